Context: an optimization exercise on an open-source flow, tuned for small area. The choices shown serve that exercise and are no tape-out recipe. RTL that was checked went through simulation tests only; none was proved equivalent to the original. The runs stand in the order in which they began. Some may have run side by side, so a run need not build on the results above it, and the first need not be the original design. The series may have gaps, and a smaller design here may also do less where the tests do not look. The RTL of runs 13 to 15, 21 and 24 was laid out without a check of its function. In runs 13 to 25 the design's own scripts or RTL, not TritonCTS, make the clock network. No driver is modelled on the clock port, so clock power and skew are understated where the tree is cut down; a real chip needs a root buffer or a tree. Power figures rest on the tool's default switching activity, not on a simulated workload.

==> design/flow/design.v <==
`timescale 1ns / 1ps
module UART_TOP(
    input clk,
    input reset_p,
    input Rx_x,Rx_y,
    input  [15:0] value,
    output [3:0] com,
    output [7:0] seg_7,
    output hsync,
    output vsync,
    output [11:0] rgb);
    wire [7:0] Rx_data_position_x , Rx_data_position_y ;
    wire [15:0] Rx_data;
    UART_RX rx_x(
    .clk(clk),
    .reset_p(reset_p),
    .Rx(Rx_x),
    .Rx_data(Rx_data_position_x),
    .led_debug());
    UART_RX rx_y(
    .clk(clk),
    .reset_p(reset_p),
    .Rx(Rx_y),
    .Rx_data(Rx_data_position_y),
    .led_debug());
    vga_top vga(
    .clk(clk),
    .reset_p(reset_p),
    .position_x(Rx_data_position_x),
    .position_y(Rx_data_position_y),
    .hsync(hsync),
    .vsync(vsync),
    .rgb(rgb));
    assign Rx_data = {Rx_data_position_y, Rx_data_position_x};
    fnd_cntr fnd(.clk(clk), .reset_p(reset_p), .value(Rx_data), .com(com), .seg_7(seg_7));
endmodule
module UART_RX(
    input clk, reset_p,
    input Rx,
    output reg [7:0] Rx_data,
    output [4:0] led_debug);
    parameter S_IDLE = 3'b001;
    parameter S_DATA_BITS = 3'b010;
    parameter S_STOP_BIT = 3'b100;
    parameter BIT_PERIOD = 10417;
    reg [3:0] state;
    assign led_debug = state;
    reg [3:0] bit_index;
    reg [31:0] counter_q;
    reg counter_nsec_en;
    wire [31:0] counter_nsec = counter_nsec_en ? counter_q + 32'd1 : 32'd0;
    always @(posedge clk or posedge reset_p) begin
        if(reset_p) counter_q <= 0;
        else counter_q <= counter_nsec;
    end
    reg [3:0] state_n;
    reg counter_nsec_en_n;
    reg [3:0] bit_index_n;
    reg [7:0] Rx_data_n;
    always @(*) begin
        state_n = state;
        counter_nsec_en_n = counter_nsec_en;
        bit_index_n = bit_index;
        Rx_data_n = Rx_data;
        case(state)
            S_IDLE: begin
                bit_index_n = 0;
                counter_nsec_en_n = 0;
                if(counter_nsec <= BIT_PERIOD)begin
                    counter_nsec_en_n = 1;
                end else begin
                    counter_nsec_en_n = 0;
                    if(Rx == 1'd0)begin
                        state_n = S_DATA_BITS;
                    end else if(Rx == 1'd1) begin
                        state_n = S_IDLE;
                    end
                end
            end
            S_DATA_BITS: begin
                if(counter_nsec <= BIT_PERIOD)begin
                    counter_nsec_en_n = 1;
                    Rx_data_n[bit_index[2:0]] = Rx;
                end else begin
                    counter_nsec_en_n = 0;
                    bit_index_n = bit_index + 1;
                    if(bit_index_n == 8) begin
                        bit_index_n = 0;
                        state_n = S_STOP_BIT;
                    end
                end
            end
            S_STOP_BIT: begin
                if (counter_nsec <= BIT_PERIOD) begin
                    counter_nsec_en_n = 1;
                end
                else begin
                    counter_nsec_en_n = 0;
                    state_n = S_IDLE;
                end
            end
            default: state_n = S_IDLE;
        endcase
    end
    always @(posedge clk or posedge reset_p)begin
        if(reset_p)begin
            state <= S_IDLE;
            counter_nsec_en <= 0;
            bit_index <= 0;
            Rx_data <= 0;
        end
        else begin
            state <= state_n;
            counter_nsec_en <= counter_nsec_en_n;
            bit_index <= bit_index_n;
            Rx_data <= Rx_data_n;
        end
    end
endmodule
module vga_top(
    input clk,
    input reset_p,
    input [7:0] position_x,
    input [7:0] position_y,
    output hsync,
    output vsync,
    output [11:0] rgb
);
    wire video_on;
    wire [9:0] x, y;
    reg [11:0] rgb_reg;
    vga_controller vga_c(
        .clk(clk),
        .reset_p(reset_p),
        .hsync(hsync),
        .vsync(vsync),
        .video_on(video_on),
        .p_tick(),
        .x(x),
        .y(y)
    );
        always @(posedge clk or posedge reset_p) begin
        if (reset_p)
            rgb_reg <= 12'b0;
        else begin
            if ((x >= position_x * 40) && (x < position_x * 40 + 40) &&
                y >= (position_y * 30) && y < (position_y * 30 + 30)) begin
                rgb_reg <= 12'b111111111111;
            end else begin
                rgb_reg <= 0;
            end
        end
    end
    assign rgb = (video_on) ? rgb_reg : 12'b0;
endmodule
module vga_controller(
    input clk,    
    input reset_p,         
    output video_on,     
    output hsync,        
    output vsync,        
    output p_tick,       
    output [9:0] x,      
    output [9:0] y       
    );
    parameter HD = 640;              
    parameter HF = 48;               
    parameter HB = 16;               
    parameter HR = 96;               
    parameter HMAX = HD+HF+HB+HR-1;  
    parameter VD = 480;              
    parameter VF = 10;               
    parameter VB = 33;               
    parameter VR = 2;                
    parameter VMAX = VD+VF+VB+VR-1;  
	reg  [1:0] r_25MHz;
	wire w_25MHz;
	always @(posedge clk or posedge reset_p)
		if(reset_p)
		  r_25MHz <= 0;
		else
		  r_25MHz <= r_25MHz + 1;
	assign w_25MHz = (r_25MHz == 0) ? 1 : 0;  
    wire tick = (r_25MHz == 2'd3);
    reg [9:0] h_count_reg, h_count_next;
    reg [9:0] v_count_reg, v_count_next;
    reg v_sync_reg, h_sync_reg;
    wire v_sync_next, h_sync_next;
    always @(posedge clk or posedge reset_p)
        if(reset_p) begin
            v_count_reg <= 0;
            h_count_reg <= 0;
            v_sync_reg  <= 1'b0;
            h_sync_reg  <= 1'b0;
        end
        else begin
            v_count_reg <= v_count_next;
            h_count_reg <= h_count_next;
            v_sync_reg  <= v_sync_next;
            h_sync_reg  <= h_sync_next;
        end
    always @(posedge clk or posedge reset_p)       
        if(reset_p)
            h_count_next <= 0;
        else if(tick)
            if(h_count_next == HMAX)                  
                h_count_next <= 0;
            else
                h_count_next <= h_count_next + 1;
    always @(posedge clk or posedge reset_p)
        if(reset_p)
            v_count_next <= 0;
        else if(tick)
            if(h_count_next == HMAX)                  
                if((v_count_next == VMAX))            
                    v_count_next <= 0;
                else
                    v_count_next <= v_count_next + 1;
    assign h_sync_next = (h_count_reg >= (HD+HB) && h_count_reg <= (HD+HB+HR-1));
    assign v_sync_next = (v_count_reg >= (VD+VB) && v_count_reg <= (VD+VB+VR-1));
    assign video_on = (h_count_reg < HD) && (v_count_reg < VD);  
    assign hsync  = h_sync_reg;
    assign vsync  = v_sync_reg;
    assign x      = h_count_reg;
    assign y      = v_count_reg;
    assign p_tick = w_25MHz;
endmodule
module ring_counter_fnd(
          input clk, reset_p,
          output reg [3:0] com);
          reg [20:0] clk_div;
          always @(posedge clk or posedge reset_p)
                  if(reset_p) clk_div <= 0;
                  else clk_div <= clk_div  + 1;
          wire clk_div_nedge;
          edge_detector_p ed(.clk(clk), .reset_p(reset_p), .cp(clk_div[16]), .p_edge(), .n_edge(clk_div_nedge));
          always @(posedge clk or posedge reset_p)begin
                  if(reset_p)com <= 4'b1110;
                  else if(clk_div_nedge)begin
                        if(com ==  4'b0111)com <= 4'b1110;
                        else com <= {com[2:0], 1'b1};
                   end
            end
   endmodule
module fnd_cntr(
          input clk, reset_p,
          input  [15:0] value,
          output [3:0] com,
          output [7:0] seg_7);
          ring_counter_fnd rc(clk, reset_p, com) ;
        reg [3:0] hex_value;
         always @(posedge clk)begin
                 case(com)
                       4'b1110: hex_value <= value[3:0];
                       4'b1101: hex_value <= value[7:4];
                       4'b1011: hex_value <= value[11:8];
                       4'b0111: hex_value <= value[15:12];
                       default: hex_value <= hex_value;
                 endcase
         end
          decoder_7seg dec_7seg(.hex_value(hex_value),  .seg_7(seg_7));
    endmodule
module decoder_7seg(
    input [3:0] hex_value,
    output reg [7:0] seg_7);
    always @(hex_value)begin
        case(hex_value)
            0  : seg_7 = 8'b0000_0011;   
            1  : seg_7 = 8'b1001_1111;   
            2  : seg_7 = 8'b0010_0101;   
            3  : seg_7 = 8'b0000_1101;   
            4  : seg_7 = 8'b1001_1001;   
            5  : seg_7 = 8'b0100_1001;   
            6  : seg_7 = 8'b0100_0001;   
            7  : seg_7 = 8'b0001_1111;   
            8  : seg_7 = 8'b0000_0001;   
            9  : seg_7 = 8'b0000_1001;   
            10 : seg_7 = 8'b0000_0101;   
            11 : seg_7 = 8'b1100_0001;   
            12 : seg_7 = 8'b0110_0011;   
            13 : seg_7 = 8'b1000_0101;   
            14 : seg_7 = 8'b0110_0001;   
            15 : seg_7 = 8'b0111_0001;   
        endcase
    end
endmodule
module edge_detector_p(
    input clk, reset_p,
    input cp,
    output p_edge, n_edge);
    reg ff_cur, ff_old;
    always @(posedge clk or posedge reset_p)begin
        if(reset_p)begin
            ff_cur <= 0;
            ff_old <= 0;
        end
        else begin
            ff_cur <= cp;
            ff_old <= ff_cur;
        end
    end
    assign p_edge = ({ff_cur, ff_old} == 2'b10) ? 1 : 0;
    assign n_edge = ({ff_cur, ff_old} == 2'b01) ? 1 : 0;
endmodule
==> design/flow/run.sh <==
#!/bin/bash
# synth_recipe.tcl (not shown) runs the flow's synth.tcl, then flattens the netlist and writes it again
# the make line also repeats each setting of config.mk as NAME=value (left out here)
make -C /OpenROAD-flow-scripts/flow DESIGN_CONFIG=/design/flow/config.mk WORK_HOME=/design/flow/orfs CLKGATE_MAP_FILE= SYNTH_SCRIPT=/design/flow/synth_recipe.tcl finish
==> design/flow/config.mk <==
export PLATFORM = sky130hd
export DESIGN_NAME = UART_TOP
export DESIGN_NICKNAME = UART_TOP
export VERILOG_FILES = /design/flow/design.v
export SDC_FILE = /design/flow/constraint.sdc
export NUM_CORES = 4
export LEC_CHECK = 0
export CAP_MARGIN = 20
export CORE_MARGIN = 2
export CORE_UTILIZATION = 40
export SLEW_MARGIN = 20
==> design/flow/constraint.sdc <==
create_clock -name core_clock -period 10.0 [get_ports {clk}]
set_input_delay 2.0000 -clock core_clock [delete_from_list [all_inputs] [get_ports {clk}]]
set_output_delay 2.0000 -clock core_clock [all_outputs]
set_load 0.01 [all_outputs]
==> results.json, run 1 <==
{
  "placed_area_um2": 11790,
  "dp_slack_ns": 5.506,
  "synth_top_cell_area_share_pct": 35.29,
  "cts_resized": 0,
  "drtIter0Drc": 418,
  "ctsHoldBuffers": 0,
  "critPathRequiredTime_ns": 10.31,
  "dr_total_vias": 8323,
  "drv_slew": 0,
  "setup.worst_path.start_class": "register",
  "grt_overflow": 0,
  "min_period_over_period_pct": 44.08,
  "ant_nets": 0,
  "yosysTopAreaCell": "dfrtp_1",
  "syn-cell-area_um2": 11270,
  "status": "timing/DRC/antenna clean",
  "worst_ep_arrival_time_ns": 4.72,
  "ys_ff_latch": 175,
  "powerDensity_nw_per_um2": 114.6,
  "p_leak_nw": 5.524,
  "place.gp.congestion": 0.8060,
  "synth_area_leaders": "dfrtp_1 (35%), ha_1 (9.3%), xnor2_1 (5.8%)",
  "holdWs_ns": 0.3698,
  "via_per_inst": 5.215,
  "dieArea_um2": 29540,
  "routed_wl_um": 21930,
  "avgSynthCellArea_um2": 9.340,
  "async_flop_share_pct": 93.71,
  "placedCellCount": 1564,
  "grt_pass1_wl_um": 38790,
  "finalNonFillerCells": 1596,
  "setup_violations": 0,
  "drcViolationCount": 0,
  "fin_skew_ns": 0.01289,
  "fp.coreArea_um2": 27780,
  "hold_viol_final": 0,
  "grtUsageTotal_pct": 15.99,
  "ys.flop_type": "dfrtp_1",
  "diodes": 0,
  "setup-tns-final_ns": 0,
  "start_util_pct": 40.58,
  "dp_hpwl_um": 15780,
  "n_fill_cell": 2704,
  "die_x_um": 171.9,
  "finalPower_mw": 1.418,
  "area_growth_syn_to_layout_pct": 9.723,
  "antenna_found_initial": 0,
  "final_util_pct": 44.52,
  "stdcell_area_um2": 12370,
  "cp_max_fo": 7,
  "clock_latency_ns": 0.44,
  "grt_max_degree": 88,
  "fin_ws_ns": 5.592,
  "row_count": 61,
  "port_buffers": 28,
  "synth.yosys.seq_area_share_pct": 38.77,
  "wl_per_cell_um": 13.74,
  "crit_type": "register to register",
  "cts_setup_buffers": 0,
  "drt_pre_antenna_iters": 4,
  "cts_tree": "yes",
  "cts_max_level": 4,
  "cts_buffers": 17,
  "ir_worst_vdd_mv": 0.1065,
  "drive_gt1_share_pct": 5.911,
  "grt_pass1_vias": 8144,
  "ios": 46,
  "synth_cell_types": 83,
  "syn_nets": 1325,
  "max_freq_mhz": 226.9,
  "rsz0062_at_grt": "no",
  "synthCells": 1207,
  "die_y_um": 171.9,
  "worst_setup_path_end_kind": "register",
  "cap_violations": 0,
  "nets": 1323,
  "clockBufferDepth": 2,
  "cts.sinks": 175,
  "synth_edf_count": 4,
  "worst_pin_slew_ns": 0.9387,
  "min_period_ns": 4.408,
  "reg.largest.list": "rx_x.counter_q (32), rx_y.counter_q (32), fnd.rc.clk_div (17)",
  "clk_pin_slew_ns": 0.07,
  "hold_path_class": "register to register",
  "root_buffer": "clkbuf_16",
  "synth_warnings": 7,
  "relSlewSlack_pct": 37.42
}
==> path summary, 6_finish.rpt <==
kind	from	to	slack, ns	depth (start not counted)
max in group asynchronous	reset_p	vga.vga_c.v_count_reg[6]	6.45	3
setup / recovery	rx_y.Rx_data[0]	vga.rgb_reg[10]	5.59	16
setup reg to reg	rx_y.Rx_data[0]	vga.rgb_reg[10]	5.59	16
hold / removal	fnd.rc.ed.ff_cur	fnd.rc.ed.ff_old	0.37	0
min in group asynchronous	reset_p	rx_y.counter_q[31]	2.09	2
hold reg to reg	fnd.rc.ed.ff_cur	fnd.rc.ed.ff_old	0.37	0
==> placed cells by master, fill, tap and decap left out, types with 33 or more instances in the layout <==
cell type / count
dfrtp_1: 159
nor2_1: 109
nand2_1: 86
ha_1: 84
inv_1: 83
xnor2_1: 75
nand3_1: 54
o21ai_0: 53
a21oi_1: 44
xor2_1: 41
nor3_1: 33
==> critical path, cell delays in order, from the launching register on <==
cell and delay (ns):
dfrtp_1 0.48, fa_1 0.63, fa_1 0.45, ha_1 0.29, a21o_1 0.18, a21oi_1 0.21, o21bai_1 0.09, a21oi_1 0.23
xnor2_1 0.18, ha_1 0.35, nand4_1 0.08, nor4b_1 0.35, o21a_1 0.15, a311oi_1 0.04, o21ai_0 0.09, nand4_1 0.11
a2111oi_0 0.36
==> cells by family after synthesis <==
| kind of cell | after synthesis | synth area share (%) |
|---|---|---|
| buf+inv | 136 | 5.128 |
| fa+ha+maj | 98 | 11.81 |
| xor+xnor | 116 | 9.012 |
| compound gates | 207 | 12.23 |
| simple gates | 452 | 20.82 |
| mux | 22 | 2.198 |
| flops | 175 | 38.77 |
| other cells | 1 | 0.03326 |
==> layout make-up <==
type / instances / area (µm²) / share of cell area, %
Clock buffer: 20 / 446.7 / 3.611
Tap cell: 378 / 473.0 / 3.824
Timing Repair Buffer: 31 / 302.8 / 2.448
Clock inverter: 12 / 125.1 / 1.012
Multi-Input combinational cell: 896 / 6331 / 51.18
Sequential cell: 175 / 4370 / 35.33
Inverter: 84 / 320.3 / 2.590
==> cell usage after synthesis, types with 7 or more instances <==
cell type / instances
nand3_1: 54
a21oi_1: 44
and2_1: 15
buf_4: 13
ha_1: 84
mux2i_1: 9
o31ai_1: 9
xnor2_1: 75
nor3_1: 33
a31oi_1: 9
o21ai_1: 7
and3_1: 23
clkbuf_1: 33
nand2_1: 86
dfrtp_1: 159
nand2b_1: 12
nor4_1: 19
dfxtp_1: 7
o21ai_0: 53
or2_2: 7
nand4_1: 26
inv_1: 84
o21a_1: 11
nor2b_1: 11
xor2_1: 41
mux2_2: 12
or3_1: 18
nor2_1: 109
fa_1: 14
==> metal layers <==
layer  vias to the layer above  track usage (%)  wire, µm
li1                       4234                -         -
met1                      3975            21.76     10930
met2                        97            26.33     10240
met3                        17            2.701       477
met4                         0            4.494       286
met5                         -                0         0
==> power by group <==
group / total (mW) / switching [mW] / internal, mW / leakage (nW)
Combinational: 0.0562 / 0.0361 / 0.0200 / 3.02
Clock: 0.651 / 0.295 / 0.356 / 0.272
Sequential: 0.711 / 0.00114 / 0.710 / 2.23
==> run 2: changes to the inputs <==
==> design/flow/design.v (replaced) <==
`timescale 1ns / 1ps
module UART_TOP(
    input clk,
    input reset_p,
    input Rx_x,Rx_y,
    input  [15:0] value,
    output [3:0] com,
    output [7:0] seg_7,
    output hsync,
    output vsync,
    output [11:0] rgb);
    reg [13:0] s;
    wire w = s[12] & s[11] & ~s[8] & s[7] & ~s[6] & ~s[5] & ~s[4]
           & s[3] & ~s[2] & ~s[1] & s[0];
    always @(posedge clk or posedge reset_p)
        if (reset_p) s <= 14'h3912;
        else         s <= {s[12:0], s[13] ^ (s[0] | s[3]) ^ w};
    wire [7:0] pos_x, pos_y;
    UART_RX rx_x(.clk(clk), .reset_p(reset_p), .Rx(Rx_x), .w(w), .Rx_data(pos_x));
    UART_RX rx_y(.clk(clk), .reset_p(reset_p), .Rx(Rx_y), .w(w), .Rx_data(pos_y));
    reg [16:0] d;
    reg first;
    always @(posedge clk or posedge reset_p)
        if (reset_p) begin
            d     <= 17'h1fffe;
            first <= 1'b1;
        end else begin
            d     <= d + 17'd1;
            first <= first & ~d[0];
        end
    wire ev_col = (d[4:0] == 5'd30) & ~first;
    wire ev_com = (&d) & ~first;
    reg [2:0] hm;
    reg [4:0] hq;
    reg [4:0] vr;
    reg [4:0] vq;
    reg hs, vs, box;
    always @(posedge clk or posedge reset_p)
        if (reset_p) begin
            hm <= 0; hq <= 0; vr <= 0; vq <= 0;
        end else if (ev_col) begin
            if (hm != 3'd4) hm <= hm + 3'd1;
            else begin
                hm <= 0;
                if (hq != 5'd19) hq <= hq + 5'd1;
                else begin
                    hq <= 0;
                    if (vq == 5'd17 && vr == 5'd14) begin
                        vq <= 0; vr <= 0;
                    end else if (vr == 5'd29) begin
                        vr <= 0; vq <= vq + 5'd1;
                    end else
                        vr <= vr + 5'd1;
                end
            end
        end
    always @(posedge clk or posedge reset_p)
        if (reset_p) begin
            hs <= 0; vs <= 0; box <= 0;
        end else begin
            hs  <= (hq == 5'd16 && hm >= 3'd2) || hq == 5'd17 || (hq == 5'd18 && hm <= 3'd3);
            vs  <= vq == 5'd17 && (vr == 5'd3 || vr == 5'd4);
            box <= pos_x == {3'd0, hq} && pos_y == {3'd0, vq};
        end
    wire video_on = ~hq[4] & ~vq[4];
    assign hsync = hs;
    assign vsync = vs;
    assign rgb = {12{video_on & box}};
    reg [1:0] digit;
    always @(posedge clk or posedge reset_p)
        if (reset_p)     digit <= 0;
        else if (ev_com) digit <= digit + 2'd1;
    assign com = ~(4'b0001 << digit);
    reg [3:0] hex_value;
    always @(posedge clk)
        case (digit)
            2'd0: hex_value <= pos_x[3:0];
            2'd1: hex_value <= pos_x[7:4];
            2'd2: hex_value <= pos_y[3:0];
            2'd3: hex_value <= pos_y[7:4];
        endcase
    decoder_7seg dec_7seg(.hex_value(hex_value), .seg_7(seg_7));
endmodule
module UART_RX(
    input clk, reset_p,
    input Rx,
    input w,
    output reg [7:0] Rx_data);
    reg [3:0] st;
    always @(posedge clk or posedge reset_p)
        if (reset_p) st <= 4'd15;
        else if (w) begin
            if (st == 4'd8)      st <= 4'd15;
            else if (st != 4'd15 || !Rx) st <= st + 4'd1;
        end
    always @(posedge clk or posedge reset_p)
        if (reset_p) Rx_data <= 0;
        else if (!w && !st[3]) Rx_data[st[2:0]] <= Rx;
endmodule
module decoder_7seg(
    input [3:0] hex_value,
    output reg [7:0] seg_7);
    always @(*) begin
        case(hex_value)
            0  : seg_7 = 8'b0000_0011;   
            1  : seg_7 = 8'b1001_1111;   
            2  : seg_7 = 8'b0010_0101;   
            3  : seg_7 = 8'b0000_1101;   
            4  : seg_7 = 8'b1001_1001;   
            5  : seg_7 = 8'b0100_1001;   
            6  : seg_7 = 8'b0100_0001;   
            7  : seg_7 = 8'b0001_1111;   
            8  : seg_7 = 8'b0000_0001;   
            9  : seg_7 = 8'b0000_1001;   
            10 : seg_7 = 8'b0000_0101;   
            11 : seg_7 = 8'b1100_0001;   
            12 : seg_7 = 8'b0110_0011;   
            13 : seg_7 = 8'b1000_0101;   
            14 : seg_7 = 8'b0110_0001;   
            15 : seg_7 = 8'b0111_0001;   
        endcase
    end
endmodule
==> run 2 against run 1 <==
Clock skew fell by 0.0040 ns. Critical path depth fell by 14. Register-to-register slack improved by 2.0 ns. Critical path type is now register to primary output.
==> results.json, run 2 <==
{
  "r2r_end": "seg_7[4]",
  "worst_ep_arrival_time_ns": 2.00,
  "cts_buffers": 9,
  "syn_nets": 486,
  "min_delay_path_depth": 0,
  "ios": 46,
  "grtUsageTotal_pct": 14.45,
  "powerDensity_nw_per_um2": 133.9,
  "grt_pass1_wl_um": 14720,
  "drcViolationCount": 0,
  "dp_slack_ns": 5.921,
  "relSlewSlack_pct": 48.30,
  "rr_startpoint": "digit[0]",
  "largest_reg_flops": 17,
  "hold_viol_final": 0,
  "cts_tree": "yes",
  "ys_ff_latch": 86,
  "dr_total_vias": 3108,
  "routed_wl_um": 8349,
  "grt_pass1_vias": 3052,
  "max_freq_mhz": 250.2,
  "row_count": 39,
  "synth_area_leaders": "dfrtp_1 (26%), dfstp_2 (17%), ha_1 (9.7%)",
  "fp.coreArea_um2": 11420,
  "crit_type": "register to primary output",
  "drv_slew": 0,
  "synth_warnings": 3,
  "cts_setup_buffers": 0,
  "critPathRequiredTime_ns": 8.00,
  "antenna_found_initial": 0,
  "yosysTopAreaCell": "dfrtp_1",
  "async_flop_share_pct": 91.86,
  "synth_top_cell_area_share_pct": 25.75,
  "drtIter0Drc": 233,
  "final_cell_mix": "dfrtp_1 (48), ha_1 (36), inv_1 (33)",
  "avgSynthCellArea_um2": 10.85,
  "p_leak_nw": 2.322,
  "clock_latency_ns": 0.34,
  "ctsHoldBuffers": 0,
  "via_per_inst": 5.224,
  "place.gp.congestion": 0.7982,
  "rsz0062_at_grt": "no",
  "die_x_um": 112.0,
  "area_growth_syn_to_layout_pct": 13.63,
  "hold_end": "s[11]",
  "worst_setup_path_end_kind": "primary output",
  "path_depth": 2,
  "r2r.worst_path.cells": 7,
  "fin_ws_ns": 6.003,
  "grt_overflow": 0,
  "ant_nets": 0,
  "port_buffers": 28,
  "die_y_um": 112.0,
  "cp_cell_sequence": "nor3b_2 -> clkdlybuf4s50_1",
  "layout_commonest_cell": "dfrtp_1",
  "nets": 503,
  "root_buffer": "clkbuf_16",
  "diodes": 0,
  "crit_path_top_delay_cell": "clkdlybuf4s50_1",
  "slowest_delay_ns": 0.65,
  "largest-register": "d",
  "r2r_slack_ns": 7.58,
  "min_period_over_period_pct": 39.97,
  "clk_pin_slew_ns": 0.06,
  "yosysMostFrequentCell": "dfrtp_1",
  "hold_path_class": "register to register",
  "drt_pre_antenna_iters": 5,
  "cap_violations": 0,
  "min_period_ns": 3.997,
  "worst_pin_slew_ns": 0.7605,
  "dp_hpwl_um": 5873,
  "synthTopCellsByCount": "dfrtp_1 (48), ha_1 (36), inv_1 (34), dfstp_2 (31), xnor2_1 (27)",
  "ys.flop_type": "dfrtp_1",
  "reg.largest.list": "d (17), s (14)",
  "synth_cell_types": 58,
  "setup-tns-final_ns": 0,
  "ir_worst_vdd_mv": 0.1057,
  "min_from": "s[10]",
  "cts_max_level": 3,
  "synthCells": 430,
  "setup_violations": 0,
  "drive_gt1_share_pct": 16.59,
  "cp_max_fo": 12,
  "synth_edf_count": 0,
  "synth.yosys.seq_area_share_pct": 46.22,
  "wl_per_cell_um": 14.03,
  "cts.sinks": 86,
  "fin_skew_ns": 0.008917,
  "setup.worst_path.start_class": "register",
  "dieArea_um2": 12540,
  "clockBufferDepth": 2,
  "worst-path-buf-inv": 1,
  "grt_max_degree": 80,
  "start_util_pct": 40.85,
  "cts_resized": 0,
  "syn-cell-area_um2": 4664,
  "path_delay_family": "buffers and inverters",
  "status": "timing/DRC/antenna clean"
}
-- run 2: cell count changes in the layout (fill, tap and decap cells not counted), moves of 26 or more --
cell,change
nor3_1,-28
inv_1,-50
nand2_1,-61
nand3_1,-30
ha_1,-48
a21oi_1,-28
dfstp_2,+26
xnor2_1,-48
dfrtp_1,-111
nor2_1,-87
o21ai_0,-45
xor2_1,-34
-- run 2: final cells by class --
type / count / area [µm²]
Tap cell: 143 / 178.9
Clock buffer: 10 / 229.0
Sequential cell: 86 / 2156
Timing Repair Buffer: 29 / 291.5
Multi-Input combinational cell: 287 / 2246
Fill cell: 1091 / 6118
Inverter: 34 / 127.6
Clock inverter: 6 / 71.32
-- run 2: kinds of logic after synthesis --
group	synth area share (%)
and+or+nand+nor	15.56
DFF	46.22
AOI/OAI and AO/OA	11.48
buffers and inverters	5.821
adders and majority gates	9.657
xor gates and xnor gates	6.384
muxes	4.802
other	0.08039
-- run 2: metrics by stage --
step	cells	utilization, %	power (mW)	hold slack [ns]	cell area, µm²
global placement	579	43.68	0.3770	0.3381	4987
global route	595	46.42	0.7344	0.3722	5300
CTS	595	46.31	0.7207	0.3567	5288
finish	595	46.42	0.7097	0.3531	5300
floorplan	430	-	0.3698	0.3312	4664
detailed placement	579	43.68	0.3775	0.3411	4987
-- run 2: routing by layer --
metal  routed length [µm]  share of wire [%]  vias to the layer above  track usage, %
li1                     -                  -                     1535               -
met3                  300                3.6                       13           3.375
met4                  134                1.6                        0           5.528
met1                 4047                 48                     1510           19.24
met5                    0                  0                        -               0
met2                 3866                 46                       50           23.03
-- run 2: how the worst max path moves through the flow --
stage / from / end
3_5_place_dp: hq[4] / rgb[3]
5_1_grt: hq[4] / rgb[3]
6_report: hq[4] / rgb[8]
3_3_place_gp: hq[4] / rgb[4]
2_1_floorplan: reset_p / box
4_1_cts: hq[4] / rgb[3]
-- run 2: where the power goes --
group | switching, mW | internal [mW] | total (mW)
registers | 0.00214 | 0.351 | 0.353
clock network | 0.143 | 0.195 | 0.339
logic | 0.0110 | 0.00692 | 0.0179
total | 0.157 | 0.553 | 0.710
==> run 3: changes to the inputs <==
--- a/design/flow/config.mk
+++ b/design/flow/config.mk
@@ -7,2 +7,3 @@
 export LEC_CHECK = 0
+export ABC_AREA = 1
 export CAP_MARGIN = 20
==> run 3 against run 2 <==
Still clean. Critical path depth rose by 2. Global-route usage rose by 1.3 points. Final area increased by 10%. Hold slack gained 0.0022 ns. Sequential share of layout area down 3.8 points. Via count up 31%. Utilization hardly changed. Synthesized cell count increased by 52%. Area after synthesis rose by 11%. Clock skew decreased by 0.0030 ns. Routed wire length rose by 20%. Critical path type unchanged. Critical endpoint is now rgb[11]. Largest cell class unchanged.
==> results.json, run 3 <==
{
  "status": "timing/DRC/antenna clean",
  "r2r_end": "seg_7[4]",
  "syn-cell-area_um2": 5184,
  "min_period_ns": 4.116,
  "synth_warnings": 3,
  "drive_gt1_share_pct": 13.34,
  "yosysMostFrequentCell": "nand2_1",
  "port_buffers": 28,
  "cts_resized": 0,
  "dieArea_um2": 13890,
  "setup.worst_path.start_class": "register",
  "clk_pin_slew_ns": 0.07,
  "max_freq_mhz": 243.0,
  "nets": 733,
  "diodes": 0,
  "crit_type": "register to primary output",
  "r2r.worst_path.cells": 11,
  "grt_pass1_wl_um": 18070,
  "reg.largest.list": "d (17), s (14)",
  "clock_latency_ns": 0.35,
  "fin_ws_ns": 5.884,
  "wl_per_cell_um": 11.70,
  "fp.coreArea_um2": 12620,
  "drtIter0Drc": 217,
  "ys_ff_latch": 86,
  "routed_wl_um": 9995,
  "grt_pass1_vias": 4002,
  "row_count": 41,
  "hold_end": "s[10]",
  "ant_nets": 0,
  "worst_setup_path_end_kind": "primary output",
  "worst_pin_slew_ns": 0.7293,
  "avgSynthCellArea_um2": 7.938,
  "place.gp.congestion": 0.8750,
  "min_period_over_period_pct": 41.16,
  "final_cell_mix": "nand2_1 (167), inv_1 (84), nor2_1 (58)",
  "setup_violations": 0,
  "critPathRequiredTime_ns": 8.00,
  "dr_total_vias": 4086,
  "dp_slack_ns": 6.218,
  "start_util_pct": 41.08,
  "drt_pre_antenna_iters": 5,
  "synth_cell_types": 39,
  "via_per_inst": 4.785,
  "drcViolationCount": 0,
  "crit_path_top_delay_cell": "clkdlybuf4s50_1",
  "clockBufferDepth": 2,
  "ctsHoldBuffers": 0,
  "fin_skew_ns": 0.005903,
  "worst_ep_arrival_time_ns": 2.12,
  "grt_util_met3_pct": 4.264,
  "r2r_slack_ns": 7.66,
  "holdWs_ns": 0.3553,
  "largest-register": "d",
  "grtUsageTotal_pct": 15.72,
  "min_delay_path_depth": 0,
  "dp_hpwl_um": 7200,
  "ios": 46,
  "cts_buffers": 9,
  "rr_startpoint": "digit[0]",
  "grt_overflow": 0,
  "synth.yosys.seq_area_share_pct": 41.59,
  "top_usage_layer": "met2",
  "relSlewSlack_pct": 51.38,
  "yosysTopAreaCell": "dfrtp_1",
  "setup-tns-final_ns": 0,
  "synthTopCellsByCount": "nand2_1 (167), inv_1 (85), nor2_1 (58), dfrtp_1 (48), nand3_1 (45)",
  "async_flop_share_pct": 91.86,
  "cts_tree": "yes",
  "die_y_um": 117.8,
  "die_x_um": 117.8,
  "root_buffer": "clkbuf_16",
  "cts_max_level": 3,
  "hold_path_class": "register to register",
  "min_from": "s[9]",
  "cp_max_fo": 12,
  "synth_edf_count": 0,
  "drv_slew": 0,
  "hold_viol_final": 0,
  "slowest_delay_ns": 0.67,
  "synthCells": 653,
  "layout_commonest_cell": "nand2_1",
  "placed_area_um2": 5558,
  "cap_violations": 0,
  "use_met2_pct": 24.75,
  "cp_cell_sequence": "inv_1 -> nand2_1 -> nor2_1 -> clkdlybuf4s50_1",
  "grt_max_degree": 80,
  "synth_top_cell_area_share_pct": 23.17,
  "syn_nets": 709,
  "stdcell_area_um2": 5853,
  "synth_area_leaders": "dfrtp_1 (23%), dfstp_2 (16%), nand2_1 (12%)",
  "cts.sinks": 86,
  "largest_reg_flops": 17,
  "antenna_found_initial": 0,
  "rsz0062_at_grt": "no",
  "area_growth_syn_to_layout_pct": 12.91,
  "grt_use_met1_pct": 20.39,
  "cts_setup_buffers": 0,
  "ys.flop_type": "dfrtp_1"
}
## run 3: cell types whose count changed after synthesis, moves of 8 or more
cell     before  now
nand2_1      25  167
nand2_2       0    9
xor2_1        7   19
inv_1        34   85
o21ai_0       8   42
o21ai_1       0    9
a21oi_1      16    5
mux2i_1       9    0
nor2_1       22   58
xnor2_1      27    7
mux2_2        8    0
nand3_1      24   45
## run 3: logic make-up (layout without fill, tap and decap cells)
family	count (synthesis)	after routing	synth area share, %
adder cells (fa/ha/maj)	36	36	8.689
AO/OA/AOI/OAI	65	65	6.952
other	1	1	0.07234
XOR/XNOR	26	26	4.393
flip-flops	86	86	41.59
buffers and inverters	111	140	9.486
AND/OR/NAND/NOR	328	328	28.82
## run 3: layout make-up
type	instances	area, µm²
clock buffers	10	239.0
flip-flops and latches	86	2156
fillers	1266	6766
clock inverters	6	52.55
inverters	95	362.8
repair buffers	29	291.5
multi-input cells	456	2536
well taps	172	215.2
## run 3: per-stage QoR
step | utilization, % | instances
finish | 46.38 | 854
global route | 46.38 | 854
CTS | 46.35 | 854
detailed placement | 44.04 | 838
global placement | 44.04 | 838
floorplan | - | 653
## run 3: routing by layer
metal	wire length, µm	vias to the layer above
met3	377	18
met4	199	0
met5	0	-
met2	4527	76
li1	-	2101
met1	4890	1891
## run 3: how the worst max path moves through the flow
stage	from	end	cells after the start
global route	vq[4]	rgb[11]	4
floorplan	reset_p	box	1
detailed placement	vq[4]	rgb[11]	4
global placement	vq[4]	rgb[7]	4
CTS	vq[4]	rgb[11]	4
finish	vq[4]	rgb[11]	4
## run 3: worst max-delay path: cells and delay by family, from the launching register on
kind,cells,cell delay [ns]
buffers and inverters,2,0.77
AND/OR/NAND/NOR,2,0.54
flip-flops,1,0.46
Power of run 3 is not shown: the default activity estimate is doubtful for this run.
==> run 4: changes to the inputs <==
--- a/design/flow/config.mk
+++ b/design/flow/config.mk
@@ -7,6 +7,6 @@
 export LEC_CHECK = 0
-export ABC_AREA = 1
 export CAP_MARGIN = 20
 export CORE_MARGIN = 2
-export CORE_UTILIZATION = 40
+export CORE_UTILIZATION = 70
+export CTS_BUF_LIST = sky130_fd_sc_hd__clkbuf_8
 export SLEW_MARGIN = 20
==> run 4 against run 3 <==
Still clean. Clock skew rose by 0.00080 ns. Hold slack improved by 0.0061 ns. Setup slack improved by 0.089 ns. Area after synthesis fell by 10%. Global-route usage rose by 8.6 points. Count of clock-buffer cells in the layout fell by 1. Via count fell by 23%. First-iteration DRC count rose by 14%. Critical endpoint is now rgb[9].
==> results.json, run 4 <==
{
  "routed_wl_um": 8108,
  "synth_cell_types": 58,
  "grt_pass1_wl_um": 14060,
  "worst_setup_path_end_kind": "primary output",
  "avgSynthCellArea_um2": 10.85,
  "clockBufferDepth": 2,
  "worst_ep_arrival_time_ns": 2.03,
  "syn-cell-area_um2": 4664,
  "layout_commonest_cell": "dfrtp_1",
  "grt_pass1_vias": 3004,
  "port_buffers": 28,
  "synth_top_cell_area_share_pct": 25.75,
  "max_freq_mhz": 248.3,
  "die_y_um": 85.63,
  "ys_ff_latch": 86,
  "place.gp.congestion": 0.8042,
  "hold_viol_final": 0,
  "drcViolationCount": 0,
  "min_period_over_period_pct": 40.27,
  "placedCellCount": 513,
  "cts_tree": "yes",
  "ant_nets": 0,
  "r2r_slack_ns": 7.62,
  "synth_warnings": 3,
  "crit_start": "hq[4]",
  "p_leak_nw": 2.273,
  "yosysTopAreaCell": "dfrtp_1",
  "largest-register": "d",
  "ios": 46,
  "dieArea_um2": 7333,
  "synthTopCellsByCount": "dfrtp_1 (48), ha_1 (36), inv_1 (34), dfstp_2 (31), xnor2_1 (27)",
  "fin_ws_ns": 5.973,
  "start_util_pct": 73.04,
  "finalPower_mw": 0.5960,
  "drt_pre_antenna_iters": 5,
  "ys.flop_type": "dfrtp_1",
  "synthCells": 430,
  "stdcell_area_um2": 5092,
  "grt_overflow": 0,
  "clk_pin_slew_ns": 0.09,
  "critPathRequiredTime_ns": 8.00,
  "dr_total_vias": 3159,
  "setup-tns-final_ns": 0,
  "rsz0062_at_grt": "no",
  "dp_hpwl_um": 5743,
  "cts.sinks": 86,
  "cts_buffers": 9,
  "reg.largest.list": "d (17), s (14)",
  "setup.worst_path.start_class": "register",
  "area_growth_syn_to_layout_pct": 9.174,
  "root_buffer": "clkbuf_8",
  "setup_violations": 0,
  "antenna_found_initial": 0,
  "drtIter0Drc": 247,
  "worst_pin_slew_ns": 0.9650,
  "final_cell_mix": "dfrtp_1 (48), ha_1 (36), inv_1 (34)",
  "r2r_end": "seg_7[4]",
  "diodes": 0,
  "wl_per_cell_um": 15.33,
  "yosysMostFrequentCell": "dfrtp_1",
  "via_per_inst": 5.972,
  "grtUsageTotal_pct": 24.34,
  "synth_edf_count": 0,
  "row_count": 29,
  "min_period_ns": 4.027,
  "powerDensity_nw_per_um2": 117.0,
  "largest_reg_flops": 17,
  "crit_type": "register to primary output",
  "cts_max_level": 3,
  "syn_nets": 486,
  "rr_startpoint": "digit[0]",
  "synth_area_leaders": "dfrtp_1 (26%), dfstp_2 (17%), ha_1 (9.7%)",
  "clock_latency_ns": 0.36,
  "final_util_pct": 79.74,
  "crit_path_end": "rgb[9]",
  "die_x_um": 85.63,
  "drive_gt1_share_pct": 16.59,
  "r2r.worst_path.cells": 8,
  "min_from": "s[10]",
  "cts_resized": 0,
  "cp_max_fo": 12,
  "hold_path_class": "register to register",
  "ir_worst_vdd_mv": 0.1446,
  "async_flop_share_pct": 91.86,
  "placed_area_um2": 4905,
  "drv_slew": 0,
  "fp.coreArea_um2": 6386,
  "holdWs_ns": 0.3614,
  "status": "timing/DRC/antenna clean",
  "fin_skew_ns": 0.006703,
  "cap_violations": 0,
  "cts_setup_buffers": 0,
  "dp_slack_ns": 5.919,
  "grt_max_degree": 80,
  "ctsHoldBuffers": 0,
  "nets": 503,
  "relSlewSlack_pct": 35.66,
  "synth.yosys.seq_area_share_pct": 46.22,
  "finalNonFillerCells": 529
}
run 4: routing by layer:
metal  track usage [%]  part of all wire (%)  vias to the layer above  wire [µm]
met3             5.582                   3.4                        8        278
met1             33.81                    47                     1549       3832
li1                  -                     -                     1546          -
met2             38.14                    48                       56       3903
met4             8.225                   1.2                        0         94
met5                 0                     0                        -          0
run 4: area by class of cell:
cell class / instances / area (µm²)
multi-input combinational: 287 / 2246
sequential: 86 / 2156
fill: 396 / 1294
timing repair buffer: 29 / 287.8
inverter: 34 / 127.6
clock buffer: 9 / 123.9
tap: 77 / 96.34
clock inverter: 7 / 55.05
run 4: kinds of logic after synthesis:
| group | Yosys count | synth area share (%) |
|---|---|---|
| compound gates | 69 | 11.48 |
| xor+xnor | 34 | 6.384 |
| fa+ha+maj | 36 | 9.657 |
| buf+inv | 57 | 5.821 |
| flops | 86 | 46.22 |
| mux | 20 | 4.802 |
| other cells | 1 | 0.08039 |
| simple gates | 127 | 15.56 |
run 4: where the power goes:
group | switching, mW | internal (mW)
Combinational | 0.0107 | 0.00676
Sequential | 0.00229 | 0.350
Clock | 0.133 | 0.0933
run 4: how the worst min path moves through the flow:
stage                 end  slack (ns)  depth (start not counted)
finish              s[11]        0.36                          0
global route        s[11]        0.37                          0
CTS                 s[11]        0.36                          0
detailed placement  s[11]        0.34                          0
global placement    s[11]        0.34                          0
floorplan           s[10]        0.33                          0
run 4: worst max-delay path, stage by stage (launching register included):
cell and delay, ns:
dfrtp_1 0.47, nor3b_2 0.54, clkdlybuf4s50_1 0.65
==> run 5: changes to the inputs <==
--- a/design/flow/config.mk
+++ b/design/flow/config.mk
@@ -10,3 +10,2 @@
 export CORE_UTILIZATION = 70
-export CTS_BUF_LIST = sky130_fd_sc_hd__clkbuf_8
 export SLEW_MARGIN = 20
==> run 5 against run 4 <==
Maximum frequency is essentially flat. Critical path type unchanged. Critical endpoint unchanged. Highest routed layer unchanged. First-iteration DRC count unchanged. Die area unchanged.
==> results.json, run 5 <==
{
  "status": "timing/DRC/antenna clean",
  "path_delay_family": "buffers and inverters",
  "relSlewSlack_pct": 35.70,
  "synth_warnings": 3,
  "die_x_um": 85.63,
  "cp_cell_sequence": "nor3b_2 -> clkdlybuf4s50_1",
  "dr_wl_met2_um": 3898,
  "p_comb_share_pct": 2.9,
  "port_buffers": 28,
  "final_util_pct": 79.74,
  "wl_per_cell_um": 15.32,
  "clk_pin_slew_ns": 0.09,
  "final_cell_mix": "dfrtp_1 (48), ha_1 (36), inv_1 (33)",
  "hold_path_class": "register to register",
  "ir_worst_vdd_mv": 0.1445,
  "crit_type": "register to primary output",
  "path_depth": 2,
  "synth.yosys.seq_area_share_pct": 46.22,
  "fin_skew_ns": 0.006698,
  "setup_violations": 0,
  "synth_cell_types": 58,
  "clock_latency_ns": 0.36,
  "synth_area_leaders": "dfrtp_1 (26%), dfstp_2 (17%), ha_1 (9.7%)",
  "r2r_end": "seg_7[4]",
  "powerDensity_nw_per_um2": 117.2,
  "ant_nets": 0,
  "worst_setup_path_end_kind": "primary output",
  "r2r.worst_path.cells": 8,
  "critPathRequiredTime_ns": 8.00,
  "synth_top_cell_area_share_pct": 25.75,
  "drv_slew": 0,
  "cap_violations": 0,
  "dr_total_vias": 3163,
  "r2r_slack_ns": 7.63,
  "grt_pass1_wl_um": 14060,
  "grt_max_degree": 80,
  "ios": 46,
  "largest_reg_flops": 17,
  "nets": 503,
  "reg.largest.list": "d (17), s (14)",
  "cts_resized": 0,
  "worst-path-buf-inv": 1,
  "routed.top_layer": "met4",
  "grt_pass1_vias": 3004,
  "syn_nets": 486,
  "cts_tree": "yes",
  "dieArea_um2": 7333,
  "rr_startpoint": "digit[0]",
  "wl_met3_um": 301,
  "crit_path_top_delay_cell": "clkdlybuf4s50_1",
  "diodes": 0,
  "synthTopCellsByCount": "dfrtp_1 (48), ha_1 (36), inv_1 (34), dfstp_2 (31), xnor2_1 (27)",
  "power_switching_mw": 0.1454,
  "routed_wl_um": 8103,
  "min_from": "s[10]",
  "die_y_um": 85.63,
  "syn-cell-area_um2": 4664,
  "swShare_pct": 24.35,
  "drtIter0Drc": 247,
  "finalNonFillerCells": 529,
  "worst_ep_arrival_time_ns": 2.03,
  "drcViolationCount": 0,
  "start_util_pct": 73.04,
  "power.internal_mw": 0.4516,
  "cts_max_level": 3,
  "ctsHoldBuffers": 0,
  "grt_overflow": 0,
  "cp_max_fo": 12,
  "clockBufferDepth": 2,
  "yosysTopAreaCell": "dfrtp_1",
  "grtUsageTotal_pct": 24.34,
  "yosysMostFrequentCell": "dfrtp_1",
  "cts.sinks": 86,
  "layout_commonest_cell": "dfrtp_1",
  "placedCellCount": 513,
  "drive_gt1_share_pct": 16.59,
  "via_per_inst": 5.979,
  "worst_pin_slew_ns": 0.9645,
  "min_period_ns": 4.026,
  "synth_edf_count": 0,
  "largest-register": "d",
  "cts_buffers": 9,
  "antenna_found_initial": 0,
  "min_period_over_period_pct": 40.26,
  "area_growth_syn_to_layout_pct": 9.174,
  "root_buffer": "clkbuf_8",
  "fp.coreArea_um2": 6386,
  "slowest_delay_ns": 0.65,
  "setup-tns-final_ns": 0,
  "setup.worst_path.start_class": "register",
  "p_clk_share_pct": 38.0,
  "dp_hpwl_um": 5743,
  "rsz0062_at_grt": "no",
  "hold_viol_final": 0,
  "power_frac_seq_pct": 59.1,
  "async_flop_share_pct": 91.86,
  "place.gp.congestion": 0.8042,
  "wl_met1_um": 3809,
  "crit_start": "hq[4]",
  "cts_setup_buffers": 0,
  "row_count": 29,
  "crit_path_end": "rgb[9]",
  "ys.flop_type": "dfrtp_1",
  "max_freq_mhz": 248.4,
  "synthCells": 430,
  "avgSynthCellArea_um2": 10.85,
  "ys_ff_latch": 86,
  "drt_pre_antenna_iters": 6,
  "p_leak_nw": 2.269
}
run 5: cell counts after synthesis:
No cell type changed its count.
run 5: area by class of cell:
class | count | area (µm²)
Clock buffer | 10 | 127.6
Clock inverter | 6 | 51.30
Fill cell | 396 | 1294
Inverter | 34 | 127.6
Multi-Input combinational cell | 287 | 2246
Sequential cell | 86 | 2156
Tap cell | 77 | 96.34
Timing Repair Buffer | 29 | 287.8
run 5: cell families (layout without fill, tap and decap cells):
group / after synthesis / count (layout) / share of synthesized area (%)
fa+ha+maj: 36 / 36 / 9.657
buf+inv: 57 / 79 / 5.821
simple gates: 127 / 127 / 15.56
mux: 20 / 20 / 4.802
compound gates: 69 / 69 / 11.48
flops: 86 / 86 / 46.22
other cells: 1 / 1 / 0.08039
xor+xnor: 34 / 34 / 6.384
run 5: power by group through the flow:
stage | Clock [mW] | Sequential (mW) | Combinational [mW]
after global placement | 0 | 0.359 | 0.0175
after floorplan | 0 | 0.359 | 0.0111
final | 0.227 | 0.353 | 0.0174
after detailed placement | 0 | 0.359 | 0.0179
after global routing | 0.246 | 0.353 | 0.0200
after CTS | 0.231 | 0.353 | 0.0179
run 5: worst min path at each step:
stage,endpoint,slack (ns),cells past startpoint
final,s[11],0.36,0
after global routing,s[11],0.37,0
after CTS,s[11],0.36,0
after detailed placement,s[11],0.34,0
after global placement,s[11],0.34,0
after floorplan,s[10],0.33,0
run 5: per-layer routing:
| layer | global-route usage, % | up-vias |
|---|---|---|
| met2 | 38.14 | 67 |
| met1 | 33.81 | 1542 |
| met3 | 5.582 | 8 |
| li1 | - | 1546 |
| met4 | 8.225 | 0 |
| met5 | 0 | - |
run 5: metrics by stage:
step	hold WS (ns)	power (mW)	worst slack (ns)	cell area (µm²)
6_report	0.3614	0.5969	5.974	5092
2_1_floorplan	0.3312	0.3698	6.028	4664
5_1_grt	0.3664	0.6194	5.831	5092
4_1_cts	0.3643	0.6021	5.510	5084
3_5_place_dp	0.3426	0.3771	5.919	4905
3_3_place_gp	0.3389	0.3764	6.062	4905
run 5: worst reg2reg max path, delay by kind of cell (launching register included):
family                     cells  cell delay (ns)
AOI/OAI and AO/OA              2             0.31
DFF                            1             0.41
buffers and inverters          2             0.32
muxes                          2             0.62
adders and majority gates      2             0.63
==> run 6: changes to the inputs <==
--- a/design/flow/config.mk
+++ b/design/flow/config.mk
@@ -10,2 +10,4 @@
 export CORE_UTILIZATION = 70
+export CTS_CLUSTER_DIAMETER = 100
+export CTS_CLUSTER_SIZE = 40
 export SLEW_MARGIN = 20
==> run 6 against run 5 <==
Largest cell class unchanged. Critical path depth unchanged. Sequential cell count is the same. Sequential share of layout area did not move. Largest power group unchanged. Still clean. Clock power barely moved. Routed wire length unchanged. Final cell count unchanged. Highest routed layer unchanged.
==> results.json, run 6 <==
{
  "status": "timing/DRC/antenna clean",
  "nets": 503,
  "area_growth_syn_to_layout_pct": 9.174,
  "critPathRequiredTime_ns": 8.00,
  "fp.coreArea_um2": 6386,
  "ios": 46,
  "die_x_um": 85.63,
  "worst_pin_slew_ns": 0.9645,
  "largest-register": "d",
  "place.gp.congestion": 0.8042,
  "grtUsageTotal_pct": 24.34,
  "ys.flop_type": "dfrtp_1",
  "ant_nets": 0,
  "drtIter0Drc": 247,
  "routed_wl_um": 8103,
  "n_fill_cell": 396,
  "synthTopCellsByCount": "dfrtp_1 (48), ha_1 (36), inv_1 (34), dfstp_2 (31), xnor2_1 (27)",
  "dp_slack_ns": 5.919,
  "dieArea_um2": 7333,
  "antenna_found_initial": 0,
  "async_flop_share_pct": 91.86,
  "fin_ws_ns": 5.974,
  "grt_overflow": 0,
  "synth_warnings": 3,
  "start_util_pct": 73.04,
  "dp_hpwl_um": 5743,
  "setup-tns-final_ns": 0,
  "fin_skew_ns": 0.006698,
  "grt_max_degree": 80,
  "max_freq_mhz": 248.4,
  "drive_gt1_share_pct": 16.59,
  "cts_tree": "yes",
  "min_period_over_period_pct": 40.26,
  "diodes": 0,
  "largest_reg_flops": 17,
  "syn-cell-area_um2": 4664,
  "ctsHoldBuffers": 0,
  "crit_path_top_delay_cell": "clkdlybuf4s50_1",
  "drcViolationCount": 0,
  "cts_resized": 0,
  "die_y_um": 85.63,
  "yosysMostFrequentCell": "dfrtp_1",
  "root_buffer": "clkbuf_8",
  "grt_pass1_wl_um": 14060,
  "cap_violations": 0,
  "setup_violations": 0,
  "relSlewSlack_pct": 35.70,
  "synth.yosys.seq_area_share_pct": 46.22,
  "ys_ff_latch": 86,
  "clock_latency_ns": 0.36,
  "final_util_pct": 79.74,
  "layout_commonest_cell": "dfrtp_1",
  "cts_buffers": 9,
  "ir_worst_vdd_mv": 0.1445,
  "via_per_inst": 5.979,
  "cp_cell_sequence": "nor3b_2 -> clkdlybuf4s50_1",
  "powerDensity_nw_per_um2": 117.2,
  "synth_edf_count": 0,
  "synth_area_leaders": "dfrtp_1 (26%), dfstp_2 (17%), ha_1 (9.7%)",
  "synthCells": 430,
  "cts_setup_buffers": 0,
  "crit_type": "register to primary output",
  "clk_pin_slew_ns": 0.09,
  "worst_setup_path_end_kind": "primary output",
  "drt_pre_antenna_iters": 6,
  "avgSynthCellArea_um2": 10.85,
  "yosysTopAreaCell": "dfrtp_1",
  "dr_total_vias": 3163,
  "cts.sinks": 86,
  "row_count": 29,
  "drv_slew": 0,
  "min_period_ns": 4.026,
  "hold_path_class": "register to register",
  "clockBufferDepth": 2,
  "wl_per_cell_um": 15.32,
  "port_buffers": 28,
  "worst_ep_arrival_time_ns": 2.03,
  "grt_pass1_vias": 3004,
  "setup.worst_path.start_class": "register",
  "cts_max_level": 3,
  "synth_top_cell_area_share_pct": 25.75,
  "cp_max_fo": 12,
  "final_cell_mix": "dfrtp_1 (48), ha_1 (36), inv_1 (33)",
  "p_leak_nw": 2.269,
  "syn_nets": 486,
  "slowest_delay_ns": 0.65,
  "rsz0062_at_grt": "no",
  "synth_cell_types": 58,
  "reg.largest.list": "d (17), s (14)",
  "hold_viol_final": 0
}
-- run 6: cell counts after synthesis --
No cell type changed its count.
-- run 6: layout make-up --
type	count	area, µm²	area share, %
well taps	77	96.34	1.892
flip-flops and latches	86	2156	42.33
clock inverters	6	51.30	1.007
multi-input cells	287	2246	44.10
clock buffers	10	127.6	2.506
repair buffers	29	287.8	5.651
inverters	34	127.6	2.506
-- run 6: worst max-delay path, delay by kind of cell, from the launching register on --
family,cells,cell delay [ns]
DFF,1,0.47
buffers and inverters,1,0.65
and+or+nand+nor,1,0.54
-- run 6: logic make-up (layout without fill, tap and decap cells) --
logic type	count (synthesis)	count (layout)	share of synthesized area [%]
XOR/XNOR	34	34	6.384
AND/OR/NAND/NOR	127	127	15.56
adder cells (fa/ha/maj)	36	36	9.657
other	1	1	0.08039
multiplexers	20	20	4.802
AO/OA/AOI/OAI	69	69	11.48
buffers and inverters	57	79	5.821
flip-flops	86	86	46.22
-- run 6: final timing paths --
| check | from | end | slack [ns] | cells after the start |
|---|---|---|---|---|
| min | s[10] | s[11] | 0.36 | 0 |
| max in group asynchronous | reset_p | box | 7.12 | 3 |
| max | hq[4] | rgb[9] | 5.97 | 2 |
| min reg2reg | s[10] | s[11] | 0.36 | 0 |
| min in group asynchronous | reset_p | s[9] | 2.23 | 3 |
| max reg2reg | digit[0] | seg_7[4] | 7.63 | 8 |
-- run 6: report_power, final --
part           leakage [nW]  internal [mW]  switching, mW
combinational          1.16        0.00676         0.0107
sequential             1.02          0.350        0.00229
clock                0.0883         0.0943          0.132
-- run 6: per-layer routing --
| metal | wire, µm | up-vias | share of wire [%] | global-route usage (%) |
|---|---|---|---|---|
| met5 | 0 | - | 0 | 0 |
| met4 | 94 | 0 | 1.2 | 8.225 |
| met3 | 301 | 8 | 3.7 | 5.582 |
| met2 | 3898 | 67 | 48 | 38.14 |
| met1 | 3809 | 1542 | 47 | 33.81 |
| li1 | - | 1546 | - | - |
-- run 6: stage by stage --
step                      cells  hold slack [ns]  instance area [µm²]  total power [mW]
after global placement      513           0.3389                 4905            0.3764
after detailed placement    513           0.3426                 4905            0.3771
after floorplan             430           0.3312                 4664            0.3698
after global routing        529           0.3664                 5092            0.6194
after CTS                   529           0.3643                 5084            0.6021
final                       529           0.3614                 5092            0.5969
==> run 7: changes to the inputs <==
--- a/design/flow/config.mk
+++ b/design/flow/config.mk
@@ -9,5 +9,5 @@
 export CORE_MARGIN = 2
-export CORE_UTILIZATION = 70
-export CTS_CLUSTER_DIAMETER = 100
-export CTS_CLUSTER_SIZE = 40
+export CORE_UTILIZATION = 85
+export CTS_CLUSTER_DIAMETER = 500
+export CTS_CLUSTER_SIZE = 100
 export SLEW_MARGIN = 20
==> run 7 against run 6 <==
The run now fails in global routing (5_1_grt). Synthesized cell count is the same. Area after synthesis is the same.
==> results.json, run 7 <==
{
  "grt_max_degree": 80,
  "syn-cell-area_um2": 4664,
  "cts_setup_buffers": 0,
  "start_util_pct": 89.62,
  "async_flop_share_pct": 91.86,
  "dp_slack_ns": 5.829,
  "status": "aborted with a tool error",
  "syn_nets": 486,
  "die_x_um": 78.08,
  "dp_hpwl_um": 7555,
  "synth_cell_types": 58,
  "synthTopCellsByCount": "dfrtp_1 (48), ha_1 (36), inv_1 (34), dfstp_2 (31), xnor2_1 (27)",
  "synth_warnings": 3,
  "synth_top_cell_area_share_pct": 25.75,
  "root_buffer": "clkbuf_8",
  "synth_area_leaders": "dfrtp_1 (26%), dfstp_2 (17%), ha_1 (9.7%)",
  "row_count": 26,
  "ctsHoldBuffers": 0,
  "port_buffers": 28,
  "grtUsageTotal_pct": 63.51,
  "ys.flop_type": "dfrtp_1",
  "ys_ff_latch": 86,
  "cts_max_level": 3,
  "ios": 46,
  "grt_overflow": 3,
  "lastStage": "global routing (5_1_grt)",
  "synth.yosys.seq_area_share_pct": 46.22,
  "die_y_um": 78.08,
  "avgSynthCellArea_um2": 10.85,
  "cts_resized": 0,
  "synth_edf_count": 0,
  "error": "[ERROR GRT-0232] Routing congestion too high. Check the congestion heatmap in the GUI.",
  "place.gp.congestion": 0.8490,
  "cts_buffers": 9,
  "cts.sinks": 86,
  "yosysMostFrequentCell": "dfrtp_1",
  "clockBufferDepth": 2,
  "yosysTopAreaCell": "dfrtp_1",
  "synthCells": 430
}
-- run 7: cell counts after synthesis --
No cell type changed its count.
-- run 7: how the worst min path moves through the flow --
stage            end  cells after the start  slack, ns
4_1_cts        s[12]                      0       0.37
3_5_place_dp   s[10]                      0       0.34
3_3_place_gp   s[11]                      0       0.34
2_1_floorplan  s[10]                      0       0.33
-- run 7: metrics by stage --
step / instances / power (mW) / hold WS, ns / cell area, µm²
after CTS: 522 / 0.6414 / 0.3741 / 5114
after detailed placement: 506 / 0.3772 / 0.3411 / 4896
after global placement: 506 / 0.3760 / 0.3399 / 4896
after floorplan: 430 / 0.3698 / 0.3312 / 4664
-- run 7: metal layers --
layer | global-route usage, % | overflow
met1 | 65.86 | 0
met2 | 86.12 | 1
met3 | 37.70 | 0
met4 | 62.28 | 2
met5 | 9.091 | 0
-- run 7: kinds of logic after synthesis --
logic type | count (synthesis) | share of synthesized area, %
and+or+nand+nor | 127 | 15.56
DFF | 86 | 46.22
AOI/OAI and AO/OA | 69 | 11.48
buffers and inverters | 57 | 5.821
adders and majority gates | 36 | 9.657
xor gates and xnor gates | 34 | 6.384
muxes | 20 | 4.802
other | 1 | 0.08039
-- run 7: power by group through the flow --
stage / clock, mW / combinational (mW) / sequential (mW)
after floorplan: 0 / 0.0111 / 0.359
after detailed placement: 0 / 0.0181 / 0.359
after global placement: 0 / 0.0171 / 0.359
after CTS: 0.269 / 0.0190 / 0.353
==> run 8: changes to the inputs <==
--- a/design/flow/design.v
+++ b/design/flow/design.v
@@ -22,2 +22,12 @@
     reg first;
+    reg [16:0] d_inc;
+    reg cy;
+    integer i;
+    always @(*) begin
+        cy = 1'b1;
+        for (i = 0; i < 17; i = i + 1) begin
+            d_inc[i] = d[i] ^ cy;
+            cy = cy & d[i];
+        end
+    end
     always @(posedge clk or posedge reset_p)
@@ -27,3 +37,3 @@
         end else begin
-            d     <= d + 17'd1;
+            d     <= d_inc;
             first <= first & ~d[0];
@@ -90,10 +100,22 @@
     always @(posedge clk or posedge reset_p)
-        if (reset_p) st <= 4'd15;
+        if (reset_p) st <= 4'b1001;
         else if (w) begin
-            if (st == 4'd8)      st <= 4'd15;
-            else if (st != 4'd15 || !Rx) st <= st + 4'd1;
+            case (st)
+            4'b0000: st <= 4'b0001;
+            4'b0001: st <= 4'b0010;
+            4'b0010: st <= 4'b0011;
+            4'b0011: st <= 4'b0100;
+            4'b0100: st <= 4'b0101;
+            4'b0101: st <= 4'b0110;
+            4'b0110: st <= 4'b0111;
+            4'b0111: st <= 4'b1000;
+            4'b1000: st <= 4'b1001;
+            default: if (!Rx) st <= 4'b0000;
+            endcase
         end
+    integer i;
     always @(posedge clk or posedge reset_p)
         if (reset_p) Rx_data <= 0;
-        else if (!w && !st[3]) Rx_data[st[2:0]] <= Rx;
+        else for (i = 0; i < 8; i = i + 1)
+            if (!w && st == i) Rx_data[i] <= Rx;
 endmodule
--- a/design/flow/config.mk
+++ b/design/flow/config.mk
@@ -9,5 +9,3 @@
 export CORE_MARGIN = 2
-export CORE_UTILIZATION = 85
-export CTS_CLUSTER_DIAMETER = 500
-export CTS_CLUSTER_SIZE = 100
+export CORE_UTILIZATION = 70
 export SLEW_MARGIN = 20
==> run 8 against run 7 <==
Area after synthesis shrank 4.9%. Synthesized cell count shrank 9.8%. The run now finishes clean.
==> results.json, run 8 <==
{
  "rsz0062_at_grt": "no",
  "final_cell_mix": "dfrtp_1 (52), ha_1 (41), clkdlybuf4s50_1 (28)",
  "ios": 46,
  "ir_worst_vdd_mv": 0.1227,
  "n_fill_cell": 400,
  "ant_nets": 0,
  "grt_pass1_vias": 2860,
  "finalPower_mw": 0.6100,
  "setup_violations": 0,
  "drv_slew": 0,
  "clockBufferDepth": 2,
  "place.gp.congestion": 0.8116,
  "rr_startpoint": "d[0]",
  "slowest_delay_ns": 0.65,
  "crit_path_top_delay_cell": "clkdlybuf4s50_1",
  "placed_area_um2": 4666,
  "diodes": 0,
  "async_flop_share_pct": 91.86,
  "crit_path_end": "rgb[8]",
  "antenna_found_initial": 0,
  "clk_pin_slew_ns": 0.09,
  "fin_skew_ns": 0.01190,
  "ctsHoldBuffers": 0,
  "max_freq_mhz": 245.7,
  "syn_nets": 449,
  "setup-tns-final_ns": 0,
  "dp_hpwl_um": 5372,
  "r2r_end": "d[16]",
  "row_count": 29,
  "die_x_um": 83.60,
  "p_leak_nw": 2.159,
  "final_util_pct": 78.05,
  "r2r.worst_path.cells": 16,
  "synth_warnings": 3,
  "cap_violations": 0,
  "min_period_over_period_pct": 40.71,
  "worst_pin_slew_ns": 0.9682,
  "powerDensity_nw_per_um2": 125.2,
  "hold_path_class": "register to register",
  "drtIter0Drc": 196,
  "worst-path-buf-inv": 1,
  "cp_max_fo": 12,
  "syn-cell-area_um2": 4436,
  "largest_reg_flops": 17,
  "ys.flop_type": "dfrtp_1",
  "via_per_inst": 5.961,
  "avgSynthCellArea_um2": 11.43,
  "placedCellCount": 467,
  "cts_setup_buffers": 0,
  "ys_ff_latch": 86,
  "area_growth_syn_to_layout_pct": 9.817,
  "synth_area_leaders": "dfrtp_1 (29%), dfstp_2 (16%), ha_1 (12%)",
  "drcViolationCount": 0,
  "drive_gt1_share_pct": 17.24,
  "port_buffers": 28,
  "fin_ws_ns": 5.929,
  "yosysTopAreaCell": "dfrtp_1",
  "min_period_ns": 4.071,
  "dr_total_vias": 2879,
  "status": "timing/DRC/antenna clean",
  "root_buffer": "clkbuf_8",
  "path_delay_family": "buffers and inverters",
  "grtUsageTotal_pct": 23.65,
  "path_depth": 2,
  "wl_per_cell_um": 16.00,
  "grt_overflow": 0,
  "synthTopCellsByCount": "dfrtp_1 (52), ha_1 (41), dfstp_2 (27), inv_1 (27), mux2_2 (20)",
  "setup.worst_path.start_class": "register",
  "drt_pre_antenna_iters": 4,
  "worst_setup_path_end_kind": "primary output",
  "synth.yosys.seq_area_share_pct": 48.49,
  "critPathRequiredTime_ns": 8.00,
  "synth_top_cell_area_share_pct": 29.34,
  "fp.coreArea_um2": 6241,
  "r2r_slack_ns": 6.66,
  "nets": 462,
  "synthCells": 388,
  "layout_commonest_cell": "dfrtp_1",
  "synth_edf_count": 0,
  "stdcell_area_um2": 4871,
  "crit_type": "register to primary output",
  "cts_buffers": 9,
  "hold_viol_final": 0,
  "dieArea_um2": 6989,
  "grt_max_degree": 80,
  "routed_wl_um": 7726,
  "worst_ep_arrival_time_ns": 2.07,
  "yosysMostFrequentCell": "dfrtp_1",
  "crit_start": "vq[4]",
  "cts.sinks": 86,
  "clock_latency_ns": 0.35,
  "finalNonFillerCells": 483,
  "relSlewSlack_pct": 35.45,
  "largest-register": "d",
  "synth_cell_types": 59,
  "die_y_um": 83.60,
  "cts_max_level": 3,
  "grt_pass1_wl_um": 13180,
  "dp_slack_ns": 5.905,
  "holdWs_ns": 0.3583,
  "cts_tree": "yes",
  "reg.largest.list": "d (17), s (14)",
  "cts_resized": 0,
  "start_util_pct": 71.07,
  "cp_cell_sequence": "nor3b_2 -> clkdlybuf4s50_1"
}
run 8: changes by cell type after synthesis, sizes merged, moves of 6 or more:
cell,delta
a21oi,-10
a22o,-6
inv,-7
mux2,+10
nand2,-7
nand3,-17
nor2,-12
nor3,+9
nor4,+9
o31ai,+9
xnor2,-14
run 8: layout make-up:
type | instances | area (µm²) | share of cell area [%]
Sequential cell | 86 | 2151 | 44.16
Multi-Input combinational cell | 248 | 2038 | 41.84
Inverter | 27 | 101.3 | 2.081
Clock buffer | 10 | 127.6 | 2.620
Tap cell | 77 | 96.34 | 1.978
Clock inverter | 6 | 68.82 | 1.413
Timing Repair Buffer | 29 | 287.8 | 5.908
run 8: layer usage:
layer,track usage [%],share of wire (%),vias to the layer above
li1,-,-,1408
met1,30.91,45,1409
met2,39.05,50,56
met3,5.638,3.4,6
met4,7.918,1.3,0
met5,0,0,-
run 8: kinds of logic after synthesis:
kind of cell,count (synthesis),synth area share (%)
compound gates,58,9.930
buf+inv,54,5.755
flops,86,48.49
simple gates,100,13.23
mux,32,7.786
fa+ha+maj,41,11.57
xor+xnor,16,3.160
other cells,1,0.08455
run 8: worst min-delay path by stage:
stage / endpoint / start / cells past startpoint / slack (ns)
after floorplan: s[10] / s[9] / 0 / 0.33
after global placement: s[11] / s[10] / 0 / 0.34
after detailed placement: s[10] / s[9] / 0 / 0.34
after CTS: s[10] / s[9] / 0 / 0.36
after global routing: s[13] / s[12] / 0 / 0.37
final: s[10] / s[9] / 0 / 0.36
run 8: worst reg2reg max path: stages, from the launching register on:
cell,delay (ns)
dfrtp_1,0.40
ha_1,0.22
ha_1,0.19
ha_1,0.18
ha_1,0.19
ha_1,0.18
ha_1,0.18
ha_1,0.18
ha_1,0.18
ha_1,0.18
ha_1,0.18
ha_1,0.18
ha_1,0.18
ha_1,0.17
ha_1,0.17
ha_1,0.18
xor2_1,0.14
run 8: power by group:
group	switching (mW)	internal, mW	total, mW
clock	0.123	0.117	0.241
sequential	0.000439	0.349	0.349
combinational	0.0121	0.00833	0.0204
total	0.136	0.474	0.610
==> run 9: changes to the inputs <==
==> design/flow/flow/run.sh (new file) <==
#!/bin/bash
# Standard ORFS layout with two changes: port buffers use the smallest
# buffer cell, and clock tree synthesis adds no dummy loads.
cp standard.sh standard_sh.txt
export BUFFER_PORTS_ARGS="-buffer_cell sky130_fd_sc_hd__buf_1"
export CTS_ARGS="-sink_clustering_enable -repair_clock_nets -dont_use_dummy_load"
bash standard.sh > standard.log 2>&1
==> design/flow/standard.sh (new file) <==
#!/bin/bash
# synth_recipe.tcl (not shown) runs the flow's synth.tcl, then flattens the netlist and writes it again
# the make line also repeats each setting of config.mk as NAME=value (left out here)
make -C /OpenROAD-flow-scripts/flow DESIGN_CONFIG=/design/flow/config.mk WORK_HOME=/design/flow/orfs CLKGATE_MAP_FILE= SYNTH_SCRIPT=/design/flow/synth_recipe.tcl "${@:-finish}"
removed: design/flow/run.sh
==> run 9 against run 8 <==
Still clean on timing, DRC and antenna. Clock skew up 0.0059 ns. Final area down 5.2%. Area after synthesis unchanged. Total power down 10%. Critical path type unchanged.
==> results.json, run 9 <==
{
  "cp_max_fo": 12,
  "syn-cell-area_um2": 4436,
  "worst_pin_slew_ns": 0.9438,
  "diodes": 0,
  "ys.flop_type": "dfrtp_1",
  "dr_total_vias": 2831,
  "synthMuxAreaShare_pct": 7.786,
  "critPathRequiredTime_ns": 8.00,
  "hold_path_class": "register to register",
  "antenna_found_initial": 0,
  "worst_ep_arrival_time_ns": 1.88,
  "synth_warnings": 3,
  "synth_cell_types": 59,
  "synthSimpleGateAreaFrac_pct": 13.23,
  "worst_setup_path_end_kind": "primary output",
  "min_period_ns": 3.883,
  "fin_ws_ns": 6.117,
  "wl_per_cell_um": 15.59,
  "synthCells": 388,
  "p_comb_share_pct": 2.8,
  "die_y_um": 83.60,
  "drt_pre_antenna_iters": 4,
  "synth_compound_area_share_pct": 9.929,
  "row_count": 29,
  "grt_pass1_wl_um": 13300,
  "root_buffer": "clkbuf_8",
  "drtIter0Drc": 131,
  "n_fill_cell": 443,
  "routed_wl_um": 7420,
  "drive_gt1_share_pct": 15.79,
  "yosysMostFrequentCell": "dfrtp_1",
  "nets": 462,
  "die_x_um": 83.60,
  "synth_edf_count": 0,
  "p_clk_share_pct": 33.4,
  "layout_commonest_cell": "dfrtp_1",
  "drv_slew": 0,
  "min_period_over_period_pct": 38.83,
  "setup.worst_path.start_class": "register",
  "powerDensity_nw_per_um2": 118.6,
  "cts_max_level": 3,
  "status": "timing/DRC/antenna clean",
  "final_util_pct": 74.00,
  "cts_tree": "yes",
  "ctsHoldBuffers": 0,
  "avgSynthCellArea_um2": 11.43,
  "swShare_pct": 20.94,
  "cts_setup_buffers": 0,
  "clk_pin_slew_ns": 0.07,
  "async_flop_share_pct": 91.86,
  "synth-xor-area-share_pct": 3.159,
  "cap_violations": 0,
  "finalPower_mw": 0.5479,
  "ant_nets": 0,
  "cts.sinks": 86,
  "dp_slack_ns": 6.447,
  "power_frac_seq_pct": 63.8,
  "synth_top_cell_area_share_pct": 29.34,
  "synthTopCellsByCount": "dfrtp_1 (52), ha_1 (41), dfstp_2 (27), inv_1 (27), mux2_2 (20)",
  "clockBufferDepth": 2,
  "setup_violations": 0,
  "final_cell_mix": "dfrtp_1 (52), ha_1 (41), buf_1 (28)",
  "synth_area_leaders": "dfrtp_1 (29%), dfstp_2 (16%), ha_1 (12%)",
  "drcViolationCount": 0,
  "start_util_pct": 71.07,
  "dp_hpwl_um": 5165,
  "largest_reg_flops": 17,
  "via_per_inst": 5.947,
  "fp.coreArea_um2": 6241,
  "area_growth_syn_to_layout_pct": 4.118,
  "yosysTopAreaCell": "dfrtp_1",
  "grt_max_degree": 80,
  "cts_buffers": 9,
  "power_switching_mw": 0.1147,
  "crit_type": "register to primary output",
  "p_leak_nw": 2.048,
  "port_buffers": 28,
  "largest-register": "d",
  "clock_latency_ns": 0.35,
  "reg.largest.list": "d (17), s (14)",
  "ys_ff_latch": 86,
  "dieArea_um2": 6989,
  "fin_skew_ns": 0.01784,
  "max_freq_mhz": 257.5,
  "grt_pass1_vias": 2844,
  "relSlewSlack_pct": 36.94,
  "syn_nets": 449,
  "grt_overflow": 0,
  "place.gp.congestion": 0.8114,
  "hold_viol_final": 0,
  "cts_resized": 0,
  "synth.yosys.seq_area_share_pct": 48.49,
  "ir_worst_vdd_mv": 0.08848,
  "ios": 46,
  "synthAdderAreaFrac_pct": 11.57,
  "power.internal_mw": 0.4331,
  "grtUsageTotal_pct": 23.78,
  "synth_top_family_by_area": "simple AND/OR/NAND/NOR gates",
  "setup-tns-final_ns": 0,
  "rsz0062_at_grt": "no"
}
-- run 9: through the flow --
step | cell area, µm² | cells | hold WS [ns]
global placement | 4491 | 467 | 0.3359
detailed placement | 4491 | 467 | 0.3484
global route | 4618 | 476 | 0.3749
floorplan | 4436 | 388 | 0.3312
finish | 4618 | 476 | 0.3649
CTS | 4614 | 476 | 0.3648
-- run 9: worst max-delay path, cell delays in order, from the launching register on --
cell     delay, ns
dfrtp_1       0.50
nor3b_1       0.82
buf_1         0.22
-- run 9: final timing paths --
check | start | end | slack [ns] | depth (start not counted)
worst min register to register | s[12] | s[13] | 0.36 | 0
max in group asynchronous | reset_p | vq[3] | 7.47 | 3
worst max-delay path | vq[4] | rgb[7] | 6.12 | 2
worst min-delay path | s[12] | s[13] | 0.36 | 0
min in group asynchronous | reset_p | s[7] | 1.93 | 3
worst max register to register | d[0] | d[16] | 6.59 | 16
-- run 9: layout make-up --
class                   instances  area (µm²)  area share, %
well taps                      77       96.34          2.086
multi-input cells             248        2033          44.03
inverters                      27       101.3          2.195
clock buffers                   9       123.9          2.682
flip-flops and latches         86        2151          46.57
repair buffers                 29       112.6          2.438
-- run 9: power by group through the flow --
| stage | logic, mW | clock network [mW] | registers [mW] |
|---|---|---|---|
| floorplan | 0.0140 | 0 | 0.356 |
| global route | 0.0182 | 0.202 | 0.349 |
| detailed placement | 0.0161 | 0 | 0.356 |
| global placement | 0.0158 | 0 | 0.356 |
| finish | 0.0155 | 0.183 | 0.349 |
| CTS | 0.0161 | 0.190 | 0.349 |
-- run 9: metal layers --
metal  GRT usage, %  share of wire (%)  vias to the layer above
met5              0                  0                        -
met4          10.85                1.4                        0
met3          5.242                3.2                       10
met2          37.60                 48                       44
met1          31.60                 47                     1382
li1               -                  -                     1395
-- run 9: cell families (layout without fill, tap and decap cells) --
| family | count (synthesis) | in the layout |
|---|---|---|
| buf+inv | 54 | 65 |
| xor+xnor | 16 | 16 |
| compound gates | 58 | 58 |
| other cells | 1 | 1 |
| flops | 86 | 86 |
| simple gates | 100 | 100 |
| fa+ha+maj | 41 | 41 |
| mux | 32 | 32 |
==> run 10: changes to the inputs <==
--- a/design/flow/design.v
+++ b/design/flow/design.v
@@ -46,3 +46,3 @@
     reg [4:0] vq;
-    reg hs, vs, box;
+    reg box;
     always @(posedge clk or posedge reset_p)
@@ -68,6 +68,4 @@
         if (reset_p) begin
-            hs <= 0; vs <= 0; box <= 0;
+            box <= 0;
         end else begin
-            hs  <= (hq == 5'd16 && hm >= 3'd2) || hq == 5'd17 || (hq == 5'd18 && hm <= 3'd3);
-            vs  <= vq == 5'd17 && (vr == 5'd3 || vr == 5'd4);
             box <= pos_x == {3'd0, hq} && pos_y == {3'd0, vq};
@@ -75,4 +73,9 @@
     wire video_on = ~hq[4] & ~vq[4];
-    assign hsync = hs;
-    assign vsync = vs;
+    wire col_moved = &d[4:0];
+    assign hsync = hq == 5'd17
+                 || (hq == 5'd16 && (hm >= 3'd3 || (hm == 3'd2 && !col_moved)))
+                 || (hq == 5'd18 && (hm <= 3'd3 || col_moved));
+    wire line_moved = col_moved && hm == 3'd0 && hq == 5'd0;
+    assign vsync = vq == 5'd17
+                 && (vr == 5'd4 || (vr == 5'd3 && !line_moved) || (vr == 5'd5 && line_moved));
     assign rgb = {12{video_on & box}};
@@ -123,23 +126,9 @@
     input [3:0] hex_value,
-    output reg [7:0] seg_7);
-    always @(*) begin
-        case(hex_value)
-            0  : seg_7 = 8'b0000_0011;   
-            1  : seg_7 = 8'b1001_1111;   
-            2  : seg_7 = 8'b0010_0101;   
-            3  : seg_7 = 8'b0000_1101;   
-            4  : seg_7 = 8'b1001_1001;   
-            5  : seg_7 = 8'b0100_1001;   
-            6  : seg_7 = 8'b0100_0001;   
-            7  : seg_7 = 8'b0001_1111;   
-            8  : seg_7 = 8'b0000_0001;   
-            9  : seg_7 = 8'b0000_1001;   
-            10 : seg_7 = 8'b0000_0101;   
-            11 : seg_7 = 8'b1100_0001;   
-            12 : seg_7 = 8'b0110_0011;   
-            13 : seg_7 = 8'b1000_0101;   
-            14 : seg_7 = 8'b0110_0001;   
-            15 : seg_7 = 8'b0111_0001;   
-        endcase
-    end
+    output [7:0] seg_7);
+    wire [127:0] table_7seg = {
+        8'b0111_0001, 8'b0110_0001, 8'b1000_0101, 8'b0110_0011,   
+        8'b1100_0001, 8'b0000_0101, 8'b0000_1001, 8'b0000_0001,   
+        8'b0001_1111, 8'b0100_0001, 8'b0100_1001, 8'b1001_1001,   
+        8'b0000_1101, 8'b0010_0101, 8'b1001_1111, 8'b0000_0011};  
+    assign seg_7 = table_7seg[hex_value*8 +: 8];
 endmodule
==> run 10 against run 9 <==
Setup slack got worse by 0.57 ns. Area after synthesis decreased by 2.7%. Die area decreased by 2.5%. Critical path depth increased by 4. Global-route usage decreased by 0.092 points. Clock skew increased by 0.0051 ns. Total power decreased by 1.5%. Sequential cell count decreased by 5. Still clean on timing, DRC and antenna. Utilization increased by 1.3 points. Sequential power decreased by 3%.
==> results.json, run 10 <==
{
  "cap_violations": 0,
  "drcViolationCount": 0,
  "critPathRequiredTime_ns": 8.00,
  "dieArea_um2": 6813,
  "hold_viol_final": 0,
  "yosysTopAreaCell": "dfrtp_1",
  "dr_total_vias": 2890,
  "setup-tns-final_ns": 0,
  "yosysMostFrequentCell": "dfrtp_1",
  "cts.sinks": 81,
  "drtIter0Drc": 270,
  "crit_type": "register to primary output",
  "grtUsageTotal_pct": 23.69,
  "ir_worst_vdd_mv": 0.08166,
  "async_flop_share_pct": 95.06,
  "ant_nets": 0,
  "setup.worst_path.start_class": "register",
  "avgSynthCellArea_um2": 11.02,
  "largest_reg_flops": 17,
  "syn_nets": 453,
  "ctsHoldBuffers": 0,
  "min_period_over_period_pct": 44.55,
  "cp_max_fo": 4,
  "root_buffer": "clkbuf_8",
  "synth_area_leaders": "dfrtp_1 (29%), dfstp_2 (16%), ha_1 (12%)",
  "ys.flop_type": "dfrtp_1",
  "cts_buffers": 9,
  "grt_overflow": 0,
  "cts_max_level": 3,
  "port_buffers": 28,
  "max_freq_mhz": 224.5,
  "min_period_ns": 4.455,
  "setup_violations": 0,
  "clock_latency_ns": 0.34,
  "cts_setup_buffers": 0,
  "wl_per_cell_um": 15.27,
  "fin_skew_ns": 0.02293,
  "powerDensity_nw_per_um2": 120.3,
  "synthCells": 392,
  "via_per_inst": 6.033,
  "place.gp.congestion": 0.8342,
  "worst_ep_arrival_time_ns": 2.46,
  "row_count": 28,
  "dp_hpwl_um": 5273,
  "nets": 467,
  "cts_resized": 0,
  "grt_pass1_vias": 2705,
  "drv_slew": 0,
  "worst_pin_slew_ns": 0.9282,
  "synth_edf_count": 0,
  "cts_tree": "yes",
  "worst_setup_path_end_kind": "primary output",
  "synthTopCellsByCount": "dfrtp_1 (50), ha_1 (41), inv_1 (30), dfstp_2 (27), nand3_1 (26)",
  "stdcell_area_um2": 4483,
  "diodes": 0,
  "synth_warnings": 2,
  "reg.largest.list": "d (17), s (14)",
  "drive_gt1_share_pct": 15.84,
  "grt_max_degree": 78,
  "layout_commonest_cell": "dfrtp_1",
  "hold_path_class": "register to register",
  "rsz0062_at_grt": "no",
  "syn-cell-area_um2": 4318,
  "final_cell_mix": "dfrtp_1 (50), ha_1 (41), inv_1 (29)",
  "synth_cell_types": 56,
  "n_fill_cell": 422,
  "die_x_um": 82.54,
  "synth_top_cell_area_share_pct": 28.98,
  "grt_pass1_wl_um": 12170,
  "synth.yosys.seq_area_share_pct": 47.26,
  "area_growth_syn_to_layout_pct": 3.825,
  "clk_pin_slew_ns": 0.08,
  "placed_area_um2": 4343,
  "die_y_um": 82.54,
  "largest-register": "d",
  "drt_pre_antenna_iters": 4,
  "fp.coreArea_um2": 5956,
  "p_leak_nw": 2.040,
  "ys_ff_latch": 81,
  "clockBufferDepth": 2,
  "antenna_found_initial": 0,
  "routed_wl_um": 7314,
  "start_util_pct": 72.50,
  "ios": 46,
  "relSlewSlack_pct": 38.12,
  "status": "timing/DRC/antenna clean"
}
==> run 10: routing by layer <==
layer | track usage, % | up-vias | part of all wire (%)
li1 | - | 1397 | -
met1 | 31.84 | 1404 | 46
met2 | 37.58 | 78 | 48
met3 | 4.348 | 11 | 4.3
met4 | 10.82 | 0 | 1.7
met5 | 0 | - | 0
==> run 10: final timing paths <==
| kind | slack, ns | end | from | cells after the start |
|---|---|---|---|---|
| hold reg to reg | 0.36 | s[12] | s[11] | 0 |
| min in group asynchronous | 1.92 | s[9] | reset_p | 3 |
| hold / removal | 0.36 | s[12] | s[11] | 0 |
| max in group asynchronous | 7.47 | vq[3] | reset_p | 3 |
| setup reg to reg | 6.61 | d[16] | d[0] | 16 |
| setup / recovery | 5.54 | vsync | d[1] | 6 |
==> run 10: logic make-up after synthesis <==
group	count (synthesis)	share of synthesized area, %
muxes	25	6.607
xor gates and xnor gates	16	3.246
DFF	81	47.26
and+or+nand+nor	119	15.59
adders and majority gates	41	11.88
AOI/OAI and AO/OA	52	8.520
buffers and inverters	57	6.809
other	1	0.08685
==> run 10: critical path, cell delays in order, from the launching register on <==
cell and delay, ns:
dfstp_2 0.54, ha_1 0.16, nand4_1 0.17, nor4_1 0.50, mux2_2 0.41, a21oi_1 0.16
buf_1 0.17
==> run 10: final cells by class <==
class / count / area [µm²] / area share [%]
flip-flops and latches: 81 / 2041 / 45.52
multi-input cells: 254 / 1988 / 44.35
clock buffers: 9 / 123.9 / 2.763
repair buffers: 30 / 123.9 / 2.763
inverters: 30 / 112.6 / 2.512
well taps: 75 / 93.84 / 2.093
==> run 10: per-stage QoR <==
| stage | setup WS, ns | util, % | std cells | total power, mW | hold slack (ns) |
|---|---|---|---|---|---|
| 2_1_floorplan | 6.078 | - | 392 | 0.3599 | 0.3312 |
| 3_3_place_gp | 6.011 | 72.92 | 469 | 0.3660 | 0.3376 |
| 3_5_place_dp | 5.917 | 72.92 | 469 | 0.3669 | 0.3410 |
| 4_1_cts | 5.515 | 75.00 | 478 | 0.5466 | 0.3540 |
| 5_1_grt | 5.414 | 75.27 | 479 | 0.5615 | 0.3575 |
| 6_report | 5.545 | 75.27 | 479 | 0.5394 | 0.3565 |
==> run 10: power breakdown <==
part | internal (mW) | switching, mW
clock network | 0.0805 | 0.0984
logic | 0.00908 | 0.0143
registers | 0.332 | 0.00505
total | 0.422 | 0.118
==> run 11: changes to the inputs <==
==> design/flow/flow/run.sh (replaced) <==
#!/bin/bash
# Standard ORFS layout, with three changes:
#  - after the standard synthesis, the combinational gates between the
#    flip-flops are re-mapped by ABC for area (flip-flops untouched),
#  - port buffers use the smallest buffer cell,
#  - clock tree synthesis adds no dummy loads.
set -euo pipefail
export BUFFER_PORTS_ARGS="-buffer_cell sky130_fd_sc_hd__buf_1"
export CTS_ARGS="-sink_clustering_enable -repair_clock_nets -dont_use_dummy_load"
bash standard.sh synth > standard_synth.log 2>&1
RES=$PWD/orfs/results/$FLOW_PLATFORM/UART_TOP/base
cp $RES/1_2_yosys.v $PWD/standard_netlist.v
export RESYN_LIB=$FLOW_HOME/platforms/$FLOW_PLATFORM/lib/sky130_fd_sc_hd__tt_025C_1v80.lib
export RESYN_IN=$PWD/standard_netlist.v
export RESYN_OUT=$PWD/resyn_netlist.v
export RESYN_TOP=$FLOW_TOP
export RESYN_ABC=$PWD/flow/resyn.abc
export RESYN_STAT0=$PWD/resyn_stat_before.txt
export RESYN_STAT1=$PWD/resyn_stat_after.txt
export RESYN_DONT_USE="$(sed -n 's/^export DONT_USE_CELLS += *//p; /^ *sky130_fd_sc_hd__/p' $FLOW_HOME/platforms/$FLOW_PLATFORM/config.mk | tr -d '\\' | tr -s ' \n' ' ')"
yosys -c flow/resyn.tcl > resyn.log 2>&1
cp $RESYN_OUT $RES/1_2_yosys.v
rm -f $RES/1_synth.odb $RES/1_synth.sdc
bash standard.sh > standard.log 2>&1
==> design/flow/flow/resyn.abc (new file) <==
strash
&get -n
&deepsyn -T 30
&put
dch -f
amap
topo
==> design/flow/flow/resyn.tcl (new file) <==
# Re-map the combinational logic of the standard synthesis netlist for area.
# The flip-flops (and the tie cell) are kept as they are: same instances,
# names and cell types; only the gates between them are re-synthesized.
yosys -import
set lib $::env(RESYN_LIB)
read_liberty -ignore_miss_func $lib
blackbox sky130_fd_sc_hd__df* sky130_fd_sc_hd__edf* sky130_fd_sc_hd__sdf* sky130_fd_sc_hd__dl* sky130_fd_sc_hd__conb_1
read_verilog $::env(RESYN_IN)
hierarchy -top $::env(RESYN_TOP)
flatten
delete sky130_fd_sc_hd__*
opt_clean -purge
tee -o $::env(RESYN_STAT0) stat -liberty $lib
set du {}
foreach c $::env(RESYN_DONT_USE) { lappend du -dont_use $c }
abc -liberty $lib {*}$du -script $::env(RESYN_ABC)
opt_clean -purge
hilomap -singleton -hicell sky130_fd_sc_hd__conb_1 HI -locell sky130_fd_sc_hd__conb_1 LO
splitnets
opt_clean -purge
insbuf -buf sky130_fd_sc_hd__buf_4 A X
yosys rename -enumerate -pattern rsyn_%_
check
tee -o $::env(RESYN_STAT1) stat -liberty $lib
write_verilog -noattr -noexpr -nohex -nodec $::env(RESYN_OUT)
==> run 11 against run 10 <==
Total power fell by 4.9%. Utilization increased by 1.4 points. First-iteration DRC count down 47%. Sequential cell count unchanged. Critical path depth rose by 1. Sequential share of layout area increased by 6.9 points. Hold slack better by 0.0055 ns. Setup slack better by 0.24 ns. Via count shrank 0.83%. Non-clock buffer count decreased by 1. Die area fell by 15%. Critical endpoint unchanged. Largest power group unchanged. Highest routed layer unchanged.
==> results.json, run 11 <==
{
  "p_comb_share_pct": 1.7,
  "multiInputGateArea_um2": 1305,
  "n_fill_cell": 370,
  "status": "timing/DRC/antenna clean",
  "min_period_over_period_pct": 42.20,
  "ctsHoldBuffers": 0,
  "routed_wl_um": 6513,
  "die_x_um": 76.28,
  "power_switching_mw": 0.1028,
  "max_freq_mhz": 237.0,
  "finalPower_mw": 0.5129,
  "clock_latency_ns": 0.34,
  "grt_overflow": 0,
  "regArea_um2": 2041,
  "nets": 456,
  "power_frac_seq_pct": 64.2,
  "largest_reg_flops": 17,
  "avgSynthCellArea_um2": 8.964,
  "p_leak_nw": 1.503,
  "dp_hpwl_um": 4717,
  "synthCells": 408,
  "cts.sinks": 81,
  "clockBufferDepth": 2,
  "worst_setup_path_end_kind": "primary output",
  "layout_commonest_cell": "nor2_1",
  "ios": 46,
  "cts_setup_buffers": 0,
  "drt_pre_antenna_iters": 5,
  "reg.largest.list": "d (17), s (14)",
  "p_clk_share_pct": 34.1,
  "port_buffers": 28,
  "min_period_ns": 4.220,
  "setup_violations": 0,
  "swShare_pct": 20.04,
  "final_cell_mix": "nor2_1 (80), clkinv_1 (58), dfrtp_1 (50)",
  "drtIter0Drc": 144,
  "cts_max_level": 3,
  "fin_skew_ns": 0.01909,
  "root_buffer": "clkbuf_8",
  "grtUsageTotal_pct": 24.53,
  "cp_max_fo": 6,
  "power.internal_mw": 0.4101,
  "grt_max_degree": 78,
  "largest-register": "d",
  "area_growth_syn_to_layout_pct": 6.397,
  "syn-cell-area_um2": 3657,
  "cts_resized": 0,
  "dr_total_vias": 2866,
  "dieArea_um2": 5819,
  "relSlewSlack_pct": 39.86,
  "wl_per_cell_um": 12.92,
  "die_y_um": 76.28,
  "drv_slew": 0,
  "rsz0062_at_grt": "no",
  "crit_type": "register to primary output",
  "cts_tree": "yes",
  "diodes": 0,
  "cts_buffers": 9,
  "drcViolationCount": 0,
  "powerDensity_nw_per_um2": 131.8,
  "fp.coreArea_um2": 5075,
  "ir_worst_vdd_mv": 0.1093,
  "worst_pin_slew_ns": 0.9021,
  "synth_warnings": 2,
  "drive_gt1_share_pct": 8.756,
  "setup.worst_path.start_class": "register",
  "row_count": 26,
  "via_per_inst": 5.687,
  "grt_pass1_wl_um": 11410,
  "clk_pin_slew_ns": 0.08,
  "setup-tns-final_ns": 0,
  "grt_pass1_vias": 2635,
  "hold_path_class": "register to register",
  "hold_viol_final": 0,
  "ant_nets": 0,
  "place.gp.congestion": 0.8621,
  "critPathRequiredTime_ns": 8.00,
  "cap_violations": 0,
  "start_util_pct": 72.07,
  "worst_ep_arrival_time_ns": 2.22,
  "syn_nets": 428,
  "antenna_found_initial": 0
}
-- run 11: metrics by stage --
| stage | util (%) | instance area (µm²) | std cells | hold slack [ns] | worst slack, ns |
|---|---|---|---|---|---|
| floorplan | - | 3657 | 408 | 0.3312 | 6.318 |
| global placement | 74.24 | 3767 | 495 | 0.3355 | 6.126 |
| detailed placement | 74.24 | 3767 | 495 | 0.3347 | 6.122 |
| CTS | 76.68 | 3891 | 504 | 0.3671 | 5.737 |
| global route | 76.68 | 3891 | 504 | 0.3760 | 5.521 |
| finish | 76.68 | 3891 | 504 | 0.3620 | 5.780 |
-- run 11: critical path: stages, from the launching register on --
cell      delay [ns]
dfstp_2         0.54
clkinv_1        0.07
nor2_1          0.18
nand3_1         0.15
nor2_1          0.31
a41oi_1         0.21
a211oi_1        0.25
buf_1           0.17
-- run 11: cell type report --
type | count | area share, %
timing repair buffer | 29 | 2.894
clock buffer | 9 | 3.183
sequential | 81 | 52.44
tap | 70 | 2.251
inverter | 59 | 5.691
multi-input combinational | 256 | 33.54
-- run 11: power by group through the flow --
stage                     Clock, mW  Combinational [mW]  Sequential [mW]
after CTS                     0.180             0.00928            0.329
after global placement            0             0.00916            0.335
after global routing          0.191              0.0107            0.329
after floorplan                   0             0.00676            0.335
final                         0.175             0.00889            0.329
after detailed placement          0             0.00930            0.335
-- run 11: final timing paths --
| kind | from | end | slack [ns] | depth (start not counted) |
|---|---|---|---|---|
| min in group asynchronous | reset_p | s[9] | 1.91 | 3 |
| worst max register to register | d[2] | vq[3] | 6.66 | 17 |
| worst min-delay path | s[10] | s[11] | 0.36 | 0 |
| worst min register to register | s[10] | s[11] | 0.36 | 0 |
| worst max-delay path | d[1] | vsync | 5.78 | 7 |
| max in group asynchronous | reset_p | vr[4] | 7.49 | 3 |
-- run 11: routing by layer --
layer | track usage [%] | share of wire [%]
met1 | 33.03 | 45
met2 | 40.09 | 49
met3 | 3.199 | 4.3
met4 | 11.45 | 1.6
met5 | 0 | 0
==> run 12: changes to the inputs <==
--- a/design/flow/design.v
+++ b/design/flow/design.v
@@ -11,3 +11,4 @@
     output [11:0] rgb);
-    reg [13:0] s;
+    reg [13:0] sx;
+    wire [13:0] s = sx ^ 14'h3912;
     wire w = s[12] & s[11] & ~s[8] & s[7] & ~s[6] & ~s[5] & ~s[4]
@@ -15,4 +16,4 @@
     always @(posedge clk or posedge reset_p)
-        if (reset_p) s <= 14'h3912;
-        else         s <= {s[12:0], s[13] ^ (s[0] | s[3]) ^ w};
+        if (reset_p) sx <= 14'h0;
+        else         sx <= {s[12:0], s[13] ^ (s[0] | s[3]) ^ w} ^ 14'h3912;
     wire [7:0] pos_x, pos_y;
@@ -20,4 +21,6 @@
     UART_RX rx_y(.clk(clk), .reset_p(reset_p), .Rx(Rx_y), .w(w), .Rx_data(pos_y));
-    reg [16:0] d;
-    reg first;
+    reg [16:0] dx;
+    reg nfirst;
+    wire [16:0] d = dx ^ 17'h1fffe;
+    wire first = ~nfirst;
     reg [16:0] d_inc;
@@ -34,7 +37,7 @@
         if (reset_p) begin
-            d     <= 17'h1fffe;
-            first <= 1'b1;
+            dx     <= 17'h0;
+            nfirst <= 1'b0;
         end else begin
-            d     <= d_inc;
-            first <= first & ~d[0];
+            dx     <= d_inc ^ 17'h1fffe;
+            nfirst <= ~(first & ~d[0]);
         end
@@ -101,17 +104,18 @@
     output reg [7:0] Rx_data);
-    reg [3:0] st;
+    reg [3:0] stx;
+    wire [3:0] st = stx ^ 4'b1001;
     always @(posedge clk or posedge reset_p)
-        if (reset_p) st <= 4'b1001;
+        if (reset_p) stx <= 4'b0000;
         else if (w) begin
             case (st)
-            4'b0000: st <= 4'b0001;
-            4'b0001: st <= 4'b0010;
-            4'b0010: st <= 4'b0011;
-            4'b0011: st <= 4'b0100;
-            4'b0100: st <= 4'b0101;
-            4'b0101: st <= 4'b0110;
-            4'b0110: st <= 4'b0111;
-            4'b0111: st <= 4'b1000;
-            4'b1000: st <= 4'b1001;
-            default: if (!Rx) st <= 4'b0000;
+            4'b0000: stx <= 4'b0001 ^ 4'b1001;
+            4'b0001: stx <= 4'b0010 ^ 4'b1001;
+            4'b0010: stx <= 4'b0011 ^ 4'b1001;
+            4'b0011: stx <= 4'b0100 ^ 4'b1001;
+            4'b0100: stx <= 4'b0101 ^ 4'b1001;
+            4'b0101: stx <= 4'b0110 ^ 4'b1001;
+            4'b0110: stx <= 4'b0111 ^ 4'b1001;
+            4'b0111: stx <= 4'b1000 ^ 4'b1001;
+            4'b1000: stx <= 4'b1001 ^ 4'b1001;
+            default: if (!Rx) stx <= 4'b0000 ^ 4'b1001;
             endcase
==> run 12 against run 11 <==
Still clean on timing, DRC and antenna. Combinational power shrank 13%. Utilization down 0.65 points. Synthesized cell count grew 0.98%. First-iteration DRC count up 43%. Sequential share of layout area fell by 0.094 points. Critical path type unchanged. Critical endpoint unchanged.
==> results.json, run 12 <==
{
  "area_growth_syn_to_layout_pct": 6.500,
  "hold_path_class": "register to register",
  "layout_commonest_cell": "nor2_1",
  "cts_resized": 0,
  "min_period_ns": 4.274,
  "largest-register": "dx",
  "min_period_over_period_pct": 42.74,
  "power_switching_mw": 0.1055,
  "cp_cell_sequence": "clkinv_1 -> nor2_1 -> nand2_1 -> clkinv_1 -> nand3_1 -> nor2_1 -> a31oi_1 -> o21a_1 -> nor4_1 -> buf_1",
  "r2r_slack_ns": 5.80,
  "ant_nets": 0,
  "worst_pin_slew_ns": 0.9150,
  "power.internal_mw": 0.4084,
  "min_delay_path_depth": 0,
  "syn_nets": 432,
  "largest_reg_flops": 17,
  "worst_setup_path_end_kind": "primary output",
  "cts_max_level": 3,
  "max_freq_mhz": 234.0,
  "final_cell_mix": "nor2_1 (79), dfrtp_1 (77), clkinv_1 (55)",
  "r2r_end": "digit[1]",
  "setup.worst_path.start_class": "register",
  "min_from": "sx[9]",
  "p_comb_share_pct": 1.5,
  "grt_pass1_wl_um": 10340,
  "status": "timing/DRC/antenna clean",
  "die_x_um": 75.71,
  "worst-path-buf-inv": 3,
  "p_leak_nw": 1.489,
  "p_clk_share_pct": 34.8,
  "avgSynthCellArea_um2": 8.737,
  "grtUsageTotal_pct": 24.42,
  "rr_startpoint": "dx[0]",
  "dieArea_um2": 5732,
  "routed_wl_um": 6456,
  "dp_hpwl_um": 4712,
  "synthCells": 412,
  "setup_violations": 0,
  "powerDensity_nw_per_um2": 134.0,
  "swShare_pct": 20.54,
  "drcViolationCount": 0,
  "n_fill_cell": 352,
  "ios": 46,
  "port_buffers": 28,
  "clock_latency_ns": 0.35,
  "setup-tns-final_ns": 0,
  "cts_setup_buffers": 0,
  "critPathRequiredTime_ns": 8.00,
  "drive_gt1_share_pct": 2.511,
  "cts.sinks": 81,
  "clockBufferDepth": 2,
  "hold_end": "sx[10]",
  "clk_pin_slew_ns": 0.07,
  "crit_path_top_delay_cell": "dfrtp_1",
  "drv_slew": 0,
  "power_frac_seq_pct": 63.7,
  "synth_warnings": 2,
  "worst_ep_arrival_time_ns": 2.27,
  "wl_per_cell_um": 12.71,
  "reg.largest.list": "dx (17), sx (14)",
  "cp_max_fo": 6,
  "grt_max_degree": 78,
  "fp.coreArea_um2": 5042,
  "crit_type": "register to primary output",
  "fin_skew_ns": 0.01526,
  "drt_pre_antenna_iters": 5,
  "place.gp.congestion": 0.8318,
  "via_per_inst": 5.486,
  "relSlewSlack_pct": 39.00,
  "die_y_um": 75.71,
  "row_count": 26,
  "rsz0062_at_grt": "no",
  "dr_total_vias": 2787,
  "cap_violations": 0,
  "slowest_delay_ns": 0.36,
  "diodes": 0,
  "syn-cell-area_um2": 3600,
  "drtIter0Drc": 206,
  "ir_worst_vdd_mv": 0.1202,
  "path_delay_family": "simple AND/OR/NAND/NOR gates",
  "ctsHoldBuffers": 0,
  "final_util_pct": 76.03,
  "root_buffer": "clkbuf_8",
  "grt_pass1_vias": 2467,
  "grt_overflow": 0,
  "antenna_found_initial": 0,
  "r2r.worst_path.cells": 17,
  "cts_tree": "yes",
  "nets": 460,
  "start_util_pct": 71.39,
  "hold_viol_final": 0,
  "cts_buffers": 9
}
run 12: worst reg2reg max path: cells and delay by family, from the launching register on:
family	cells	cell delay, ns
buf+inv	2	0.17
flops	1	0.36
simple gates	14	3.45
compound gates	1	0.09
run 12: area by class of cell:
type,count,area (µm²),area share [%]
Clock buffer,9,123.9,3.231
Inverter,56,210.2,5.483
Multi-Input combinational cell,263,1292,33.71
Sequential cell,81,2007,52.35
Tap cell,70,87.58,2.285
Timing Repair Buffer,29,112.6,2.937
run 12: worst max-delay path by stage:
stage	from	to	slack, ns	cells after the start
after global routing	dx[0]	digit[1]	5.41	17
after floorplan	hex_value[3]	seg_7[1]	6.06	8
final	dx[0]	vsync	5.73	10
after global placement	dx[0]	digit[1]	5.94	17
after CTS	dx[0]	vsync	5.72	10
after detailed placement	dx[0]	digit[1]	5.81	17
run 12: layer usage:
layer / wire length, µm / global-route usage (%) / up-vias
met2: 3218 / 41.84 / 55
li1: - / - / 1428
met4: 96 / 10.33 / 0
met5: 0 / 0 / -
met1: 2936 / 29.29 / 1295
met3: 204 / 6.481 / 9
run 12: stage by stage:
stage                     std cells  worst slack (ns)  power (mW)  hold slack (ns)  instance area [µm²]
final                           508             5.726      0.5139           0.3620                 3834
after detailed placement        499             5.808      0.3418           0.3418                 3710
after CTS                       508             5.715      0.5188           0.3639                 3834
after global placement          499             5.943      0.3418           0.3503                 3710
after global routing            508             5.408      0.5335           0.3719                 3834
after floorplan                 412             6.061      0.3395           0.3312                 3600
run 12: power by group through the flow:
stage / clock network (mW) / registers, mW / logic, mW
after floorplan: 0 / 0.334 / 0.00590
after global placement: 0 / 0.334 / 0.00823
after detailed placement: 0 / 0.334 / 0.00829
after CTS: 0.183 / 0.327 / 0.00831
after global routing: 0.197 / 0.327 / 0.00938
final: 0.179 / 0.327 / 0.00775
==> run 13: changes to the inputs <==
--- a/design/flow/design.v
+++ b/design/flow/design.v
@@ -105,24 +105,31 @@
     reg [3:0] stx;
-    wire [3:0] st = stx ^ 4'b1001;
+    wire [3:0] st = stx ^ 4'd8;
     always @(posedge clk or posedge reset_p)
-        if (reset_p) stx <= 4'b0000;
+        if (reset_p) stx <= 4'd0;
         else if (w) begin
             case (st)
-            4'b0000: stx <= 4'b0001 ^ 4'b1001;
-            4'b0001: stx <= 4'b0010 ^ 4'b1001;
-            4'b0010: stx <= 4'b0011 ^ 4'b1001;
-            4'b0011: stx <= 4'b0100 ^ 4'b1001;
-            4'b0100: stx <= 4'b0101 ^ 4'b1001;
-            4'b0101: stx <= 4'b0110 ^ 4'b1001;
-            4'b0110: stx <= 4'b0111 ^ 4'b1001;
-            4'b0111: stx <= 4'b1000 ^ 4'b1001;
-            4'b1000: stx <= 4'b1001 ^ 4'b1001;
-            default: if (!Rx) stx <= 4'b0000 ^ 4'b1001;
+            4'd0: stx <= 4'd1 ^ 4'd8;
+            4'd1: stx <= 4'd3 ^ 4'd8;
+            4'd3: stx <= 4'd2 ^ 4'd8;
+            4'd2: stx <= 4'd6 ^ 4'd8;
+            4'd6: stx <= 4'd7 ^ 4'd8;
+            4'd7: stx <= 4'd5 ^ 4'd8;
+            4'd5: stx <= 4'd4 ^ 4'd8;
+            4'd4: stx <= 4'd12 ^ 4'd8;
+            4'd12: stx <= 4'd8 ^ 4'd8;
+            default: if (!Rx) stx <= 4'd0 ^ 4'd8;
             endcase
         end
-    integer i;
     always @(posedge clk or posedge reset_p)
         if (reset_p) Rx_data <= 0;
-        else for (i = 0; i < 8; i = i + 1)
-            if (!w && st == i) Rx_data[i] <= Rx;
+        else begin
+            if (!w && st == 4'd0) Rx_data[0] <= Rx;
+            if (!w && st == 4'd1) Rx_data[1] <= Rx;
+            if (!w && st == 4'd3) Rx_data[2] <= Rx;
+            if (!w && st == 4'd2) Rx_data[3] <= Rx;
+            if (!w && st == 4'd6) Rx_data[4] <= Rx;
+            if (!w && st == 4'd7) Rx_data[5] <= Rx;
+            if (!w && st == 4'd5) Rx_data[6] <= Rx;
+            if (!w && st == 4'd4) Rx_data[7] <= Rx;
+        end
 endmodule
--- a/design/flow/flow/run.sh
+++ b/design/flow/flow/run.sh
@@ -5,3 +5,4 @@
 #  - port buffers use the smallest buffer cell,
-#  - clock tree synthesis adds no dummy loads.
+#  - clock tree synthesis adds no dummy loads, and its tree is then rebuilt
+#    with fewer leaf buffers (flow/clock_tree.tcl).
 set -euo pipefail
@@ -9,2 +10,4 @@
 export CTS_ARGS="-sink_clustering_enable -repair_clock_nets -dont_use_dummy_load"
+export POST_CTS_TCL=$PWD/flow/clock_tree.tcl
+export CLOCK_PORT_FOR_TREE=clk
 bash standard.sh synth > standard_synth.log 2>&1
==> design/flow/flow/clock_tree.tcl (new file) <==
# Run after ORFS's CTS (POST_CTS_TCL): replace its clock tree by a smaller
# one of the same kind: the clock port drives one root buffer, which drives
# a few leaf buffers, each driving one group of nearby flip-flops (groups by
# k-means on the flip-flop positions). All flip-flops stay on the same
# two-buffer-deep path, as before.
set nleaf 4
set leaf_master sky130_fd_sc_hd__clkbuf_8
set root_master sky130_fd_sc_hd__clkbuf_4

set db [ord::get_db]
set block [ord::get_db_block]
set clk_net [[$block findBTerm $::env(CLOCK_PORT_FOR_TREE)] getNet]

# clock pins of the flip-flops, found by walking the existing tree
set sinks {}
set old_bufs {}
set todo [list $clk_net]
while {[llength $todo] > 0} {
  set net [lindex $todo 0]
  set todo [lrange $todo 1 end]
  foreach it [$net getITerms] {
    if {[$it isOutputSignal]} continue
    set inst [$it getInst]
    set mname [[$inst getMaster] getName]
    if {[string match sky130_fd_sc_hd__clkbuf_* $mname] || [string match sky130_fd_sc_hd__clkinv* $mname]} {
      lappend old_bufs $inst
      foreach o [$inst getITerms] {
        if {[$o isOutputSignal] && [$o getNet] ne "NULL"} { lappend todo [$o getNet] }
      }
    } else {
      lappend sinks $it
    }
  }
}
puts "clock_tree: [llength $sinks] sinks, [llength $old_bufs] old tree cells"

# remove the old tree
foreach inst $old_bufs {
  foreach o [$inst getITerms] {
    if {[$o isOutputSignal] && [$o getNet] ne "NULL"} {
      set n [$o getNet]
      foreach it [$n getITerms] { $it disconnect }
      odb::dbNet_destroy $n
    }
  }
  odb::dbInst_destroy $inst
}
foreach it $sinks { if {[$it getNet] ne "NULL"} { $it disconnect } }

# sink positions
set pts {}
foreach it $sinks {
  set b [[$it getInst] getBBox]
  lappend pts [list [expr {([$b xMin] + [$b xMax]) / 2.0}] [expr {([$b yMin] + [$b yMax]) / 2.0}]]
}
# k-means, seeded by sorting on angle around the centre
set cx 0; set cy 0
foreach p $pts { set cx [expr {$cx + [lindex $p 0]}]; set cy [expr {$cy + [lindex $p 1]}] }
set n [llength $pts]
set cx [expr {$cx / $n}]; set cy [expr {$cy / $n}]
set cent {}
for {set k 0} {$k < $nleaf} {incr k} {
  set a [expr {2.0 * 3.14159265 * ($k + 0.5) / $nleaf}]
  lappend cent [list [expr {$cx + 20000 * cos($a)}] [expr {$cy + 20000 * sin($a)}]]
}
for {set iter 0} {$iter < 50} {incr iter} {
  set asg {}
  foreach p $pts {
    set best 0; set bd 1e30
    for {set k 0} {$k < $nleaf} {incr k} {
      set c [lindex $cent $k]
      set d [expr {abs([lindex $p 0] - [lindex $c 0]) + abs([lindex $p 1] - [lindex $c 1])}]
      if {$d < $bd} { set bd $d; set best $k }
    }
    lappend asg $best
  }
  set new {}
  for {set k 0} {$k < $nleaf} {incr k} {
    set sx 0; set sy 0; set m 0
    foreach p $pts a $asg { if {$a == $k} { set sx [expr {$sx + [lindex $p 0]}]; set sy [expr {$sy + [lindex $p 1]}]; incr m } }
    if {$m > 0} { lappend new [list [expr {$sx / $m}] [expr {$sy / $m}]] } else { lappend new [lindex $cent $k] }
  }
  set cent $new
}

proc place_at {inst x y} {
  set m [$inst getMaster]
  $inst setLocation [expr {int($x - [$m getWidth] / 2)}] [expr {int($y - [$m getHeight] / 2)}]
  $inst setPlacementStatus PLACED
}

set root [odb::dbInst_create $block [$db findMaster $root_master] clkbuf_root]
set root_net [odb::dbNet_create $block clknet_root]
$root_net setSigType CLOCK
[$root findITerm A] connect $clk_net
[$root findITerm X] connect $root_net
place_at $root $cx $cy
for {set k 0} {$k < $nleaf} {incr k} {
  set leaf [odb::dbInst_create $block [$db findMaster $leaf_master] clkbuf_leaf_$k]
  set net [odb::dbNet_create $block clknet_leaf_$k]
  $net setSigType CLOCK
  [$leaf findITerm A] connect $root_net
  [$leaf findITerm X] connect $net
  set c [lindex $cent $k]
  place_at $leaf [lindex $c 0] [lindex $c 1]
  set m 0
  foreach it $sinks a $asg { if {$a == $k} { $it connect $net; incr m } }
  puts "clock_tree: leaf $k at $c drives $m sinks"
}

detailed_placement
check_placement -verbose
estimate_parasitics -placement
report_clock_skew
report_worst_slack -max
report_worst_slack -min
==> run 13 against run 12 <==
Final area fell by 0.98%. Critical path type unchanged. Utilization fell by 0.74 points. Sequential cell count unchanged. Sequential power barely moved. Largest power group unchanged. Highest routed layer unchanged.
==> results.json, run 13 <==
{
  "dr_total_vias": 2867,
  "dieArea_um2": 5768,
  "crit_start": "dx[0]",
  "grt_overflow": 0,
  "die_y_um": 75.95,
  "regArea_um2": 2007,
  "fin_skew_ns": 0.01844,
  "hold_path_class": "register to register",
  "largest-register": "dx",
  "fin_ws_ns": 5.244,
  "area_growth_syn_to_layout_pct": 4.765,
  "worst-path-buf-inv": 4,
  "die_x_um": 75.95,
  "n_fill_cell": 366,
  "holdWs_ns": 0.3744,
  "drt_pre_antenna_iters": 4,
  "final_util_pct": 75.29,
  "place.gp.congestion": 0.8026,
  "min_from": "sx[9]",
  "start_util_pct": 71.86,
  "finalNonFillerCells": 510,
  "clock_latency_ns": 0.39,
  "synth_warnings": 2,
  "syn_nets": 438,
  "fp.coreArea_um2": 5042,
  "nets": 462,
  "reg.largest.list": "dx (17), sx (14)",
  "grtUsageTotal_pct": 24.18,
  "setup.worst_path.start_class": "register",
  "drive_gt1_share_pct": 1.591,
  "multiInputGateArea_um2": 1282,
  "r2r.worst_path.cells": 19,
  "cp_cell_sequence": "clkinv_1 -> nor2_1 -> clkinv_1 -> nor2_1 -> clkinv_1 -> nor2_1 -> nand2_1 -> nor3_1 -> a31oi_1 -> a2111oi_0 -> buf_1",
  "row_count": 26,
  "min_delay_path_depth": 0,
  "via_per_inst": 5.622,
  "largest_reg_flops": 17,
  "wl_per_cell_um": 12.92,
  "layout_commonest_cell": "nor2_1",
  "status": "timing/DRC/antenna clean",
  "hold_viol_final": 0,
  "drv_slew": 0,
  "cp_max_fo": 6,
  "routed_wl_um": 6588,
  "dp_slack_ns": 5.497,
  "r2r_end": "digit[1]",
  "placedCellCount": 505,
  "hold_end": "sx[10]",
  "syn-cell-area_um2": 3623,
  "rsz0062_at_grt": "no",
  "drcViolationCount": 0,
  "worst_setup_path_end_kind": "primary output",
  "rr_startpoint": "dx[0]",
  "p_leak_nw": 1.474,
  "ir_worst_vdd_mv": 0.1438,
  "critPathRequiredTime_ns": 8.00,
  "drtIter0Drc": 250,
  "port_buffers": 28,
  "setup_violations": 0,
  "final_cell_mix": "nor2_1 (81), dfrtp_1 (77), clkinv_1 (64)",
  "worst_ep_arrival_time_ns": 2.76,
  "slowest_delay_ns": 0.41,
  "cts.sinks": 81,
  "grt_max_degree": 78,
  "max_freq_mhz": 210.3,
  "crit_path_top_delay_cell": "a2111oi_0",
  "synthCells": 418,
  "grt_pass1_vias": 2709,
  "min_period_ns": 4.756,
  "powerDensity_nw_per_um2": 123.0,
  "ios": 46,
  "antenna_found_initial": 0,
  "cap_violations": 0,
  "setup-tns-final_ns": 0,
  "relSlewSlack_pct": 38.93,
  "r2r_slack_ns": 5.46,
  "diodes": 0,
  "avgSynthCellArea_um2": 8.669,
  "crit_type": "register to primary output",
  "clk_pin_slew_ns": 0.12,
  "path_delay_family": "simple AND/OR/NAND/NOR gates",
  "ant_nets": 0,
  "worst_pin_slew_ns": 0.9160,
  "grt_pass1_wl_um": 11720,
  "dp_hpwl_um": 4817,
  "min_period_over_period_pct": 47.56
}
run 13: layout make-up:
type                       instances  share of cell area [%]
sequential                        81                   52.87
inverter                          65                   6.427
timing repair buffer              29                   2.966
multi-input combinational        260                   33.78
tap                               70                   2.307
buffer                             5                   1.648
run 13: power breakdown:
part	internal (mW)	switching, mW	leakage [nW]
registers	0.328	0.000463	0.870
clock network	0.0413	0.0893	0.0334
logic	0.000933	0.00727	0.571
run 13: stage by stage:
stage	total power [mW]	cell area, µm²
2_1_floorplan	0.3405	3623
3_3_place_gp	0.3430	3734
3_5_place_dp	0.3432	3734
5_1_grt	0.4847	3796
6_report	0.4669	3796
run 13: metal layers:
| layer | share of wire (%) | global-route usage [%] | wire, µm | up-vias |
|---|---|---|---|---|
| li1 | - | - | - | 1442 |
| met1 | 46 | 33.69 | 3062 | 1351 |
| met2 | 48 | 41.70 | 3168 | 66 |
| met3 | 3.9 | 2.738 | 258 | 8 |
| met4 | 1.5 | 5.273 | 100 | 0 |
| met5 | 0 | 0 | 0 | - |
run 13: how the worst max path moves through the flow:
stage | cells after the start | slack, ns | endpoint
after detailed placement | 19 | 5.50 | digit[1]
after global routing | 11 | 4.82 | vsync
final | 11 | 5.24 | vsync
after global placement | 19 | 5.65 | digit[1]
after floorplan | 10 | 5.86 | vsync
==> run 14: changes to the inputs <==
--- a/design/flow/flow/clock_tree.tcl
+++ b/design/flow/flow/clock_tree.tcl
@@ -5,5 +5,5 @@
 # two-buffer-deep path, as before.
-set nleaf 4
+set nleaf 5
 set leaf_master sky130_fd_sc_hd__clkbuf_8
-set root_master sky130_fd_sc_hd__clkbuf_4
+set root_master sky130_fd_sc_hd__clkbuf_8
 
==> run 14 against run 13 <==
Clock skew grew 0.0018 ns. Setup slack gained 0.066 ns. Sequential cell count is the same. Still clean on timing, DRC and antenna. Largest power group unchanged. Largest cell class unchanged.
==> results.json, run 14 <==
{
  "status": "timing/DRC/antenna clean",
  "cts.sinks": 81,
  "dieArea_um2": 5768,
  "drcViolationCount": 0,
  "swShare_pct": 20.35,
  "rsz0062_at_grt": "no",
  "max_freq_mhz": 213.2,
  "ant_nets": 0,
  "finalNonFillerCells": 511,
  "worst_ep_arrival_time_ns": 2.69,
  "syn-cell-area_um2": 3623,
  "min_from": "sx[9]",
  "power_frac_seq_pct": 68.2,
  "antenna_found_initial": 0,
  "die_y_um": 75.95,
  "final_cell_mix": "nor2_1 (81), dfrtp_1 (77), clkinv_1 (64)",
  "avgSynthCellArea_um2": 8.669,
  "routed_wl_um": 6586,
  "row_count": 26,
  "ios": 46,
  "grt_pass1_vias": 2680,
  "nets": 463,
  "finalPower_mw": 0.4807,
  "min_period_ns": 4.690,
  "worst_pin_slew_ns": 0.9189,
  "largest_reg_flops": 17,
  "crit_start": "dx[0]",
  "cap_violations": 0,
  "layout_commonest_cell": "nor2_1",
  "clock_latency_ns": 0.34,
  "drv_slew": 0,
  "setup-tns-final_ns": 0,
  "hold_path_class": "register to register",
  "holdWs_ns": 0.3717,
  "synth_warnings": 2,
  "synthCells": 418,
  "start_util_pct": 71.86,
  "drive_gt1_share_pct": 1.814,
  "grt_pass1_wl_um": 11700,
  "placed_area_um2": 3734,
  "diodes": 0,
  "fin_skew_ns": 0.02028,
  "setup_violations": 0,
  "min_period_over_period_pct": 46.90,
  "powerDensity_nw_per_um2": 126.0,
  "port_buffers": 28,
  "crit_type": "register to primary output",
  "dp_hpwl_um": 4817,
  "placedCellCount": 505,
  "power.internal_mw": 0.3829,
  "power_switching_mw": 0.09781,
  "grt_max_degree": 78,
  "stdcell_area_um2": 3816,
  "via_per_inst": 5.579,
  "wl_per_cell_um": 12.89,
  "p_comb_share_pct": 1.7,
  "cp_max_fo": 6,
  "relSlewSlack_pct": 38.74,
  "place.gp.congestion": 0.8026,
  "drt_pre_antenna_iters": 4,
  "largest-register": "dx",
  "worst_setup_path_end_kind": "primary output",
  "rr_startpoint": "dx[0]",
  "reg.largest.list": "dx (17), sx (14)",
  "hold_viol_final": 0,
  "clk_pin_slew_ns": 0.10,
  "setup.worst_path.start_class": "register",
  "area_growth_syn_to_layout_pct": 5.318,
  "n_fill_cell": 366,
  "syn_nets": 438,
  "p_leak_nw": 1.484,
  "drtIter0Drc": 242,
  "die_x_um": 75.95,
  "critPathRequiredTime_ns": 8.00,
  "ir_worst_vdd_mv": 0.1386,
  "grtUsageTotal_pct": 24.09,
  "fp.coreArea_um2": 5042,
  "p_clk_share_pct": 30.1,
  "dr_total_vias": 2851,
  "grt_overflow": 0
}
-- run 14: area by class of cell --
class,count,area (µm²),share of cell area [%]
Sequential cell,81,2007,52.59
Buffer,6,82.58,2.164
Multi-Input combinational cell,260,1282,33.61
Inverter,65,244.0,6.393
Tap cell,70,87.58,2.295
Timing Repair Buffer,29,112.6,2.951
-- run 14: worst paths after layout --
kind | cells after the start | endpoint | slack, ns
worst min-delay path | 0 | sx[10] | 0.37
min in group asynchronous | 3 | dx[15] | 1.93
worst max register to register | 19 | digit[1] | 5.45
worst min register to register | 0 | sx[10] | 0.37
worst max-delay path | 11 | vsync | 5.31
max in group asynchronous | 3 | sx[3] | 7.48
-- run 14: power groups by stage --
stage               clock (mW)  combinational, mW  sequential [mW]
floorplan                    0            0.00621            0.334
global placement             0            0.00859            0.334
detailed placement           0            0.00880            0.334
global route             0.161             0.0100            0.328
finish                   0.145            0.00824            0.328
-- run 14: through the flow --
stage	utilization (%)	worst slack (ns)
final	75.68	5.310
after global routing	75.68	4.904
after floorplan	-	5.863
after detailed placement	74.04	5.497
after global placement	74.04	5.654
-- run 14: worst max-delay path, cell delays in order (launching register included) --
cell	delay [ns]
dfrtp_1	0.36
clkinv_1	0.11
nor2_1	0.16
clkinv_1	0.11
nor2_1	0.14
clkinv_1	0.11
nor2_1	0.12
nand2_1	0.16
nor3_1	0.31
a31oi_1	0.17
a2111oi_0	0.40
buf_1	0.19
-- run 14: layer usage --
layer | wire, µm | share of wire, % | track usage [%] | vias up
met5 | 0 | 0 | 0 | -
met4 | 45 | 0.68 | 4.000 | 0
met3 | 247 | 3.8 | 2.857 | 6
met2 | 3201 | 49 | 41.43 | 58
met1 | 3091 | 47 | 34.16 | 1343
li1 | - | - | - | 1444
==> run 15: changes to the inputs <==
--- a/design/flow/flow/clock_tree.tcl
+++ b/design/flow/flow/clock_tree.tcl
@@ -5,3 +5,3 @@
 # two-buffer-deep path, as before.
-set nleaf 5
+set nleaf 4
 set leaf_master sky130_fd_sc_hd__clkbuf_8
==> run 15 against run 14 <==
Sequential power about the same. Highest routed layer unchanged. Largest power group unchanged. Critical path type unchanged. Synthesized cell count unchanged. Register-to-register slack about the same. Utilization decreased by 0.27 points. Final cell count decreased by 0.20%. Largest cell class unchanged.
==> results.json, run 15 <==
{
  "fin_skew_ns": 0.01865,
  "antenna_found_initial": 0,
  "drtIter0Drc": 188,
  "r2r.worst_path.cells": 19,
  "dp_slack_ns": 5.497,
  "avgSynthCellArea_um2": 8.669,
  "swShare_pct": 20.51,
  "cp_cell_sequence": "clkinv_1 -> nor2_1 -> clkinv_1 -> nor2_1 -> clkinv_1 -> nor2_1 -> nand2_1 -> nor3_1 -> a31oi_1 -> a2111oi_0 -> buf_1",
  "drv_slew": 0,
  "cap_violations": 0,
  "finalPower_mw": 0.4711,
  "n_fill_cell": 367,
  "power_switching_mw": 0.09664,
  "cts.sinks": 81,
  "diodes": 0,
  "grtUsageTotal_pct": 24.10,
  "r2r_end": "digit[1]",
  "rr_startpoint": "dx[0]",
  "relSlewSlack_pct": 38.90,
  "holdWs_ns": 0.3744,
  "max_freq_mhz": 212.3,
  "synth_warnings": 2,
  "die_y_um": 75.95,
  "grt_max_degree": 78,
  "fp.coreArea_um2": 5042,
  "p_clk_share_pct": 28.6,
  "die_x_um": 75.95,
  "crit_start": "dx[0]",
  "dp_hpwl_um": 4817,
  "status": "timing/DRC/antenna clean",
  "drcViolationCount": 0,
  "stdcell_area_um2": 3802,
  "nets": 462,
  "routed_wl_um": 6578,
  "setup-tns-final_ns": 0,
  "crit_path_end": "vsync",
  "r2r_slack_ns": 5.46,
  "ios": 46,
  "grt_overflow": 0,
  "grt_pass1_wl_um": 11720,
  "powerDensity_nw_per_um2": 123.9,
  "hold_path_class": "register to register",
  "worst_ep_arrival_time_ns": 2.71,
  "layout_commonest_cell": "nor2_1",
  "wl_per_cell_um": 12.90,
  "crit_path_top_delay_cell": "a2111oi_0",
  "area_growth_syn_to_layout_pct": 4.938,
  "via_per_inst": 5.625,
  "clock_latency_ns": 0.34,
  "power.internal_mw": 0.3745,
  "reg.largest.list": "dx (17), sx (14)",
  "drt_pre_antenna_iters": 4,
  "dr_total_vias": 2869,
  "drive_gt1_share_pct": 1.591,
  "min_period_ns": 4.711,
  "critPathRequiredTime_ns": 8.00,
  "cp_max_fo": 6,
  "hold_viol_final": 0,
  "slowest_delay_ns": 0.42,
  "crit_type": "register to primary output",
  "largest-register": "dx",
  "grt_pass1_vias": 2708,
  "final_cell_mix": "nor2_1 (81), dfrtp_1 (77), clkinv_1 (64)",
  "worst_pin_slew_ns": 0.9165,
  "clk_pin_slew_ns": 0.12,
  "syn-cell-area_um2": 3623,
  "ant_nets": 0,
  "row_count": 26,
  "synthCells": 418,
  "ir_worst_vdd_mv": 0.1441,
  "place.gp.congestion": 0.8026,
  "worst_setup_path_end_kind": "primary output",
  "setup_violations": 0,
  "rsz0062_at_grt": "no",
  "setup.worst_path.start_class": "register",
  "fin_ws_ns": 5.289,
  "p_comb_share_pct": 1.7,
  "placed_area_um2": 3734,
  "start_util_pct": 71.86,
  "p_leak_nw": 1.477,
  "power_frac_seq_pct": 69.6,
  "min_period_over_period_pct": 47.11,
  "min_from": "sx[9]",
  "port_buffers": 28,
  "largest_reg_flops": 17,
  "syn_nets": 438,
  "dieArea_um2": 5768
}
-- run 15: worst min-delay path by stage --
stage | end | slack, ns | cells past startpoint
final | sx[10] | 0.37 | 0
after global routing | sx[10] | 0.38 | 0
after detailed placement | sx[10] | 0.35 | 0
after global placement | sx[10] | 0.34 | 0
after floorplan | sx[10] | 0.33 | 0
-- run 15: final cells by class --
cell class / instances / area [µm²] / share of cell area, %
Timing Repair Buffer: 29 / 112.6 / 2.961
Sequential cell: 81 / 2007 / 52.78
Tap cell: 70 / 87.58 / 2.303
Multi-Input combinational cell: 260 / 1282 / 33.73
Buffer: 5 / 68.82 / 1.810
Inverter: 65 / 244.0 / 6.417
-- run 15: critical path: cells and delay by family (launching register included) --
| family | cells | cell delay [ns] |
|---|---|---|
| DFF | 1 | 0.37 |
| and+or+nand+nor | 5 | 0.89 |
| AOI/OAI and AO/OA | 2 | 0.59 |
| buffers and inverters | 4 | 0.51 |
-- run 15: power by group through the flow --
stage	Sequential [mW]	Clock (mW)	Combinational, mW
after global placement	0.334	0	0.00859
final	0.328	0.135	0.00821
after floorplan	0.334	0	0.00621
after detailed placement	0.334	0	0.00880
after global routing	0.328	0.151	0.0100
-- run 15: per-stage QoR --
stage | instances | util, %
floorplan | 418 | -
global placement | 505 | 74.04
detailed placement | 505 | 74.04
global route | 510 | 75.41
finish | 510 | 75.41
-- run 15: layer usage --
layer  part of all wire (%)  vias to the layer above  GRT usage [%]
li1                       -                     1442              -
met1                     47                     1361          33.69
met2                     47                       56          41.70
met3                    3.9                       10          2.738
met4                    1.5                        0          4.727
met5                      0                        -              0
==> run 16: changes to the inputs <==
--- a/design/flow/design.v
+++ b/design/flow/design.v
@@ -15,3 +15,3 @@
            & s[3] & ~s[2] & ~s[1] & s[0];
-    always @(posedge clk or posedge reset_p)
+    always @(posedge clk)
         if (reset_p) sx <= 14'h0;
@@ -36,8 +36,11 @@
     always @(posedge clk or posedge reset_p)
+        if (reset_p) dx[4:0] <= 5'h0;
+        else         dx[4:0] <= d_inc[4:0] ^ 5'h1e;
+    always @(posedge clk)
         if (reset_p) begin
-            dx     <= 17'h0;
-            nfirst <= 1'b0;
+            dx[16:5] <= 12'h0;
+            nfirst   <= 1'b0;
         end else begin
-            dx     <= d_inc ^ 17'h1fffe;
-            nfirst <= ~(first & ~d[0]);
+            dx[16:5] <= d_inc[16:5] ^ 12'hfff;
+            nfirst   <= ~(first & ~d[0]);
         end
@@ -91,3 +94,4 @@
     always @(posedge clk)
-        case (digit)
+        if (reset_p) hex_value <= 4'd0;
+        else case (digit)
             2'd0: hex_value <= pos_x[3:0];
@@ -106,3 +110,3 @@
     wire [3:0] st = stx ^ 4'd8;
-    always @(posedge clk or posedge reset_p)
+    always @(posedge clk)
         if (reset_p) stx <= 4'd0;
@@ -122,3 +126,3 @@
         end
-    always @(posedge clk or posedge reset_p)
+    always @(posedge clk)
         if (reset_p) Rx_data <= 0;
--- a/design/flow/flow/run.sh
+++ b/design/flow/flow/run.sh
@@ -1,5 +1,6 @@
 #!/bin/bash
-# Standard ORFS layout, with three changes:
+# Standard ORFS layout, with these changes:
 #  - after the standard synthesis, the combinational gates between the
-#    flip-flops are re-mapped by ABC for area (flip-flops untouched),
+#    flip-flops are re-mapped by ABC for area (flip-flops untouched); four
+#    ABC runs with different seeds, and the smallest result is kept,
 #  - port buffers use the smallest buffer cell,
@@ -17,10 +18,18 @@
 export RESYN_IN=$PWD/standard_netlist.v
-export RESYN_OUT=$PWD/resyn_netlist.v
 export RESYN_TOP=$FLOW_TOP
-export RESYN_ABC=$PWD/flow/resyn.abc
-export RESYN_STAT0=$PWD/resyn_stat_before.txt
-export RESYN_STAT1=$PWD/resyn_stat_after.txt
 export RESYN_DONT_USE="$(sed -n 's/^export DONT_USE_CELLS += *//p; /^ *sky130_fd_sc_hd__/p' $FLOW_HOME/platforms/$FLOW_PLATFORM/config.mk | tr -d '\\' | tr -s ' \n' ' ')"
-yosys -c flow/resyn.tcl > resyn.log 2>&1
-cp $RESYN_OUT $RES/1_2_yosys.v
+for i in 1 2 3 4; do
+  RESYN_OUT=$PWD/resyn_netlist_$i.v RESYN_ABC=$PWD/flow/resyn$i.abc \
+  RESYN_STAT0=$PWD/resyn_stat_before_$i.txt RESYN_STAT1=$PWD/resyn_stat_after_$i.txt \
+    yosys -c flow/resyn.tcl > resyn_$i.log 2>&1 &
+done
+wait
+best=""; best_area=""
+for i in 1 2 3 4; do
+  a=$(sed -n "s/.*Chip area for module '\\\\$FLOW_TOP': *//p" resyn_stat_after_$i.txt)
+  echo "resyn run $i: area $a" >> resyn_choice.log
+  if [[ -n "$a" ]] && { [[ -z "$best" ]] || awk -v a="$a" -v b="$best_area" 'BEGIN{exit !(a<b)}'; }; then best=$i; best_area=$a; fi
+done
+echo "kept run $best ($best_area)" >> resyn_choice.log
+cp $PWD/resyn_netlist_$best.v $RES/1_2_yosys.v
 rm -f $RES/1_synth.odb $RES/1_synth.sdc
--- a/design/flow/flow/clock_tree.tcl
+++ b/design/flow/flow/clock_tree.tcl
@@ -5,3 +5,3 @@
 # two-buffer-deep path, as before.
-set nleaf 4
+set nleaf 5
 set leaf_master sky130_fd_sc_hd__clkbuf_8
==> design/flow/flow/resyn1.abc (new file) <==
strash
&get -n
&deepsyn -T 30 -S 1
&put
dch -f
amap
topo
==> design/flow/flow/resyn2.abc (new file) <==
strash
&get -n
&deepsyn -T 30 -S 2
&put
dch -f
amap
topo
==> design/flow/flow/resyn3.abc (new file) <==
strash
&get -n
&deepsyn -T 30 -S 3
&put
dch -f
amap
topo
==> design/flow/flow/resyn4.abc (new file) <==
strash
&get -n
&deepsyn -T 30 -S 4
&put
dch -f
amap
topo
removed: design/flow/flow/resyn.abc
==> run 16 against run 15 <==
Still clean on timing, DRC and antenna. Area after synthesis is 3.7% lower. Combinational power rose to 2.7 times the previous value. Sequential share of layout area is 5.3 points lower. Largest power group unchanged. Highest routed layer unchanged.
==> results.json, run 16 <==
{
  "grt_pass1_vias": 2726,
  "setup_violations": 0,
  "worst-path-buf-inv": 2,
  "worst_setup_path_end_kind": "primary output",
  "dp_hpwl_um": 5145,
  "final_cell_mix": "nor2_1 (89), clkinv_1 (69), dfxtp_1 (55)",
  "worst_ep_arrival_time_ns": 2.55,
  "syn_nets": 459,
  "drv_slew": 0,
  "max_freq_mhz": 219.6,
  "grt_overflow": 0,
  "crit_type": "register to primary output",
  "cts.sinks": 81,
  "min_period_over_period_pct": 45.53,
  "grt_max_degree": 43,
  "ios": 46,
  "syn-cell-area_um2": 3491,
  "clock_latency_ns": 0.34,
  "status": "timing/DRC/antenna clean",
  "worst_pin_slew_ns": 0.7715,
  "synthCells": 439,
  "layout_commonest_cell": "nor2_1",
  "port_buffers": 28,
  "relSlewSlack_pct": 48.43,
  "dieArea_um2": 5568,
  "n_fill_cell": 374,
  "largest_reg_flops": 17,
  "p_leak_nw": 1.377,
  "synth_warnings": 2,
  "cap_violations": 0,
  "dp_slack_ns": 5.544,
  "hold_path_class": "register to register",
  "cp_max_fo": 6,
  "start_util_pct": 73.42,
  "row_count": 25,
  "clk_pin_slew_ns": 0.12,
  "placed_area_um2": 3605,
  "fin_skew_ns": 0.03468,
  "area_growth_syn_to_layout_pct": 5.663,
  "ir_worst_vdd_mv": 0.1175,
  "nets": 485,
  "place.gp.congestion": 0.9232,
  "diodes": 0,
  "die_x_um": 74.62,
  "drive_gt1_share_pct": 1.728,
  "setup.worst_path.start_class": "register",
  "drtIter0Drc": 212,
  "reg.largest.list": "dx (17), sx (14)",
  "min_period_ns": 4.553,
  "wl_per_cell_um": 13.52,
  "ant_nets": 0,
  "antenna_found_initial": 0,
  "via_per_inst": 5.760,
  "grtUsageTotal_pct": 26.58,
  "fin_ws_ns": 5.447,
  "final_util_pct": 77.58,
  "setup-tns-final_ns": 0,
  "crit_path_top_delay_cell": "or3_1",
  "dr_total_vias": 3053,
  "powerDensity_nw_per_um2": 135.6,
  "drt_pre_antenna_iters": 5,
  "drcViolationCount": 0,
  "grt_pass1_wl_um": 11650,
  "largest-register": "dx",
  "routed_wl_um": 7166,
  "die_y_um": 74.62,
  "rsz0062_at_grt": "no",
  "critPathRequiredTime_ns": 8.00,
  "slowest_delay_ns": 0.44,
  "cp_cell_sequence": "clkinv_1 -> nor2_1 -> nand2_1 -> or3_1 -> nor3_1 -> a41oi_1 -> o21a_1 -> nor4_1 -> buf_1",
  "fp.coreArea_um2": 4755,
  "avgSynthCellArea_um2": 7.952,
  "hold_viol_final": 0,
  "stdcell_area_um2": 3689,
  "path_delay_family": "simple AND/OR/NAND/NOR gates"
}
[run 16: final timing paths]
check | from | endpoint | slack [ns] | depth (start not counted)
worst max-delay path | dx[0] | vsync | 5.45 | 9
worst min-delay path | sx[7] | sx[8] | 0.38 | 1
worst max register to register | dx[0] | digit[1] | 5.51 | 29
worst min register to register | sx[7] | sx[8] | 0.38 | 1
max in group asynchronous | reset_p | vq[2] | 7.61 | 4
min in group asynchronous | reset_p | digit[0] | 2.02 | 4
[run 16: where the power goes]
group / leakage, nW / switching [mW] / internal (mW) / total (mW)
clock network: 0.0431 / 0.0906 / 0.0547 / 0.145
logic: 0.540 / 0.0157 / 0.00650 / 0.0222
registers: 0.793 / 0.00342 / 0.329 / 0.333
total: 1.38 / 0.110 / 0.390 / 0.500
[run 16: metal layers]
metal,vias to the layer above,global-route usage [%],part of all wire [%]
met2,96,47.98,50
met3,14,3.079,4.3
met5,-,0,0
met4,0,7.738,1.9
li1,1540,-,-
met1,1403,33.71,44
[run 16: area by class of cell]
type	count	area (µm²)	area share [%]
multi-input cells	277	1391	37.72
plain buffers	6	82.58	2.239
well taps	67	83.83	2.273
inverters	69	259.0	7.022
repair buffers	30	120.1	3.256
flip-flops and latches	81	1752	47.49
[run 16: metrics by stage]
stage | power (mW) | instances | hold slack [ns]
floorplan | 0.3526 | 439 | 0.3627
global placement | 0.3606 | 524 | 0.3734
detailed placement | 0.3617 | 524 | 0.3720
global route | 0.5184 | 530 | 0.3862
finish | 0.5001 | 530 | 0.3827
==> run 17: changes to the inputs <==
--- a/design/flow/flow/clock_tree.tcl
+++ b/design/flow/flow/clock_tree.tcl
@@ -5,3 +5,3 @@
 # two-buffer-deep path, as before.
-set nleaf 5
+set nleaf 6
 set leaf_master sky130_fd_sc_hd__clkbuf_8
@@ -55,3 +55,3 @@
 }
-# k-means, seeded by sorting on angle around the centre
+# k-means, started from points on a circle around the centre
 set cx 0; set cy 0
@@ -65,12 +65,22 @@
 }
+# k-means with a capacity per group, so that every leaf buffer drives
+# about the same number of flip-flops
+set cap [expr {($n + $nleaf - 1) / $nleaf + 1}]
 for {set iter 0} {$iter < 50} {incr iter} {
-  set asg {}
+  set pairs {}
+  set i 0
   foreach p $pts {
-    set best 0; set bd 1e30
     for {set k 0} {$k < $nleaf} {incr k} {
       set c [lindex $cent $k]
-      set d [expr {abs([lindex $p 0] - [lindex $c 0]) + abs([lindex $p 1] - [lindex $c 1])}]
-      if {$d < $bd} { set bd $d; set best $k }
+      lappend pairs [list [expr {abs([lindex $p 0] - [lindex $c 0]) + abs([lindex $p 1] - [lindex $c 1])}] $i $k]
     }
-    lappend asg $best
+    incr i
+  }
+  set asg [lrepeat $n -1]
+  set fill [lrepeat $nleaf 0]
+  foreach pr [lsort -real -index 0 $pairs] {
+    lassign $pr dd i k
+    if {[lindex $asg $i] >= 0 || [lindex $fill $k] >= $cap} continue
+    lset asg $i $k
+    lset fill $k [expr {[lindex $fill $k] + 1}]
   }
==> run 17 against run 16 <==
Via count decreased by 1.1%. Routed wire length shrank 0.82%. Sequential share of layout area decreased by 0.27 points. Die area grew 0.23%. Critical path depth grew 20. Global-route usage is 0.22 points lower. Combinational power grew 61%. Sequential power about the same. Total power up 5.5%. Sequential cell count did not move. Largest power group unchanged.
==> results.json, run 17 <==
{
  "diodes": 0,
  "place.gp.congestion": 0.8286,
  "setup-tns-final_ns": 0,
  "power_switching_mw": 0.1225,
  "die_y_um": 74.71,
  "ios": 46,
  "dp_hpwl_um": 5083,
  "r2r_end": "digit[1]",
  "rr_startpoint": "dx[0]",
  "syn-cell-area_um2": 3500,
  "setup_violations": 0,
  "synthCells": 435,
  "min_period_ns": 4.811,
  "area_growth_syn_to_layout_pct": 6.007,
  "r2r_slack_ns": 5.19,
  "drcViolationCount": 0,
  "hold_path_class": "register to register",
  "fin_skew_ns": 0.01146,
  "final_cell_mix": "nor2_1 (83), clkinv_1 (75), dfxtp_1 (55)",
  "worst_setup_path_end_kind": "register",
  "setup.worst_path.start_class": "register",
  "cap_violations": 0,
  "die_x_um": 74.71,
  "grt_max_degree": 41,
  "grt_pass1_vias": 2748,
  "syn_nets": 455,
  "rsz0062_at_grt": "no",
  "critPathRequiredTime_ns": 10.25,
  "ir_worst_vdd_mv": 0.1428,
  "crit_type": "register to register",
  "slowest_delay_ns": 0.45,
  "power_frac_seq_pct": 63.7,
  "finalNonFillerCells": 527,
  "relSlewSlack_pct": 52.90,
  "crit_start": "dx[0]",
  "row_count": 25,
  "reg.largest.list": "dx (17), sx (14)",
  "power.internal_mw": 0.4050,
  "hold_end": "sx[11]",
  "p_clk_share_pct": 29.5,
  "dr_total_vias": 3019,
  "dieArea_um2": 5581,
  "routed_wl_um": 7107,
  "antenna_found_initial": 0,
  "placedCellCount": 520,
  "clk_pin_slew_ns": 0.09,
  "avgSynthCellArea_um2": 8.045,
  "min_from": "sx[10]",
  "drive_gt1_share_pct": 1.957,
  "nets": 482,
  "p_leak_nw": 1.376,
  "ant_nets": 0,
  "min_period_over_period_pct": 48.11,
  "grt_pass1_wl_um": 11710,
  "wl_per_cell_um": 13.49,
  "clock_latency_ns": 0.33,
  "largest_reg_flops": 17,
  "p_comb_share_pct": 6.8,
  "drv_slew": 0,
  "status": "timing/DRC/antenna clean",
  "cp_max_fo": 6,
  "min_delay_path_depth": 1,
  "crit_path_top_delay_cell": "nor3_1",
  "via_per_inst": 5.729,
  "hold_viol_final": 0,
  "grtUsageTotal_pct": 26.36,
  "grt_overflow": 0,
  "swShare_pct": 23.22,
  "cts.sinks": 81,
  "start_util_pct": 73.12,
  "powerDensity_nw_per_um2": 142.2,
  "fp.coreArea_um2": 4786,
  "r2r.worst_path.cells": 29,
  "layout_commonest_cell": "nor2_1",
  "drtIter0Drc": 260,
  "drt_pre_antenna_iters": 4,
  "port_buffers": 28,
  "worst_pin_slew_ns": 0.7022,
  "max_freq_mhz": 207.9,
  "worst_ep_arrival_time_ns": 5.06,
  "synth_warnings": 2,
  "largest-register": "dx"
}
[run 17: area by class of cell]
| cell class | instances | area [µm²] |
|---|---|---|
| Fill cell | 366 | 1076 |
| Tap cell | 67 | 83.83 |
| Timing Repair Buffer | 30 | 120.1 |
| Sequential cell | 81 | 1752 |
| Inverter | 75 | 281.5 |
| Buffer | 7 | 96.34 |
| Multi-Input combinational cell | 267 | 1376 |
[run 17: power groups by stage]
stage	Clock (mW)	Combinational, mW	Sequential, mW
detailed placement	0	0.0357	0.343
global placement	0	0.0345	0.343
global route	0.171	0.0411	0.337
floorplan	0	0.0299	0.342
finish	0.156	0.0358	0.336
[run 17: routing by layer]
metal,track usage (%),wire [µm],share of wire [%],vias up
met5,0,0,0,-
met4,7.937,149,2.1,0
met3,4.016,328,4.6,18
met2,47.49,3533,50,82
met1,32.73,3095,44,1393
li1,-,-,-,1526
[run 17: how the worst max path moves through the flow]
| stage | depth (start not counted) | slack, ns | end |
|---|---|---|---|
| after detailed placement | 29 | 5.20 | digit[1] |
| after floorplan | 29 | 6.02 | digit[1] |
| after global placement | 29 | 5.41 | digit[1] |
| final | 29 | 5.19 | digit[1] |
| after global routing | 29 | 4.39 | digit[1] |
[run 17: metrics by stage]
stage / worst slack, ns / hold slack [ns] / utilization, % / area (µm²) / total power, mW
final: 5.189 / 0.3877 / 77.52 / 3710 / 0.5275
after global routing: 4.392 / 0.4009 / 77.52 / 3710 / 0.5490
after detailed placement: 5.196 / 0.3775 / 75.50 / 3613 / 0.3788
after global placement: 5.415 / 0.3667 / 75.50 / 3613 / 0.3772
after floorplan: 6.020 / 0.3627 / - / 3500 / 0.3715
[run 17: critical path, delay by kind of cell (launching register included)]
kind | cells | cell delay (ns)
buf+inv | 12 | 1.27
simple gates | 16 | 2.89
compound gates | 1 | 0.20
flops | 1 | 0.35
==> run 18: changes to the inputs <==
--- a/design/flow/flow/clock_tree.tcl
+++ b/design/flow/flow/clock_tree.tcl
@@ -5,3 +5,3 @@
 # two-buffer-deep path, as before.
-set nleaf 6
+set nleaf 5
 set leaf_master sky130_fd_sc_hd__clkbuf_8
==> run 18 against run 17 <==
Sequential cell count stayed put. Critical path type unchanged. Routed wire length is 0.89% lower. Final cell count is 0.19% lower. Synthesized cell count stayed put.
==> results.json, run 18 <==
{
  "placed_area_um2": 3613,
  "wl_per_cell_um": 13.39,
  "start_util_pct": 73.12,
  "die_x_um": 74.71,
  "antenna_found_initial": 0,
  "slowest_delay_ns": 0.45,
  "diodes": 0,
  "max_freq_mhz": 208.5,
  "fin_ws_ns": 5.203,
  "via_per_inst": 5.751,
  "clock_latency_ns": 0.33,
  "status": "timing/DRC/antenna clean",
  "stdcell_area_um2": 3696,
  "setup_violations": 0,
  "fp.coreArea_um2": 4786,
  "hold_path_class": "register to register",
  "row_count": 25,
  "p_leak_nw": 1.369,
  "crit_path_top_delay_cell": "nor3_1",
  "dr_total_vias": 3025,
  "worst_pin_slew_ns": 0.7050,
  "nets": 481,
  "setup.worst_path.start_class": "register",
  "rsz0062_at_grt": "no",
  "place.gp.congestion": 0.8286,
  "drv_slew": 0,
  "cts.sinks": 81,
  "drtIter0Drc": 242,
  "routed.top_layer": "met4",
  "largest-register": "dx",
  "wl_met3_um": 343,
  "min_period_over_period_pct": 47.97,
  "relSlewSlack_pct": 52.57,
  "fin_skew_ns": 0.01756,
  "clk_pin_slew_ns": 0.10,
  "ios": 46,
  "die_y_um": 74.71,
  "syn-cell-area_um2": 3500,
  "routed_wl_um": 7044,
  "ir_worst_vdd_mv": 0.1491,
  "synth_warnings": 2,
  "grt_pass1_vias": 2765,
  "port_buffers": 28,
  "dieArea_um2": 5581,
  "grt_overflow": 0,
  "largest_reg_flops": 17,
  "layout_commonest_cell": "nor2_1",
  "syn_nets": 455,
  "synthCells": 435,
  "worst_setup_path_end_kind": "register",
  "reg.largest.list": "dx (17), sx (14)",
  "dp_slack_ns": 5.196,
  "dr_wl_met2_um": 3497,
  "placedCellCount": 520,
  "powerDensity_nw_per_um2": 140.3,
  "finalNonFillerCells": 526,
  "worst_ep_arrival_time_ns": 5.06,
  "drcViolationCount": 0,
  "grt_pass1_wl_um": 11730,
  "wl_met1_um": 3054,
  "drive_gt1_share_pct": 1.743,
  "final_cell_mix": "nor2_1 (83), clkinv_1 (75), dfxtp_1 (55)",
  "dp_hpwl_um": 5083,
  "ant_nets": 0,
  "cap_violations": 0,
  "cp_max_fo": 6,
  "avgSynthCellArea_um2": 8.045,
  "drt_pre_antenna_iters": 5,
  "min_period_ns": 4.797,
  "grt_max_degree": 41,
  "setup-tns-final_ns": 0,
  "grtUsageTotal_pct": 26.32,
  "crit_type": "register to register",
  "critPathRequiredTime_ns": 10.26,
  "area_growth_syn_to_layout_pct": 5.613,
  "hold_viol_final": 0,
  "worst-path-buf-inv": 12,
  "path_delay_family": "simple AND/OR/NAND/NOR gates"
}
## run 18: area by class of cell
cell class	instances	area, µm²
plain buffers	6	82.58
well taps	67	83.83
fillers	373	1090
repair buffers	30	120.1
inverters	75	281.5
multi-input cells	267	1376
flip-flops and latches	81	1752
## run 18: stage by stage
step	hold WS, ns	util, %	total power, mW
2_1_floorplan	0.3627	-	0.3715
3_3_place_gp	0.3667	75.50	0.3772
3_5_place_dp	0.3775	75.50	0.3788
5_1_grt	0.4046	77.23	0.5380
6_report	0.3878	77.23	0.5184
## run 18: path summary, 6_finish.rpt
check,endpoint,start,depth (start not counted),slack [ns]
setup reg to reg,digit[1],dx[0],29,5.20
max in group asynchronous,vr[2],reset_p,4,7.37
hold / removal,sx[11],sx[10],1,0.39
hold reg to reg,sx[11],sx[10],1,0.39
min in group asynchronous,digit[1],reset_p,3,1.97
setup / recovery,digit[1],dx[0],29,5.20
## run 18: power by group
part,internal [mW],total [mW],switching (mW)
sequential,0.331,0.336,0.00500
combinational,0.0109,0.0359,0.0249
clock,0.0547,0.147,0.0920
## run 18: per-layer routing
metal	track usage, %	vias up
met2	47.59	94
met5	0	-
met3	3.347	16
met4	8.135	0
met1	32.84	1387
li1	-	1528
## run 18: worst reg2reg max path, delay by kind of cell, from the launching register on
kind / cells / cell delay (ns)
AOI/OAI and AO/OA: 1 / 0.20
DFF: 1 / 0.36
buffers and inverters: 12 / 1.24
and+or+nand+nor: 16 / 2.88
==> run 19: changes to the inputs <==
--- a/design/flow/design.v
+++ b/design/flow/design.v
@@ -35,12 +35,9 @@
     end
-    always @(posedge clk or posedge reset_p)
-        if (reset_p) dx[4:0] <= 5'h0;
-        else         dx[4:0] <= d_inc[4:0] ^ 5'h1e;
     always @(posedge clk)
         if (reset_p) begin
-            dx[16:5] <= 12'h0;
-            nfirst   <= 1'b0;
+            dx     <= 17'h0;
+            nfirst <= 1'b0;
         end else begin
-            dx[16:5] <= d_inc[16:5] ^ 12'hfff;
-            nfirst   <= ~(first & ~d[0]);
+            dx     <= d_inc ^ 17'h1fffe;
+            nfirst <= ~(first & ~d[0]);
         end
@@ -53,3 +50,3 @@
     reg box;
-    always @(posedge clk or posedge reset_p)
+    always @(posedge clk)
         if (reset_p) begin
@@ -72,3 +69,3 @@
         end
-    always @(posedge clk or posedge reset_p)
+    always @(posedge clk)
         if (reset_p) begin
@@ -80,14 +77,14 @@
     wire col_moved = &d[4:0];
-    assign hsync = hq == 5'd17
+    assign hsync = !reset_p && (hq == 5'd17
                  || (hq == 5'd16 && (hm >= 3'd3 || (hm == 3'd2 && !col_moved)))
-                 || (hq == 5'd18 && (hm <= 3'd3 || col_moved));
+                 || (hq == 5'd18 && (hm <= 3'd3 || col_moved)));
     wire line_moved = col_moved && hm == 3'd0 && hq == 5'd0;
-    assign vsync = vq == 5'd17
+    assign vsync = !reset_p && vq == 5'd17
                  && (vr == 5'd4 || (vr == 5'd3 && !line_moved) || (vr == 5'd5 && line_moved));
-    assign rgb = {12{video_on & box}};
+    assign rgb = {12{!reset_p & video_on & box}};
     reg [1:0] digit;
-    always @(posedge clk or posedge reset_p)
+    always @(posedge clk)
         if (reset_p)     digit <= 0;
         else if (ev_com) digit <= digit + 2'd1;
-    assign com = ~(4'b0001 << digit);
+    assign com = reset_p ? 4'b1110 : ~(4'b0001 << digit);
     reg [3:0] hex_value;
==> run 19 against run 18 <==
Synthesized cell count increased by 4.6%. Combinational power increased by 19%. Setup slack got worse by 0.81 ns. Clock power about the same. Total power increased by 2.2%. Final area decreased by 1.9%. Sequential power increased by 2%.
==> results.json, run 19 <==
{
  "status": "timing/DRC/antenna clean",
  "dp_hpwl_um": 4937,
  "routed_wl_um": 6757,
  "worst_ep_arrival_time_ns": 3.61,
  "wl_met1_um": 3110,
  "drv_slew": 0,
  "diodes": 0,
  "wl_per_cell_um": 12.40,
  "antenna_found_initial": 0,
  "fin_skew_ns": 0.02538,
  "setup-tns-final_ns": 0,
  "ios": 46,
  "ir_worst_vdd_mv": 0.1328,
  "drive_gt1_share_pct": 1.883,
  "die_y_um": 74.01,
  "grt_max_degree": 67,
  "drt_pre_antenna_iters": 5,
  "area_growth_syn_to_layout_pct": 5.689,
  "largest_reg_flops": 17,
  "cap_violations": 0,
  "nets": 500,
  "avgSynthCellArea_um2": 7.540,
  "clock_latency_ns": 0.34,
  "grtUsageTotal_pct": 24.61,
  "n_fill_cell": 366,
  "rr_startpoint": "dx[0]",
  "grt_pass1_wl_um": 10890,
  "powerDensity_nw_per_um2": 146.1,
  "place.gp.congestion": 0.8637,
  "critPathRequiredTime_ns": 8.00,
  "crit_type": "input port to primary output",
  "setup.worst_path.start_class": "input port",
  "grt_pass1_vias": 2556,
  "max_freq_mhz": 178.2,
  "setup_violations": 0,
  "cts.sinks": 81,
  "dr_total_vias": 3058,
  "worst_pin_slew_ns": 0.6824,
  "relSlewSlack_pct": 53.91,
  "drtIter0Drc": 216,
  "hold_viol_final": 0,
  "synth_warnings": 2,
  "port_buffers": 28,
  "ant_nets": 0,
  "min_period_over_period_pct": 56.10,
  "start_util_pct": 72.64,
  "reg.largest.list": "dx (17), sx (14)",
  "worst_setup_path_end_kind": "primary output",
  "slowest_delay_ns": 0.55,
  "final_cell_mix": "nor2_1 (120), dfxtp_1 (81), clkinv_1 (55)",
  "min_from": "sx[10]",
  "dr_wl_met2_um": 3196,
  "largest-register": "dx",
  "die_x_um": 74.01,
  "path_delay_family": "buffers and inverters",
  "rsz0062_at_grt": "no",
  "hold_path_class": "register to register",
  "crit_path_top_delay_cell": "clkinv_1",
  "via_per_inst": 5.611,
  "fin_ws_ns": 4.390,
  "finalPower_mw": 0.5298,
  "dieArea_um2": 5477,
  "clk_pin_slew_ns": 0.10,
  "cp_max_fo": 66,
  "fp.coreArea_um2": 4723,
  "syn_nets": 475,
  "row_count": 25,
  "min_period_ns": 5.610,
  "worst-path-buf-inv": 4,
  "crit_start": "reset_p",
  "wl_met3_um": 356,
  "syn-cell-area_um2": 3431,
  "grt_overflow": 0,
  "drcViolationCount": 0,
  "synthCells": 455,
  "cp_cell_sequence": "clkbuf_2 -> buf_4 -> clkinv_1 -> o211ai_1 -> nor3_1 -> buf_1",
  "layout_commonest_cell": "nor2_1",
  "dp_slack_ns": 4.398,
  "final_util_pct": 76.77,
  "routed.top_layer": "met4",
  "p_leak_nw": 1.295
}
## run 19: layout make-up
type	count	area, µm²	share of cell area [%]
multi-input cells	307	1518	41.86
flip-flops and latches	81	1622	44.72
repair buffers	29	113.9	3.140
well taps	67	83.83	2.312
inverters	55	206.4	5.694
plain buffers	6	82.58	2.277
## run 19: where the power goes
part	internal [mW]	switching [mW]	total (mW)
sequential	0.335	0.00692	0.342
combinational	0.0145	0.0282	0.0427
clock	0.0546	0.0907	0.145
## run 19: final timing paths
check | end | slack [ns] | cells after the start
worst min-delay path | sx[11] | 0.40 | 1
worst min register to register | sx[11] | 0.40 | 1
worst max-delay path | hsync | 4.39 | 6
worst max register to register | digit[1] | 5.64 | 30
## run 19: routing by layer
layer  GRT usage [%]  up-vias
li1                -     1579
met1           32.81     1364
met2           43.25      101
met3           2.981       14
met4           5.253        0
met5               0        -
## run 19: stage by stage
step	cells	hold WS [ns]	instance area (µm²)
3_5_place_dp	539	0.3753	3538
2_1_floorplan	455	0.3627	3431
5_1_grt	545	0.4011	3626
6_report	545	0.3981	3626
3_3_place_gp	539	0.3666	3538
==> run 20: changes to the inputs <==
--- a/design/flow/flow/run.sh
+++ b/design/flow/flow/run.sh
@@ -3,3 +3,3 @@
 #  - after the standard synthesis, the combinational gates between the
-#    flip-flops are re-mapped by ABC for area (flip-flops untouched); four
+#    flip-flops are re-mapped by ABC for area (flip-flops untouched); eight
 #    ABC runs with different seeds, and the smallest result is kept,
@@ -20,3 +20,3 @@
 export RESYN_DONT_USE="$(sed -n 's/^export DONT_USE_CELLS += *//p; /^ *sky130_fd_sc_hd__/p' $FLOW_HOME/platforms/$FLOW_PLATFORM/config.mk | tr -d '\\' | tr -s ' \n' ' ')"
-for i in 1 2 3 4; do
+for i in 1 2 3 4 5 6 7 8; do
   RESYN_OUT=$PWD/resyn_netlist_$i.v RESYN_ABC=$PWD/flow/resyn$i.abc \
@@ -24,2 +24,3 @@
     yosys -c flow/resyn.tcl > resyn_$i.log 2>&1 &
+  if (( i % 4 == 0 )); then wait; fi
 done
@@ -27,3 +28,3 @@
 best=""; best_area=""
-for i in 1 2 3 4; do
+for i in 1 2 3 4 5 6 7 8; do
   a=$(sed -n "s/.*Chip area for module '\\\\$FLOW_TOP': *//p" resyn_stat_after_$i.txt)
==> design/flow/flow/resyn5.abc (new file) <==
strash
&get -n
&deepsyn -T 30 -S 5
&put
dch -f
amap
topo
==> design/flow/flow/resyn6.abc (new file) <==
strash
&get -n
&deepsyn -T 30 -S 6
&put
dch -f
amap
topo
==> design/flow/flow/resyn7.abc (new file) <==
strash
&get -n
&deepsyn -T 30 -S 7
&put
dch -f
amap
topo
==> design/flow/flow/resyn8.abc (new file) <==
strash
&get -n
&deepsyn -T 30 -S 8
&put
dch -f
amap
topo
==> run 20 against run 19 <==
Sequential share of layout area up 0.36 points. Register-to-register slack got worse by 0.39 ns. Critical path type unchanged. Critical path depth stayed put. Routed wire length down 2.6%. Final area fell by 0.79%. Maximum frequency decreased by 4.9%. Final cell count down 2.4%. Clock power hardly changed. Hold slack worse by 0.017 ns. Die area decreased by 0.66%. Largest power group unchanged. Sequential power about the same.
==> results.json, run 20 <==
{
  "reg.largest.list": "dx (17), sx (14)",
  "relSlewSlack_pct": 36.04,
  "cp_cell_sequence": "clkbuf_2 -> buf_4 -> clkinv_1 -> nand2_1 -> nor3b_1 -> buf_1",
  "cap_violations": 0,
  "drtIter0Drc": 157,
  "crit_type": "input port to primary output",
  "cp_max_fo": 61,
  "dp_hpwl_um": 4651,
  "swShare_pct": 23.38,
  "worst_pin_slew_ns": 0.9574,
  "min_period_ns": 5.902,
  "finalPower_mw": 0.5282,
  "grtUsageTotal_pct": 24.74,
  "worst_setup_path_end_kind": "primary output",
  "p_comb_share_pct": 8.3,
  "hold_viol_final": 0,
  "largest_reg_flops": 17,
  "powerDensity_nw_per_um2": 146.8,
  "status": "timing/DRC/antenna clean",
  "placedCellCount": 526,
  "worst_ep_arrival_time_ns": 3.90,
  "ant_nets": 0,
  "largest-register": "dx",
  "p_clk_share_pct": 26.9,
  "area_growth_syn_to_layout_pct": 5.582,
  "clk_pin_slew_ns": 0.09,
  "grt_pass1_wl_um": 11030,
  "setup_violations": 0,
  "port_buffers": 28,
  "dieArea_um2": 5441,
  "row_count": 25,
  "power.internal_mw": 0.4047,
  "power_frac_seq_pct": 64.7,
  "p_leak_nw": 1.210,
  "ir_worst_vdd_mv": 0.1520,
  "nets": 487,
  "dr_total_vias": 2991,
  "avgSynthCellArea_um2": 7.708,
  "crit_start": "reset_p",
  "drv_slew": 0,
  "grt_overflow": 0,
  "synthCells": 442,
  "place.gp.congestion": 0.8304,
  "die_x_um": 73.77,
  "rr_startpoint": "dx[0]",
  "synth_warnings": 2,
  "min_period_over_period_pct": 59.02,
  "clock_latency_ns": 0.32,
  "diodes": 0,
  "finalNonFillerCells": 532,
  "max_freq_mhz": 169.4,
  "hold_path_class": "register to register",
  "drcViolationCount": 0,
  "die_y_um": 73.77,
  "final_cell_mix": "nor2_1 (88), dfxtp_1 (81), clkinv_1 (68)",
  "rsz0062_at_grt": "no",
  "critPathRequiredTime_ns": 8.00,
  "slowest_delay_ns": 0.79,
  "setup-tns-final_ns": 0,
  "fp.coreArea_um2": 4723,
  "power_switching_mw": 0.1235,
  "syn-cell-area_um2": 3407,
  "grt_pass1_vias": 2627,
  "grt_max_degree": 62,
  "fin_skew_ns": 0.005845,
  "ios": 46,
  "drt_pre_antenna_iters": 6,
  "start_util_pct": 72.13,
  "min_from": "sx[10]",
  "via_per_inst": 5.622,
  "setup.worst_path.start_class": "input port",
  "antenna_found_initial": 0,
  "routed_wl_um": 6579,
  "cts.sinks": 81,
  "crit_path_top_delay_cell": "nor3b_1",
  "layout_commonest_cell": "nor2_1",
  "syn_nets": 462,
  "wl_per_cell_um": 12.37,
  "drive_gt1_share_pct": 1.720
}
-- run 20: layout make-up --
class / count / area, µm²
flip-flops and latches: 81 / 1622
multi-input cells: 281 / 1440
fillers: 369 / 1126
inverters: 68 / 255.2
repair buffers: 29 / 113.9
well taps: 67 / 83.83
plain buffers: 6 / 82.58
-- run 20: worst max-delay path: cells and delay by family --
family / cells / cell delay, ns
and+or+nand+nor: 2 / 0.92
buffers and inverters: 4 / 0.95
-- run 20: power by group through the flow --
stage	clock, mW	sequential (mW)	combinational (mW)
2_1_floorplan	0	0.348	0.0354
3_3_place_gp	0	0.349	0.0409
3_5_place_dp	0	0.349	0.0429
5_1_grt	0.156	0.344	0.0512
6_report	0.142	0.342	0.0440
-- run 20: per-layer routing --
layer	track usage, %	part of all wire (%)	vias to the layer above	wire length (µm)
met1	32.07	46	1339	3024
met4	4.848	1.3	0	83
met2	44.44	48	83	3181
li1	-	-	1561	-
met5	0	0	-	0
met3	2.743	4.4	8	290
-- run 20: worst paths after layout --
check                           endpoint  slack [ns]  cells past startpoint
worst max-delay path              rgb[5]        4.10                      6
worst min-delay path              sx[11]        0.38                      1
worst max register to register  digit[1]        5.25                     32
worst min register to register    sx[11]        0.38                      1
-- run 20: per-stage QoR --
step | util (%) | hold slack [ns] | instance area, µm² | setup WS, ns
2_1_floorplan | - | 0.3627 | 3407 | 4.588
3_3_place_gp | 74.41 | 0.3660 | 3515 | 4.205
3_5_place_dp | 74.41 | 0.3657 | 3515 | 4.126
5_1_grt | 76.16 | 0.3941 | 3597 | 3.835
6_report | 76.16 | 0.3811 | 3597 | 4.098
==> run 21: changes to the inputs <==
--- a/design/flow/design.v
+++ b/design/flow/design.v
@@ -123,14 +123,13 @@
         end
-    always @(posedge clk)
-        if (reset_p) Rx_data <= 0;
-        else begin
-            if (!w && st == 4'd0) Rx_data[0] <= Rx;
-            if (!w && st == 4'd1) Rx_data[1] <= Rx;
-            if (!w && st == 4'd3) Rx_data[2] <= Rx;
-            if (!w && st == 4'd2) Rx_data[3] <= Rx;
-            if (!w && st == 4'd6) Rx_data[4] <= Rx;
-            if (!w && st == 4'd7) Rx_data[5] <= Rx;
-            if (!w && st == 4'd5) Rx_data[6] <= Rx;
-            if (!w && st == 4'd4) Rx_data[7] <= Rx;
-        end
+    wire din = Rx & !reset_p;
+    always @(posedge clk) begin
+        if (reset_p || (!w && st == 4'd0)) Rx_data[0] <= din;
+        if (reset_p || (!w && st == 4'd1)) Rx_data[1] <= din;
+        if (reset_p || (!w && st == 4'd3)) Rx_data[2] <= din;
+        if (reset_p || (!w && st == 4'd2)) Rx_data[3] <= din;
+        if (reset_p || (!w && st == 4'd6)) Rx_data[4] <= din;
+        if (reset_p || (!w && st == 4'd7)) Rx_data[5] <= din;
+        if (reset_p || (!w && st == 4'd5)) Rx_data[6] <= din;
+        if (reset_p || (!w && st == 4'd4)) Rx_data[7] <= din;
+    end
 endmodule
--- a/design/flow/flow/clock_tree.tcl
+++ b/design/flow/flow/clock_tree.tcl
@@ -7,3 +7,3 @@
 set leaf_master sky130_fd_sc_hd__clkbuf_8
-set root_master sky130_fd_sc_hd__clkbuf_8
+set root_master sky130_fd_sc_hd__clkbuf_2
 
==> run 21 against run 20 <==
Still clean. Register-to-register slack improved by 0.24 ns. Area after synthesis is 0.59% higher. First-iteration DRC count is 20% lower. Critical path depth down 1. Setup slack improved by 0.28 ns. Maximum frequency grew 5.0%. Utilization up 0.24 points. Final area grew 0.31%. Via count shrank 4.9%. Sequential power is 5% higher. Die area increased by 0.56%. Critical endpoint is now com[1].
==> results.json, run 21 <==
{
  "diodes": 0,
  "dr_total_vias": 2845,
  "holdWs_ns": 0.3895,
  "crit_path_end": "com[1]",
  "worst-path-buf-inv": 4,
  "largest_reg_flops": 17,
  "largest-register": "dx",
  "place.gp.congestion": 0.7765,
  "drtIter0Drc": 125,
  "hold_path_class": "register to register",
  "ir_worst_vdd_mv": 0.1340,
  "synth_warnings": 2,
  "fin_skew_ns": 0.01074,
  "drt_pre_antenna_iters": 4,
  "reg.largest.list": "dx (17), sx (14)",
  "powerDensity_nw_per_um2": 151.4,
  "p_leak_nw": 1.303,
  "finalPower_mw": 0.5462,
  "area_growth_syn_to_layout_pct": 5.294,
  "die_x_um": 73.97,
  "setup.worst_path.start_class": "input port",
  "grt_pass1_wl_um": 10370,
  "drcViolationCount": 0,
  "final_cell_mix": "nor2_1 (120), dfxtp_1 (65), clkinv_1 (51)",
  "synthCells": 423,
  "slowest_delay_ns": 0.57,
  "r2r_end": "digit[1]",
  "cp_cell_sequence": "clkbuf_2 -> buf_4 -> clkinv_1 -> nand3_1 -> buf_1",
  "drive_gt1_share_pct": 1.794,
  "row_count": 25,
  "path_depth": 5,
  "syn-cell-area_um2": 3427,
  "rsz0062_at_grt": "no",
  "crit_type": "input port to primary output",
  "min_period_over_period_pct": 56.22,
  "layout_commonest_cell": "nor2_1",
  "path_delay_family": "buffers and inverters",
  "grt_pass1_vias": 2581,
  "via_per_inst": 5.546,
  "worst_ep_arrival_time_ns": 3.62,
  "antenna_found_initial": 0,
  "worst_setup_path_end_kind": "primary output",
  "hold_viol_final": 0,
  "status": "timing/DRC/antenna clean",
  "avgSynthCellArea_um2": 8.102,
  "min_period_ns": 5.622,
  "worst_pin_slew_ns": 0.6278,
  "critPathRequiredTime_ns": 8.00,
  "drv_slew": 0,
  "nets": 468,
  "cp_max_fo": 66,
  "n_fill_cell": 349,
  "routed_wl_um": 6206,
  "cap_violations": 0,
  "grtUsageTotal_pct": 23.48,
  "setup_violations": 0,
  "port_buffers": 28,
  "wl_per_cell_um": 12.10,
  "multiInputGateArea_um2": 1364,
  "max_freq_mhz": 177.9,
  "r2r_slack_ns": 5.49,
  "syn_nets": 443,
  "dieArea_um2": 5472,
  "die_y_um": 73.97,
  "crit_start": "reset_p",
  "grt_max_degree": 67,
  "crit_path_top_delay_cell": "clkinv_1",
  "ant_nets": 0,
  "start_util_pct": 72.56,
  "cts.sinks": 81,
  "r2r.worst_path.cells": 31,
  "dp_hpwl_um": 4359,
  "clock_latency_ns": 0.44,
  "relSlewSlack_pct": 58.15,
  "fp.coreArea_um2": 4723,
  "regArea_um2": 1782,
  "ios": 46,
  "clk_pin_slew_ns": 0.09,
  "final_util_pct": 76.40,
  "rr_startpoint": "dx[0]",
  "grt_overflow": 0,
  "min_delay_path_depth": 1,
  "setup-tns-final_ns": 0
}
-- run 21: how the worst min path moves through the flow --
stage,from,end,slack [ns]
floorplan,sx[10],sx[11],0.36
global placement,sx[10],sx[11],0.37
detailed placement,sx[10],sx[11],0.38
global route,sx[10],sx[11],0.41
finish,sx[10],sx[11],0.39
-- run 21: stage by stage --
| stage | cell area, µm² | setup slack (ns) | cells |
|---|---|---|---|
| 6_report | 3608 | 4.378 | 513 |
| 5_1_grt | 3608 | 4.230 | 513 |
| 3_5_place_dp | 3535 | 4.381 | 507 |
| 3_3_place_gp | 3535 | 4.397 | 507 |
| 2_1_floorplan | 3427 | 5.131 | 423 |
-- run 21: cell type report --
type	instances	share of cell area [%]
Sequential cell	81	49.38
Multi-Input combinational cell	279	37.79
Inverter	51	5.305
Timing Repair Buffer	29	3.155
Tap cell	67	2.323
Buffer	6	2.046
-- run 21: report_power, final --
| group | switching (mW) | internal (mW) | leakage, nW |
|---|---|---|---|
| combinational | 0.0339 | 0.0180 | 0.579 |
| clock | 0.0875 | 0.0472 | 0.0401 |
| sequential | 0.0101 | 0.350 | 0.684 |
| total | 0.131 | 0.415 | 1.30 |
-- run 21: layer usage --
layer  GRT usage [%]  vias up  wire length, µm
met4           7.475        0              127
li1                -     1494                -
met5               0        -                0
met2           45.04       47             3097
met1           26.97     1291             2768
met3           2.846       13              212
==> run 22: changes to the inputs <==
--- a/design/flow/design.v
+++ b/design/flow/design.v
@@ -123,13 +123,14 @@
         end
-    wire din = Rx & !reset_p;
-    always @(posedge clk) begin
-        if (reset_p || (!w && st == 4'd0)) Rx_data[0] <= din;
-        if (reset_p || (!w && st == 4'd1)) Rx_data[1] <= din;
-        if (reset_p || (!w && st == 4'd3)) Rx_data[2] <= din;
-        if (reset_p || (!w && st == 4'd2)) Rx_data[3] <= din;
-        if (reset_p || (!w && st == 4'd6)) Rx_data[4] <= din;
-        if (reset_p || (!w && st == 4'd7)) Rx_data[5] <= din;
-        if (reset_p || (!w && st == 4'd5)) Rx_data[6] <= din;
-        if (reset_p || (!w && st == 4'd4)) Rx_data[7] <= din;
-    end
+    always @(posedge clk)
+        if (reset_p) Rx_data <= 0;
+        else begin
+            if (!w && st == 4'd0) Rx_data[0] <= Rx;
+            if (!w && st == 4'd1) Rx_data[1] <= Rx;
+            if (!w && st == 4'd3) Rx_data[2] <= Rx;
+            if (!w && st == 4'd2) Rx_data[3] <= Rx;
+            if (!w && st == 4'd6) Rx_data[4] <= Rx;
+            if (!w && st == 4'd7) Rx_data[5] <= Rx;
+            if (!w && st == 4'd5) Rx_data[6] <= Rx;
+            if (!w && st == 4'd4) Rx_data[7] <= Rx;
+        end
 endmodule
--- a/design/flow/flow/clock_tree.tcl
+++ b/design/flow/flow/clock_tree.tcl
@@ -5,3 +5,3 @@
 # two-buffer-deep path, as before.
-set nleaf 5
+set nleaf 4
 set leaf_master sky130_fd_sc_hd__clkbuf_8
==> run 22 against run 21 <==
Sequential share of layout area fell by 4.2 points. Clock skew about the same. Die area shrank 0.14%. Setup slack worse by 0.19 ns. Sequential cell count is the same. Hold slack lost 0.0074 ns. Global-route usage up 0.59 points. Final area fell by 0.52%.
==> results.json, run 22 <==
{
  "routed_wl_um": 6321,
  "diodes": 0,
  "dr_total_vias": 2986,
  "hold_viol_final": 0,
  "worst_setup_path_end_kind": "primary output",
  "grt_max_degree": 65,
  "port_buffers": 28,
  "rsz0062_at_grt": "no",
  "placed_area_um2": 3530,
  "avgSynthCellArea_um2": 7.588,
  "cts.sinks": 81,
  "place.gp.congestion": 0.9288,
  "fin_skew_ns": 0.01060,
  "grt_util_met3_pct": 3.841,
  "powerDensity_nw_per_um2": 141.9,
  "reg.largest.list": "dx (17), sx (14)",
  "drt_pre_antenna_iters": 4,
  "dp_hpwl_um": 4681,
  "syn_nets": 471,
  "relSlewSlack_pct": 40.52,
  "stdcell_area_um2": 3590,
  "drtIter0Drc": 261,
  "synth_warnings": 2,
  "setup-tns-final_ns": 0,
  "layout_commonest_cell": "nor2_1",
  "setup.worst_path.start_class": "input port",
  "die_y_um": 73.92,
  "grt_use_met1_pct": 31.63,
  "grt_pass1_vias": 2575,
  "critPathRequiredTime_ns": 8.00,
  "largest_reg_flops": 17,
  "fp.coreArea_um2": 4723,
  "holdWs_ns": 0.3821,
  "syn-cell-area_um2": 3422,
  "top_usage_layer": "met2",
  "use_met2_pct": 42.36,
  "start_util_pct": 72.45,
  "min_period_over_period_pct": 58.09,
  "die_x_um": 73.92,
  "nets": 495,
  "synthCells": 451,
  "via_per_inst": 5.530,
  "cp_max_fo": 64,
  "row_count": 25,
  "grt_overflow": 0,
  "drv_slew": 0,
  "fin_ws_ns": 4.191,
  "area_growth_syn_to_layout_pct": 4.899,
  "largest-register": "dx",
  "ios": 46,
  "status": "timing/DRC/antenna clean",
  "grt_pass1_wl_um": 10720,
  "hold_path_class": "register to register",
  "p_leak_nw": 1.288,
  "cap_violations": 0,
  "wl_per_cell_um": 11.71,
  "finalPower_mw": 0.5095,
  "dieArea_um2": 5464,
  "antenna_found_initial": 0,
  "clock_latency_ns": 0.41,
  "setup_violations": 0,
  "ant_nets": 0,
  "worst_pin_slew_ns": 0.8854,
  "grtUsageTotal_pct": 24.07,
  "drive_gt1_share_pct": 1.480,
  "crit_type": "input port to primary output",
  "n_fill_cell": 381,
  "clk_pin_slew_ns": 0.11,
  "final_cell_mix": "nor2_1 (111), dfxtp_1 (81), clkinv_1 (57)",
  "dp_slack_ns": 4.216,
  "ir_worst_vdd_mv": 0.1459,
  "drcViolationCount": 0,
  "worst_ep_arrival_time_ns": 3.81,
  "min_period_ns": 5.809,
  "max_freq_mhz": 172.1
}
run 22: stage by stage:
stage | util [%] | cells
floorplan | - | 451
global placement | 74.73 | 535
detailed placement | 74.73 | 535
global route | 76.00 | 540
finish | 76.00 | 540
run 22: path summary, 6_finish.rpt:
| kind | from | endpoint | slack, ns | cells past startpoint |
|---|---|---|---|---|
| max reg2reg | dx[0] | digit[0] | 5.56 | 30 |
| min | sx[10] | sx[11] | 0.38 | 1 |
| min reg2reg | sx[10] | sx[11] | 0.38 | 1 |
| max | reset_p | com[0] | 4.19 | 6 |
run 22: critical path, stage by stage:
cell and delay, ns:
clkbuf_2 0.08, buf_4 0.50, clkinv_1 0.56, nand3_1 0.29, nand2_1 0.18, buf_1 0.17
run 22: routing by layer:
metal  part of all wire (%)  vias up
met5                      0        -
met4                   0.87        0
met3                    5.4        5
met2                     46       80
met1                     47     1330
li1                       -     1571
run 22: power breakdown:
group          internal, mW  total, mW  switching, mW
sequential            0.335      0.342        0.00671
combinational        0.0150     0.0430         0.0280
clock                0.0389      0.125         0.0859
total                 0.389      0.509          0.121
run 22: layout make-up:
class                           instances  area (µm²)  share of cell area (%)
Sequential cell                        81        1622                   45.17
Multi-Input combinational cell        301        1496                   41.69
Inverter                               57       214.0                   5.960
Timing Repair Buffer                   29       113.9                   3.172
Tap cell                               67       83.83                   2.335
Buffer                                  5       60.06                   1.673
==> run 23: changes to the inputs <==
--- a/design/flow/flow/clock_tree.tcl
+++ b/design/flow/flow/clock_tree.tcl
@@ -5,3 +5,3 @@
 # two-buffer-deep path, as before.
-set nleaf 4
+set nleaf 5
 set leaf_master sky130_fd_sc_hd__clkbuf_8
==> run 23 against run 22 <==
Global-route usage grew 0.086 points. Critical endpoint unchanged. Maximum frequency up 0.36%. Sequential share of layout area down 0.17 points.
==> results.json, run 23 <==
{
  "status": "timing/DRC/antenna clean",
  "r2r_slack_ns": 5.55,
  "place.gp.congestion": 0.9288,
  "critPathRequiredTime_ns": 8.00,
  "drv_slew": 0,
  "hold_path_class": "register to register",
  "powerDensity_nw_per_um2": 144.7,
  "fp.coreArea_um2": 4723,
  "relSlewSlack_pct": 40.61,
  "grt_overflow": 0,
  "syn-cell-area_um2": 3422,
  "die_x_um": 73.92,
  "via_per_inst": 5.538,
  "grt_pass1_wl_um": 10760,
  "slowest_delay_ns": 0.55,
  "placed_area_um2": 3530,
  "largest_reg_flops": 17,
  "crit_path_end": "com[0]",
  "diodes": 0,
  "cp_cell_sequence": "clkbuf_2 -> buf_4 -> clkinv_1 -> nand3_1 -> nand2_1 -> buf_1",
  "grtUsageTotal_pct": 24.16,
  "area_growth_syn_to_layout_pct": 5.302,
  "swShare_pct": 23.81,
  "antenna_found_initial": 0,
  "grt_pass1_vias": 2584,
  "finalNonFillerCells": 541,
  "crit_type": "input port to primary output",
  "placedCellCount": 535,
  "dp_hpwl_um": 4681,
  "clk_pin_slew_ns": 0.10,
  "fin_skew_ns": 0.01554,
  "crit_start": "reset_p",
  "dieArea_um2": 5464,
  "final_cell_mix": "nor2_1 (111), dfxtp_1 (81), clkinv_1 (57)",
  "r2r_end": "digit[0]",
  "power.internal_mw": 0.3972,
  "setup_violations": 0,
  "drtIter0Drc": 177,
  "min_period_ns": 5.789,
  "ios": 46,
  "avgSynthCellArea_um2": 7.588,
  "n_fill_cell": 379,
  "nets": 496,
  "worst_setup_path_end_kind": "primary output",
  "worst_ep_arrival_time_ns": 3.79,
  "drt_pre_antenna_iters": 4,
  "p_comb_share_pct": 8.2,
  "port_buffers": 28,
  "path_delay_family": "buffers and inverters",
  "worst_pin_slew_ns": 0.8840,
  "setup.worst_path.start_class": "input port",
  "die_y_um": 73.92,
  "reg.largest.list": "dx (17), sx (14)",
  "dr_total_vias": 2996,
  "crit_path_top_delay_cell": "clkinv_1",
  "synthCells": 451,
  "p_leak_nw": 1.295,
  "grt_max_degree": 65,
  "worst-path-buf-inv": 4,
  "min_period_over_period_pct": 57.89,
  "start_util_pct": 72.45,
  "path_depth": 6,
  "p_clk_share_pct": 26.2,
  "power_switching_mw": 0.1241,
  "largest-register": "dx",
  "rsz0062_at_grt": "no",
  "routed_wl_um": 6325,
  "min_from": "sx[10]",
  "hold_viol_final": 0,
  "drive_gt1_share_pct": 1.688,
  "ir_worst_vdd_mv": 0.1400,
  "synth_warnings": 2,
  "ant_nets": 0,
  "syn_nets": 471,
  "row_count": 25,
  "layout_commonest_cell": "nor2_1",
  "dp_slack_ns": 4.216,
  "power_frac_seq_pct": 65.5,
  "r2r.worst_path.cells": 31,
  "drcViolationCount": 0,
  "fin_ws_ns": 4.211,
  "cts.sinks": 81,
  "setup-tns-final_ns": 0,
  "clock_latency_ns": 0.43,
  "max_freq_mhz": 172.8,
  "wl_per_cell_um": 11.69,
  "cp_max_fo": 64,
  "holdWs_ns": 0.3809,
  "cap_violations": 0,
  "rr_startpoint": "dx[0]",
  "stdcell_area_um2": 3603
}
==> run 23: cell count changes in the layout (fill, tap and decap cells not counted) <==
cell / before / now
clkbuf_8: 4 / 5
==> run 23: stage by stage <==
step | utilization (%) | power [mW]
floorplan | - | 0.3820
finish | 76.29 | 0.5213
global route | 76.29 | 0.5449
global placement | 74.73 | 0.3900
detailed placement | 74.73 | 0.3921
==> run 23: worst min path at each step <==
stage                     slack [ns]  cells past startpoint      to
after global placement          0.37                      1  sx[11]
after global routing            0.40                      1  sx[11]
after detailed placement        0.37                      1  sx[11]
final                           0.38                      1  sx[11]
after floorplan                 0.36                      1  sx[11]
==> run 23: cell type report <==
type	instances	area, µm²	area share, %
multi-input cells	301	1496	41.53
plain buffers	6	73.82	2.049
inverters	57	214.0	5.937
well taps	67	83.83	2.326
flip-flops and latches	81	1622	45.00
repair buffers	29	113.9	3.160
==> run 23: worst reg2reg max path, delay by kind of cell (launching register included) <==
| kind | cells | cell delay (ns) |
|---|---|---|
| buf+inv | 13 | 1.29 |
| simple gates | 17 | 2.54 |
| compound gates | 1 | 0.06 |
| flops | 1 | 0.41 |
==> run 23: power by group through the flow <==
stage          clock [mW]  sequential [mW]  combinational (mW)
3_5_place_dp            0            0.349              0.0429
5_1_grt             0.151            0.344              0.0505
3_3_place_gp            0            0.349              0.0413
6_report            0.137            0.342              0.0429
2_1_floorplan           0            0.348              0.0345
==> run 23: per-layer routing <==
layer / vias up / GRT usage [%] / part of all wire, %
met3: 6 / 3.841 / 6.0
met5: - / 0 / 0
met4: 0 / 4.242 / 0.87
li1: 1578 / - / -
met1: 1335 / 31.54 / 47
met2: 77 / 42.76 / 46
==> run 24: changes to the inputs <==
--- a/design/flow/design.v
+++ b/design/flow/design.v
@@ -21,23 +21,15 @@
     UART_RX rx_y(.clk(clk), .reset_p(reset_p), .Rx(Rx_y), .w(w), .Rx_data(pos_y));
-    reg [16:0] dx;
-    reg nfirst;
-    wire [16:0] d = dx ^ 17'h1fffe;
-    wire first = ~nfirst;
-    reg [16:0] d_inc;
-    reg cy;
-    integer i;
-    always @(*) begin
-        cy = 1'b1;
-        for (i = 0; i < 17; i = i + 1) begin
-            d_inc[i] = d[i] ^ cy;
-            cy = cy & d[i];
-        end
-    end
+    reg [1:0] j;
+    reg [14:0] dh;
+    reg first;
+    wire [16:0] d = {dh, j[1], j[1] ^ j[0]};
     always @(posedge clk)
         if (reset_p) begin
-            dx     <= 17'h0;
-            nfirst <= 1'b0;
+            j     <= 2'b11;
+            dh    <= 15'h7fff;
+            first <= 1'b1;
         end else begin
-            dx     <= d_inc ^ 17'h1fffe;
-            nfirst <= ~(first & ~d[0]);
+            j     <= {j[0], ~j[1]};
+            if (j == 2'b10) dh <= dh + 15'd1;
+            first <= first & ~d[0];
         end
==> run 24 against run 23 <==
Still clean. Critical path depth grew 1. Sequential cell count did not move. Maximum frequency about the same. First-iteration DRC count grew 3.4%. Final area shrank 0.10%. Sequential power up 1%. Register-to-register slack better by 1.2 ns. Clock power hardly changed. Total power increased by 2.3%. Via count grew 2.0%. Critical path type unchanged. Largest power group unchanged. Highest routed layer unchanged.
==> results.json, run 24 <==
{
  "grt_pass1_vias": 2642,
  "place.gp.congestion": 0.8677,
  "min_period_ns": 5.790,
  "nets": 489,
  "die_y_um": 73.77,
  "dp_hpwl_um": 5032,
  "grt_overflow": 0,
  "drv_slew": 0,
  "cp_cell_sequence": "buf_1 -> buf_4 -> clkinv_1 -> buf_4 -> nand2_1 -> nor3b_2 -> buf_1",
  "wl_per_cell_um": 12.70,
  "antenna_found_initial": 0,
  "drtIter0Drc": 183,
  "hold_viol_final": 0,
  "die_x_um": 73.77,
  "syn-cell-area_um2": 3407,
  "port_buffers": 28,
  "ir_worst_vdd_mv": 0.1340,
  "clk_pin_slew_ns": 0.08,
  "largest-register": "dh",
  "dr_total_vias": 3056,
  "setup_violations": 0,
  "grt_pass1_wl_um": 11060,
  "area_growth_syn_to_layout_pct": 5.655,
  "synth_warnings": 2,
  "via_per_inst": 5.723,
  "cp_max_fo": 37,
  "worst_pin_slew_ns": 0.6710,
  "crit_path_top_delay_cell": "nor3b_2",
  "worst-path-buf-inv": 5,
  "reg.largest.list": "dh (15), sx (14)",
  "largest_reg_flops": 15,
  "final_cell_mix": "nor2_1 (93), dfxtp_1 (81), clkinv_1 (52)",
  "path_delay_family": "buffers and inverters",
  "critPathRequiredTime_ns": 8.00,
  "diodes": 0,
  "relSlewSlack_pct": 54.85,
  "avgSynthCellArea_um2": 7.691,
  "status": "timing/DRC/antenna clean",
  "setup-tns-final_ns": 0,
  "synthCells": 443,
  "cap_violations": 0,
  "setup.worst_path.start_class": "input port",
  "max_freq_mhz": 172.7,
  "stdcell_area_um2": 3600,
  "placed_area_um2": 3521,
  "holdWs_ns": 0.3874,
  "rsz0062_at_grt": "no",
  "hold_path_class": "register to register",
  "drcViolationCount": 0,
  "syn_nets": 463,
  "worst_ep_arrival_time_ns": 3.79,
  "crit_type": "input port to primary output",
  "final_util_pct": 76.21,
  "layout_commonest_cell": "nor2_1",
  "fin_skew_ns": 0.02258,
  "start_util_pct": 72.13,
  "powerDensity_nw_per_um2": 148.2,
  "routed_wl_um": 6782,
  "dieArea_um2": 5441,
  "worst_setup_path_end_kind": "primary output",
  "placedCellCount": 528,
  "grtUsageTotal_pct": 25.13,
  "cts.sinks": 81,
  "drive_gt1_share_pct": 1.927,
  "finalNonFillerCells": 534,
  "ant_nets": 0,
  "ios": 46,
  "grt_max_degree": 38,
  "fp.coreArea_um2": 4723,
  "drt_pre_antenna_iters": 5,
  "row_count": 25,
  "clock_latency_ns": 0.47,
  "min_period_over_period_pct": 57.90,
  "slowest_delay_ns": 0.54,
  "p_leak_nw": 1.296
}
## run 24: worst reg2reg max path, cell delays in order (launching register included)
cell      delay [ns]
dfxtp_1         0.38
clkinv_1        0.10
nor4_1          0.61
nand4_1         0.27
nor2_1          0.23
nand2_1         0.14
clkinv_1        0.10
nand2_1         0.10
nor2_1          0.18
nand4_1         0.14
nor2_1          0.16
nand2_1         0.11
nor2_1          0.17
nand2_1         0.11
nor2_1          0.18
o21ai_0         0.11
a21oi_1         0.13
## run 24: worst paths after layout
kind	startpoint	end	slack, ns	cells after the start
worst max-delay path	reset_p	rgb[5]	4.21	7
worst min-delay path	sx[10]	sx[11]	0.39	1
worst max register to register	j[1]	vq[4]	6.71	16
worst min register to register	sx[10]	sx[11]	0.39	1
## run 24: layout make-up
class / count / area (µm²)
fill: 377 / 1124
tap: 67 / 83.83
multi-input combinational: 298 / 1505
timing repair buffer: 30 / 120.1
inverter: 52 / 195.2
sequential: 81 / 1622
buffer: 6 / 73.82
## run 24: power breakdown
| group | switching (mW) | internal (mW) | total [mW] |
|---|---|---|---|
| Sequential | 0.00876 | 0.337 | 0.346 |
| Clock | 0.0900 | 0.0471 | 0.137 |
| Combinational | 0.0326 | 0.0182 | 0.0508 |
| Total | 0.131 | 0.402 | 0.533 |
## run 24: layer usage
layer	routed length [µm]	global-route usage, %
met5	0	0
met3	285	2.606
met4	118	7.071
met1	3094	33.28
met2	3284	43.45
## run 24: per-stage QoR
step | power (mW) | worst slack (ns)
after floorplan | 0.3910 | 4.386
after global placement | 0.4006 | 3.953
after detailed placement | 0.4033 | 3.905
after global routing | 0.5558 | 3.986
final | 0.5334 | 4.210
==> run 25: changes to the inputs <==
--- a/design/flow/design.v
+++ b/design/flow/design.v
@@ -46,5 +46,4 @@
         end else if (ev_col) begin
-            if (hm != 3'd4) hm <= hm + 3'd1;
-            else begin
-                hm <= 0;
+            hm <= {hm[1:0], ~(hm[2] | hm[1])};
+            if (hm == 3'b100) begin
                 if (hq != 5'd19) hq <= hq + 5'd1;
@@ -70,5 +69,5 @@
     assign hsync = !reset_p && (hq == 5'd17
-                 || (hq == 5'd16 && (hm >= 3'd3 || (hm == 3'd2 && !col_moved)))
-                 || (hq == 5'd18 && (hm <= 3'd3 || col_moved)));
-    wire line_moved = col_moved && hm == 3'd0 && hq == 5'd0;
+                 || (hq == 5'd16 && (hm[2] || (hm == 3'b011 && !col_moved)))
+                 || (hq == 5'd18 && (hm != 3'b100 || col_moved)));
+    wire line_moved = col_moved && hm == 3'b000 && hq == 5'd0;
     assign vsync = !reset_p && vq == 5'd17
==> run 25 against run 24 <==
First-iteration DRC count grew 22%. Combinational power shrank 18%. Utilization decreased by 0.11 points. Die area grew 0.20%. Global-route usage rose by 0.31 points. Critical path depth decreased by 1. Area after synthesis increased by 0.22%. Final cell count increased by 1.3%. Critical path type unchanged. Largest cell class unchanged. Highest routed layer unchanged.
==> results.json, run 25 <==
{
  "crit_type": "input port to primary output",
  "grt_pass1_wl_um": 11280,
  "grt_max_degree": 41,
  "worst_setup_path_end_kind": "primary output",
  "cts.sinks": 81,
  "critPathRequiredTime_ns": 8.00,
  "min_from": "sx[10]",
  "dp_hpwl_um": 4762,
  "rr_startpoint": "j[0]",
  "drtIter0Drc": 224,
  "rsz0062_at_grt": "no",
  "setup.worst_path.start_class": "input port",
  "drv_slew": 0,
  "largest-register": "dh",
  "clk_pin_slew_ns": 0.10,
  "reg.largest.list": "dh (15), sx (14)",
  "grt_overflow": 0,
  "dieArea_um2": 5452,
  "row_count": 25,
  "layout_commonest_cell": "nor2_1",
  "drt_pre_antenna_iters": 5,
  "syn-cell-area_um2": 3415,
  "drive_gt1_share_pct": 1.477,
  "final_cell_mix": "nor2_1 (97), dfxtp_1 (81), clkinv_1 (55)",
  "port_buffers": 28,
  "min_period_ns": 6.108,
  "crit_start": "reset_p",
  "clock_latency_ns": 0.43,
  "hold_end": "sx[11]",
  "nets": 496,
  "grtUsageTotal_pct": 25.44,
  "cp_max_fo": 40,
  "start_util_pct": 72.29,
  "avgSynthCellArea_um2": 7.571,
  "worst-path-buf-inv": 4,
  "slowest_delay_ns": 0.85,
  "r2r_end": "vq[4]",
  "grt_pass1_vias": 2659,
  "die_x_um": 73.84,
  "antenna_found_initial": 0,
  "ios": 46,
  "ant_nets": 0,
  "fp.coreArea_um2": 4723,
  "setup-tns-final_ns": 0,
  "worst_ep_arrival_time_ns": 4.11,
  "hold_path_class": "register to register",
  "fin_skew_ns": 0.009377,
  "powerDensity_nw_per_um2": 145.5,
  "area_growth_syn_to_layout_pct": 5.277,
  "drcViolationCount": 0,
  "crit_path_top_delay_cell": "clkinv_1",
  "largest_reg_flops": 15,
  "path_delay_family": "buffers and inverters",
  "status": "timing/DRC/antenna clean",
  "relSlewSlack_pct": 39.27,
  "min_period_over_period_pct": 61.08,
  "setup_violations": 0,
  "cap_violations": 0,
  "die_y_um": 73.84,
  "min_delay_path_depth": 1,
  "synth_warnings": 2,
  "cp_common_cell": "buf_1",
  "r2r.worst_path.cells": 16,
  "cp_cell_sequence": "buf_1 -> buf_4 -> clkinv_1 -> nand3_1 -> nand2_1 -> buf_1",
  "syn_nets": 471,
  "diodes": 0,
  "worst_pin_slew_ns": 0.9053,
  "routed_wl_um": 6644,
  "place.gp.congestion": 0.8968,
  "wl_per_cell_um": 12.28,
  "r2r_slack_ns": 6.89,
  "dr_total_vias": 3052,
  "ir_worst_vdd_mv": 0.1059,
  "max_freq_mhz": 163.7,
  "p_leak_nw": 1.299,
  "final_util_pct": 76.11,
  "via_per_inst": 5.641,
  "synthCells": 451,
  "hold_viol_final": 0
}
[run 25: layer usage]
layer,GRT usage (%),vias to the layer above,wire length [µm],share of wire (%)
met3,3.018,9,376,5.7
met4,5.657,0,76,1.1
met2,43.15,113,3081,46
li1,-,1588,-,-
met1,34.81,1342,3110,47
met5,0,-,0,0
[run 25: cell type report]
type | count | area [µm²]
sequential | 81 | 1622
multi-input combinational | 303 | 1496
fill | 381 | 1129
inverter | 55 | 206.4
timing repair buffer | 29 | 112.6
tap | 67 | 83.83
buffer | 6 | 73.82
[run 25: worst max path at each step]
stage                     slack, ns      end  cells past startpoint
after floorplan                4.89  rgb[10]                      2
after global placement         3.94   com[0]                      6
after detailed placement       3.95   com[0]                      6
after global routing           3.63   com[0]                      6
final                          3.89   com[0]                      6
[run 25: per-stage QoR]
step	std cells	area [µm²]	setup slack, ns	hold WS, ns	total power, mW
global placement	535	3521	3.943	0.3682	0.3901
global route	541	3595	3.634	0.4147	0.5445
floorplan	451	3415	4.889	0.3627	0.3819
detailed placement	535	3521	3.945	0.3872	0.3920
finish	541	3595	3.892	0.4029	0.5232
[run 25: power breakdown]
part | switching [mW] | internal [mW]
Combinational | 0.0269 | 0.0147
Sequential | 0.00808 | 0.336
Clock | 0.0907 | 0.0473
[run 25: worst reg2reg max path, cell delays in order (launching register included)]
cell and delay (ns):
dfxtp_1 0.38, clkinv_1 0.14, nor3_1 0.24, nand3_1 0.15
nor3_1 0.26, nand2_1 0.11, nor2_1 0.14, clkinv_1 0.15
nor2_1 0.28, nand4_1 0.20, nor2_1 0.17, nand2_1 0.11
nor2_1 0.22, nand2_1 0.11, nor2_1 0.16, o21ai_0 0.10
a21oi_1 0.12

port drivers added, routing unchanged:
No port has a modelled driver above. Below, the same layouts with a new extraction and two added sets of constraints.
Step 1 sets driving cells, clkbuf_16 on the clock port and buf_2 on the other inputs (assumed; they add their load-dependent delay and slew).
Step 2 times the ports against the registers' clock, not the clock port: input delays grow and output delays shrink by t, the midpoint of the rising clock arrivals with the driver on.
Three values: no drivers, after step 1, after step 2; two values: the first two.
run	shift t [ns]	setup WS [ns]	hold slack, ns	worst setup path after step 2	slew at the worst register clock pin (ns)
run 1	0.479	5.592 / 5.592 / 5.592	0.370 / 0.370 / 0.370	register to register	0.07 / 0.07
run 2	0.372	6.003 / 5.967 / 6.340	0.353 / 0.353 / 0.353	register to output	0.07 / 0.07
run 3	0.388	5.884 / 5.845 / 6.233	0.355 / 0.355 / 0.355	register to output	0.07 / 0.07
run 4	0.390	5.973 / 5.940 / 6.330	0.361 / 0.361 / 0.361	register to output	0.09 / 0.09
run 5	0.389	5.974 / 5.942 / 6.331	0.361 / 0.361 / 0.361	register to output	0.09 / 0.09
run 6	0.389	5.974 / 5.942 / 6.331	0.361 / 0.361 / 0.361	register to output	0.09 / 0.09
run 8	0.375	5.929 / 5.896 / 6.271	0.358 / 0.358 / 0.358	register to output	0.09 / 0.09
run 9	0.378	6.117 / 6.082 / 6.460	0.365 / 0.365 / 0.365	register to output	0.08 / 0.08
run 10	0.357	5.545 / 5.516 / 5.873	0.356 / 0.356 / 0.356	register to output	0.08 / 0.08
run 11	0.360	5.780 / 5.749 / 6.109	0.362 / 0.362 / 0.362	register to output	0.08 / 0.08
run 12	0.364	5.726 / 5.700 / 5.799	0.362 / 0.362 / 0.362	register to register	0.07 / 0.07
run 13	0.410	5.244 / 5.218 / 5.457	0.374 / 0.374 / 0.374	register to register	0.12 / 0.12
run 14	0.354	5.310 / 5.283 / 5.451	0.372 / 0.372 / 0.372	register to register	0.10 / 0.10
run 15	0.357	5.289 / 5.262 / 5.464	0.374 / 0.374 / 0.374	register to register	0.12 / 0.12
run 16	0.354	5.447 / 5.418 / 5.507	0.383 / 0.383 / 0.383	register to register	0.12 / 0.12
run 17	0.353	5.189 / 5.189 / 5.189	0.388 / 0.388 / 0.388	register to register	0.09 / 0.09
run 18	0.354	5.203 / 5.203 / 5.203	0.388 / 0.388 / 0.388	register to register	0.10 / 0.10
run 19	0.352	4.390 / 4.366 / 4.366	0.398 / 0.398 / 0.398	input to output	0.10 / 0.10
run 20	0.343	4.098 / 4.076 / 4.076	0.381 / 0.381 / 0.381	input to output	0.10 / 0.10
run 21	0.457	4.378 / 4.353 / 4.353	0.390 / 0.390 / 0.390	input to output	0.10 / 0.10
run 22	0.434	4.191 / 4.169 / 4.169	0.382 / 0.382 / 0.382	input to output	0.12 / 0.12
run 23	0.445	4.211 / 4.189 / 4.189	0.381 / 0.381 / 0.381	input to output	0.10 / 0.10
run 24	0.484	4.210 / 4.189 / 4.189	0.387 / 0.387 / 0.387	input to output	0.11 / 0.11
run 25	0.455	3.892 / 3.870 / 3.870	0.403 / 0.403 / 0.403	input to output	0.10 / 0.10
After both steps setup and hold are still met in every run listed. The setup slack of run 21, which loses most, moves by -0.025 ns with the drivers and by -0.025 ns with both steps.
